Context: an optimization exercise on an open-source flow, tuned for small area, a short achievable clock period and few clock cycles. The choices shown serve that exercise and are no tape-out recipe. Only simulation tests tie the RTL to the original design; equivalence was not proved. The runs stand in the order in which they began. Some may have run side by side, so a run need not build on the results above it, and the first need not be the original design. Not every run is shown, and edits may drop behaviour that the tests do not exercise.

<file path="config.mk">
export PLATFORM = sky130hd
export DESIGN_NAME = MDC
export DESIGN_NICKNAME = MDC
export VERILOG_FILES = /design/flow/design.v
export SDC_FILE = /design/flow/constraint.sdc
export NUM_CORES = 4
export LEC_CHECK = 0
export CAP_MARGIN = 20
export CORE_MARGIN = 2
export CORE_UTILIZATION = 30
export SLEW_MARGIN = 20
</file>
<file path="constraint.sdc">
create_clock -name core_clock -period 13.5 [get_ports {clk}]
set_input_delay 2.7000 -clock core_clock [delete_from_list [all_inputs] [get_ports {clk}]]
set_output_delay 2.7000 -clock core_clock [all_outputs]
set_load 0.01 [all_outputs]
</file>
<file path="design.v">
module HAMMING_IP #(parameter IP_BIT = 8) (
    IN_code,
    OUT_code
);
input [IP_BIT+4-1:0] IN_code;
output reg [IP_BIT-1:0] OUT_code;
integer i;
wire [IP_BIT + 14:0] IN_pad = {IN_code, 11'b0};
wire [14:0] IN_ext = IN_pad[IP_BIT + 14:IP_BIT];
reg [14:0] corrected_code;
reg [10:0] OUT_ext;
wire signal_2_4;
wire signal_1_5, signal_1_6, signal_1_7, signal_1_8, signal_2_5, signal_2_6, signal_2_7, signal_2_8, signal_3_4, signal_3_5, signal_3_6, signal_3_7, signal_3_8, signal_4_2, signal_4_3, signal_4_4, signal_4_5, signal_4_6, signal_4_7, signal_4_8;
reg hamming_1, hamming_2, hamming_3, hamming_4;
wire [3:0] hamming_num;
assign signal_1_5 = IN_ext[14] ^ IN_ext[12] ^ IN_ext[10] ^ IN_ext[8] ^ IN_ext[6];
assign signal_1_6 = signal_1_5 ^ IN_ext[4];
assign signal_1_7 = signal_1_6 ^ IN_ext[2];
assign signal_1_8 = signal_1_7 ^ IN_ext[0];
assign signal_2_4 = IN_ext[13] ^ IN_ext[12] ^ IN_ext[9] ^ IN_ext[8];
assign signal_2_5 = signal_2_4 ^ IN_ext[5];
assign signal_2_6 = signal_2_5 ^ IN_ext[4];
assign signal_2_7 = signal_2_6 ^ IN_ext[1];
assign signal_2_8 = signal_2_7 ^ IN_ext[0];
assign signal_3_4 = IN_ext[11] ^ IN_ext[10] ^ IN_ext[9] ^ IN_ext[8];
assign signal_3_5 = signal_3_4 ^ IN_ext[3];
assign signal_3_6 = signal_3_5 ^ IN_ext[2];
assign signal_3_7 = signal_3_6 ^ IN_ext[1];
assign signal_3_8 = signal_3_7 ^ IN_ext[0];
assign signal_4_2 = IN_ext[7] ^ IN_ext[6];
assign signal_4_3 = signal_4_2 ^ IN_ext[5];
assign signal_4_4 = signal_4_3 ^ IN_ext[4];
assign signal_4_5 = signal_4_4 ^ IN_ext[3];
assign signal_4_6 = signal_4_5 ^ IN_ext[2];
assign signal_4_7 = signal_4_6 ^ IN_ext[1];
assign signal_4_8 = signal_4_7 ^ IN_ext[0];
always @(*) begin
    case(IP_BIT)
        5: hamming_1 = signal_4_2;
        6: hamming_1 = signal_4_3;
        7: hamming_1 = signal_4_4;
        8: hamming_1 = signal_4_5;
        9: hamming_1 = signal_4_6;
        10: hamming_1 = signal_4_7;
        11: hamming_1 = signal_4_8;
        default: hamming_1 = signal_4_2;
    endcase
end
always @(*) begin
    case(IP_BIT)
        5, 6, 7: hamming_2 = signal_3_4;
        8: hamming_2 = signal_3_5;
        9: hamming_2 = signal_3_6;
        10: hamming_2 = signal_3_7;
        11: hamming_2 = signal_3_8;
        default: hamming_2 = signal_3_4;
    endcase
end
always @(*) begin
    case(IP_BIT)
        5: hamming_3 = signal_2_4;
        6: hamming_3 = signal_2_5;
        7, 8, 9: hamming_3 = signal_2_6;
        10: hamming_3 = signal_2_7;
        11: hamming_3 = signal_2_8;
        default: hamming_3 = signal_2_6;
    endcase
end
always @(*) begin
    case(IP_BIT)
        5, 6: hamming_4 = signal_1_5;
        7, 8: hamming_4 = signal_1_6;
        9, 10: hamming_4 = signal_1_7;
        11: hamming_4 = signal_1_8;
        default: hamming_4 = signal_1_5;
    endcase
end
assign hamming_num = {hamming_1,hamming_2,hamming_3,hamming_4};
always @(*) begin
    for(i = 1; i <= 15; i  = i + 1) begin
        corrected_code[(15 - i)] = (i == hamming_num) ? ~IN_ext[(15 - i)] : IN_ext[(15 - i)];
    end
end
always @(*) begin
    OUT_ext[10] = corrected_code[12];
    OUT_ext[9] = corrected_code[10];
    OUT_ext[8] = corrected_code[9];
    OUT_ext[7] = corrected_code[8];
    OUT_ext[6] = corrected_code[6];
    OUT_ext[5] = corrected_code[5];
    OUT_ext[4] = corrected_code[4];
    OUT_ext[3] = corrected_code[3];
    OUT_ext[2] = corrected_code[2];
    OUT_ext[1] = corrected_code[1];
    OUT_ext[0] = corrected_code[0];
    OUT_code = OUT_ext[10 -: IP_BIT];
end
endmodule
module MDC(
    clk,
	rst_n,
	in_valid,
    in_data, 
	in_mode,
    out_valid, 
	out_data
);
input clk, rst_n, in_valid;
input [8:0] in_mode;
input [14:0] in_data;
output reg out_valid;
output reg [206:0] out_data;
parameter IN_DATA_BIT = 11;
parameter IN_MODE_BIT = 5;
wire [4:0] mode;
wire signed [10:0] indata;
reg [4:0] mode_reg;
reg [4:0] cnt;
reg signed [10:0] a,b,c,d,e,f,g,h,i;
reg signed [22:0] af_be, bg_cf, ch_dg, ej_fi, fk_gj ,gl_hk, jo_kn;
wire signed [22:0] kp_lo, in_jm;
reg signed [22:0] ag_ce, bh_df, ah_de, ek_gi, fl_hj;
reg signed [10:0] multiplicand_1, multiplicand_2, multiplicand_3, multiplicand_4, multiplicand_5, multiplier_1, multiplier_2;
reg signed [22:0] multiplier_3, multiplier_4, multiplier_5;
wire signed [10:0] multiplicand_6, multiplicand_7;
wire signed [35:0] multiplier_6, multiplier_7;
reg signed [35:0] summand1;
reg signed [35:0] ibg_jag_kaf, jch_kbh_lbg, ich_kah_lag, ibh_jah_laf, mfk_nek_oej;  
reg signed [35:0] jch_kbh, ibh_jah, ich_kah, ibg_jag, mfk_nek, ngl_ofl;
wire signed [35:0] ngl_ofl_pfk;
wire signed [22:0] mm12;
wire signed [35:0] mm34;
wire signed [35:0] smm5;
wire signed [47:0] mm67;
wire signed [47:0] det_4x4;
reg signed [47:0] mn;
HAMMING_IP #(IN_DATA_BIT) 
    IN_DECODE(.IN_code(in_data),.OUT_code(indata));
HAMMING_IP #(IN_MODE_BIT) 
    MODE_DECODE(.IN_code(in_mode),.OUT_code(mode));
always @(posedge clk or negedge rst_n) begin
    if(!rst_n) mode_reg <= 0;
    else if(in_valid && (cnt == 0)) mode_reg <= mode;
end
always @(posedge clk or negedge rst_n) begin
    if(!rst_n) out_data <= 0;
    else if(cnt == 16) begin
        if(mode_reg[4]) out_data <= {{159{det_4x4[47]}}, det_4x4};
        else if(mode_reg[1]) out_data <= {3'b0, {{15{ibg_jag_kaf[35]}},ibg_jag_kaf}, {{15{jch_kbh_lbg[35]}},jch_kbh_lbg}, {{15{mfk_nek_oej[35]}},mfk_nek_oej}, {{15{ngl_ofl_pfk[35]}},ngl_ofl_pfk}}; 
        else out_data <= {af_be, bg_cf, ch_dg, ej_fi, fk_gj, gl_hk, in_jm, jo_kn, kp_lo};   
    end
    else begin
        out_data <= 0;
    end
end
always @(posedge clk) begin
    if(in_valid) cnt <= cnt + 1;
    else cnt <= 0;
end
always @(posedge clk or negedge rst_n) begin
    if(!rst_n) out_valid <= 0;
    else if(cnt == 16) out_valid <= 1;
    else out_valid <= 0;
end
always @(posedge clk) begin
    if(in_valid && (cnt == 0 || cnt == 9)) a <= indata;  
end
always @(posedge clk) begin
    if(in_valid && (cnt == 1 || cnt == 10)) b <= indata;  
end
always @(posedge clk) begin
    if(in_valid && (cnt == 2 || cnt == 11)) c <= indata;  
end
always @(posedge clk) begin
    if(in_valid && (cnt == 3 || cnt == 12)) d <= indata;  
end
always @(posedge clk) begin
    if(in_valid && (cnt == 4 || cnt == 13)) e <= indata;  
end
always @(posedge clk) begin
    if(in_valid && (cnt == 5 || cnt == 14)) f <= indata;  
end
always @(posedge clk) begin
    if(in_valid && (cnt == 6 || cnt == 15)) g <= indata;  
end
always @(posedge clk) begin
    if(in_valid && cnt == 7) h <= indata;
end
always @(posedge clk) begin
    if(in_valid && cnt == 8) i <= indata;
end
always @(*) begin
    case(cnt)
        8: multiplicand_1 = c;
        10: multiplicand_1 = e;
        11: multiplicand_1 = f;
        12: multiplicand_1 = e;
        13: multiplicand_1 = f;
        14: multiplicand_1 = g;
        16: multiplicand_1 = i;
        default: multiplicand_1 = a;
    endcase
end
always @(*) begin
    case(cnt)
        6: multiplier_1 = f;
        7: multiplier_1 = g;
        8: multiplier_1 = h;
        10: multiplier_1 = a;
        13: multiplier_1 = c;
        14: multiplier_1 = c;
        15: multiplier_1 = f;
        16: multiplier_1 = e;
        default: multiplier_1 = b;
    endcase
end
always @(*) begin
    case(cnt)
        6: multiplicand_2 = b;
        7: multiplicand_2 = c;
        8: multiplicand_2 = d;
        10: multiplicand_2 = f;
        13: multiplicand_2 = h;
        14: multiplicand_2 = h;
        15: multiplicand_2 = b;
        16: multiplicand_2 = a;
        default: multiplicand_2 = g;
    endcase
end
always @(*) begin
    case(cnt)
        8: multiplier_2 = g;
        10: multiplier_2 = i;
        11: multiplier_2 = a;
        12: multiplier_2 = i;
        13: multiplier_2 = a;
        14: multiplier_2 = b;
        16: multiplier_2 = d;
        default: multiplier_2 = e;
    endcase
end
assign mm12 = multiplicand_1 * multiplier_1 - multiplicand_2 * multiplier_2;
always @(posedge clk) begin
    if(in_valid && cnt == 6) af_be <= mm12;
end
always @(posedge clk) begin
    if(in_valid && cnt == 7) ag_ce <= mm12;
end
always @(posedge clk) begin
    if(in_valid && cnt == 8) ch_dg <= mm12;
end
always @(posedge clk) begin
    if(in_valid && cnt == 10) ej_fi <= mm12;
end
always @(posedge clk) begin
    if(in_valid && cnt == 11) fk_gj <= mm12;
end
always @(posedge clk) begin
    if(in_valid && cnt == 12) ek_gi <= mm12;
end
always @(posedge clk) begin
    if(in_valid && cnt == 13) fl_hj <= mm12;
end
always @(posedge clk) begin
    if(in_valid && cnt == 14) gl_hk <= mm12;
end
always @(posedge clk) begin
    if(in_valid && cnt == 15) jo_kn <= mm12;
end
assign  in_jm = (cnt == 16) ? mm12 : 0;
always @(*) begin
    case(cnt)
        8: multiplicand_3 = a;
        10: multiplicand_3 = i;
        11: multiplicand_3 = a;
        12: multiplicand_3 = i;
        13: multiplicand_3 = i;
        14: multiplicand_3 = d;
        15: multiplicand_3 = e;
        default: multiplicand_3 = b;
    endcase
end
always @(*) begin
    case(cnt)
        7: multiplier_3 = g;
        10: multiplier_3 = bg_cf;
        11: multiplier_3 = ch_dg;
        12: multiplier_3 = ch_dg;
        13: multiplier_3 = bh_df;
        14: multiplier_3 = fk_gj;
        15: multiplier_3 = gl_hk;
        16: multiplier_3 = g;
        default: multiplier_3 = h;
    endcase
end
always @(*) begin
    case(cnt)
        7: multiplicand_4 = c;
        8: multiplicand_4 = d;
        9: multiplicand_4 = d;
        10: multiplicand_4 = a;
        13: multiplicand_4 = a;
        14: multiplicand_4 = e;
        15: multiplicand_4 = f;
        16: multiplicand_4 = c;
        default: multiplicand_4 = b;
    endcase
end
always @(*) begin
    case(cnt)
        8: multiplier_4 = e;
        10: multiplier_4 = ag_ce;
        11: multiplier_4 = bh_df;
        12: multiplier_4 = ah_de;
        13: multiplier_4 = ah_de;
        14: multiplier_4 = ek_gi;
        15: multiplier_4 = fl_hj;
        default: multiplier_4 = f;
    endcase
end
assign mm34 = multiplier_3 * multiplicand_3 - multiplier_4 * multiplicand_4;
always @(posedge clk) begin
    if(in_valid && cnt == 7) bg_cf <= mm34;
end
always @(posedge clk) begin
    if(in_valid && cnt == 8) ah_de <= mm34;
end
always @(posedge clk) begin
    if(in_valid && cnt == 9) bh_df <= mm34;
end
always @(posedge clk) begin
    if(in_valid && cnt == 10) ibg_jag <= mm34;
end
always @(posedge clk) begin
    if(in_valid && cnt == 11) jch_kbh <= mm34;
end
always @(posedge clk) begin
    if(in_valid && cnt == 12) ich_kah <= mm34;
end
always @(posedge clk) begin
    if(in_valid && cnt == 13) ibh_jah <= mm34;
end
always @(posedge clk) begin
    if(in_valid && cnt == 14) mfk_nek <= mm34;
end
always @(posedge clk) begin
    if(in_valid && cnt == 15) ngl_ofl <= mm34;
end
assign  kp_lo = (cnt == 16) ? mm34 : 0;
always @(*) begin
    case(cnt)
        11: summand1 = ibg_jag;
        12: summand1 = jch_kbh;
        13: summand1 = ich_kah;
        14: summand1 = ibh_jah;
        15: summand1 = mfk_nek;
        16: summand1 = ngl_ofl;
        default: summand1 = 0;
    endcase
end
always @(*) begin
    case(cnt)
        11: multiplicand_5 = b;
        15: multiplicand_5 = f;
        16: multiplicand_5 = g;
        default: multiplicand_5 = c;
    endcase
end
always @(*) begin
    case(cnt)
        11: multiplier_5 = af_be;
        12: multiplier_5 = bg_cf;
        13: multiplier_5 = ag_ce;
        14: multiplier_5 = af_be;
        15: multiplier_5 = ej_fi;
        16: multiplier_5 = fk_gj;
        default: multiplier_5 = 0;
    endcase
end
assign smm5 = summand1 + multiplier_5 * multiplicand_5;
always @(posedge clk) begin
    if(in_valid && cnt == 11) ibg_jag_kaf <= smm5;
end
always @(posedge clk) begin
    if(in_valid && cnt == 12) jch_kbh_lbg <= smm5;
end
always @(posedge clk) begin
    if(in_valid && cnt == 13) ich_kah_lag <= smm5;
end
always @(posedge clk) begin
    if(in_valid && cnt == 14) ibh_jah_laf <= smm5;
end
always @(posedge clk) begin
    if(in_valid && cnt == 15) mfk_nek_oej <= smm5;
end
assign ngl_ofl_pfk = (cnt == 16) ? smm5 : 0;
assign multiplicand_6 = (cnt == 16) ? g : e;
assign multiplier_6 = (cnt == 16) ? ibg_jag_kaf : ich_kah_lag;
assign multiplicand_7 = (cnt == 16) ? f : d;
assign multiplier_7 = (cnt == 16) ? ibh_jah_laf : jch_kbh_lbg;
assign mm67 =  multiplier_6 * multiplicand_6 - multiplier_7 * multiplicand_7;
always @(posedge clk) begin
    if(cnt == 14) mn <= mm67;
end
assign  det_4x4 = (cnt == 16) ? (mn + mm67) : 0;
endmodule
</file>
<file path="run.sh">
#!/bin/bash
# synth_recipe.tcl (not shown) runs the flow's synth.tcl, then flattens the netlist and writes it again
# the make line also repeats each setting of config.mk as NAME=value (left out here)
make -C /OpenROAD-flow-scripts/flow DESIGN_CONFIG=/design/flow/config.mk WORK_HOME=/design/flow/orfs CLKGATE_MAP_FILE= SYNTH_SCRIPT=/design/flow/synth_recipe.tcl finish
</file>
==> impl_metrics.csv, run 1 <==
group,metric,value,unit
finish,nets,12913,
synth,synth_cell_types,79,
timing,rsz0062_at_grt,"false",
clock_tree,clk_latency,830,ps
detailed_routing,drt-initial-drc-count,9683,
placement,dp_cells,15184,
synth,syn_avg_cell_area,10.4,µm²
worst_setup_path,crit_required,14110,ps
clock_tree,htreeDepth,3,
global_routing,grt_pass1_wl,602,mm
global_routing,grt_max_degree,114,
finish,nFillCells,35850,
clock_tree,cts_tree,"yes",
synth,yosysSeqAreaShare,27.8,%
synth,synth_flop_cell,"edfxtp_1",
die,core_area,355000,µm²
worst_setup_path,slowest_stage,"a21boi_4",
clock_tree,ctsHoldBuffers,0,
detailed_routing,routed_wl,424,mm
die,start_util,30.1,%
synth,synth_area_leader_cell,"fa_1",
timing,finalMaxSlewViolations,0,
placement,dp.final_hpwl,340,mm
placement,port_buffers,234,
worst_setup_path,reg2reg_depth,43,
timing,finClkSkew,96.5,ps
clock_tree,clk_pin_slew,60,ps
synth,synth_seq_cells,1028,
worst_setup_path,cp-startpoint,"cnt[0]$_SDFF_PN0_",
global_routing,overflow,0,
synth,synth-edff-count,813,
timing,setup_slack,598,ps
timing,slew_headroom,9.43,%
hold_path,hold_class,"reg2reg",
worst_setup_path,crit_arrival,13520,ps
timing,tns,0,ps
detailed_routing,viasPerCell,5.22,
clock_tree,ctsLongestPathBuffers,3,
worst_setup_path,worstSetupEndpoint,"out_data[100]$_DFF_PN0_",
finish,final_cell_mix,"1837 x inv_1, 1837 x fa_1, 1410 x nand2_1",
worst_setup_path,path_max_fanout,45,
die,die_width,601,µm
detailed_routing,drc,0,
placement,place_area,117000,µm²
die,die_y,601,µm
detailed_routing,vias,80590,
die,dieArea,361000,µm²
worst_setup_path,cp-start-kind,"register",
placement,place_congestion,1.00,
timing,finalCriticalPeriod,12900,ps
finish,syn_to_final_growth,13.2,%
synth,synth_area_leaders,"fa_1 34%, edfxtp_1 23%, inv_1 6.5%",
synth,syn_area,107000,µm²
worst_setup_path,path_class,"reg2reg",
die,io_pins,235,
timing,fmax,0.0775,GHz
detailed_routing,drt_pass1_iterations,13,
finish,fin_area,121000,µm²
clock_tree,clk_root_buffer_cell,"clkbuf_16",
worst_setup_path,r2r_start,"cnt[0]$_SDFF_PN0_",
timing,hold_viol,0,
timing,finalSetupViolations,0,
worst_setup_path,setup.worst_path.end_class,"register",
status,status,"finished clean",
clock_tree,cts_buffers,113,
die,rows,219,
finish,layout-drive-gt1-share,7.97,%
finish,top_register,"out_data",
clock_tree,numClockSinks,1028,
synth,syn-instance-count,10313,
finish,largest_register_ffs,207,
detailed_routing,final_antenna_net_count,0,
timing,worst_pin_slew,1360,ps
detailed_routing,routedWlPerCell,27.5,µm
job,cap_violations,0,
worst_setup_path,reg2reg_to,"out_data[100]$_DFF_PN0_",
global_routing,grt_pass1_vias,81687,
synth,synthArstFlopShare,20.4,%
global_routing,antenna_found_initial,41,
synth,syn-num-nets,12675,
finish,top_regs,"out_data (207), mn (48)",
synth,yosysWarnings,3,
placement,dp_slack,364,ps
timing,post-route-period-util,95.6,%
worst_setup_path,cpMostUsedCell,"fa_1",
finish,finalNonFillerCells,15429,
synth,synth_top_cell_area_share,34.4,%
global_routing,grt_usage,23.3,%
worst_setup_path,slowest_delay,640,ps
worst_setup_path,r2r_setup_slack,600,ps
-- kinds of logic after synthesis --
logic type	count (synthesis)	share of synthesized area, %
buffers and inverters	2311	8.24
flip-flops	1028	27.8
adder cells (fa/ha/maj)	2335	40.2
AND/OR/NAND/NOR	2952	11.7
multiplexers	195	1.83
AO/OA/AOI/OAI	1239	8.08
XOR/XNOR	253	2.07
-- area by class of cell --
class / instances / area [µm²] / area share, %
tap: 4751 / 5940 / 4.91
clock inverter: 73 / 822 / 0.679
sequential: 1028 / 29800 / 24.6
inverter: 1841 / 6930 / 5.72
multi-input combinational: 6974 / 69100 / 57.1
timing repair buffer: 593 / 5250 / 4.34
clock buffer: 142 / 3130 / 2.59
antenna: 27 / 67.6 / 0.0558
-- routing by layer --
metal  wire (µm)  up-vias  GRT usage [%]
li1            -    33415              -
met1      150000    41290           28.0
met2      185000     4647           35.1
met3       45500     1210           6.13
met4       42800       28           18.9
met5         180        -              0
-- per-stage QoR --
stage / hold slack, ps / util, %
after floorplan: 451 / -
after global placement: 482 / 32.9
after detailed placement: 476 / 32.9
after CTS: 491 / 34.0
after global routing: 529 / 34.0
final: 499 / 34.1
-- synthesized netlist by cell type (all sizes together) (8+ instances only) --
library cell	instances
a41oi	27
a221oi	46
o21ai	137
fa	1837
a21o	81
a22oi	275
and4	30
o22ai	9
or2	138
clkbuf	393
nor2	934
nor3	43
nand4	66
a21oi	315
nand2	1410
and3	13
dfrtp	210
o211ai	15
nand2b	54
mux2i	191
xor2	64
edfxtp	813
a211oi	43
a222oi	66
a31oi	56
nor3b	11
xnor2	189
inv	1841
a31o	15
or3	8
nor2b	83
o21bai	26
and2	52
buf	77
o31ai	9
a41o	15
a22o	10
a21boi	13
ha	498
nand3	92
o21a	26
-- how the worst min path moves through the flow --
stage | slack, ps | from | cells past startpoint | end
floorplan | 450 | cnt[0]$_SDFF_PN0_ | 1 | cnt[0]$_SDFF_PN0_
global placement | 480 | cnt[0]$_SDFF_PN0_ | 1 | cnt[0]$_SDFF_PN0_
detailed placement | 480 | cnt[0]$_SDFF_PN0_ | 1 | cnt[0]$_SDFF_PN0_
CTS | 490 | cnt[0]$_SDFF_PN0_ | 1 | cnt[0]$_SDFF_PN0_
global route | 530 | cnt[0]$_SDFF_PN0_ | 1 | cnt[0]$_SDFF_PN0_
finish | 500 | cnt[0]$_SDFF_PN0_ | 1 | cnt[0]$_SDFF_PN0_
-- timing repair --
action / 4_1_cts / 5_1_grt
endpoints found under the setup margin: 0 / 129
buffers inserted: 0 / 2
gates resized for setup: 0 / 5
-- critical path, delay by kind of cell, from the launching register on --
kind	cells	cell delay [ps]
simple gates	13	3430
buf+inv	9	1580
compound gates	10	2590
fa+ha+maj	10	4440
flops	1	400
xor+xnor	1	180
Testbench counts, summed over its fixed seeds: cycles 8,168.
Power of run 1 is left out: the tool's default activity adds up to more than one toggle a clock period on the data nets, which glitch-free logic cannot reach.
==> run 2: changes to the inputs <==
==> design.v (replaced) <==
module HAMMING_IP #(parameter IP_BIT = 8) (
    IN_code,
    OUT_code
);
input  [IP_BIT+4-1:0] IN_code;
output reg [IP_BIT-1:0] OUT_code;
localparam N = IP_BIT + 4;
integer p, k;
reg [3:0] syn;
always @(*) begin
    syn = 4'd0;
    for (p = 1; p <= N; p = p + 1)
        if (IN_code[N-p]) syn = syn ^ p[3:0];
    k = IP_BIT - 1;
    OUT_code = {IP_BIT{1'b0}};
    for (p = 1; p <= N; p = p + 1) begin
        if ((p & (p - 1)) != 0) begin
            OUT_code[k] = IN_code[N-p] ^ (syn == p[3:0]);
            k = k - 1;
        end
    end
end
endmodule
module MDC(
    clk,
    rst_n,
    in_valid,
    in_data,
    in_mode,
    out_valid,
    out_data
);
input clk, rst_n, in_valid;
input [8:0] in_mode;
input [14:0] in_data;
output reg out_valid;
output reg [206:0] out_data;
wire [10:0] dec_data;
wire [4:0] dec_mode;
HAMMING_IP #(11) IN_DECODE (.IN_code(in_data), .OUT_code(dec_data));
HAMMING_IP #(5) MODE_DECODE (.IN_code(in_mode), .OUT_code(dec_mode));
reg [3:0] cnt;         
reg       v_r;         
reg [3:0] s_r;         
reg [10:0] x_r;
reg m4, m3;            
always @(posedge clk or negedge rst_n) begin
    if (!rst_n) begin
        cnt <= 4'd0;
        v_r <= 1'b0;
        s_r <= 4'd0;
        out_valid <= 1'b0;
    end else begin
        cnt <= in_valid ? cnt + 4'd1 : 4'd0;
        v_r <= in_valid;
        s_r <= cnt;
        out_valid <= v_r & (s_r == 4'd15);
    end
end
always @(posedge clk) begin
    if (in_valid) x_r <= dec_data;
    if (in_valid && cnt == 4'd0) begin
        m4 <= dec_mode[4];
        m3 <= ~dec_mode[4] & dec_mode[1];
    end
end
wire m2 = ~m4 & ~m3;
wire [15:0] sl = v_r ? (16'd1 << s_r) : 16'd0;
reg signed [10:0] E0, E1, E2, E3, F0, F1, F2, F3;
reg [21:0] P1a;
reg [21:0] P1b;
reg [24:0] P2a;
reg [21:0] P2b;
reg [21:0] P3a;
reg [21:0] P3b;
reg [33:0] Q1;
reg [33:0] Q2;
reg [33:0] Q3;
reg [33:0] Q4;
wire [10:0] X1;
wire [21:0] Y1;
wire [33:0] A1, S1;
wire init1, neg1;
assign X1 = ({11{(m4 & sl[4]) | (m4 & sl[5]) | (m4 & sl[6]) | (m4 & sl[7]) | (m4 & sl[8]) | (m4 & sl[9]) | (m4 & sl[10]) | (m4 & sl[11]) | (m4 & sl[12]) | (m4 & sl[13]) | (m4 & sl[14]) | (m4 & sl[15]) | (m3 & sl[8]) | (m3 & sl[9]) | (m3 & sl[10]) | (m3 & sl[11]) | (m3 & sl[12]) | (m3 & sl[13]) | (m3 & sl[14]) | (m2 & sl[4]) | (m2 & sl[5]) | (m2 & sl[6]) | (m2 & sl[7]) | (m2 & sl[12]) | (m2 & sl[13]) | (m2 & sl[14]) | (m2 & sl[15])}} & x_r);
assign Y1 = ({22{(m4 & sl[5]) | (m2 & sl[5]) | (m2 & sl[13])}} & {{11{E0[10]}}, E0})
    | ({22{(m4 & sl[4]) | (m2 & sl[4]) | (m2 & sl[12])}} & {{11{E1[10]}}, E1})
    | ({22{(m4 & sl[7]) | (m2 & sl[7]) | (m2 & sl[15])}} & {{11{E2[10]}}, E2})
    | ({22{(m4 & sl[6]) | (m2 & sl[6]) | (m2 & sl[14])}} & {{11{E3[10]}}, E3})
    | ({22{(m3 & sl[9])}} & {{11{F0[10]}}, F0})
    | ({22{(m3 & sl[8])}} & {{11{F1[10]}}, F1})
    | ({22{(m3 & sl[11])}} & {{11{F2[10]}}, F2})
    | ({22{(m3 & sl[10])}} & {{11{F3[10]}}, F3})
    | ({22{(m3 & sl[14])}} & P1a[21:0])
    | ({22{(m4 & sl[9])}} & P1b[21:0])
    | ({22{(m3 & sl[13])}} & P2a[21:0])
    | ({22{(m4 & sl[10])}} & P2b[21:0])
    | ({22{(m3 & sl[12])}} & P3a[21:0])
    | ({22{(m4 & sl[8]) | (m4 & sl[11])}} & P3b[21:0])
    | ({22{(m4 & sl[12])}} & Q1[33:12])
    | ({22{(m4 & sl[13])}} & Q2[33:12])
    | ({22{(m4 & sl[14])}} & Q3[33:12])
    | ({22{(m4 & sl[15])}} & Q4[33:12]);
assign A1 = ({34{(m4 & sl[5]) | (m3 & sl[9]) | (m2 & sl[5])}} & {{12{P1a[21]}}, P1a})
    | ({34{(m4 & sl[7]) | (m3 & sl[11]) | (m2 & sl[7])}} & {{12{P1b[21]}}, P1b})
    | ({34{(m4 & sl[10]) | (m4 & sl[11]) | (m4 & sl[13]) | (m4 & sl[14]) | (m4 & sl[15]) | (m3 & sl[13]) | (m3 & sl[14]) | (m2 & sl[13])}} & Q1)
    | ({34{(m2 & sl[15])}} & Q4);
assign neg1 = (m4 & sl[4]) | (m4 & sl[6]) | (m4 & sl[10]) | (m4 & sl[12]) | (m4 & sl[14]) | (m3 & sl[8]) | (m3 & sl[10]) | (m3 & sl[13]) | (m2 & sl[4]) | (m2 & sl[6]) | (m2 & sl[12]) | (m2 & sl[14]);
boothmac L1 (.x(X1), .sub(neg1), .y(Y1), .acc(A1), .sum(S1));
wire [10:0] X2;
wire [21:0] Y2;
wire [33:0] A2, S2;
wire init2, neg2;
assign X2 = ({11{(m3 & sl[12])}} & E1)
    | ({11{(m4 & sl[4]) | (m4 & sl[5]) | (m4 & sl[6]) | (m4 & sl[7]) | (m4 & sl[8]) | (m4 & sl[9]) | (m4 & sl[10]) | (m4 & sl[11]) | (m4 & sl[12]) | (m4 & sl[13]) | (m4 & sl[14]) | (m4 & sl[15]) | (m3 & sl[8]) | (m3 & sl[9]) | (m3 & sl[10]) | (m3 & sl[11]) | (m3 & sl[13]) | (m3 & sl[14]) | (m3 & sl[15]) | (m2 & sl[5]) | (m2 & sl[6]) | (m2 & sl[9]) | (m2 & sl[10])}} & x_r);
assign Y2 = ({22{(m4 & sl[6])}} & {{11{E0[10]}}, E0})
    | ({22{(m4 & sl[7]) | (m2 & sl[6])}} & {{11{E1[10]}}, E1})
    | ({22{(m4 & sl[4]) | (m2 & sl[5])}} & {{11{E2[10]}}, E2})
    | ({22{(m4 & sl[5])}} & {{11{E3[10]}}, E3})
    | ({22{(m3 & sl[10])}} & {{11{F0[10]}}, F0})
    | ({22{(m3 & sl[11]) | (m2 & sl[10])}} & {{11{F1[10]}}, F1})
    | ({22{(m3 & sl[8]) | (m2 & sl[9])}} & {{11{F2[10]}}, F2})
    | ({22{(m3 & sl[9])}} & {{11{F3[10]}}, F3})
    | ({22{(m4 & sl[8]) | (m3 & sl[12]) | (m3 & sl[13])}} & P1b[21:0])
    | ({22{(m4 & sl[9]) | (m4 & sl[11])}} & P2a[21:0])
    | ({22{(m3 & sl[14])}} & P2b[21:0])
    | ({22{(m4 & sl[10]) | (m3 & sl[15])}} & P3a[21:0])
    | ({22{(m4 & sl[12])}} & {10'd0, Q1[11:0]})
    | ({22{(m4 & sl[13])}} & {10'd0, Q2[11:0]})
    | ({22{(m4 & sl[14])}} & {10'd0, Q3[11:0]})
    | ({22{(m4 & sl[15])}} & {10'd0, Q4[11:0]});
assign A2 = ({34{(m4 & sl[6]) | (m4 & sl[13]) | (m4 & sl[14]) | (m4 & sl[15]) | (m3 & sl[10]) | (m2 & sl[6])}} & {{9{P2a[24]}}, P2a})
    | ({34{(m4 & sl[7]) | (m3 & sl[11]) | (m2 & sl[10])}} & {{12{P2b[21]}}, P2b})
    | ({34{(m4 & sl[10]) | (m4 & sl[11]) | (m3 & sl[14]) | (m3 & sl[15])}} & Q2)
    | ({34{(m4 & sl[9])}} & Q4);
assign neg2 = (m4 & sl[4]) | (m4 & sl[5]) | (m4 & sl[9]) | (m4 & sl[10]) | (m4 & sl[12]) | (m4 & sl[14]) | (m3 & sl[8]) | (m3 & sl[9]) | (m3 & sl[14]) | (m2 & sl[5]) | (m2 & sl[9]);
boothmac L2 (.x(X2), .sub(neg2), .y(Y2), .acc(A2), .sum(S2));
wire [10:0] X3;
wire [21:0] Y3;
wire [33:0] A3, S3;
wire init3, neg3;
assign X3 = ({11{(m3 & sl[11])}} & E0)
    | ({11{(m3 & sl[12])}} & E1)
    | ({11{(m3 & sl[13]) | (m3 & sl[14])}} & E2)
    | ({11{(m3 & sl[15])}} & E3)
    | ({11{(m4 & sl[4]) | (m4 & sl[5]) | (m4 & sl[6]) | (m4 & sl[7]) | (m4 & sl[8]) | (m4 & sl[9]) | (m4 & sl[10]) | (m4 & sl[11]) | (m3 & sl[9]) | (m3 & sl[10]) | (m2 & sl[8]) | (m2 & sl[9]) | (m2 & sl[10]) | (m2 & sl[11]) | (m2 & sl[13]) | (m2 & sl[14])}} & x_r);
assign Y3 = ({22{(m4 & sl[7])}} & {{11{E0[10]}}, E0})
    | ({22{(m4 & sl[6]) | (m2 & sl[14])}} & {{11{E1[10]}}, E1})
    | ({22{(m4 & sl[5]) | (m2 & sl[13])}} & {{11{E2[10]}}, E2})
    | ({22{(m4 & sl[4])}} & {{11{E3[10]}}, E3})
    | ({22{(m2 & sl[9])}} & {{11{F0[10]}}, F0})
    | ({22{(m3 & sl[10]) | (m2 & sl[8])}} & {{11{F1[10]}}, F1})
    | ({22{(m3 & sl[9]) | (m2 & sl[11])}} & {{11{F2[10]}}, F2})
    | ({22{(m2 & sl[10])}} & {{11{F3[10]}}, F3})
    | ({22{(m4 & sl[10]) | (m4 & sl[11]) | (m3 & sl[13])}} & P1a[21:0])
    | ({22{(m3 & sl[12])}} & P2a[21:0])
    | ({22{(m4 & sl[8]) | (m3 & sl[14])}} & P2b[21:0])
    | ({22{(m4 & sl[9]) | (m3 & sl[11]) | (m3 & sl[15])}} & P3a[21:0]);
assign A3 = ({34{(m4 & sl[7]) | (m3 & sl[10]) | (m2 & sl[9])}} & {{12{P3a[21]}}, P3a})
    | ({34{(m4 & sl[6]) | (m2 & sl[11])}} & {{12{P3b[21]}}, P3b})
    | ({34{(m4 & sl[9]) | (m4 & sl[11]) | (m3 & sl[12]) | (m3 & sl[13]) | (m2 & sl[14])}} & Q3)
    | ({34{(m4 & sl[10]) | (m3 & sl[14]) | (m3 & sl[15])}} & Q4);
assign neg3 = (m4 & sl[4]) | (m4 & sl[5]) | (m4 & sl[9]) | (m3 & sl[9]) | (m3 & sl[12]) | (m3 & sl[14]) | (m2 & sl[8]) | (m2 & sl[10]) | (m2 & sl[13]);
boothmac L3 (.x(X3), .sub(neg3), .y(Y3), .acc(A3), .sum(S3));
always @(posedge clk) begin
    if ((m4 & sl[4]) | (m4 & sl[5]) | (m3 & sl[8]) | (m3 & sl[9]) | (m2 & sl[4]) | (m2 & sl[5])) P1a <= S1[21:0];
    if ((m4 & sl[6]) | (m4 & sl[7]) | (m3 & sl[10]) | (m3 & sl[11]) | (m2 & sl[6]) | (m2 & sl[7])) P1b <= S1[21:0];
    if ((m4 & sl[4]) | (m4 & sl[6]) | (m4 & sl[12]) | (m4 & sl[13]) | (m4 & sl[14]) | (m4 & sl[15]) | (m3 & sl[8]) | (m3 & sl[10]) | (m2 & sl[5]) | (m2 & sl[6])) P2a <= S2[24:0];
    if ((m4 & sl[5]) | (m4 & sl[7]) | (m3 & sl[9]) | (m3 & sl[11]) | (m2 & sl[9]) | (m2 & sl[10])) P2b <= S2[21:0];
    if ((m4 & sl[4]) | (m4 & sl[7]) | (m3 & sl[9]) | (m3 & sl[10]) | (m2 & sl[8]) | (m2 & sl[9])) P3a <= S3[21:0];
    if ((m4 & sl[5]) | (m4 & sl[6]) | (m2 & sl[10]) | (m2 & sl[11])) P3b <= S3[21:0];
    if ((m4 & sl[9]) | (m4 & sl[10]) | (m4 & sl[11]) | (m4 & sl[12]) | (m4 & sl[13]) | (m4 & sl[14]) | (m4 & sl[15]) | (m3 & sl[12]) | (m3 & sl[13]) | (m3 & sl[14]) | (m2 & sl[12]) | (m2 & sl[13])) Q1 <= S1[33:0];
    if ((m4 & sl[8]) | (m4 & sl[10]) | (m4 & sl[11]) | (m3 & sl[13]) | (m3 & sl[14]) | (m3 & sl[15])) Q2 <= S2[33:0];
    if ((m4 & sl[8]) | (m4 & sl[9]) | (m4 & sl[11]) | (m3 & sl[11]) | (m3 & sl[12]) | (m3 & sl[13]) | (m2 & sl[13]) | (m2 & sl[14])) Q3 <= S3[33:0];
    if ((m4 & sl[8]) | (m2 & sl[14]) | (m2 & sl[15])) Q4 <= S1[33:0];
    else if ((m4 & sl[9]) | (m3 & sl[12])) Q4 <= S2[33:0];
    else if ((m4 & sl[10]) | (m3 & sl[14]) | (m3 & sl[15])) Q4 <= S3[33:0];
    if ((m2 & sl[0]) | (m3 & sl[0]) | (m4 & sl[0]) | (m2 & sl[8])) E0 <= x_r;
    if ((m2 & sl[1]) | (m3 & sl[1]) | (m4 & sl[1]) | (m2 & sl[9])) E1 <= x_r;
    if ((m2 & sl[2]) | (m3 & sl[2]) | (m4 & sl[2]) | (m2 & sl[10])) E2 <= x_r;
    if ((m2 & sl[3]) | (m3 & sl[3]) | (m4 & sl[3]) | (m2 & sl[11])) E3 <= x_r;
    if ((m2 & sl[4]) | (m3 & sl[4])) F0 <= x_r;
    if ((m2 & sl[5]) | (m3 & sl[5])) F1 <= x_r;
    if ((m2 & sl[6]) | (m3 & sl[6])) F2 <= x_r;
    if ((m2 & sl[7]) | (m3 & sl[7])) F3 <= x_r;
end
wire [33:0] det_hi = Q1 + {{21{P2a[24]}}, P2a[24:12]};
wire [45:0] det = {det_hi, P2a[11:0]};
always @(*) begin
    if (m4)
        out_data = {{161{det[45]}}, det};
    else if (m3)
        out_data = {3'b000, {17{Q3[33]}}, Q3, {17{Q4[33]}}, Q4,
                    {17{Q1[33]}}, Q1, {17{Q2[33]}}, Q2};
    else
        out_data = {P1a[21], P1a, P2a[21], P2a[21:0], P1b[21], P1b,
                    P3a[21], P3a, P2b[21], P2b, P3b[21], P3b,
                    Q1[21], Q1[21:0], Q3[21], Q3[21:0], Q4[21], Q4[21:0]};
end
endmodule
module boothmac (
    input  [10:0] x,
    input         sub,
    input  [21:0] y,
    input  [33:0] acc,
    output [33:0] sum
);
localparam YW = 22;
localparam AW = 34;
wire [12:0] xe = {x[10], x, 1'b0};
reg [AW-1:0] rows0, rows1, rows2, rows3, rows4, rows5, negs, cst;
reg [AW-1:0] r;
reg [YW:0] b;
reg one, two, ng;
integer j, i;
always @(*) begin
    cst = {AW{1'b0}};
    negs = {AW{1'b0}};
    rows0 = 0; rows1 = 0; rows2 = 0; rows3 = 0; rows4 = 0; rows5 = 0;
    for (j = 0; j < 6; j = j + 1) begin
        one = xe[2*j+1] ^ xe[2*j];
        two = (xe[2*j+2] & ~xe[2*j+1] & ~xe[2*j]) | (~xe[2*j+2] & xe[2*j+1] & xe[2*j]);
        ng  = (xe[2*j+2] ^ sub) & (one | two);
        for (i = 0; i <= YW; i = i + 1)
            b[i] = ((one & (i < YW ? y[i] : y[YW-1])) | (two & (i > 0 ? y[i-1] : 1'b0))) ^ ng;
        b[YW] = ~b[YW];
        r = {AW{1'b0}};
        for (i = 0; i <= YW; i = i + 1)
            if (i + 2*j < AW) r[i+2*j] = b[i];
        case (j)
            0: rows0 = r;
            1: rows1 = r;
            2: rows2 = r;
            3: rows3 = r;
            4: rows4 = r;
            default: rows5 = r;
        endcase
        negs[2*j] = ng;
        cst = cst - ({{(AW-1){1'b0}}, 1'b1} << (YW + 2*j));
    end
end
wire [AW-1:0] s1a = rows0 ^ rows1 ^ rows2;
wire [AW-1:0] c1a = ((rows0 & rows1) | (rows0 & rows2) | (rows1 & rows2)) << 1;
wire [AW-1:0] s1b = rows3 ^ rows4 ^ rows5;
wire [AW-1:0] c1b = ((rows3 & rows4) | (rows3 & rows5) | (rows4 & rows5)) << 1;
wire [AW-1:0] s1c = negs ^ cst ^ acc;
wire [AW-1:0] c1c = ((negs & cst) | (negs & acc) | (cst & acc)) << 1;
wire [AW-1:0] s2a = s1a ^ c1a ^ s1b;
wire [AW-1:0] c2a = ((s1a & c1a) | (s1a & s1b) | (c1a & s1b)) << 1;
wire [AW-1:0] s2b = c1b ^ s1c ^ c1c;
wire [AW-1:0] c2b = ((c1b & s1c) | (c1b & c1c) | (s1c & c1c)) << 1;
wire [AW-1:0] s3 = s2a ^ c2a ^ s2b;
wire [AW-1:0] c3 = ((s2a & c2a) | (s2a & s2b) | (c2a & s2b)) << 1;
wire [AW-1:0] s4 = s3 ^ c3 ^ c2b;
wire [AW-1:0] c4 = ((s3 & c3) | (s3 & c2b) | (c3 & c2b)) << 1;
assign sum = s4 + c4;
endmodule
==> run 2 against run 1 <==
Sequential share of layout area down 4.5 points. Via count down 36%. Die area fell by 53%. Highest routed layer unchanged. Critical path type unchanged. Hold slack worse by 62 ps. Worst setup slack better by 1500 ps. Core utilization increased by 0.33 points.
==> impl_metrics.csv, run 2 <==
group,metric,value,unit
timing,tns,0,ps
die,io_pins,235,
worst_setup_path,path_class,"reg2reg",
detailed_routing,final_antenna_net_count,0,
finish,final_cell_mix,"684 x nand2_1, 577 x inv_1, 533 x a21oi_1",
timing,worst_pin_slew,1240,ps
detailed_routing,vias,51667,
clock_tree,numClockSinks,382,
worst_setup_path,r2r_setup_slack,2100,ps
finish,syn_to_final_growth,13.7,%
clock_tree,ctsLongestPathBuffers,3,
job,cap_violations,0,
placement,port_buffers,234,
clock_tree,cts_tree,"yes",
detailed_routing,drt-initial-drc-count,10027,
placement,place_congestion,1.09,
worst_setup_path,cp.buffers_inverters,1,
worst_setup_path,cp.depth,26,
worst_setup_path,cp-startpoint,"m3$_DFFE_PP_",
detailed_routing,routed_wl,289,mm
clock_tree,htreeDepth,2,
status,status,"finished clean",
synth,syn-num-nets,6432,
clock_tree,cts_buffers,47,
timing,hold_viol,0,
placement,dp.final_hpwl,223,mm
finish,layout-drive-gt1-share,7.40,%
timing,finClkSkew,44.2,ps
synth,syn-instance-count,5766,
worst_setup_path,cpMostUsedCell,"fa_1",
timing,finalCriticalPeriod,11400,ps
worst_setup_path,worstSetupEndpoint,"Q4[31]$_DFFE_PP_",
synth,synth_area_leaders,"edfxtp_1 22%, fa_1 14%, ha_1 7.2%",
finish,fin_util,34.4,%
worst_setup_path,reg2reg_depth,26,
synth,synth_flop_cell,"edfxtp_1",
global_routing,overflow,0,
die,die_width,412,µm
worst_setup_path,path_max_fanout,25,
die,core_area,165000,µm²
synth,syn_avg_cell_area,8.67,µm²
timing,rsz0062_at_grt,"false",
detailed_routing,routedWlPerCell,36.1,µm
hold_path,hold_class,"reg2reg",
detailed_routing,drc,0,
die,die_y,412,µm
clock_tree,cts_resized,0,
timing,post-route-period-util,84.5,%
synth,syn_area,50000,µm²
timing,fmax,0.0877,GHz
clock_tree,post-cts-setup-buffer-count,0,
worst_setup_path,r2r_start,"m3$_DFFE_PP_",
synth,synth_seq_cells,382,
detailed_routing,viasPerCell,6.44,
die,start_util,30.3,%
finish,final_common_cell,"nand2_1",
worst_setup_path,crit_arrival,11820,ps
die,rows,149,
clock_tree,clk_latency,660,ps
synth,synth_top_cell_area_share,22.4,%
synth,synth-edff-count,372,
detailed_routing,drt_pass1_iterations,14,
timing,slew_headroom,17.5,%
worst_setup_path,cp-start-kind,"register",
synth,synthArstFlopShare,2.62,%
synth,ys_top_cells_by_count,"685 x nand2_1, 577 x inv_1, 540 x a21oi_1, 372 x edfxtp_1, 352 x fa_1",
worst_setup_path,slowest_delay,950,ps
clock_tree,clk_pin_slew,70,ps
worst_setup_path,setup.worst_path.end_class,"register",
global_routing,grt_usage,32.9,%
synth,synth_area_leader_cell,"edfxtp_1",
synth,yosysSeqAreaShare,22.9,%
synth,synth.most_common_cell,"nand2_1",
synth,synth_cell_types,99,
clock_tree,ctsHoldBuffers,0,
worst_setup_path,reg2reg_to,"Q4[31]$_DFFE_PP_",
global_routing,antenna_found_initial,23,
timing,finalSetupViolations,0,
die,dieArea,170000,µm²
worst_setup_path,crit_required,13920,ps
finish,nets,6455,
worst_setup_path,slowest_stage,"edfxtp_1",
global_routing,grt_pass1_wl,394,mm
global_routing,grt_pass1_vias,47910,
synth,yosysWarnings,4,
worst_setup_path,path_delay_family,"compound AO/OA/AOI/OAI gates",
timing,finalMaxSlewViolations,0,
global_routing,grt_max_degree,126,
clock_tree,clk_root_buffer_cell,"clkbuf_16",
run 2: changes by cell type in the layout (fill, tap and decap cells not counted), sizes merged, moves of 69 or more:
cell	previous run	this run
ha	498	287
buf	360	190
inv	1856	583
nand2	1410	687
xnor2	189	258
a222oi	66	148
or2	138	23
a21oi	315	540
fa	1837	352
edfxtp	813	372
dfrtp	210	10
a31oi	56	170
nor2	934	247
clkbuf	142	52
run 2: worst min path at each step:
stage / start / endpoint / slack [ps] / cells past startpoint
CTS: cnt[1]$_DFF_PN0_ / s_r[1]$_DFF_PN0_ / 440 / 0
finish: cnt[1]$_DFF_PN0_ / s_r[1]$_DFF_PN0_ / 440 / 0
global placement: cnt[3]$_DFF_PN0_ / s_r[3]$_DFF_PN0_ / 410 / 0
global route: cnt[1]$_DFF_PN0_ / s_r[1]$_DFF_PN0_ / 450 / 0
floorplan: cnt[3]$_DFF_PN0_ / s_r[3]$_DFF_PN0_ / 390 / 0
detailed placement: cnt[1]$_DFF_PN0_ / s_r[1]$_DFF_PN0_ / 420 / 0
run 2: through the flow:
stage	setup slack (ps)	cell area, µm²	cells	hold slack [ps]
detailed placement	2340	55000	7924	423
floorplan	5640	50000	5766	394
global placement	2470	54900	7922	408
finish	2100	56800	8023	437
global route	1620	56800	8013	448
CTS	2300	56700	8008	437
run 2: layout make-up:
type | instances | area, µm²
Timing Repair Buffer | 426 | 3870
Clock inverter | 34 | 488
Clock buffer | 50 | 1190
Fill cell | 17123 | 108000
Inverter | 579 | 2170
Tap cell | 2189 | 2740
Multi-Input combinational cell | 4353 | 34900
Sequential cell | 382 | 11400
Antenna cell | 10 | 25.0
run 2: metal layers:
metal  part of all wire, %  GRT usage (%)  up-vias
li1                      -              -    21049
met1                    38           42.7    25571
met2                    40           46.5     4200
met3                    15           13.2      827
met4                   6.7           17.6       20
met5                 0.046              0        -
run 2: kinds of logic (layout without fill, tap and decap cells):
family,Yosys count,after routing,synth area share [%]
adders and majority gates,639,639,21.3
xor gates and xnor gates,382,382,6.85
buffers and inverters,1031,1089,8.17
other,0,10,0
DFF,382,382,22.9
and+or+nand+nor,1296,1296,11.5
muxes,128,128,2.57
AOI/OAI and AO/OA,1908,1908,26.7
Testbench counts for the RTL of run 2, summed over its fixed seeds: cycles 8,168.
Power of run 2 is not shown: the default activity estimate is doubtful for this run.
==> run 3: changes to the inputs <==
==> design.v (replaced) <==
module HAMMING_IP #(parameter IP_BIT = 8) (
    IN_code,
    OUT_code
);
input  [IP_BIT+4-1:0] IN_code;
output reg [IP_BIT-1:0] OUT_code;
localparam N = IP_BIT + 4;
integer p, k;
reg [3:0] syn;
always @(*) begin
    syn = 4'd0;
    for (p = 1; p <= N; p = p + 1)
        if (IN_code[N-p]) syn = syn ^ p[3:0];
    k = IP_BIT - 1;
    OUT_code = {IP_BIT{1'b0}};
    for (p = 1; p <= N; p = p + 1) begin
        if ((p & (p - 1)) != 0) begin
            OUT_code[k] = IN_code[N-p] ^ (syn == p[3:0]);
            k = k - 1;
        end
    end
end
endmodule
module MDC(
    clk,
    rst_n,
    in_valid,
    in_data,
    in_mode,
    out_valid,
    out_data
);
input clk, rst_n, in_valid;
input [8:0] in_mode;
input [14:0] in_data;
output reg out_valid;
output reg [206:0] out_data;
wire [10:0] dec_data;
wire [4:0] dec_mode;
HAMMING_IP #(11) IN_DECODE (.IN_code(in_data), .OUT_code(dec_data));
HAMMING_IP #(5) MODE_DECODE (.IN_code(in_mode), .OUT_code(dec_mode));
reg [3:0] cnt;         
reg last_r;            
reg m4, m3, m2;        
always @(posedge clk or negedge rst_n) begin
    if (!rst_n) begin
        cnt <= 4'd0;
        last_r <= 1'b0;
        out_valid <= 1'b0;
    end else begin
        cnt <= in_valid ? cnt + 4'd1 : 4'd0;
        last_r <= in_valid & (cnt == 4'd15);
        out_valid <= last_r;
    end
end
always @(posedge clk) begin
    if (in_valid && cnt == 4'd0) begin
        m4 <= dec_mode[4];
        m3 <= ~dec_mode[4] & dec_mode[1];
        m2 <= ~dec_mode[4] & ~dec_mode[1];
    end
end
reg signed [10:0] E0, E1, E2, E3, F0, F1, F2, F3;
reg [21:0] P1a;
reg [21:0] P1b;
reg [24:0] P2a;
reg [21:0] P2b;
reg [21:0] P3a;
reg [21:0] P3b;
reg [33:0] Q1;
reg [33:0] Q2;
reg [33:0] Q3;
reg [33:0] Q4;
function [17:0] booth;
    input [10:0] v;
    input sub;
    reg [12:0] e;
    integer j;
    reg o, t;
    begin
        e = {v[10], v, 1'b0};
        for (j = 0; j < 6; j = j + 1) begin
            o = e[2*j+1] ^ e[2*j];
            t = (e[2*j+2] & ~e[2*j+1] & ~e[2*j]) | (~e[2*j+2] & e[2*j+1] & e[2*j]);
            booth[j] = o;
            booth[6+j] = t;
            booth[12+j] = (e[2*j+2] ^ sub) & (o | t);
        end
    end
endfunction
wire [10:0] Xin1;
wire [21:0] Yin1;
wire sub1;
reg [17:0] BX1;
reg [21:0] Y1;
wire [33:0] A1, S1;
assign Xin1 = dec_data;
assign sub1 = (in_valid & (((cnt == 4'd4) & (m2 | m4)) | ((cnt == 4'd6) & (m2 | m4)) | ((cnt == 4'd8) & (m3)) | ((cnt == 4'd10) & (m3 | m4)) | ((cnt == 4'd12) & (m2 | m4)) | ((cnt == 4'd13) & (m3)) | ((cnt == 4'd14) & (m2 | m4))));
assign Yin1 = ({22{(in_valid & (((cnt == 4'd5) & (m2 | m4)) | ((cnt == 4'd13) & (m2))))}} & {{11{E0[10]}}, E0})
    | ({22{(in_valid & (((cnt == 4'd4) & (m2 | m4)) | ((cnt == 4'd12) & (m2))))}} & {{11{E1[10]}}, E1})
    | ({22{(in_valid & (((cnt == 4'd7) & (m2 | m4)) | ((cnt == 4'd15) & (m2))))}} & {{11{E2[10]}}, E2})
    | ({22{(in_valid & (((cnt == 4'd6) & (m2 | m4)) | ((cnt == 4'd14) & (m2))))}} & {{11{E3[10]}}, E3})
    | ({22{(in_valid & (((cnt == 4'd9) & (m3))))}} & {{11{F0[10]}}, F0})
    | ({22{(in_valid & (((cnt == 4'd8) & (m3))))}} & {{11{F1[10]}}, F1})
    | ({22{(in_valid & (((cnt == 4'd11) & (m3))))}} & {{11{F2[10]}}, F2})
    | ({22{(in_valid & (((cnt == 4'd10) & (m3))))}} & {{11{F3[10]}}, F3})
    | ({22{(in_valid & (((cnt == 4'd14) & (m3))))}} & P1a[21:0])
    | ({22{(in_valid & (((cnt == 4'd9) & (m4))))}} & P1b[21:0])
    | ({22{(in_valid & (((cnt == 4'd13) & (m3))))}} & P2a[21:0])
    | ({22{(in_valid & (((cnt == 4'd10) & (m4))))}} & P2b[21:0])
    | ({22{(in_valid & (((cnt == 4'd12) & (m3))))}} & P3a[21:0])
    | ({22{(in_valid & (((cnt == 4'd8) & (m4)) | ((cnt == 4'd11) & (m4))))}} & P3b[21:0])
    | ({22{(in_valid & (((cnt == 4'd12) & (m4))))}} & S1[33:12])
    | ({22{(in_valid & (((cnt == 4'd13) & (m4))))}} & Q2[33:12])
    | ({22{(in_valid & (((cnt == 4'd14) & (m4))))}} & Q3[33:12])
    | ({22{(in_valid & (((cnt == 4'd15) & (m4))))}} & Q4[33:12]);
always @(posedge clk) begin
    BX1 <= booth(Xin1, sub1);
    Y1 <= Yin1;
end
assign A1 = ({34{k0}} & {{12{P1a[21]}}, P1a})
    | ({34{k1}} & {{12{P1b[21]}}, P1b})
    | ({34{k2}} & Q1)
    | ({34{k3}} & Q4);
boothmac L1 (.one_i(BX1[5:0]), .two_i(BX1[11:6]), .ng_i(BX1[17:12]), .y(Y1), .acc(A1), .sum(S1));
wire [10:0] Xin2;
wire [21:0] Yin2;
wire sub2;
reg [17:0] BX2;
reg [21:0] Y2;
wire [33:0] A2, S2;
assign Xin2 = ({11{(in_valid & (((cnt == 4'd12) & (m3))))}} & E1)
    | ({11{(in_valid & (((cnt == 4'd4) & (m4)) | ((cnt == 4'd5) & (m2 | m4)) | ((cnt == 4'd6) & (m2 | m4)) | ((cnt == 4'd7) & (m4)) | ((cnt == 4'd8) & (m3 | m4)) | (cnt == 4'd9) | (cnt == 4'd10) | ((cnt == 4'd11) & (m3 | m4)) | ((cnt == 4'd12) & (m4)) | ((cnt == 4'd13) & (m3 | m4)) | ((cnt == 4'd14) & (m3 | m4)) | ((cnt == 4'd15) & (m3 | m4))))}} & dec_data);
assign sub2 = (in_valid & (((cnt == 4'd4) & (m4)) | ((cnt == 4'd5) & (m2 | m4)) | ((cnt == 4'd8) & (m3)) | (cnt == 4'd9) | ((cnt == 4'd10) & (m4)) | ((cnt == 4'd12) & (m4)) | ((cnt == 4'd14) & (m3 | m4))));
assign Yin2 = ({22{(in_valid & (((cnt == 4'd6) & (m4))))}} & {{11{E0[10]}}, E0})
    | ({22{(in_valid & (((cnt == 4'd6) & (m2)) | ((cnt == 4'd7) & (m4))))}} & {{11{E1[10]}}, E1})
    | ({22{(in_valid & (((cnt == 4'd4) & (m4)) | ((cnt == 4'd5) & (m2))))}} & {{11{E2[10]}}, E2})
    | ({22{(in_valid & (((cnt == 4'd5) & (m4))))}} & {{11{E3[10]}}, E3})
    | ({22{(in_valid & (((cnt == 4'd10) & (m3))))}} & {{11{F0[10]}}, F0})
    | ({22{(in_valid & (((cnt == 4'd10) & (m2)) | ((cnt == 4'd11) & (m3))))}} & {{11{F1[10]}}, F1})
    | ({22{(in_valid & (((cnt == 4'd8) & (m3)) | ((cnt == 4'd9) & (m2))))}} & {{11{F2[10]}}, F2})
    | ({22{(in_valid & (((cnt == 4'd9) & (m3))))}} & {{11{F3[10]}}, F3})
    | ({22{(in_valid & (((cnt == 4'd13) & (m3))))}} & P1b[21:0])
    | ({22{(in_valid & (((cnt == 4'd8) & (m4)) | ((cnt == 4'd12) & (m3))))}} & S1[21:0])
    | ({22{(in_valid & (((cnt == 4'd9) & (m4)) | ((cnt == 4'd11) & (m4))))}} & P2a[21:0])
    | ({22{(in_valid & (((cnt == 4'd14) & (m3))))}} & P2b[21:0])
    | ({22{(in_valid & (((cnt == 4'd10) & (m4)) | ((cnt == 4'd15) & (m3))))}} & P3a[21:0])
    | ({22{(in_valid & (((cnt == 4'd12) & (m4))))}} & {10'd0, S1[11:0]})
    | ({22{(in_valid & (((cnt == 4'd13) & (m4))))}} & {10'd0, Q2[11:0]})
    | ({22{(in_valid & (((cnt == 4'd14) & (m4))))}} & {10'd0, Q3[11:0]})
    | ({22{(in_valid & (((cnt == 4'd15) & (m4))))}} & {10'd0, Q4[11:0]});
always @(posedge clk) begin
    BX2 <= booth(Xin2, sub2);
    Y2 <= Yin2;
end
assign A2 = ({34{k4}} & {{9{P2a[24]}}, P2a})
    | ({34{k5}} & {{12{P2b[21]}}, P2b})
    | ({34{k6}} & Q2)
    | ({34{k7}} & Q4);
boothmac L2 (.one_i(BX2[5:0]), .two_i(BX2[11:6]), .ng_i(BX2[17:12]), .y(Y2), .acc(A2), .sum(S2));
wire [10:0] Xin3;
wire [21:0] Yin3;
wire sub3;
reg [17:0] BX3;
reg [21:0] Y3;
wire [33:0] A3, S3;
assign Xin3 = ({11{(in_valid & (((cnt == 4'd11) & (m3))))}} & E0)
    | ({11{(in_valid & (((cnt == 4'd12) & (m3))))}} & E1)
    | ({11{(in_valid & (((cnt == 4'd13) & (m3)) | ((cnt == 4'd14) & (m3))))}} & E2)
    | ({11{(in_valid & (((cnt == 4'd15) & (m3))))}} & E3)
    | ({11{(in_valid & (((cnt == 4'd4) & (m4)) | ((cnt == 4'd5) & (m4)) | ((cnt == 4'd6) & (m4)) | ((cnt == 4'd7) & (m4)) | ((cnt == 4'd8) & (m2 | m4)) | (cnt == 4'd9) | (cnt == 4'd10) | ((cnt == 4'd11) & (m2 | m4)) | ((cnt == 4'd13) & (m2)) | ((cnt == 4'd14) & (m2))))}} & dec_data);
assign sub3 = (in_valid & (((cnt == 4'd4) & (m4)) | ((cnt == 4'd5) & (m4)) | ((cnt == 4'd8) & (m2)) | ((cnt == 4'd9) & (m3 | m4)) | ((cnt == 4'd10) & (m2)) | ((cnt == 4'd12) & (m3)) | ((cnt == 4'd13) & (m2)) | ((cnt == 4'd14) & (m3))));
assign Yin3 = ({22{(in_valid & (((cnt == 4'd7) & (m4))))}} & {{11{E0[10]}}, E0})
    | ({22{(in_valid & (((cnt == 4'd6) & (m4)) | ((cnt == 4'd14) & (m2))))}} & {{11{E1[10]}}, E1})
    | ({22{(in_valid & (((cnt == 4'd5) & (m4)) | ((cnt == 4'd13) & (m2))))}} & {{11{E2[10]}}, E2})
    | ({22{(in_valid & (((cnt == 4'd4) & (m4))))}} & {{11{E3[10]}}, E3})
    | ({22{(in_valid & (((cnt == 4'd9) & (m2))))}} & {{11{F0[10]}}, F0})
    | ({22{(in_valid & (((cnt == 4'd8) & (m2)) | ((cnt == 4'd10) & (m3))))}} & {{11{F1[10]}}, F1})
    | ({22{(in_valid & (((cnt == 4'd9) & (m3)) | ((cnt == 4'd11) & (m2))))}} & {{11{F2[10]}}, F2})
    | ({22{(in_valid & (((cnt == 4'd10) & (m2))))}} & {{11{F3[10]}}, F3})
    | ({22{(in_valid & (((cnt == 4'd10) & (m4)) | ((cnt == 4'd11) & (m4)) | ((cnt == 4'd13) & (m3))))}} & P1a[21:0])
    | ({22{(in_valid & (((cnt == 4'd12) & (m3))))}} & P2a[21:0])
    | ({22{(in_valid & (((cnt == 4'd14) & (m3))))}} & P2b[21:0])
    | ({22{(in_valid & (((cnt == 4'd8) & (m4))))}} & S2[21:0])
    | ({22{(in_valid & (((cnt == 4'd9) & (m4)) | ((cnt == 4'd15) & (m3))))}} & P3a[21:0])
    | ({22{(in_valid & (((cnt == 4'd11) & (m3))))}} & S3[21:0]);
always @(posedge clk) begin
    BX3 <= booth(Xin3, sub3);
    Y3 <= Yin3;
end
assign A3 = ({34{k8}} & {{12{P3a[21]}}, P3a})
    | ({34{k9}} & {{12{P3b[21]}}, P3b})
    | ({34{k10}} & Q3)
    | ({34{k11}} & Q4);
boothmac L3 (.one_i(BX3[5:0]), .two_i(BX3[11:6]), .ng_i(BX3[17:12]), .y(Y3), .acc(A3), .sum(S3));
always @(posedge clk) begin
    if (k12) P1a <= S1[21:0];
    if (k13) P1b <= S1[21:0];
    if (k14) P2a <= S2[24:0];
    if (k15) P2b <= S2[21:0];
    if (k16) P3a <= S3[21:0];
    if (k17) P3b <= S3[21:0];
    if (k18) Q1 <= S1[33:0];
    if (k19) Q2 <= S2[33:0];
    if (k20) Q3 <= S3[33:0];
    if (k21) Q4 <= S1[33:0];
    else if (k22) Q4 <= S2[33:0];
    else if (k11) Q4 <= S3[33:0];
    if ((in_valid & ((cnt == 4'd0) | ((cnt == 4'd8) & (m2))))) E0 <= dec_data;
    if ((in_valid & ((cnt == 4'd1) | ((cnt == 4'd9) & (m2))))) E1 <= dec_data;
    if ((in_valid & ((cnt == 4'd2) | ((cnt == 4'd10) & (m2))))) E2 <= dec_data;
    if ((in_valid & ((cnt == 4'd3) | ((cnt == 4'd11) & (m2))))) E3 <= dec_data;
    if ((in_valid & (((cnt == 4'd4) & (m2 | m3))))) F0 <= dec_data;
    if ((in_valid & (((cnt == 4'd5) & (m2 | m3))))) F1 <= dec_data;
    if ((in_valid & (((cnt == 4'd6) & (m2 | m3))))) F2 <= dec_data;
    if ((in_valid & (((cnt == 4'd7) & (m2 | m3))))) F3 <= dec_data;
end
reg k0;
always @(posedge clk) k0 <= (in_valid & (((cnt == 4'd5) & (m2 | m4)) | ((cnt == 4'd9) & (m3))));
reg k1;
always @(posedge clk) k1 <= (in_valid & (((cnt == 4'd7) & (m2 | m4)) | ((cnt == 4'd11) & (m3))));
reg k2;
always @(posedge clk) k2 <= (in_valid & (((cnt == 4'd10) & (m4)) | ((cnt == 4'd11) & (m4)) | (cnt == 4'd13) | ((cnt == 4'd14) & (m3 | m4)) | ((cnt == 4'd15) & (m4))));
reg k3;
always @(posedge clk) k3 <= (in_valid & (((cnt == 4'd15) & (m2))));
reg k4;
always @(posedge clk) k4 <= (in_valid & (((cnt == 4'd6) & (m2 | m4)) | ((cnt == 4'd10) & (m3)) | ((cnt == 4'd13) & (m4)) | ((cnt == 4'd14) & (m4)) | ((cnt == 4'd15) & (m4))));
reg k5;
always @(posedge clk) k5 <= (in_valid & (((cnt == 4'd7) & (m4)) | ((cnt == 4'd10) & (m2)) | ((cnt == 4'd11) & (m3))));
reg k6;
always @(posedge clk) k6 <= (in_valid & (((cnt == 4'd10) & (m4)) | ((cnt == 4'd11) & (m4)) | ((cnt == 4'd14) & (m3)) | ((cnt == 4'd15) & (m3))));
reg k7;
always @(posedge clk) k7 <= (in_valid & (((cnt == 4'd9) & (m4))));
reg k8;
always @(posedge clk) k8 <= (in_valid & (((cnt == 4'd7) & (m4)) | ((cnt == 4'd9) & (m2)) | ((cnt == 4'd10) & (m3))));
reg k9;
always @(posedge clk) k9 <= (in_valid & (((cnt == 4'd6) & (m4)) | ((cnt == 4'd11) & (m2))));
reg k10;
always @(posedge clk) k10 <= (in_valid & (((cnt == 4'd9) & (m4)) | ((cnt == 4'd11) & (m4)) | ((cnt == 4'd12) & (m3)) | ((cnt == 4'd13) & (m3)) | ((cnt == 4'd14) & (m2))));
reg k11;
always @(posedge clk) k11 <= (in_valid & (((cnt == 4'd10) & (m4)) | ((cnt == 4'd14) & (m3)) | ((cnt == 4'd15) & (m3))));
reg k12;
always @(posedge clk) k12 <= (in_valid & (((cnt == 4'd4) & (m2 | m4)) | ((cnt == 4'd5) & (m2 | m4)) | ((cnt == 4'd8) & (m3)) | ((cnt == 4'd9) & (m3))));
reg k13;
always @(posedge clk) k13 <= (in_valid & (((cnt == 4'd6) & (m2 | m4)) | ((cnt == 4'd7) & (m2 | m4)) | ((cnt == 4'd10) & (m3)) | ((cnt == 4'd11) & (m3))));
reg k14;
always @(posedge clk) k14 <= (in_valid & (((cnt == 4'd4) & (m4)) | ((cnt == 4'd5) & (m2)) | ((cnt == 4'd6) & (m2 | m4)) | ((cnt == 4'd8) & (m3)) | ((cnt == 4'd10) & (m3)) | ((cnt == 4'd12) & (m4)) | ((cnt == 4'd13) & (m4)) | ((cnt == 4'd14) & (m4)) | ((cnt == 4'd15) & (m4))));
reg k15;
always @(posedge clk) k15 <= (in_valid & (((cnt == 4'd5) & (m4)) | ((cnt == 4'd7) & (m4)) | ((cnt == 4'd9) & (m2 | m3)) | ((cnt == 4'd10) & (m2)) | ((cnt == 4'd11) & (m3))));
reg k16;
always @(posedge clk) k16 <= (in_valid & (((cnt == 4'd4) & (m4)) | ((cnt == 4'd7) & (m4)) | ((cnt == 4'd8) & (m2)) | ((cnt == 4'd9) & (m2 | m3)) | ((cnt == 4'd10) & (m3))));
reg k17;
always @(posedge clk) k17 <= (in_valid & (((cnt == 4'd5) & (m4)) | ((cnt == 4'd6) & (m4)) | ((cnt == 4'd10) & (m2)) | ((cnt == 4'd11) & (m2))));
reg k18;
always @(posedge clk) k18 <= (in_valid & (((cnt == 4'd9) & (m4)) | ((cnt == 4'd10) & (m4)) | ((cnt == 4'd11) & (m4)) | (cnt == 4'd12) | (cnt == 4'd13) | ((cnt == 4'd14) & (m3 | m4)) | ((cnt == 4'd15) & (m4))));
reg k19;
always @(posedge clk) k19 <= (in_valid & (((cnt == 4'd8) & (m4)) | ((cnt == 4'd10) & (m4)) | ((cnt == 4'd11) & (m4)) | ((cnt == 4'd13) & (m3)) | ((cnt == 4'd14) & (m3)) | ((cnt == 4'd15) & (m3))));
reg k20;
always @(posedge clk) k20 <= (in_valid & (((cnt == 4'd8) & (m4)) | ((cnt == 4'd9) & (m4)) | ((cnt == 4'd11) & (m3 | m4)) | ((cnt == 4'd12) & (m3)) | ((cnt == 4'd13) & (m2 | m3)) | ((cnt == 4'd14) & (m2))));
reg k21;
always @(posedge clk) k21 <= (in_valid & (((cnt == 4'd8) & (m4)) | ((cnt == 4'd14) & (m2)) | ((cnt == 4'd15) & (m2))));
reg k22;
always @(posedge clk) k22 <= (in_valid & (((cnt == 4'd9) & (m4)) | ((cnt == 4'd12) & (m3))));
wire [33:0] det_hi = Q1 + {{21{P2a[24]}}, P2a[24:12]};
wire [45:0] det = {det_hi, P2a[11:0]};
always @(*) begin
    if (m4)
        out_data = {{161{det[45]}}, det};
    else if (m3)
        out_data = {3'b000, {17{Q3[33]}}, Q3, {17{Q4[33]}}, Q4,
                    {17{Q1[33]}}, Q1, {17{Q2[33]}}, Q2};
    else
        out_data = {P1a[21], P1a, P2a[21], P2a[21:0], P1b[21], P1b,
                    P3a[21], P3a, P2b[21], P2b, P3b[21], P3b,
                    Q1[21], Q1[21:0], Q3[21], Q3[21:0], Q4[21], Q4[21:0]};
end
endmodule
module boothmac (
    input  [5:0] one_i,
    input  [5:0] two_i,
    input  [5:0] ng_i,
    input  [21:0] y,
    input  [33:0] acc,
    output [33:0] sum
);
wire one0 = one_i[0];
wire two0 = two_i[0];
wire ng0 = ng_i[0];
wire [22:0] pp0;
assign pp0[0] = ((one0 & y[0]) | (two0 & 1'b0)) ^ ng0;
assign pp0[1] = ((one0 & y[1]) | (two0 & y[0])) ^ ng0;
assign pp0[2] = ((one0 & y[2]) | (two0 & y[1])) ^ ng0;
assign pp0[3] = ((one0 & y[3]) | (two0 & y[2])) ^ ng0;
assign pp0[4] = ((one0 & y[4]) | (two0 & y[3])) ^ ng0;
assign pp0[5] = ((one0 & y[5]) | (two0 & y[4])) ^ ng0;
assign pp0[6] = ((one0 & y[6]) | (two0 & y[5])) ^ ng0;
assign pp0[7] = ((one0 & y[7]) | (two0 & y[6])) ^ ng0;
assign pp0[8] = ((one0 & y[8]) | (two0 & y[7])) ^ ng0;
assign pp0[9] = ((one0 & y[9]) | (two0 & y[8])) ^ ng0;
assign pp0[10] = ((one0 & y[10]) | (two0 & y[9])) ^ ng0;
assign pp0[11] = ((one0 & y[11]) | (two0 & y[10])) ^ ng0;
assign pp0[12] = ((one0 & y[12]) | (two0 & y[11])) ^ ng0;
assign pp0[13] = ((one0 & y[13]) | (two0 & y[12])) ^ ng0;
assign pp0[14] = ((one0 & y[14]) | (two0 & y[13])) ^ ng0;
assign pp0[15] = ((one0 & y[15]) | (two0 & y[14])) ^ ng0;
assign pp0[16] = ((one0 & y[16]) | (two0 & y[15])) ^ ng0;
assign pp0[17] = ((one0 & y[17]) | (two0 & y[16])) ^ ng0;
assign pp0[18] = ((one0 & y[18]) | (two0 & y[17])) ^ ng0;
assign pp0[19] = ((one0 & y[19]) | (two0 & y[18])) ^ ng0;
assign pp0[20] = ((one0 & y[20]) | (two0 & y[19])) ^ ng0;
assign pp0[21] = ((one0 & y[21]) | (two0 & y[20])) ^ ng0;
assign pp0[22] = ~(((one0 & y[21]) | (two0 & y[21])) ^ ng0);
wire one1 = one_i[1];
wire two1 = two_i[1];
wire ng1 = ng_i[1];
wire [22:0] pp1;
assign pp1[0] = ((one1 & y[0]) | (two1 & 1'b0)) ^ ng1;
assign pp1[1] = ((one1 & y[1]) | (two1 & y[0])) ^ ng1;
assign pp1[2] = ((one1 & y[2]) | (two1 & y[1])) ^ ng1;
assign pp1[3] = ((one1 & y[3]) | (two1 & y[2])) ^ ng1;
assign pp1[4] = ((one1 & y[4]) | (two1 & y[3])) ^ ng1;
assign pp1[5] = ((one1 & y[5]) | (two1 & y[4])) ^ ng1;
assign pp1[6] = ((one1 & y[6]) | (two1 & y[5])) ^ ng1;
assign pp1[7] = ((one1 & y[7]) | (two1 & y[6])) ^ ng1;
assign pp1[8] = ((one1 & y[8]) | (two1 & y[7])) ^ ng1;
assign pp1[9] = ((one1 & y[9]) | (two1 & y[8])) ^ ng1;
assign pp1[10] = ((one1 & y[10]) | (two1 & y[9])) ^ ng1;
assign pp1[11] = ((one1 & y[11]) | (two1 & y[10])) ^ ng1;
assign pp1[12] = ((one1 & y[12]) | (two1 & y[11])) ^ ng1;
assign pp1[13] = ((one1 & y[13]) | (two1 & y[12])) ^ ng1;
assign pp1[14] = ((one1 & y[14]) | (two1 & y[13])) ^ ng1;
assign pp1[15] = ((one1 & y[15]) | (two1 & y[14])) ^ ng1;
assign pp1[16] = ((one1 & y[16]) | (two1 & y[15])) ^ ng1;
assign pp1[17] = ((one1 & y[17]) | (two1 & y[16])) ^ ng1;
assign pp1[18] = ((one1 & y[18]) | (two1 & y[17])) ^ ng1;
assign pp1[19] = ((one1 & y[19]) | (two1 & y[18])) ^ ng1;
assign pp1[20] = ((one1 & y[20]) | (two1 & y[19])) ^ ng1;
assign pp1[21] = ((one1 & y[21]) | (two1 & y[20])) ^ ng1;
assign pp1[22] = ~(((one1 & y[21]) | (two1 & y[21])) ^ ng1);
wire one2 = one_i[2];
wire two2 = two_i[2];
wire ng2 = ng_i[2];
wire [22:0] pp2;
assign pp2[0] = ((one2 & y[0]) | (two2 & 1'b0)) ^ ng2;
assign pp2[1] = ((one2 & y[1]) | (two2 & y[0])) ^ ng2;
assign pp2[2] = ((one2 & y[2]) | (two2 & y[1])) ^ ng2;
assign pp2[3] = ((one2 & y[3]) | (two2 & y[2])) ^ ng2;
assign pp2[4] = ((one2 & y[4]) | (two2 & y[3])) ^ ng2;
assign pp2[5] = ((one2 & y[5]) | (two2 & y[4])) ^ ng2;
assign pp2[6] = ((one2 & y[6]) | (two2 & y[5])) ^ ng2;
assign pp2[7] = ((one2 & y[7]) | (two2 & y[6])) ^ ng2;
assign pp2[8] = ((one2 & y[8]) | (two2 & y[7])) ^ ng2;
assign pp2[9] = ((one2 & y[9]) | (two2 & y[8])) ^ ng2;
assign pp2[10] = ((one2 & y[10]) | (two2 & y[9])) ^ ng2;
assign pp2[11] = ((one2 & y[11]) | (two2 & y[10])) ^ ng2;
assign pp2[12] = ((one2 & y[12]) | (two2 & y[11])) ^ ng2;
assign pp2[13] = ((one2 & y[13]) | (two2 & y[12])) ^ ng2;
assign pp2[14] = ((one2 & y[14]) | (two2 & y[13])) ^ ng2;
assign pp2[15] = ((one2 & y[15]) | (two2 & y[14])) ^ ng2;
assign pp2[16] = ((one2 & y[16]) | (two2 & y[15])) ^ ng2;
assign pp2[17] = ((one2 & y[17]) | (two2 & y[16])) ^ ng2;
assign pp2[18] = ((one2 & y[18]) | (two2 & y[17])) ^ ng2;
assign pp2[19] = ((one2 & y[19]) | (two2 & y[18])) ^ ng2;
assign pp2[20] = ((one2 & y[20]) | (two2 & y[19])) ^ ng2;
assign pp2[21] = ((one2 & y[21]) | (two2 & y[20])) ^ ng2;
assign pp2[22] = ~(((one2 & y[21]) | (two2 & y[21])) ^ ng2);
wire one3 = one_i[3];
wire two3 = two_i[3];
wire ng3 = ng_i[3];
wire [22:0] pp3;
assign pp3[0] = ((one3 & y[0]) | (two3 & 1'b0)) ^ ng3;
assign pp3[1] = ((one3 & y[1]) | (two3 & y[0])) ^ ng3;
assign pp3[2] = ((one3 & y[2]) | (two3 & y[1])) ^ ng3;
assign pp3[3] = ((one3 & y[3]) | (two3 & y[2])) ^ ng3;
assign pp3[4] = ((one3 & y[4]) | (two3 & y[3])) ^ ng3;
assign pp3[5] = ((one3 & y[5]) | (two3 & y[4])) ^ ng3;
assign pp3[6] = ((one3 & y[6]) | (two3 & y[5])) ^ ng3;
assign pp3[7] = ((one3 & y[7]) | (two3 & y[6])) ^ ng3;
assign pp3[8] = ((one3 & y[8]) | (two3 & y[7])) ^ ng3;
assign pp3[9] = ((one3 & y[9]) | (two3 & y[8])) ^ ng3;
assign pp3[10] = ((one3 & y[10]) | (two3 & y[9])) ^ ng3;
assign pp3[11] = ((one3 & y[11]) | (two3 & y[10])) ^ ng3;
assign pp3[12] = ((one3 & y[12]) | (two3 & y[11])) ^ ng3;
assign pp3[13] = ((one3 & y[13]) | (two3 & y[12])) ^ ng3;
assign pp3[14] = ((one3 & y[14]) | (two3 & y[13])) ^ ng3;
assign pp3[15] = ((one3 & y[15]) | (two3 & y[14])) ^ ng3;
assign pp3[16] = ((one3 & y[16]) | (two3 & y[15])) ^ ng3;
assign pp3[17] = ((one3 & y[17]) | (two3 & y[16])) ^ ng3;
assign pp3[18] = ((one3 & y[18]) | (two3 & y[17])) ^ ng3;
assign pp3[19] = ((one3 & y[19]) | (two3 & y[18])) ^ ng3;
assign pp3[20] = ((one3 & y[20]) | (two3 & y[19])) ^ ng3;
assign pp3[21] = ((one3 & y[21]) | (two3 & y[20])) ^ ng3;
assign pp3[22] = ~(((one3 & y[21]) | (two3 & y[21])) ^ ng3);
wire one4 = one_i[4];
wire two4 = two_i[4];
wire ng4 = ng_i[4];
wire [22:0] pp4;
assign pp4[0] = ((one4 & y[0]) | (two4 & 1'b0)) ^ ng4;
assign pp4[1] = ((one4 & y[1]) | (two4 & y[0])) ^ ng4;
assign pp4[2] = ((one4 & y[2]) | (two4 & y[1])) ^ ng4;
assign pp4[3] = ((one4 & y[3]) | (two4 & y[2])) ^ ng4;
assign pp4[4] = ((one4 & y[4]) | (two4 & y[3])) ^ ng4;
assign pp4[5] = ((one4 & y[5]) | (two4 & y[4])) ^ ng4;
assign pp4[6] = ((one4 & y[6]) | (two4 & y[5])) ^ ng4;
assign pp4[7] = ((one4 & y[7]) | (two4 & y[6])) ^ ng4;
assign pp4[8] = ((one4 & y[8]) | (two4 & y[7])) ^ ng4;
assign pp4[9] = ((one4 & y[9]) | (two4 & y[8])) ^ ng4;
assign pp4[10] = ((one4 & y[10]) | (two4 & y[9])) ^ ng4;
assign pp4[11] = ((one4 & y[11]) | (two4 & y[10])) ^ ng4;
assign pp4[12] = ((one4 & y[12]) | (two4 & y[11])) ^ ng4;
assign pp4[13] = ((one4 & y[13]) | (two4 & y[12])) ^ ng4;
assign pp4[14] = ((one4 & y[14]) | (two4 & y[13])) ^ ng4;
assign pp4[15] = ((one4 & y[15]) | (two4 & y[14])) ^ ng4;
assign pp4[16] = ((one4 & y[16]) | (two4 & y[15])) ^ ng4;
assign pp4[17] = ((one4 & y[17]) | (two4 & y[16])) ^ ng4;
assign pp4[18] = ((one4 & y[18]) | (two4 & y[17])) ^ ng4;
assign pp4[19] = ((one4 & y[19]) | (two4 & y[18])) ^ ng4;
assign pp4[20] = ((one4 & y[20]) | (two4 & y[19])) ^ ng4;
assign pp4[21] = ((one4 & y[21]) | (two4 & y[20])) ^ ng4;
assign pp4[22] = ~(((one4 & y[21]) | (two4 & y[21])) ^ ng4);
wire one5 = one_i[5];
wire two5 = two_i[5];
wire ng5 = ng_i[5];
wire [22:0] pp5;
assign pp5[0] = ((one5 & y[0]) | (two5 & 1'b0)) ^ ng5;
assign pp5[1] = ((one5 & y[1]) | (two5 & y[0])) ^ ng5;
assign pp5[2] = ((one5 & y[2]) | (two5 & y[1])) ^ ng5;
assign pp5[3] = ((one5 & y[3]) | (two5 & y[2])) ^ ng5;
assign pp5[4] = ((one5 & y[4]) | (two5 & y[3])) ^ ng5;
assign pp5[5] = ((one5 & y[5]) | (two5 & y[4])) ^ ng5;
assign pp5[6] = ((one5 & y[6]) | (two5 & y[5])) ^ ng5;
assign pp5[7] = ((one5 & y[7]) | (two5 & y[6])) ^ ng5;
assign pp5[8] = ((one5 & y[8]) | (two5 & y[7])) ^ ng5;
assign pp5[9] = ((one5 & y[9]) | (two5 & y[8])) ^ ng5;
assign pp5[10] = ((one5 & y[10]) | (two5 & y[9])) ^ ng5;
assign pp5[11] = ((one5 & y[11]) | (two5 & y[10])) ^ ng5;
assign pp5[12] = ((one5 & y[12]) | (two5 & y[11])) ^ ng5;
assign pp5[13] = ((one5 & y[13]) | (two5 & y[12])) ^ ng5;
assign pp5[14] = ((one5 & y[14]) | (two5 & y[13])) ^ ng5;
assign pp5[15] = ((one5 & y[15]) | (two5 & y[14])) ^ ng5;
assign pp5[16] = ((one5 & y[16]) | (two5 & y[15])) ^ ng5;
assign pp5[17] = ((one5 & y[17]) | (two5 & y[16])) ^ ng5;
assign pp5[18] = ((one5 & y[18]) | (two5 & y[17])) ^ ng5;
assign pp5[19] = ((one5 & y[19]) | (two5 & y[18])) ^ ng5;
assign pp5[20] = ((one5 & y[20]) | (two5 & y[19])) ^ ng5;
assign pp5[21] = ((one5 & y[21]) | (two5 & y[20])) ^ ng5;
assign pp5[22] = ~(((one5 & y[21]) | (two5 & y[21])) ^ ng5);
wire s1 = pp0[8] ^ pp1[6];
wire c2 = pp0[8] & pp1[6];
wire s3 = pp0[9] ^ pp1[7];
wire c4 = pp0[9] & pp1[7];
wire s5 = pp0[10] ^ pp1[8] ^ pp2[6];
wire c6 = (pp0[10] & pp1[8]) | (pp0[10] & pp2[6]) | (pp1[8] & pp2[6]);
wire s7 = pp3[4] ^ pp4[2];
wire c8 = pp3[4] & pp4[2];
wire s9 = pp0[11] ^ pp1[9] ^ pp2[7];
wire c10 = (pp0[11] & pp1[9]) | (pp0[11] & pp2[7]) | (pp1[9] & pp2[7]);
wire s11 = pp3[5] ^ pp4[3];
wire c12 = pp3[5] & pp4[3];
wire s13 = pp0[12] ^ pp1[10] ^ pp2[8];
wire c14 = (pp0[12] & pp1[10]) | (pp0[12] & pp2[8]) | (pp1[10] & pp2[8]);
wire s15 = pp3[6] ^ pp4[4];
wire c16 = pp3[6] & pp4[4];
wire s17 = pp0[13] ^ pp1[11] ^ pp2[9];
wire c18 = (pp0[13] & pp1[11]) | (pp0[13] & pp2[9]) | (pp1[11] & pp2[9]);
wire s19 = pp3[7] ^ pp4[5];
wire c20 = pp3[7] & pp4[5];
wire s21 = pp0[14] ^ pp1[12] ^ pp2[10];
wire c22 = (pp0[14] & pp1[12]) | (pp0[14] & pp2[10]) | (pp1[12] & pp2[10]);
wire s23 = pp3[8] ^ pp4[6];
wire c24 = pp3[8] & pp4[6];
wire s25 = pp0[15] ^ pp1[13] ^ pp2[11];
wire c26 = (pp0[15] & pp1[13]) | (pp0[15] & pp2[11]) | (pp1[13] & pp2[11]);
wire s27 = pp3[9] ^ pp4[7];
wire c28 = pp3[9] & pp4[7];
wire s29 = pp0[16] ^ pp1[14] ^ pp2[12];
wire c30 = (pp0[16] & pp1[14]) | (pp0[16] & pp2[12]) | (pp1[14] & pp2[12]);
wire s31 = pp3[10] ^ pp4[8];
wire c32 = pp3[10] & pp4[8];
wire s33 = pp0[17] ^ pp1[15] ^ pp2[13];
wire c34 = (pp0[17] & pp1[15]) | (pp0[17] & pp2[13]) | (pp1[15] & pp2[13]);
wire s35 = pp3[11] ^ pp4[9];
wire c36 = pp3[11] & pp4[9];
wire s37 = pp0[18] ^ pp1[16] ^ pp2[14];
wire c38 = (pp0[18] & pp1[16]) | (pp0[18] & pp2[14]) | (pp1[16] & pp2[14]);
wire s39 = pp3[12] ^ pp4[10];
wire c40 = pp3[12] & pp4[10];
wire s41 = pp0[19] ^ pp1[17] ^ pp2[15];
wire c42 = (pp0[19] & pp1[17]) | (pp0[19] & pp2[15]) | (pp1[17] & pp2[15]);
wire s43 = pp3[13] ^ pp4[11];
wire c44 = pp3[13] & pp4[11];
wire s45 = pp0[20] ^ pp1[18] ^ pp2[16];
wire c46 = (pp0[20] & pp1[18]) | (pp0[20] & pp2[16]) | (pp1[18] & pp2[16]);
wire s47 = pp3[14] ^ pp4[12];
wire c48 = pp3[14] & pp4[12];
wire s49 = pp0[21] ^ pp1[19] ^ pp2[17];
wire c50 = (pp0[21] & pp1[19]) | (pp0[21] & pp2[17]) | (pp1[19] & pp2[17]);
wire s51 = pp3[15] ^ pp4[13];
wire c52 = pp3[15] & pp4[13];
wire s53 = pp0[22] ^ pp1[20] ^ pp2[18];
wire c54 = (pp0[22] & pp1[20]) | (pp0[22] & pp2[18]) | (pp1[20] & pp2[18]);
wire s55 = pp3[16] ^ pp4[14] ^ pp5[12];
wire c56 = (pp3[16] & pp4[14]) | (pp3[16] & pp5[12]) | (pp4[14] & pp5[12]);
wire s57 = pp1[21] ^ pp2[19] ^ pp3[17];
wire c58 = (pp1[21] & pp2[19]) | (pp1[21] & pp3[17]) | (pp2[19] & pp3[17]);
wire s59 = pp4[15] ^ pp5[13];
wire c60 = pp4[15] & pp5[13];
wire s61 = pp1[22] ^ pp2[20] ^ pp3[18];
wire c62 = (pp1[22] & pp2[20]) | (pp1[22] & pp3[18]) | (pp2[20] & pp3[18]);
wire s63 = pp2[21] ^ pp3[19];
wire c64 = pp2[21] & pp3[19];
wire s65 = pp0[4] ^ pp1[2];
wire c66 = pp0[4] & pp1[2];
wire s67 = pp0[5] ^ pp1[3];
wire c68 = pp0[5] & pp1[3];
wire s69 = pp0[6] ^ pp1[4] ^ pp2[2];
wire c70 = (pp0[6] & pp1[4]) | (pp0[6] & pp2[2]) | (pp1[4] & pp2[2]);
wire s71 = pp3[0] ^ ng3;
wire c72 = pp3[0] & ng3;
wire s73 = pp0[7] ^ pp1[5] ^ pp2[3];
wire c74 = (pp0[7] & pp1[5]) | (pp0[7] & pp2[3]) | (pp1[5] & pp2[3]);
wire s75 = pp3[1] ^ acc[7];
wire c76 = pp3[1] & acc[7];
wire s77 = s1 ^ pp2[4] ^ pp3[2];
wire c78 = (s1 & pp2[4]) | (s1 & pp3[2]) | (pp2[4] & pp3[2]);
wire s79 = pp4[0] ^ ng4 ^ acc[8];
wire c80 = (pp4[0] & ng4) | (pp4[0] & acc[8]) | (ng4 & acc[8]);
wire s81 = c2 ^ s3 ^ pp2[5];
wire c82 = (c2 & s3) | (c2 & pp2[5]) | (s3 & pp2[5]);
wire s83 = pp3[3] ^ pp4[1] ^ acc[9];
wire c84 = (pp3[3] & pp4[1]) | (pp3[3] & acc[9]) | (pp4[1] & acc[9]);
wire s85 = c4 ^ s5 ^ s7;
wire c86 = (c4 & s5) | (c4 & s7) | (s5 & s7);
wire s87 = pp5[0] ^ ng5 ^ acc[10];
wire c88 = (pp5[0] & ng5) | (pp5[0] & acc[10]) | (ng5 & acc[10]);
wire s89 = c6 ^ c8 ^ s9;
wire c90 = (c6 & c8) | (c6 & s9) | (c8 & s9);
wire s91 = s11 ^ pp5[1] ^ acc[11];
wire c92 = (s11 & pp5[1]) | (s11 & acc[11]) | (pp5[1] & acc[11]);
wire s93 = c10 ^ c12 ^ s13;
wire c94 = (c10 & c12) | (c10 & s13) | (c12 & s13);
wire s95 = s15 ^ pp5[2] ^ acc[12];
wire c96 = (s15 & pp5[2]) | (s15 & acc[12]) | (pp5[2] & acc[12]);
wire s97 = c14 ^ c16 ^ s17;
wire c98 = (c14 & c16) | (c14 & s17) | (c16 & s17);
wire s99 = s19 ^ pp5[3] ^ acc[13];
wire c100 = (s19 & pp5[3]) | (s19 & acc[13]) | (pp5[3] & acc[13]);
wire s101 = c18 ^ c20 ^ s21;
wire c102 = (c18 & c20) | (c18 & s21) | (c20 & s21);
wire s103 = s23 ^ pp5[4] ^ acc[14];
wire c104 = (s23 & pp5[4]) | (s23 & acc[14]) | (pp5[4] & acc[14]);
wire s105 = c22 ^ c24 ^ s25;
wire c106 = (c22 & c24) | (c22 & s25) | (c24 & s25);
wire s107 = s27 ^ pp5[5] ^ acc[15];
wire c108 = (s27 & pp5[5]) | (s27 & acc[15]) | (pp5[5] & acc[15]);
wire s109 = c26 ^ c28 ^ s29;
wire c110 = (c26 & c28) | (c26 & s29) | (c28 & s29);
wire s111 = s31 ^ pp5[6] ^ acc[16];
wire c112 = (s31 & pp5[6]) | (s31 & acc[16]) | (pp5[6] & acc[16]);
wire s113 = c30 ^ c32 ^ s33;
wire c114 = (c30 & c32) | (c30 & s33) | (c32 & s33);
wire s115 = s35 ^ pp5[7] ^ acc[17];
wire c116 = (s35 & pp5[7]) | (s35 & acc[17]) | (pp5[7] & acc[17]);
wire s117 = c34 ^ c36 ^ s37;
wire c118 = (c34 & c36) | (c34 & s37) | (c36 & s37);
wire s119 = s39 ^ pp5[8] ^ acc[18];
wire c120 = (s39 & pp5[8]) | (s39 & acc[18]) | (pp5[8] & acc[18]);
wire s121 = c38 ^ c40 ^ s41;
wire c122 = (c38 & c40) | (c38 & s41) | (c40 & s41);
wire s123 = s43 ^ pp5[9] ^ acc[19];
wire c124 = (s43 & pp5[9]) | (s43 & acc[19]) | (pp5[9] & acc[19]);
wire s125 = c42 ^ c44 ^ s45;
wire c126 = (c42 & c44) | (c42 & s45) | (c44 & s45);
wire s127 = s47 ^ pp5[10] ^ acc[20];
wire c128 = (s47 & pp5[10]) | (s47 & acc[20]) | (pp5[10] & acc[20]);
wire s129 = c46 ^ c48 ^ s49;
wire c130 = (c46 & c48) | (c46 & s49) | (c48 & s49);
wire s131 = s51 ^ pp5[11] ^ acc[21];
wire c132 = (s51 & pp5[11]) | (s51 & acc[21]) | (pp5[11] & acc[21]);
wire s133 = c50 ^ c52 ^ s53;
wire c134 = (c50 & c52) | (c50 & s53) | (c52 & s53);
wire s135 = s55 ^ acc[22] ^ 1'b1;
wire c136 = (s55 & acc[22]) | (s55 & 1'b1) | (acc[22] & 1'b1);
wire s137 = c54 ^ c56 ^ s57;
wire c138 = (c54 & c56) | (c54 & s57) | (c56 & s57);
wire s139 = s59 ^ acc[23] ^ 1'b1;
wire c140 = (s59 & acc[23]) | (s59 & 1'b1) | (acc[23] & 1'b1);
wire s141 = c58 ^ c60 ^ s61;
wire c142 = (c58 & c60) | (c58 & s61) | (c60 & s61);
wire s143 = pp4[16] ^ pp5[14] ^ acc[24];
wire c144 = (pp4[16] & pp5[14]) | (pp4[16] & acc[24]) | (pp5[14] & acc[24]);
wire s145 = c62 ^ s63 ^ pp4[17];
wire c146 = (c62 & s63) | (c62 & pp4[17]) | (s63 & pp4[17]);
wire s147 = pp5[15] ^ acc[25] ^ 1'b1;
wire c148 = (pp5[15] & acc[25]) | (pp5[15] & 1'b1) | (acc[25] & 1'b1);
wire s149 = c64 ^ pp2[22] ^ pp3[20];
wire c150 = (c64 & pp2[22]) | (c64 & pp3[20]) | (pp2[22] & pp3[20]);
wire s151 = pp4[18] ^ pp5[16] ^ acc[26];
wire c152 = (pp4[18] & pp5[16]) | (pp4[18] & acc[26]) | (pp5[16] & acc[26]);
wire s153 = pp3[21] ^ pp4[19] ^ pp5[17];
wire c154 = (pp3[21] & pp4[19]) | (pp3[21] & pp5[17]) | (pp4[19] & pp5[17]);
wire s155 = acc[27] ^ 1'b1;
wire c156 = acc[27] & 1'b1;
wire s157 = pp3[22] ^ pp4[20] ^ pp5[18];
wire c158 = (pp3[22] & pp4[20]) | (pp3[22] & pp5[18]) | (pp4[20] & pp5[18]);
wire s159 = pp4[21] ^ pp5[19];
wire c160 = pp4[21] & pp5[19];
wire s161 = pp0[2] ^ pp1[0];
wire c162 = pp0[2] & pp1[0];
wire s163 = pp0[3] ^ pp1[1];
wire c164 = pp0[3] & pp1[1];
wire s165 = s65 ^ pp2[0] ^ ng2;
wire c166 = (s65 & pp2[0]) | (s65 & ng2) | (pp2[0] & ng2);
wire s167 = c66 ^ s67 ^ pp2[1];
wire c168 = (c66 & s67) | (c66 & pp2[1]) | (s67 & pp2[1]);
wire s169 = c68 ^ s69 ^ s71;
wire c170 = (c68 & s69) | (c68 & s71) | (s69 & s71);
wire s171 = c70 ^ c72 ^ s73;
wire c172 = (c70 & c72) | (c70 & s73) | (c72 & s73);
wire s173 = c74 ^ c76 ^ s77;
wire c174 = (c74 & c76) | (c74 & s77) | (c76 & s77);
wire s175 = c78 ^ c80 ^ s81;
wire c176 = (c78 & c80) | (c78 & s81) | (c80 & s81);
wire s177 = c82 ^ c84 ^ s85;
wire c178 = (c82 & c84) | (c82 & s85) | (c84 & s85);
wire s179 = c86 ^ c88 ^ s89;
wire c180 = (c86 & c88) | (c86 & s89) | (c88 & s89);
wire s181 = c90 ^ c92 ^ s93;
wire c182 = (c90 & c92) | (c90 & s93) | (c92 & s93);
wire s183 = c94 ^ c96 ^ s97;
wire c184 = (c94 & c96) | (c94 & s97) | (c96 & s97);
wire s185 = c98 ^ c100 ^ s101;
wire c186 = (c98 & c100) | (c98 & s101) | (c100 & s101);
wire s187 = c102 ^ c104 ^ s105;
wire c188 = (c102 & c104) | (c102 & s105) | (c104 & s105);
wire s189 = c106 ^ c108 ^ s109;
wire c190 = (c106 & c108) | (c106 & s109) | (c108 & s109);
wire s191 = c110 ^ c112 ^ s113;
wire c192 = (c110 & c112) | (c110 & s113) | (c112 & s113);
wire s193 = c114 ^ c116 ^ s117;
wire c194 = (c114 & c116) | (c114 & s117) | (c116 & s117);
wire s195 = c118 ^ c120 ^ s121;
wire c196 = (c118 & c120) | (c118 & s121) | (c120 & s121);
wire s197 = c122 ^ c124 ^ s125;
wire c198 = (c122 & c124) | (c122 & s125) | (c124 & s125);
wire s199 = c126 ^ c128 ^ s129;
wire c200 = (c126 & c128) | (c126 & s129) | (c128 & s129);
wire s201 = c130 ^ c132 ^ s133;
wire c202 = (c130 & c132) | (c130 & s133) | (c132 & s133);
wire s203 = c134 ^ c136 ^ s137;
wire c204 = (c134 & c136) | (c134 & s137) | (c136 & s137);
wire s205 = c138 ^ c140 ^ s141;
wire c206 = (c138 & c140) | (c138 & s141) | (c140 & s141);
wire s207 = c142 ^ c144 ^ s145;
wire c208 = (c142 & c144) | (c142 & s145) | (c144 & s145);
wire s209 = c146 ^ c148 ^ s149;
wire c210 = (c146 & c148) | (c146 & s149) | (c148 & s149);
wire s211 = c150 ^ c152 ^ s153;
wire c212 = (c150 & c152) | (c150 & s153) | (c152 & s153);
wire s213 = c154 ^ c156 ^ s157;
wire c214 = (c154 & c156) | (c154 & s157) | (c156 & s157);
wire s215 = c158 ^ s159 ^ acc[29];
wire c216 = (c158 & s159) | (c158 & acc[29]) | (s159 & acc[29]);
wire s217 = c160 ^ pp4[22] ^ pp5[20];
wire c218 = (c160 & pp4[22]) | (c160 & pp5[20]) | (pp4[22] & pp5[20]);
wire s219 = pp5[21] ^ acc[31];
wire c220 = pp5[21] & acc[31];
wire s221 = pp0[0] ^ ng0;
wire c222 = pp0[0] & ng0;
wire s223 = pp0[1] ^ acc[1];
wire c224 = pp0[1] & acc[1];
wire s225 = s161 ^ ng1 ^ acc[2];
wire c226 = (s161 & ng1) | (s161 & acc[2]) | (ng1 & acc[2]);
wire s227 = c162 ^ s163 ^ acc[3];
wire c228 = (c162 & s163) | (c162 & acc[3]) | (s163 & acc[3]);
wire s229 = c164 ^ s165 ^ acc[4];
wire c230 = (c164 & s165) | (c164 & acc[4]) | (s165 & acc[4]);
wire s231 = c166 ^ s167 ^ acc[5];
wire c232 = (c166 & s167) | (c166 & acc[5]) | (s167 & acc[5]);
wire s233 = c168 ^ s169 ^ acc[6];
wire c234 = (c168 & s169) | (c168 & acc[6]) | (s169 & acc[6]);
wire s235 = c170 ^ s171 ^ s75;
wire c236 = (c170 & s171) | (c170 & s75) | (s171 & s75);
wire s237 = c172 ^ s173 ^ s79;
wire c238 = (c172 & s173) | (c172 & s79) | (s173 & s79);
wire s239 = c174 ^ s175 ^ s83;
wire c240 = (c174 & s175) | (c174 & s83) | (s175 & s83);
wire s241 = c176 ^ s177 ^ s87;
wire c242 = (c176 & s177) | (c176 & s87) | (s177 & s87);
wire s243 = c178 ^ s179 ^ s91;
wire c244 = (c178 & s179) | (c178 & s91) | (s179 & s91);
wire s245 = c180 ^ s181 ^ s95;
wire c246 = (c180 & s181) | (c180 & s95) | (s181 & s95);
wire s247 = c182 ^ s183 ^ s99;
wire c248 = (c182 & s183) | (c182 & s99) | (s183 & s99);
wire s249 = c184 ^ s185 ^ s103;
wire c250 = (c184 & s185) | (c184 & s103) | (s185 & s103);
wire s251 = c186 ^ s187 ^ s107;
wire c252 = (c186 & s187) | (c186 & s107) | (s187 & s107);
wire s253 = c188 ^ s189 ^ s111;
wire c254 = (c188 & s189) | (c188 & s111) | (s189 & s111);
wire s255 = c190 ^ s191 ^ s115;
wire c256 = (c190 & s191) | (c190 & s115) | (s191 & s115);
wire s257 = c192 ^ s193 ^ s119;
wire c258 = (c192 & s193) | (c192 & s119) | (s193 & s119);
wire s259 = c194 ^ s195 ^ s123;
wire c260 = (c194 & s195) | (c194 & s123) | (s195 & s123);
wire s261 = c196 ^ s197 ^ s127;
wire c262 = (c196 & s197) | (c196 & s127) | (s197 & s127);
wire s263 = c198 ^ s199 ^ s131;
wire c264 = (c198 & s199) | (c198 & s131) | (s199 & s131);
wire s265 = c200 ^ s201 ^ s135;
wire c266 = (c200 & s201) | (c200 & s135) | (s201 & s135);
wire s267 = c202 ^ s203 ^ s139;
wire c268 = (c202 & s203) | (c202 & s139) | (s203 & s139);
wire s269 = c204 ^ s205 ^ s143;
wire c270 = (c204 & s205) | (c204 & s143) | (s205 & s143);
wire s271 = c206 ^ s207 ^ s147;
wire c272 = (c206 & s207) | (c206 & s147) | (s207 & s147);
wire s273 = c208 ^ s209 ^ s151;
wire c274 = (c208 & s209) | (c208 & s151) | (s209 & s151);
wire s275 = c210 ^ s211 ^ s155;
wire c276 = (c210 & s211) | (c210 & s155) | (s211 & s155);
wire s277 = c212 ^ s213 ^ acc[28];
wire c278 = (c212 & s213) | (c212 & acc[28]) | (s213 & acc[28]);
wire s279 = c214 ^ s215 ^ 1'b1;
wire c280 = (c214 & s215) | (c214 & 1'b1) | (s215 & 1'b1);
wire s281 = c216 ^ s217 ^ acc[30];
wire c282 = (c216 & s217) | (c216 & acc[30]) | (s217 & acc[30]);
wire s283 = c218 ^ s219 ^ 1'b1;
wire c284 = (c218 & s219) | (c218 & 1'b1) | (s219 & 1'b1);
wire s285 = c220 ^ pp5[22] ^ acc[32];
wire c286 = (c220 & pp5[22]) | (c220 & acc[32]) | (pp5[22] & acc[32]);
wire s287 = acc[33] ^ 1'b1;
wire c288 = acc[33] & 1'b1;
wire [33:0] ra = {c286, c284, c282, c280, c278, c276, c274, c272, c270, c268, c266, c264, c262, c260, c258, c256, c254, c252, c250, c248, c246, c244, c242, c240, c238, c236, c234, c232, c230, c228, c226, c224, c222, s221};
wire [33:0] rb = {s287, s285, s283, s281, s279, s277, s275, s273, s271, s269, s267, s265, s263, s261, s259, s257, s255, s253, s251, s249, s247, s245, s243, s241, s239, s237, s235, s233, s231, s229, s227, s225, s223, acc[0]};
wire [33:0] pg_p0 = ra ^ rb;
wire [33:0] pg_g0 = ra & rb;
wire [33:0] pg_p1, pg_g1;
assign pg_g1[0] = pg_g0[0];
assign pg_p1[0] = pg_p0[0];
assign pg_g1[1] = pg_g0[1] | (pg_p0[1] & pg_g0[0]);
assign pg_p1[1] = pg_p0[1] & pg_p0[0];
assign pg_g1[2] = pg_g0[2] | (pg_p0[2] & pg_g0[1]);
assign pg_p1[2] = pg_p0[2] & pg_p0[1];
assign pg_g1[3] = pg_g0[3] | (pg_p0[3] & pg_g0[2]);
assign pg_p1[3] = pg_p0[3] & pg_p0[2];
assign pg_g1[4] = pg_g0[4] | (pg_p0[4] & pg_g0[3]);
assign pg_p1[4] = pg_p0[4] & pg_p0[3];
assign pg_g1[5] = pg_g0[5] | (pg_p0[5] & pg_g0[4]);
assign pg_p1[5] = pg_p0[5] & pg_p0[4];
assign pg_g1[6] = pg_g0[6] | (pg_p0[6] & pg_g0[5]);
assign pg_p1[6] = pg_p0[6] & pg_p0[5];
assign pg_g1[7] = pg_g0[7] | (pg_p0[7] & pg_g0[6]);
assign pg_p1[7] = pg_p0[7] & pg_p0[6];
assign pg_g1[8] = pg_g0[8] | (pg_p0[8] & pg_g0[7]);
assign pg_p1[8] = pg_p0[8] & pg_p0[7];
assign pg_g1[9] = pg_g0[9] | (pg_p0[9] & pg_g0[8]);
assign pg_p1[9] = pg_p0[9] & pg_p0[8];
assign pg_g1[10] = pg_g0[10] | (pg_p0[10] & pg_g0[9]);
assign pg_p1[10] = pg_p0[10] & pg_p0[9];
assign pg_g1[11] = pg_g0[11] | (pg_p0[11] & pg_g0[10]);
assign pg_p1[11] = pg_p0[11] & pg_p0[10];
assign pg_g1[12] = pg_g0[12] | (pg_p0[12] & pg_g0[11]);
assign pg_p1[12] = pg_p0[12] & pg_p0[11];
assign pg_g1[13] = pg_g0[13] | (pg_p0[13] & pg_g0[12]);
assign pg_p1[13] = pg_p0[13] & pg_p0[12];
assign pg_g1[14] = pg_g0[14] | (pg_p0[14] & pg_g0[13]);
assign pg_p1[14] = pg_p0[14] & pg_p0[13];
assign pg_g1[15] = pg_g0[15] | (pg_p0[15] & pg_g0[14]);
assign pg_p1[15] = pg_p0[15] & pg_p0[14];
assign pg_g1[16] = pg_g0[16] | (pg_p0[16] & pg_g0[15]);
assign pg_p1[16] = pg_p0[16] & pg_p0[15];
assign pg_g1[17] = pg_g0[17] | (pg_p0[17] & pg_g0[16]);
assign pg_p1[17] = pg_p0[17] & pg_p0[16];
assign pg_g1[18] = pg_g0[18] | (pg_p0[18] & pg_g0[17]);
assign pg_p1[18] = pg_p0[18] & pg_p0[17];
assign pg_g1[19] = pg_g0[19] | (pg_p0[19] & pg_g0[18]);
assign pg_p1[19] = pg_p0[19] & pg_p0[18];
assign pg_g1[20] = pg_g0[20] | (pg_p0[20] & pg_g0[19]);
assign pg_p1[20] = pg_p0[20] & pg_p0[19];
assign pg_g1[21] = pg_g0[21] | (pg_p0[21] & pg_g0[20]);
assign pg_p1[21] = pg_p0[21] & pg_p0[20];
assign pg_g1[22] = pg_g0[22] | (pg_p0[22] & pg_g0[21]);
assign pg_p1[22] = pg_p0[22] & pg_p0[21];
assign pg_g1[23] = pg_g0[23] | (pg_p0[23] & pg_g0[22]);
assign pg_p1[23] = pg_p0[23] & pg_p0[22];
assign pg_g1[24] = pg_g0[24] | (pg_p0[24] & pg_g0[23]);
assign pg_p1[24] = pg_p0[24] & pg_p0[23];
assign pg_g1[25] = pg_g0[25] | (pg_p0[25] & pg_g0[24]);
assign pg_p1[25] = pg_p0[25] & pg_p0[24];
assign pg_g1[26] = pg_g0[26] | (pg_p0[26] & pg_g0[25]);
assign pg_p1[26] = pg_p0[26] & pg_p0[25];
assign pg_g1[27] = pg_g0[27] | (pg_p0[27] & pg_g0[26]);
assign pg_p1[27] = pg_p0[27] & pg_p0[26];
assign pg_g1[28] = pg_g0[28] | (pg_p0[28] & pg_g0[27]);
assign pg_p1[28] = pg_p0[28] & pg_p0[27];
assign pg_g1[29] = pg_g0[29] | (pg_p0[29] & pg_g0[28]);
assign pg_p1[29] = pg_p0[29] & pg_p0[28];
assign pg_g1[30] = pg_g0[30] | (pg_p0[30] & pg_g0[29]);
assign pg_p1[30] = pg_p0[30] & pg_p0[29];
assign pg_g1[31] = pg_g0[31] | (pg_p0[31] & pg_g0[30]);
assign pg_p1[31] = pg_p0[31] & pg_p0[30];
assign pg_g1[32] = pg_g0[32] | (pg_p0[32] & pg_g0[31]);
assign pg_p1[32] = pg_p0[32] & pg_p0[31];
assign pg_g1[33] = pg_g0[33] | (pg_p0[33] & pg_g0[32]);
assign pg_p1[33] = pg_p0[33] & pg_p0[32];
wire [33:0] pg_p2, pg_g2;
assign pg_g2[0] = pg_g1[0];
assign pg_p2[0] = pg_p1[0];
assign pg_g2[1] = pg_g1[1];
assign pg_p2[1] = pg_p1[1];
assign pg_g2[2] = pg_g1[2] | (pg_p1[2] & pg_g1[0]);
assign pg_p2[2] = pg_p1[2] & pg_p1[0];
assign pg_g2[3] = pg_g1[3] | (pg_p1[3] & pg_g1[1]);
assign pg_p2[3] = pg_p1[3] & pg_p1[1];
assign pg_g2[4] = pg_g1[4] | (pg_p1[4] & pg_g1[2]);
assign pg_p2[4] = pg_p1[4] & pg_p1[2];
assign pg_g2[5] = pg_g1[5] | (pg_p1[5] & pg_g1[3]);
assign pg_p2[5] = pg_p1[5] & pg_p1[3];
assign pg_g2[6] = pg_g1[6] | (pg_p1[6] & pg_g1[4]);
assign pg_p2[6] = pg_p1[6] & pg_p1[4];
assign pg_g2[7] = pg_g1[7] | (pg_p1[7] & pg_g1[5]);
assign pg_p2[7] = pg_p1[7] & pg_p1[5];
assign pg_g2[8] = pg_g1[8] | (pg_p1[8] & pg_g1[6]);
assign pg_p2[8] = pg_p1[8] & pg_p1[6];
assign pg_g2[9] = pg_g1[9] | (pg_p1[9] & pg_g1[7]);
assign pg_p2[9] = pg_p1[9] & pg_p1[7];
assign pg_g2[10] = pg_g1[10] | (pg_p1[10] & pg_g1[8]);
assign pg_p2[10] = pg_p1[10] & pg_p1[8];
assign pg_g2[11] = pg_g1[11] | (pg_p1[11] & pg_g1[9]);
assign pg_p2[11] = pg_p1[11] & pg_p1[9];
assign pg_g2[12] = pg_g1[12] | (pg_p1[12] & pg_g1[10]);
assign pg_p2[12] = pg_p1[12] & pg_p1[10];
assign pg_g2[13] = pg_g1[13] | (pg_p1[13] & pg_g1[11]);
assign pg_p2[13] = pg_p1[13] & pg_p1[11];
assign pg_g2[14] = pg_g1[14] | (pg_p1[14] & pg_g1[12]);
assign pg_p2[14] = pg_p1[14] & pg_p1[12];
assign pg_g2[15] = pg_g1[15] | (pg_p1[15] & pg_g1[13]);
assign pg_p2[15] = pg_p1[15] & pg_p1[13];
assign pg_g2[16] = pg_g1[16] | (pg_p1[16] & pg_g1[14]);
assign pg_p2[16] = pg_p1[16] & pg_p1[14];
assign pg_g2[17] = pg_g1[17] | (pg_p1[17] & pg_g1[15]);
assign pg_p2[17] = pg_p1[17] & pg_p1[15];
assign pg_g2[18] = pg_g1[18] | (pg_p1[18] & pg_g1[16]);
assign pg_p2[18] = pg_p1[18] & pg_p1[16];
assign pg_g2[19] = pg_g1[19] | (pg_p1[19] & pg_g1[17]);
assign pg_p2[19] = pg_p1[19] & pg_p1[17];
assign pg_g2[20] = pg_g1[20] | (pg_p1[20] & pg_g1[18]);
assign pg_p2[20] = pg_p1[20] & pg_p1[18];
assign pg_g2[21] = pg_g1[21] | (pg_p1[21] & pg_g1[19]);
assign pg_p2[21] = pg_p1[21] & pg_p1[19];
assign pg_g2[22] = pg_g1[22] | (pg_p1[22] & pg_g1[20]);
assign pg_p2[22] = pg_p1[22] & pg_p1[20];
assign pg_g2[23] = pg_g1[23] | (pg_p1[23] & pg_g1[21]);
assign pg_p2[23] = pg_p1[23] & pg_p1[21];
assign pg_g2[24] = pg_g1[24] | (pg_p1[24] & pg_g1[22]);
assign pg_p2[24] = pg_p1[24] & pg_p1[22];
assign pg_g2[25] = pg_g1[25] | (pg_p1[25] & pg_g1[23]);
assign pg_p2[25] = pg_p1[25] & pg_p1[23];
assign pg_g2[26] = pg_g1[26] | (pg_p1[26] & pg_g1[24]);
assign pg_p2[26] = pg_p1[26] & pg_p1[24];
assign pg_g2[27] = pg_g1[27] | (pg_p1[27] & pg_g1[25]);
assign pg_p2[27] = pg_p1[27] & pg_p1[25];
assign pg_g2[28] = pg_g1[28] | (pg_p1[28] & pg_g1[26]);
assign pg_p2[28] = pg_p1[28] & pg_p1[26];
assign pg_g2[29] = pg_g1[29] | (pg_p1[29] & pg_g1[27]);
assign pg_p2[29] = pg_p1[29] & pg_p1[27];
assign pg_g2[30] = pg_g1[30] | (pg_p1[30] & pg_g1[28]);
assign pg_p2[30] = pg_p1[30] & pg_p1[28];
assign pg_g2[31] = pg_g1[31] | (pg_p1[31] & pg_g1[29]);
assign pg_p2[31] = pg_p1[31] & pg_p1[29];
assign pg_g2[32] = pg_g1[32] | (pg_p1[32] & pg_g1[30]);
assign pg_p2[32] = pg_p1[32] & pg_p1[30];
assign pg_g2[33] = pg_g1[33] | (pg_p1[33] & pg_g1[31]);
assign pg_p2[33] = pg_p1[33] & pg_p1[31];
wire [33:0] pg_p3, pg_g3;
assign pg_g3[0] = pg_g2[0];
assign pg_p3[0] = pg_p2[0];
assign pg_g3[1] = pg_g2[1];
assign pg_p3[1] = pg_p2[1];
assign pg_g3[2] = pg_g2[2];
assign pg_p3[2] = pg_p2[2];
assign pg_g3[3] = pg_g2[3];
assign pg_p3[3] = pg_p2[3];
assign pg_g3[4] = pg_g2[4] | (pg_p2[4] & pg_g2[0]);
assign pg_p3[4] = pg_p2[4] & pg_p2[0];
assign pg_g3[5] = pg_g2[5] | (pg_p2[5] & pg_g2[1]);
assign pg_p3[5] = pg_p2[5] & pg_p2[1];
assign pg_g3[6] = pg_g2[6] | (pg_p2[6] & pg_g2[2]);
assign pg_p3[6] = pg_p2[6] & pg_p2[2];
assign pg_g3[7] = pg_g2[7] | (pg_p2[7] & pg_g2[3]);
assign pg_p3[7] = pg_p2[7] & pg_p2[3];
assign pg_g3[8] = pg_g2[8] | (pg_p2[8] & pg_g2[4]);
assign pg_p3[8] = pg_p2[8] & pg_p2[4];
assign pg_g3[9] = pg_g2[9] | (pg_p2[9] & pg_g2[5]);
assign pg_p3[9] = pg_p2[9] & pg_p2[5];
assign pg_g3[10] = pg_g2[10] | (pg_p2[10] & pg_g2[6]);
assign pg_p3[10] = pg_p2[10] & pg_p2[6];
assign pg_g3[11] = pg_g2[11] | (pg_p2[11] & pg_g2[7]);
assign pg_p3[11] = pg_p2[11] & pg_p2[7];
assign pg_g3[12] = pg_g2[12] | (pg_p2[12] & pg_g2[8]);
assign pg_p3[12] = pg_p2[12] & pg_p2[8];
assign pg_g3[13] = pg_g2[13] | (pg_p2[13] & pg_g2[9]);
assign pg_p3[13] = pg_p2[13] & pg_p2[9];
assign pg_g3[14] = pg_g2[14] | (pg_p2[14] & pg_g2[10]);
assign pg_p3[14] = pg_p2[14] & pg_p2[10];
assign pg_g3[15] = pg_g2[15] | (pg_p2[15] & pg_g2[11]);
assign pg_p3[15] = pg_p2[15] & pg_p2[11];
assign pg_g3[16] = pg_g2[16] | (pg_p2[16] & pg_g2[12]);
assign pg_p3[16] = pg_p2[16] & pg_p2[12];
assign pg_g3[17] = pg_g2[17] | (pg_p2[17] & pg_g2[13]);
assign pg_p3[17] = pg_p2[17] & pg_p2[13];
assign pg_g3[18] = pg_g2[18] | (pg_p2[18] & pg_g2[14]);
assign pg_p3[18] = pg_p2[18] & pg_p2[14];
assign pg_g3[19] = pg_g2[19] | (pg_p2[19] & pg_g2[15]);
assign pg_p3[19] = pg_p2[19] & pg_p2[15];
assign pg_g3[20] = pg_g2[20] | (pg_p2[20] & pg_g2[16]);
assign pg_p3[20] = pg_p2[20] & pg_p2[16];
assign pg_g3[21] = pg_g2[21] | (pg_p2[21] & pg_g2[17]);
assign pg_p3[21] = pg_p2[21] & pg_p2[17];
assign pg_g3[22] = pg_g2[22] | (pg_p2[22] & pg_g2[18]);
assign pg_p3[22] = pg_p2[22] & pg_p2[18];
assign pg_g3[23] = pg_g2[23] | (pg_p2[23] & pg_g2[19]);
assign pg_p3[23] = pg_p2[23] & pg_p2[19];
assign pg_g3[24] = pg_g2[24] | (pg_p2[24] & pg_g2[20]);
assign pg_p3[24] = pg_p2[24] & pg_p2[20];
assign pg_g3[25] = pg_g2[25] | (pg_p2[25] & pg_g2[21]);
assign pg_p3[25] = pg_p2[25] & pg_p2[21];
assign pg_g3[26] = pg_g2[26] | (pg_p2[26] & pg_g2[22]);
assign pg_p3[26] = pg_p2[26] & pg_p2[22];
assign pg_g3[27] = pg_g2[27] | (pg_p2[27] & pg_g2[23]);
assign pg_p3[27] = pg_p2[27] & pg_p2[23];
assign pg_g3[28] = pg_g2[28] | (pg_p2[28] & pg_g2[24]);
assign pg_p3[28] = pg_p2[28] & pg_p2[24];
assign pg_g3[29] = pg_g2[29] | (pg_p2[29] & pg_g2[25]);
assign pg_p3[29] = pg_p2[29] & pg_p2[25];
assign pg_g3[30] = pg_g2[30] | (pg_p2[30] & pg_g2[26]);
assign pg_p3[30] = pg_p2[30] & pg_p2[26];
assign pg_g3[31] = pg_g2[31] | (pg_p2[31] & pg_g2[27]);
assign pg_p3[31] = pg_p2[31] & pg_p2[27];
assign pg_g3[32] = pg_g2[32] | (pg_p2[32] & pg_g2[28]);
assign pg_p3[32] = pg_p2[32] & pg_p2[28];
assign pg_g3[33] = pg_g2[33] | (pg_p2[33] & pg_g2[29]);
assign pg_p3[33] = pg_p2[33] & pg_p2[29];
wire [33:0] pg_p4, pg_g4;
assign pg_g4[0] = pg_g3[0];
assign pg_p4[0] = pg_p3[0];
assign pg_g4[1] = pg_g3[1];
assign pg_p4[1] = pg_p3[1];
assign pg_g4[2] = pg_g3[2];
assign pg_p4[2] = pg_p3[2];
assign pg_g4[3] = pg_g3[3];
assign pg_p4[3] = pg_p3[3];
assign pg_g4[4] = pg_g3[4];
assign pg_p4[4] = pg_p3[4];
assign pg_g4[5] = pg_g3[5];
assign pg_p4[5] = pg_p3[5];
assign pg_g4[6] = pg_g3[6];
assign pg_p4[6] = pg_p3[6];
assign pg_g4[7] = pg_g3[7];
assign pg_p4[7] = pg_p3[7];
assign pg_g4[8] = pg_g3[8] | (pg_p3[8] & pg_g3[0]);
assign pg_p4[8] = pg_p3[8] & pg_p3[0];
assign pg_g4[9] = pg_g3[9] | (pg_p3[9] & pg_g3[1]);
assign pg_p4[9] = pg_p3[9] & pg_p3[1];
assign pg_g4[10] = pg_g3[10] | (pg_p3[10] & pg_g3[2]);
assign pg_p4[10] = pg_p3[10] & pg_p3[2];
assign pg_g4[11] = pg_g3[11] | (pg_p3[11] & pg_g3[3]);
assign pg_p4[11] = pg_p3[11] & pg_p3[3];
assign pg_g4[12] = pg_g3[12] | (pg_p3[12] & pg_g3[4]);
assign pg_p4[12] = pg_p3[12] & pg_p3[4];
assign pg_g4[13] = pg_g3[13] | (pg_p3[13] & pg_g3[5]);
assign pg_p4[13] = pg_p3[13] & pg_p3[5];
assign pg_g4[14] = pg_g3[14] | (pg_p3[14] & pg_g3[6]);
assign pg_p4[14] = pg_p3[14] & pg_p3[6];
assign pg_g4[15] = pg_g3[15] | (pg_p3[15] & pg_g3[7]);
assign pg_p4[15] = pg_p3[15] & pg_p3[7];
assign pg_g4[16] = pg_g3[16] | (pg_p3[16] & pg_g3[8]);
assign pg_p4[16] = pg_p3[16] & pg_p3[8];
assign pg_g4[17] = pg_g3[17] | (pg_p3[17] & pg_g3[9]);
assign pg_p4[17] = pg_p3[17] & pg_p3[9];
assign pg_g4[18] = pg_g3[18] | (pg_p3[18] & pg_g3[10]);
assign pg_p4[18] = pg_p3[18] & pg_p3[10];
assign pg_g4[19] = pg_g3[19] | (pg_p3[19] & pg_g3[11]);
assign pg_p4[19] = pg_p3[19] & pg_p3[11];
assign pg_g4[20] = pg_g3[20] | (pg_p3[20] & pg_g3[12]);
assign pg_p4[20] = pg_p3[20] & pg_p3[12];
assign pg_g4[21] = pg_g3[21] | (pg_p3[21] & pg_g3[13]);
assign pg_p4[21] = pg_p3[21] & pg_p3[13];
assign pg_g4[22] = pg_g3[22] | (pg_p3[22] & pg_g3[14]);
assign pg_p4[22] = pg_p3[22] & pg_p3[14];
assign pg_g4[23] = pg_g3[23] | (pg_p3[23] & pg_g3[15]);
assign pg_p4[23] = pg_p3[23] & pg_p3[15];
assign pg_g4[24] = pg_g3[24] | (pg_p3[24] & pg_g3[16]);
assign pg_p4[24] = pg_p3[24] & pg_p3[16];
assign pg_g4[25] = pg_g3[25] | (pg_p3[25] & pg_g3[17]);
assign pg_p4[25] = pg_p3[25] & pg_p3[17];
assign pg_g4[26] = pg_g3[26] | (pg_p3[26] & pg_g3[18]);
assign pg_p4[26] = pg_p3[26] & pg_p3[18];
assign pg_g4[27] = pg_g3[27] | (pg_p3[27] & pg_g3[19]);
assign pg_p4[27] = pg_p3[27] & pg_p3[19];
assign pg_g4[28] = pg_g3[28] | (pg_p3[28] & pg_g3[20]);
assign pg_p4[28] = pg_p3[28] & pg_p3[20];
assign pg_g4[29] = pg_g3[29] | (pg_p3[29] & pg_g3[21]);
assign pg_p4[29] = pg_p3[29] & pg_p3[21];
assign pg_g4[30] = pg_g3[30] | (pg_p3[30] & pg_g3[22]);
assign pg_p4[30] = pg_p3[30] & pg_p3[22];
assign pg_g4[31] = pg_g3[31] | (pg_p3[31] & pg_g3[23]);
assign pg_p4[31] = pg_p3[31] & pg_p3[23];
assign pg_g4[32] = pg_g3[32] | (pg_p3[32] & pg_g3[24]);
assign pg_p4[32] = pg_p3[32] & pg_p3[24];
assign pg_g4[33] = pg_g3[33] | (pg_p3[33] & pg_g3[25]);
assign pg_p4[33] = pg_p3[33] & pg_p3[25];
wire [33:0] pg_p5, pg_g5;
assign pg_g5[0] = pg_g4[0];
assign pg_p5[0] = pg_p4[0];
assign pg_g5[1] = pg_g4[1];
assign pg_p5[1] = pg_p4[1];
assign pg_g5[2] = pg_g4[2];
assign pg_p5[2] = pg_p4[2];
assign pg_g5[3] = pg_g4[3];
assign pg_p5[3] = pg_p4[3];
assign pg_g5[4] = pg_g4[4];
assign pg_p5[4] = pg_p4[4];
assign pg_g5[5] = pg_g4[5];
assign pg_p5[5] = pg_p4[5];
assign pg_g5[6] = pg_g4[6];
assign pg_p5[6] = pg_p4[6];
assign pg_g5[7] = pg_g4[7];
assign pg_p5[7] = pg_p4[7];
assign pg_g5[8] = pg_g4[8];
assign pg_p5[8] = pg_p4[8];
assign pg_g5[9] = pg_g4[9];
assign pg_p5[9] = pg_p4[9];
assign pg_g5[10] = pg_g4[10];
assign pg_p5[10] = pg_p4[10];
assign pg_g5[11] = pg_g4[11];
assign pg_p5[11] = pg_p4[11];
assign pg_g5[12] = pg_g4[12];
assign pg_p5[12] = pg_p4[12];
assign pg_g5[13] = pg_g4[13];
assign pg_p5[13] = pg_p4[13];
assign pg_g5[14] = pg_g4[14];
assign pg_p5[14] = pg_p4[14];
assign pg_g5[15] = pg_g4[15];
assign pg_p5[15] = pg_p4[15];
assign pg_g5[16] = pg_g4[16] | (pg_p4[16] & pg_g4[0]);
assign pg_p5[16] = pg_p4[16] & pg_p4[0];
assign pg_g5[17] = pg_g4[17] | (pg_p4[17] & pg_g4[1]);
assign pg_p5[17] = pg_p4[17] & pg_p4[1];
assign pg_g5[18] = pg_g4[18] | (pg_p4[18] & pg_g4[2]);
assign pg_p5[18] = pg_p4[18] & pg_p4[2];
assign pg_g5[19] = pg_g4[19] | (pg_p4[19] & pg_g4[3]);
assign pg_p5[19] = pg_p4[19] & pg_p4[3];
assign pg_g5[20] = pg_g4[20] | (pg_p4[20] & pg_g4[4]);
assign pg_p5[20] = pg_p4[20] & pg_p4[4];
assign pg_g5[21] = pg_g4[21] | (pg_p4[21] & pg_g4[5]);
assign pg_p5[21] = pg_p4[21] & pg_p4[5];
assign pg_g5[22] = pg_g4[22] | (pg_p4[22] & pg_g4[6]);
assign pg_p5[22] = pg_p4[22] & pg_p4[6];
assign pg_g5[23] = pg_g4[23] | (pg_p4[23] & pg_g4[7]);
assign pg_p5[23] = pg_p4[23] & pg_p4[7];
assign pg_g5[24] = pg_g4[24] | (pg_p4[24] & pg_g4[8]);
assign pg_p5[24] = pg_p4[24] & pg_p4[8];
assign pg_g5[25] = pg_g4[25] | (pg_p4[25] & pg_g4[9]);
assign pg_p5[25] = pg_p4[25] & pg_p4[9];
assign pg_g5[26] = pg_g4[26] | (pg_p4[26] & pg_g4[10]);
assign pg_p5[26] = pg_p4[26] & pg_p4[10];
assign pg_g5[27] = pg_g4[27] | (pg_p4[27] & pg_g4[11]);
assign pg_p5[27] = pg_p4[27] & pg_p4[11];
assign pg_g5[28] = pg_g4[28] | (pg_p4[28] & pg_g4[12]);
assign pg_p5[28] = pg_p4[28] & pg_p4[12];
assign pg_g5[29] = pg_g4[29] | (pg_p4[29] & pg_g4[13]);
assign pg_p5[29] = pg_p4[29] & pg_p4[13];
assign pg_g5[30] = pg_g4[30] | (pg_p4[30] & pg_g4[14]);
assign pg_p5[30] = pg_p4[30] & pg_p4[14];
assign pg_g5[31] = pg_g4[31] | (pg_p4[31] & pg_g4[15]);
assign pg_p5[31] = pg_p4[31] & pg_p4[15];
assign pg_g5[32] = pg_g4[32] | (pg_p4[32] & pg_g4[16]);
assign pg_p5[32] = pg_p4[32] & pg_p4[16];
assign pg_g5[33] = pg_g4[33] | (pg_p4[33] & pg_g4[17]);
assign pg_p5[33] = pg_p4[33] & pg_p4[17];
wire [33:0] pg_p6, pg_g6;
assign pg_g6[0] = pg_g5[0];
assign pg_p6[0] = pg_p5[0];
assign pg_g6[1] = pg_g5[1];
assign pg_p6[1] = pg_p5[1];
assign pg_g6[2] = pg_g5[2];
assign pg_p6[2] = pg_p5[2];
assign pg_g6[3] = pg_g5[3];
assign pg_p6[3] = pg_p5[3];
assign pg_g6[4] = pg_g5[4];
assign pg_p6[4] = pg_p5[4];
assign pg_g6[5] = pg_g5[5];
assign pg_p6[5] = pg_p5[5];
assign pg_g6[6] = pg_g5[6];
assign pg_p6[6] = pg_p5[6];
assign pg_g6[7] = pg_g5[7];
assign pg_p6[7] = pg_p5[7];
assign pg_g6[8] = pg_g5[8];
assign pg_p6[8] = pg_p5[8];
assign pg_g6[9] = pg_g5[9];
assign pg_p6[9] = pg_p5[9];
assign pg_g6[10] = pg_g5[10];
assign pg_p6[10] = pg_p5[10];
assign pg_g6[11] = pg_g5[11];
assign pg_p6[11] = pg_p5[11];
assign pg_g6[12] = pg_g5[12];
assign pg_p6[12] = pg_p5[12];
assign pg_g6[13] = pg_g5[13];
assign pg_p6[13] = pg_p5[13];
assign pg_g6[14] = pg_g5[14];
assign pg_p6[14] = pg_p5[14];
assign pg_g6[15] = pg_g5[15];
assign pg_p6[15] = pg_p5[15];
assign pg_g6[16] = pg_g5[16];
assign pg_p6[16] = pg_p5[16];
assign pg_g6[17] = pg_g5[17];
assign pg_p6[17] = pg_p5[17];
assign pg_g6[18] = pg_g5[18];
assign pg_p6[18] = pg_p5[18];
assign pg_g6[19] = pg_g5[19];
assign pg_p6[19] = pg_p5[19];
assign pg_g6[20] = pg_g5[20];
assign pg_p6[20] = pg_p5[20];
assign pg_g6[21] = pg_g5[21];
assign pg_p6[21] = pg_p5[21];
assign pg_g6[22] = pg_g5[22];
assign pg_p6[22] = pg_p5[22];
assign pg_g6[23] = pg_g5[23];
assign pg_p6[23] = pg_p5[23];
assign pg_g6[24] = pg_g5[24];
assign pg_p6[24] = pg_p5[24];
assign pg_g6[25] = pg_g5[25];
assign pg_p6[25] = pg_p5[25];
assign pg_g6[26] = pg_g5[26];
assign pg_p6[26] = pg_p5[26];
assign pg_g6[27] = pg_g5[27];
assign pg_p6[27] = pg_p5[27];
assign pg_g6[28] = pg_g5[28];
assign pg_p6[28] = pg_p5[28];
assign pg_g6[29] = pg_g5[29];
assign pg_p6[29] = pg_p5[29];
assign pg_g6[30] = pg_g5[30];
assign pg_p6[30] = pg_p5[30];
assign pg_g6[31] = pg_g5[31];
assign pg_p6[31] = pg_p5[31];
assign pg_g6[32] = pg_g5[32] | (pg_p5[32] & pg_g5[0]);
assign pg_p6[32] = pg_p5[32] & pg_p5[0];
assign pg_g6[33] = pg_g5[33] | (pg_p5[33] & pg_g5[1]);
assign pg_p6[33] = pg_p5[33] & pg_p5[1];
assign sum = pg_p0 ^ {pg_g6[32:0], 1'b0};
endmodule
--- a/config.mk
+++ b/config.mk
@@ -8,4 +8,5 @@
 export CAP_MARGIN = 20
 export CORE_MARGIN = 2
-export CORE_UTILIZATION = 30
+export CORE_UTILIZATION = 40
+export SETUP_SLACK_MARGIN = 5
 export SLEW_MARGIN = 20
==> run 3 against run 2 <==
Critical endpoint is now out_data[91]. Maximum frequency grew 39%. Worst setup slack better by 3200 ps. Die area is 26% lower. Clock skew increased by 28 ps. First-iteration DRC count down 17%. Flip-flop and latch count increased by 126. Final area shrank 2.8%. Synthesized cell count is 9.7% lower. Register-to-register slack gained 3900 ps. Hold slack worse by 85 ps.
==> impl_metrics.csv, run 3 <==
group,metric,value,unit
status,status,"finished clean",
synth,synth_seq_cells,508,
clock_tree,ctsLongestPathBuffers,3,
global_routing,grt_max_degree,132,
die,start_util,40.2,%
timing,hold_viol,0,
synth,synth_top_cell_area_share,22.2,%
hold_path,holdPathStages,0,
timing,finalMaxSlewViolations,0,
global_routing,grt_usage,40.1,%
die,die_y,354,µm
clock_tree,cts_resized,3,
global_routing,grt_pass1_vias,43489,
placement,place_congestion,1.10,
worst_setup_path,reg2reg_depth,20,
finish,nets,5791,
clock_tree,numClockSinks,508,
detailed_routing,drc,0,
die,io_pins,235,
hold_path,holdPathEnd,"out_valid$_DFF_PN0_",
timing,post-route-period-util,60.7,%
global_routing,antenna_found_initial,34,
detailed_routing,viasPerCell,6.76,
worst_setup_path,r2r_setup_slack,5970,ps
clock_tree,clk_root_buffer_cell,"clkbuf_16",
synth,syn_area,48900,µm²
timing,finalCriticalPeriod,8190,ps
die,dieArea,125000,µm²
synth,synth_flop_cell,"edfxtp_1",
clock_tree,cts_buffers,59,
worst_setup_path,setup.worst_path.end_class,"primary output",
die,core_area,122000,µm²
finish,nFillCells,11605,
synth,synth_cell_types,84,
clock_tree,htreeDepth,2,
synth,syn-instance-count,5207,
timing,tns,0,ps
hold_path,hold_class,"reg2reg",
detailed_routing,final_antenna_net_count,0,
placement,port_buffers,234,
worst_setup_path,crit_arrival,5490,ps
worst_setup_path,path_class,"reg2out",
synth,yosysSeqAreaShare,28.3,%
timing,fmax,0.122,GHz
job,cap_violations,0,
timing,finalSetupViolations,0,
worst_setup_path,crit_required,10800,ps
finish,layout-drive-gt1-share,6.71,%
clock_tree,ctsHoldBuffers,0,
timing,finClkSkew,72.3,ps
timing,rsz0062_at_grt,"false",
clock_tree,clk_latency,740,ps
placement,dp.final_hpwl,195,mm
timing,worst_pin_slew,1350,ps
synth,ys_top_cells_by_count,"536 x a22oi_1, 452 x inv_1, 379 x nand2_1, 370 x clkbuf_1, 362 x edfxtp_1",
worst_setup_path,r2r_start,"BX2[2]$_DFF_P_",
detailed_routing,routedWlPerCell,37.4,µm
global_routing,grt_pass1_wl,354,mm
worst_setup_path,path_max_fanout,131,
timing,slew_headroom,9.81,%
finish,syn_to_final_growth,13.0,%
die,die_width,354,µm
finish,final_common_cell,"a22oi_1",
synth,synth-edff-count,362,
clock_tree,clk_pin_slew,60,ps
finish,final_cell_mix,"536 x a22oi_1, 452 x inv_1, 379 x nand2_1",
detailed_routing,vias,46751,
synth,syn-num-nets,5785,
synth,synth_area_leader_cell,"edfxtp_1",
clock_tree,post-cts-setup-buffer-count,0,
detailed_routing,routed_wl,258,mm
detailed_routing,drt_pass1_iterations,10,
synth,synth_area_leaders,"edfxtp_1 22%, fa_1 13%, a22oi_1 8.2%",
clock_tree,cts_tree,"yes",
synth,synthArstFlopShare,1.18,%
detailed_routing,drt-initial-drc-count,8371,
die,rows,128,
global_routing,overflow,0,
synth,syn_avg_cell_area,9.39,µm²
hold_path,min_from,"last_r$_DFF_PN0_",
synth,yosysWarnings,3,
synth,synth.most_common_cell,"a22oi_1",
worst_setup_path,reg2reg_to,"Q4[32]$_DFFE_PP_",
worst_setup_path,cp-start-kind,"register",
run 3: cell count changes after synthesis, sizes merged, moves of 137 or more:
cell and delta:
a22oi +225, o21ai +174, a31oi -157, xor2 +137, dfxtp +140, a21oi -286
nand2 -308
run 3: worst max path at each step:
stage                    start               end  slack (ps)  cells after the start
2_1_floorplan  BX2[13]$_DFF_P_  Q4[32]$_DFFE_PP_        7290                     22
3_3_place_gp   Q1[1]$_DFFE_PP_      out_data[91]        5260                     13
3_5_place_dp   Q1[1]$_DFFE_PP_      out_data[91]        5120                     13
4_1_cts        Q1[1]$_DFFE_PP_      out_data[91]        5050                     13
5_1_grt        Q1[1]$_DFFE_PP_      out_data[91]        5170                     13
6_report       Q1[1]$_DFFE_PP_      out_data[91]        5310                     13
run 3: layout make-up:
| type | count | area (µm²) | area share [%] |
|---|---|---|---|
| inverter | 455 | 1710 | 3.09 |
| clock inverter | 31 | 377 | 0.682 |
| multi-input combinational | 3808 | 32100 | 58.1 |
| clock buffer | 81 | 1630 | 2.96 |
| antenna | 25 | 62.6 | 0.113 |
| tap | 1625 | 2030 | 3.68 |
| sequential | 508 | 13800 | 25.1 |
| timing repair buffer | 381 | 3480 | 6.31 |
run 3: cells by family (layout without fill, tap and decap cells):
logic type	Yosys count	count (layout)	share of synthesized area [%]
XOR/XNOR	573	573	10.5
adder cells (fa/ha/maj)	554	554	19.2
flip-flops	508	508	28.3
AND/OR/NAND/NOR	862	862	8.14
buffers and inverters	891	948	6.88
multiplexers	151	151	3.12
AO/OA/AOI/OAI	1668	1668	23.9
other	0	25	0
run 3: through the flow:
stage	instance area (µm²)	util, %	hold slack, ps	setup slack (ps)	instances
6_report	55200	45.4	352	5310	6914
5_1_grt	55200	45.4	378	5170	6892
4_1_cts	55100	45.3	355	5050	6886
3_5_place_dp	53100	43.7	340	5120	6774
3_3_place_gp	53000	43.6	336	5260	6774
2_1_floorplan	48900	-	331	7290	5207
run 3: worst max-delay path, stage by stage, from the launching register on:
cell	delay, ps
edfxtp_1	550
ha_1	340
a21o_1	160
a21oi_1	280
o31a_1	270
a31oi_1	150
nor3b_1	440
o21ai_0	230
a21oi_1	340
o21ai_0	190
mux2_4	460
buf_16	300
o21ai_2	270
clkdlybuf4s50_1	750
run 3: routing by layer:
layer | wire length, µm | up-vias | GRT usage [%]
li1 | - | 19005 | -
met5 | 302 | - | 0.717
met4 | 19500 | 28 | 24.5
met2 | 102000 | 3776 | 54.6
met1 | 99500 | 23105 | 52.1
met3 | 37500 | 837 | 16.9
Testbench counts for the RTL of run 3, summed over its fixed seeds: cycles 8,168.
Power of run 3 is not shown: the default activity estimate is doubtful for this run.
==> run 4: changes to the inputs <==
==> flow/run.sh (new file) <==
#!/bin/bash
set -euo pipefail
MARGIN=$(cat flow/margin.txt)
bash standard.sh synth > synth.log 2>&1
sed 's/"\${@:-finish}"/SETUP_SLACK_MARGIN='"$MARGIN"' "${@:-finish}"/' standard.sh > standard_margin.sh
grep -q "SETUP_SLACK_MARGIN=$MARGIN" standard_margin.sh
bash standard_margin.sh finish > layout.log 2>&1
==> flow/margin.txt (new file) <==
7.5
==> standard.sh (new file) <==
#!/bin/bash
# synth_recipe.tcl (not shown) runs the flow's synth.tcl, then flattens the netlist and writes it again
# the make line also repeats each setting of config.mk as NAME=value (left out here)
make -C /OpenROAD-flow-scripts/flow DESIGN_CONFIG=/design/flow/config.mk WORK_HOME=/design/flow/orfs CLKGATE_MAP_FILE= SYNTH_SCRIPT=/design/flow/synth_recipe.tcl "${@:-finish}"
removed: run.sh
==> run 4 against run 3 <==
Synthesized cell count unchanged. Final area up 6.8%. Sequential share of layout area is 1.3 points lower. Count of clock-buffer cells in the layout shrank 1. Critical path type unchanged. Non-clock buffer count increased by 175. Flip-flop and latch count stayed put. Die area unchanged. Worst setup slack improved by 1400 ps. First-iteration DRC count up 11%. Still clean on timing, DRC and antenna. Register-to-register slack improved by 1500 ps. Clock skew decreased by 39 ps.
==> impl_metrics.csv, run 4 <==
group,metric,value,unit
status,status,"finished clean",
synth,yosysWarnings,3,
timing,slew_headroom,9.02,%
detailed_routing,routedWlPerCell,39.0,µm
detailed_routing,drt_pass1_iterations,14,
worst_setup_path,slowest_stage,"edfxtp_1",
synth,synth_seq_cells,508,
finish,final_cell_mix,"496 x a22oi_1, 448 x inv_1, 371 x nand2_1",
finish,nets,5969,
detailed_routing,viasPerCell,6.86,
job,cap_violations,0,
synth,synth_area_leaders,"edfxtp_1 22%, fa_1 13%, a22oi_1 8.2%",
die,die_y,354,µm
detailed_routing,routed_wl,277,mm
die,rows,128,
synth,synth_area_leader_cell,"edfxtp_1",
clock_tree,cts_buffers,60,
worst_setup_path,setup.worst_path.end_class,"primary output",
finish,final_common_cell,"a22oi_1",
timing,post-route-period-util,50.4,%
worst_setup_path,path_max_fanout,6,
die,dieArea,125000,µm²
synth,syn-num-nets,5785,
timing,finalCriticalPeriod,6800,ps
detailed_routing,final_antenna_net_count,0,
detailed_routing,drt-initial-drc-count,9259,
worst_setup_path,path_delay_family,"compound AO/OA/AOI/OAI gates",
die,die_width,354,µm
clock_tree,cts_tree,"yes",
placement,port_buffers,234,
synth,synth-edff-count,362,
clock_tree,clk_latency,700,ps
global_routing,grt_usage,42.1,%
finish,finalNonFillerCells,7087,
finish,syn_to_final_growth,20.6,%
placement,place_congestion,1.11,
clock_tree,numClockSinks,508,
clock_tree,ctsLongestPathBuffers,3,
timing,finClkSkew,33.6,ps
clock_tree,clk_root_buffer_cell,"clkbuf_16",
timing,finalMaxSlewViolations,0,
detailed_routing,vias,48605,
worst_setup_path,crit_required,10800,ps
timing,holdWs,349,ps
synth,synth_cell_types,84,
synth,ys_top_cells_by_count,"536 x a22oi_1, 452 x inv_1, 379 x nand2_1, 370 x clkbuf_1, 362 x edfxtp_1",
global_routing,overflow,0,
clock_tree,ctsHoldBuffers,0,
clock_tree,htreeDepth,2,
global_routing,antenna_found_initial,41,
timing,tns,0,ps
worst_setup_path,slowest_delay,430,ps
synth,yosysSeqAreaShare,28.3,%
timing,fmax,0.147,GHz
clock_tree,clk_pin_slew,70,ps
synth,synth_flop_cell,"edfxtp_1",
global_routing,grt_max_degree,131,
timing,rsz0062_at_grt,"true",
worst_setup_path,path_class,"reg2out",
global_routing,grt_pass1_wl,371,mm
synth,syn_avg_cell_area,9.39,µm²
worst_setup_path,cp.buffers_inverters,4,
placement,dp_cells,6785,
global_routing,grt_pass1_vias,44860,
worst_setup_path,cp_cell_sequence,"buf_6 -> buf_12 -> ha_4 -> and3_4 -> a221o_1 -> a21o_1 -> a211o_1 -> o2111ai_2 -> a21oi_2 -> a211o_1 -> buf_6 -> xnor2_2 -> a21oi_2 -> buf_2",
die,core_area,122000,µm²
worst_setup_path,crit_arrival,4100,ps
synth,synthArstFlopShare,1.18,%
finish,layout-drive-gt1-share,20.2,%
die,start_util,40.2,%
synth,synth.most_common_cell,"a22oi_1",
worst_setup_path,cp-start-kind,"register",
synth,synth_top_cell_area_share,22.2,%
timing,finalSetupViolations,0,
detailed_routing,drc,0,
synth,syn_area,48900,µm²
hold_path,hold_class,"reg2reg",
finish,fin_util,48.5,%
synth,syn-instance-count,5207,
timing,worst_pin_slew,1360,ps
timing,hold_viol,0,
die,io_pins,235,
placement,dp.final_hpwl,196,mm
==> run 4: worst paths after layout <==
| path | start | endpoint | slack (ps) | cells after the start |
|---|---|---|---|---|
| worst max-delay path | P2a[24]$_DFFE_PP_ | out_data[40] | 6700 | 14 |
| worst min-delay path | last_r$_DFF_PN0_ | out_valid$_DFF_PN0_ | 350 | 0 |
| worst max register to register | BX2[7]$_DFF_P_ | Y3[19]$_DFF_P_ | 7480 | 27 |
| worst min register to register | last_r$_DFF_PN0_ | out_valid$_DFF_PN0_ | 350 | 0 |
| max in group asynchronous | rst_n | cnt[2]$_DFF_PN0_ | 11070 | 1 |
| min in group asynchronous | rst_n | last_r$_DFF_PN0_ | 2230 | 1 |
==> run 4: through the flow <==
step | instance area (µm²) | setup slack, ps
after floorplan | 48900 | 7450
after CTS | 57100 | 6720
after detailed placement | 53100 | 5870
after global routing | 58900 | 6650
after global placement | 53100 | 6060
final | 58900 | 6700
==> run 4: final cells by class <==
type | count | area (µm²)
Fill cell | 11388 | 62600
Multi-Input combinational cell | 3810 | 34000
Sequential cell | 508 | 14000
Timing Repair Buffer | 556 | 5070
Tap cell | 1625 | 2030
Inverter | 455 | 1710
Clock buffer | 80 | 1670
Clock inverter | 33 | 377
Antenna cell | 20 | 50.0
==> run 4: kinds of logic after synthesis <==
group | count (synthesis) | share of synthesized area, %
compound gates | 1668 | 23.9
xor+xnor | 573 | 10.5
fa+ha+maj | 554 | 19.2
buf+inv | 891 | 6.88
flops | 508 | 28.3
mux | 151 | 3.12
simple gates | 862 | 8.14
==> run 4: metal layers <==
metal	wire length, µm	part of all wire [%]	global-route usage [%]	up-vias
met3	43500	16	18.6	923
met1	104000	38	55.0	24058
met5	494	0.18	0	-
met2	108000	39	56.9	4182
li1	-	-	-	19400
met4	21000	7.6	25.0	42
==> run 4: repair_timing <==
item,in CTS,in global routing
setup endpoints to repair,289,265
resized for setup,1102,451
cloned,22,10
endpoints found under the hold margin,0,0
buffers inserted,87,50
pin swaps,80,152
Power of run 4 is not shown: the default activity estimate is doubtful for this run.
==> run 5: changes to the inputs <==
--- a/design.v
+++ b/design.v
@@ -42,4 +42,5 @@
 reg [3:0] cnt;         
 reg last_r;            
+reg fin_r;             
 reg m4, m3, m2;        
 always @(posedge clk or negedge rst_n) begin
@@ -47,9 +48,11 @@
         cnt <= 4'd0;
         last_r <= 1'b0;
+        fin_r <= 1'b0;
         out_valid <= 1'b0;
     end else begin
         cnt <= in_valid ? cnt + 4'd1 : 4'd0;
         last_r <= in_valid & (cnt == 4'd15);
-        out_valid <= last_r;
+        fin_r <= last_r;
+        out_valid <= fin_r;
     end
 end
@@ -95,24 +98,26 @@
 reg [21:0] Y1;
 wire [33:0] A1, S1;
-assign Xin1 = dec_data;
-assign sub1 = (in_valid & (((cnt == 4'd4) & (m2 | m4)) | ((cnt == 4'd6) & (m2 | m4)) | ((cnt == 4'd8) & (m3)) | ((cnt == 4'd10) & (m3 | m4)) | ((cnt == 4'd12) & (m2 | m4)) | ((cnt == 4'd13) & (m3)) | ((cnt == 4'd14) & (m2 | m4))));
-assign Yin1 = ({22{(in_valid & (((cnt == 4'd5) & (m2 | m4)) | ((cnt == 4'd13) & (m2))))}} & {{11{E0[10]}}, E0})
-    | ({22{(in_valid & (((cnt == 4'd4) & (m2 | m4)) | ((cnt == 4'd12) & (m2))))}} & {{11{E1[10]}}, E1})
-    | ({22{(in_valid & (((cnt == 4'd7) & (m2 | m4)) | ((cnt == 4'd15) & (m2))))}} & {{11{E2[10]}}, E2})
-    | ({22{(in_valid & (((cnt == 4'd6) & (m2 | m4)) | ((cnt == 4'd14) & (m2))))}} & {{11{E3[10]}}, E3})
-    | ({22{(in_valid & (((cnt == 4'd9) & (m3))))}} & {{11{F0[10]}}, F0})
-    | ({22{(in_valid & (((cnt == 4'd8) & (m3))))}} & {{11{F1[10]}}, F1})
-    | ({22{(in_valid & (((cnt == 4'd11) & (m3))))}} & {{11{F2[10]}}, F2})
-    | ({22{(in_valid & (((cnt == 4'd10) & (m3))))}} & {{11{F3[10]}}, F3})
-    | ({22{(in_valid & (((cnt == 4'd14) & (m3))))}} & P1a[21:0])
-    | ({22{(in_valid & (((cnt == 4'd9) & (m4))))}} & P1b[21:0])
-    | ({22{(in_valid & (((cnt == 4'd13) & (m3))))}} & P2a[21:0])
-    | ({22{(in_valid & (((cnt == 4'd10) & (m4))))}} & P2b[21:0])
-    | ({22{(in_valid & (((cnt == 4'd12) & (m3))))}} & P3a[21:0])
-    | ({22{(in_valid & (((cnt == 4'd8) & (m4)) | ((cnt == 4'd11) & (m4))))}} & P3b[21:0])
-    | ({22{(in_valid & (((cnt == 4'd12) & (m4))))}} & S1[33:12])
-    | ({22{(in_valid & (((cnt == 4'd13) & (m4))))}} & Q2[33:12])
-    | ({22{(in_valid & (((cnt == 4'd14) & (m4))))}} & Q3[33:12])
-    | ({22{(in_valid & (((cnt == 4'd15) & (m4))))}} & Q4[33:12]);
+assign Xin1 = ({11{((last_r & (m4)))}} & 11'd1)
+    | ({11{((in_valid & (((cnt == 4'd4) & (m2 | m4)) | ((cnt == 4'd5) & (m2 | m4)) | ((cnt == 4'd6) & (m2 | m4)) | ((cnt == 4'd7) & (m2 | m4)) | ((cnt == 4'd8) & (m3 | m4)) | ((cnt == 4'd9) & (m3 | m4)) | ((cnt == 4'd10) & (m3 | m4)) | ((cnt == 4'd11) & (m3 | m4)) | (cnt == 4'd12) | (cnt == 4'd13) | (cnt == 4'd14) | ((cnt == 4'd15) & (m2 | m4)))))}} & dec_data);
+assign sub1 = ((in_valid & (((cnt == 4'd4) & (m2 | m4)) | ((cnt == 4'd6) & (m2 | m4)) | ((cnt == 4'd8) & (m3)) | ((cnt == 4'd10) & (m3 | m4)) | ((cnt == 4'd12) & (m2 | m4)) | ((cnt == 4'd13) & (m3)) | ((cnt == 4'd14) & (m2 | m4)))));
+assign Yin1 = ({22{((in_valid & (((cnt == 4'd5) & (m2 | m4)) | ((cnt == 4'd13) & (m2)))))}} & {{11{E0[10]}}, E0})
+    | ({22{((in_valid & (((cnt == 4'd4) & (m2 | m4)) | ((cnt == 4'd12) & (m2)))))}} & {{11{E1[10]}}, E1})
+    | ({22{((in_valid & (((cnt == 4'd7) & (m2 | m4)) | ((cnt == 4'd15) & (m2)))))}} & {{11{E2[10]}}, E2})
+    | ({22{((in_valid & (((cnt == 4'd6) & (m2 | m4)) | ((cnt == 4'd14) & (m2)))))}} & {{11{E3[10]}}, E3})
+    | ({22{((in_valid & (((cnt == 4'd9) & (m3)))))}} & {{11{F0[10]}}, F0})
+    | ({22{((in_valid & (((cnt == 4'd8) & (m3)))))}} & {{11{F1[10]}}, F1})
+    | ({22{((in_valid & (((cnt == 4'd11) & (m3)))))}} & {{11{F2[10]}}, F2})
+    | ({22{((in_valid & (((cnt == 4'd10) & (m3)))))}} & {{11{F3[10]}}, F3})
+    | ({22{((in_valid & (((cnt == 4'd14) & (m3)))))}} & P1a[21:0])
+    | ({22{((in_valid & (((cnt == 4'd9) & (m4)))))}} & P1b[21:0])
+    | ({22{((in_valid & (((cnt == 4'd13) & (m3)))))}} & P2a[21:0])
+    | ({22{((last_r & (m4)))}} & {{9{S2[24]}}, S2[24:12]})
+    | ({22{((in_valid & (((cnt == 4'd10) & (m4)))))}} & P2b[21:0])
+    | ({22{((in_valid & (((cnt == 4'd12) & (m3)))))}} & P3a[21:0])
+    | ({22{((in_valid & (((cnt == 4'd8) & (m4)) | ((cnt == 4'd11) & (m4)))))}} & P3b[21:0])
+    | ({22{((in_valid & (((cnt == 4'd12) & (m4)))))}} & S1[33:12])
+    | ({22{((in_valid & (((cnt == 4'd13) & (m4)))))}} & Q2[33:12])
+    | ({22{((in_valid & (((cnt == 4'd14) & (m4)))))}} & Q3[33:12])
+    | ({22{((in_valid & (((cnt == 4'd15) & (m4)))))}} & Q4[33:12]);
 always @(posedge clk) begin
     BX1 <= booth(Xin1, sub1);
@@ -130,24 +135,24 @@
 reg [21:0] Y2;
 wire [33:0] A2, S2;
-assign Xin2 = ({11{(in_valid & (((cnt == 4'd12) & (m3))))}} & E1)
-    | ({11{(in_valid & (((cnt == 4'd4) & (m4)) | ((cnt == 4'd5) & (m2 | m4)) | ((cnt == 4'd6) & (m2 | m4)) | ((cnt == 4'd7) & (m4)) | ((cnt == 4'd8) & (m3 | m4)) | (cnt == 4'd9) | (cnt == 4'd10) | ((cnt == 4'd11) & (m3 | m4)) | ((cnt == 4'd12) & (m4)) | ((cnt == 4'd13) & (m3 | m4)) | ((cnt == 4'd14) & (m3 | m4)) | ((cnt == 4'd15) & (m3 | m4))))}} & dec_data);
-assign sub2 = (in_valid & (((cnt == 4'd4) & (m4)) | ((cnt == 4'd5) & (m2 | m4)) | ((cnt == 4'd8) & (m3)) | (cnt == 4'd9) | ((cnt == 4'd10) & (m4)) | ((cnt == 4'd12) & (m4)) | ((cnt == 4'd14) & (m3 | m4))));
-assign Yin2 = ({22{(in_valid & (((cnt == 4'd6) & (m4))))}} & {{11{E0[10]}}, E0})
-    | ({22{(in_valid & (((cnt == 4'd6) & (m2)) | ((cnt == 4'd7) & (m4))))}} & {{11{E1[10]}}, E1})
-    | ({22{(in_valid & (((cnt == 4'd4) & (m4)) | ((cnt == 4'd5) & (m2))))}} & {{11{E2[10]}}, E2})
-    | ({22{(in_valid & (((cnt == 4'd5) & (m4))))}} & {{11{E3[10]}}, E3})
-    | ({22{(in_valid & (((cnt == 4'd10) & (m3))))}} & {{11{F0[10]}}, F0})
-    | ({22{(in_valid & (((cnt == 4'd10) & (m2)) | ((cnt == 4'd11) & (m3))))}} & {{11{F1[10]}}, F1})
-    | ({22{(in_valid & (((cnt == 4'd8) & (m3)) | ((cnt == 4'd9) & (m2))))}} & {{11{F2[10]}}, F2})
-    | ({22{(in_valid & (((cnt == 4'd9) & (m3))))}} & {{11{F3[10]}}, F3})
-    | ({22{(in_valid & (((cnt == 4'd13) & (m3))))}} & P1b[21:0])
-    | ({22{(in_valid & (((cnt == 4'd8) & (m4)) | ((cnt == 4'd12) & (m3))))}} & S1[21:0])
-    | ({22{(in_valid & (((cnt == 4'd9) & (m4)) | ((cnt == 4'd11) & (m4))))}} & P2a[21:0])
-    | ({22{(in_valid & (((cnt == 4'd14) & (m3))))}} & P2b[21:0])
-    | ({22{(in_valid & (((cnt == 4'd10) & (m4)) | ((cnt == 4'd15) & (m3))))}} & P3a[21:0])
-    | ({22{(in_valid & (((cnt == 4'd12) & (m4))))}} & {10'd0, S1[11:0]})
-    | ({22{(in_valid & (((cnt == 4'd13) & (m4))))}} & {10'd0, Q2[11:0]})
-    | ({22{(in_valid & (((cnt == 4'd14) & (m4))))}} & {10'd0, Q3[11:0]})
-    | ({22{(in_valid & (((cnt == 4'd15) & (m4))))}} & {10'd0, Q4[11:0]});
+assign Xin2 = ({11{((in_valid & (((cnt == 4'd12) & (m3)))))}} & E1)
+    | ({11{((in_valid & (((cnt == 4'd4) & (m4)) | ((cnt == 4'd5) & (m2 | m4)) | ((cnt == 4'd6) & (m2 | m4)) | ((cnt == 4'd7) & (m4)) | ((cnt == 4'd8) & (m3 | m4)) | (cnt == 4'd9) | (cnt == 4'd10) | ((cnt == 4'd11) & (m3 | m4)) | ((cnt == 4'd12) & (m4)) | ((cnt == 4'd13) & (m3 | m4)) | ((cnt == 4'd14) & (m3 | m4)) | ((cnt == 4'd15) & (m3 | m4)))))}} & dec_data);
+assign sub2 = ((in_valid & (((cnt == 4'd4) & (m4)) | ((cnt == 4'd5) & (m2 | m4)) | ((cnt == 4'd8) & (m3)) | (cnt == 4'd9) | ((cnt == 4'd10) & (m4)) | ((cnt == 4'd12) & (m4)) | ((cnt == 4'd14) & (m3 | m4)))));
+assign Yin2 = ({22{((in_valid & (((cnt == 4'd6) & (m4)))))}} & {{11{E0[10]}}, E0})
+    | ({22{((in_valid & (((cnt == 4'd6) & (m2)) | ((cnt == 4'd7) & (m4)))))}} & {{11{E1[10]}}, E1})
+    | ({22{((in_valid & (((cnt == 4'd4) & (m4)) | ((cnt == 4'd5) & (m2)))))}} & {{11{E2[10]}}, E2})
+    | ({22{((in_valid & (((cnt == 4'd5) & (m4)))))}} & {{11{E3[10]}}, E3})
+    | ({22{((in_valid & (((cnt == 4'd10) & (m3)))))}} & {{11{F0[10]}}, F0})
+    | ({22{((in_valid & (((cnt == 4'd10) & (m2)) | ((cnt == 4'd11) & (m3)))))}} & {{11{F1[10]}}, F1})
+    | ({22{((in_valid & (((cnt == 4'd8) & (m3)) | ((cnt == 4'd9) & (m2)))))}} & {{11{F2[10]}}, F2})
+    | ({22{((in_valid & (((cnt == 4'd9) & (m3)))))}} & {{11{F3[10]}}, F3})
+    | ({22{((in_valid & (((cnt == 4'd13) & (m3)))))}} & P1b[21:0])
+    | ({22{((in_valid & (((cnt == 4'd8) & (m4)) | ((cnt == 4'd12) & (m3)))))}} & S1[21:0])
+    | ({22{((in_valid & (((cnt == 4'd9) & (m4)) | ((cnt == 4'd11) & (m4)))))}} & P2a[21:0])
+    | ({22{((in_valid & (((cnt == 4'd14) & (m3)))))}} & P2b[21:0])
+    | ({22{((in_valid & (((cnt == 4'd10) & (m4)) | ((cnt == 4'd15) & (m3)))))}} & P3a[21:0])
+    | ({22{((in_valid & (((cnt == 4'd12) & (m4)))))}} & {10'd0, S1[11:0]})
+    | ({22{((in_valid & (((cnt == 4'd13) & (m4)))))}} & {10'd0, Q2[11:0]})
+    | ({22{((in_valid & (((cnt == 4'd14) & (m4)))))}} & {10'd0, Q3[11:0]})
+    | ({22{((in_valid & (((cnt == 4'd15) & (m4)))))}} & {10'd0, Q4[11:0]});
 always @(posedge clk) begin
     BX2 <= booth(Xin2, sub2);
@@ -165,24 +170,24 @@
 reg [21:0] Y3;
 wire [33:0] A3, S3;
-assign Xin3 = ({11{(in_valid & (((cnt == 4'd11) & (m3))))}} & E0)
-    | ({11{(in_valid & (((cnt == 4'd12) & (m3))))}} & E1)
-    | ({11{(in_valid & (((cnt == 4'd13) & (m3)) | ((cnt == 4'd14) & (m3))))}} & E2)
-    | ({11{(in_valid & (((cnt == 4'd15) & (m3))))}} & E3)
-    | ({11{(in_valid & (((cnt == 4'd4) & (m4)) | ((cnt == 4'd5) & (m4)) | ((cnt == 4'd6) & (m4)) | ((cnt == 4'd7) & (m4)) | ((cnt == 4'd8) & (m2 | m4)) | (cnt == 4'd9) | (cnt == 4'd10) | ((cnt == 4'd11) & (m2 | m4)) | ((cnt == 4'd13) & (m2)) | ((cnt == 4'd14) & (m2))))}} & dec_data);
-assign sub3 = (in_valid & (((cnt == 4'd4) & (m4)) | ((cnt == 4'd5) & (m4)) | ((cnt == 4'd8) & (m2)) | ((cnt == 4'd9) & (m3 | m4)) | ((cnt == 4'd10) & (m2)) | ((cnt == 4'd12) & (m3)) | ((cnt == 4'd13) & (m2)) | ((cnt == 4'd14) & (m3))));
-assign Yin3 = ({22{(in_valid & (((cnt == 4'd7) & (m4))))}} & {{11{E0[10]}}, E0})
-    | ({22{(in_valid & (((cnt == 4'd6) & (m4)) | ((cnt == 4'd14) & (m2))))}} & {{11{E1[10]}}, E1})
-    | ({22{(in_valid & (((cnt == 4'd5) & (m4)) | ((cnt == 4'd13) & (m2))))}} & {{11{E2[10]}}, E2})
-    | ({22{(in_valid & (((cnt == 4'd4) & (m4))))}} & {{11{E3[10]}}, E3})
-    | ({22{(in_valid & (((cnt == 4'd9) & (m2))))}} & {{11{F0[10]}}, F0})
-    | ({22{(in_valid & (((cnt == 4'd8) & (m2)) | ((cnt == 4'd10) & (m3))))}} & {{11{F1[10]}}, F1})
-    | ({22{(in_valid & (((cnt == 4'd9) & (m3)) | ((cnt == 4'd11) & (m2))))}} & {{11{F2[10]}}, F2})
-    | ({22{(in_valid & (((cnt == 4'd10) & (m2))))}} & {{11{F3[10]}}, F3})
-    | ({22{(in_valid & (((cnt == 4'd10) & (m4)) | ((cnt == 4'd11) & (m4)) | ((cnt == 4'd13) & (m3))))}} & P1a[21:0])
-    | ({22{(in_valid & (((cnt == 4'd12) & (m3))))}} & P2a[21:0])
-    | ({22{(in_valid & (((cnt == 4'd14) & (m3))))}} & P2b[21:0])
-    | ({22{(in_valid & (((cnt == 4'd8) & (m4))))}} & S2[21:0])
-    | ({22{(in_valid & (((cnt == 4'd9) & (m4)) | ((cnt == 4'd15) & (m3))))}} & P3a[21:0])
-    | ({22{(in_valid & (((cnt == 4'd11) & (m3))))}} & S3[21:0]);
+assign Xin3 = ({11{((in_valid & (((cnt == 4'd11) & (m3)))))}} & E0)
+    | ({11{((in_valid & (((cnt == 4'd12) & (m3)))))}} & E1)
+    | ({11{((in_valid & (((cnt == 4'd13) & (m3)) | ((cnt == 4'd14) & (m3)))))}} & E2)
+    | ({11{((in_valid & (((cnt == 4'd15) & (m3)))))}} & E3)
+    | ({11{((in_valid & (((cnt == 4'd4) & (m4)) | ((cnt == 4'd5) & (m4)) | ((cnt == 4'd6) & (m4)) | ((cnt == 4'd7) & (m4)) | ((cnt == 4'd8) & (m2 | m4)) | (cnt == 4'd9) | (cnt == 4'd10) | ((cnt == 4'd11) & (m2 | m4)) | ((cnt == 4'd13) & (m2)) | ((cnt == 4'd14) & (m2)))))}} & dec_data);
+assign sub3 = ((in_valid & (((cnt == 4'd4) & (m4)) | ((cnt == 4'd5) & (m4)) | ((cnt == 4'd8) & (m2)) | ((cnt == 4'd9) & (m3 | m4)) | ((cnt == 4'd10) & (m2)) | ((cnt == 4'd12) & (m3)) | ((cnt == 4'd13) & (m2)) | ((cnt == 4'd14) & (m3)))));
+assign Yin3 = ({22{((in_valid & (((cnt == 4'd7) & (m4)))))}} & {{11{E0[10]}}, E0})
+    | ({22{((in_valid & (((cnt == 4'd6) & (m4)) | ((cnt == 4'd14) & (m2)))))}} & {{11{E1[10]}}, E1})
+    | ({22{((in_valid & (((cnt == 4'd5) & (m4)) | ((cnt == 4'd13) & (m2)))))}} & {{11{E2[10]}}, E2})
+    | ({22{((in_valid & (((cnt == 4'd4) & (m4)))))}} & {{11{E3[10]}}, E3})
+    | ({22{((in_valid & (((cnt == 4'd9) & (m2)))))}} & {{11{F0[10]}}, F0})
+    | ({22{((in_valid & (((cnt == 4'd8) & (m2)) | ((cnt == 4'd10) & (m3)))))}} & {{11{F1[10]}}, F1})
+    | ({22{((in_valid & (((cnt == 4'd9) & (m3)) | ((cnt == 4'd11) & (m2)))))}} & {{11{F2[10]}}, F2})
+    | ({22{((in_valid & (((cnt == 4'd10) & (m2)))))}} & {{11{F3[10]}}, F3})
+    | ({22{((in_valid & (((cnt == 4'd10) & (m4)) | ((cnt == 4'd11) & (m4)) | ((cnt == 4'd13) & (m3)))))}} & P1a[21:0])
+    | ({22{((in_valid & (((cnt == 4'd12) & (m3)))))}} & P2a[21:0])
+    | ({22{((in_valid & (((cnt == 4'd14) & (m3)))))}} & P2b[21:0])
+    | ({22{((in_valid & (((cnt == 4'd8) & (m4)))))}} & S2[21:0])
+    | ({22{((in_valid & (((cnt == 4'd9) & (m4)) | ((cnt == 4'd15) & (m3)))))}} & P3a[21:0])
+    | ({22{((in_valid & (((cnt == 4'd11) & (m3)))))}} & S3[21:0]);
 always @(posedge clk) begin
     BX3 <= booth(Xin3, sub3);
@@ -207,61 +212,60 @@
     else if (k22) Q4 <= S2[33:0];
     else if (k11) Q4 <= S3[33:0];
-    if ((in_valid & ((cnt == 4'd0) | ((cnt == 4'd8) & (m2))))) E0 <= dec_data;
-    if ((in_valid & ((cnt == 4'd1) | ((cnt == 4'd9) & (m2))))) E1 <= dec_data;
-    if ((in_valid & ((cnt == 4'd2) | ((cnt == 4'd10) & (m2))))) E2 <= dec_data;
-    if ((in_valid & ((cnt == 4'd3) | ((cnt == 4'd11) & (m2))))) E3 <= dec_data;
-    if ((in_valid & (((cnt == 4'd4) & (m2 | m3))))) F0 <= dec_data;
-    if ((in_valid & (((cnt == 4'd5) & (m2 | m3))))) F1 <= dec_data;
-    if ((in_valid & (((cnt == 4'd6) & (m2 | m3))))) F2 <= dec_data;
-    if ((in_valid & (((cnt == 4'd7) & (m2 | m3))))) F3 <= dec_data;
+    if (((in_valid & ((cnt == 4'd0) | ((cnt == 4'd8) & (m2)))))) E0 <= dec_data;
+    if (((in_valid & ((cnt == 4'd1) | ((cnt == 4'd9) & (m2)))))) E1 <= dec_data;
+    if (((in_valid & ((cnt == 4'd2) | ((cnt == 4'd10) & (m2)))))) E2 <= dec_data;
+    if (((in_valid & ((cnt == 4'd3) | ((cnt == 4'd11) & (m2)))))) E3 <= dec_data;
+    if (((in_valid & (((cnt == 4'd4) & (m2 | m3)))))) F0 <= dec_data;
+    if (((in_valid & (((cnt == 4'd5) & (m2 | m3)))))) F1 <= dec_data;
+    if (((in_valid & (((cnt == 4'd6) & (m2 | m3)))))) F2 <= dec_data;
+    if (((in_valid & (((cnt == 4'd7) & (m2 | m3)))))) F3 <= dec_data;
 end
 reg k0;
-always @(posedge clk) k0 <= (in_valid & (((cnt == 4'd5) & (m2 | m4)) | ((cnt == 4'd9) & (m3))));
+always @(posedge clk) k0 <= ((in_valid & (((cnt == 4'd5) & (m2 | m4)) | ((cnt == 4'd9) & (m3)))));
 reg k1;
-always @(posedge clk) k1 <= (in_valid & (((cnt == 4'd7) & (m2 | m4)) | ((cnt == 4'd11) & (m3))));
+always @(posedge clk) k1 <= ((in_valid & (((cnt == 4'd7) & (m2 | m4)) | ((cnt == 4'd11) & (m3)))));
 reg k2;
-always @(posedge clk) k2 <= (in_valid & (((cnt == 4'd10) & (m4)) | ((cnt == 4'd11) & (m4)) | (cnt == 4'd13) | ((cnt == 4'd14) & (m3 | m4)) | ((cnt == 4'd15) & (m4))));
+always @(posedge clk) k2 <= ((in_valid & (((cnt == 4'd10) & (m4)) | ((cnt == 4'd11) & (m4)) | (cnt == 4'd13) | ((cnt == 4'd14) & (m3 | m4)) | ((cnt == 4'd15) & (m4)))) | (last_r & (m4)));
 reg k3;
-always @(posedge clk) k3 <= (in_valid & (((cnt == 4'd15) & (m2))));
+always @(posedge clk) k3 <= ((in_valid & (((cnt == 4'd15) & (m2)))));
 reg k4;
-always @(posedge clk) k4 <= (in_valid & (((cnt == 4'd6) & (m2 | m4)) | ((cnt == 4'd10) & (m3)) | ((cnt == 4'd13) & (m4)) | ((cnt == 4'd14) & (m4)) | ((cnt == 4'd15) & (m4))));
+always @(posedge clk) k4 <= ((in_valid & (((cnt == 4'd6) & (m2 | m4)) | ((cnt == 4'd10) & (m3)) | ((cnt == 4'd13) & (m4)) | ((cnt == 4'd14) & (m4)) | ((cnt == 4'd15) & (m4)))));
 reg k5;
-always @(posedge clk) k5 <= (in_valid & (((cnt == 4'd7) & (m4)) | ((cnt == 4'd10) & (m2)) | ((cnt == 4'd11) & (m3))));
+always @(posedge clk) k5 <= ((in_valid & (((cnt == 4'd7) & (m4)) | ((cnt == 4'd10) & (m2)) | ((cnt == 4'd11) & (m3)))));
 reg k6;
-always @(posedge clk) k6 <= (in_valid & (((cnt == 4'd10) & (m4)) | ((cnt == 4'd11) & (m4)) | ((cnt == 4'd14) & (m3)) | ((cnt == 4'd15) & (m3))));
+always @(posedge clk) k6 <= ((in_valid & (((cnt == 4'd10) & (m4)) | ((cnt == 4'd11) & (m4)) | ((cnt == 4'd14) & (m3)) | ((cnt == 4'd15) & (m3)))));
 reg k7;
-always @(posedge clk) k7 <= (in_valid & (((cnt == 4'd9) & (m4))));
+always @(posedge clk) k7 <= ((in_valid & (((cnt == 4'd9) & (m4)))));
 reg k8;
-always @(posedge clk) k8 <= (in_valid & (((cnt == 4'd7) & (m4)) | ((cnt == 4'd9) & (m2)) | ((cnt == 4'd10) & (m3))));
+always @(posedge clk) k8 <= ((in_valid & (((cnt == 4'd7) & (m4)) | ((cnt == 4'd9) & (m2)) | ((cnt == 4'd10) & (m3)))));
 reg k9;
-always @(posedge clk) k9 <= (in_valid & (((cnt == 4'd6) & (m4)) | ((cnt == 4'd11) & (m2))));
+always @(posedge clk) k9 <= ((in_valid & (((cnt == 4'd6) & (m4)) | ((cnt == 4'd11) & (m2)))));
 reg k10;
-always @(posedge clk) k10 <= (in_valid & (((cnt == 4'd9) & (m4)) | ((cnt == 4'd11) & (m4)) | ((cnt == 4'd12) & (m3)) | ((cnt == 4'd13) & (m3)) | ((cnt == 4'd14) & (m2))));
+always @(posedge clk) k10 <= ((in_valid & (((cnt == 4'd9) & (m4)) | ((cnt == 4'd11) & (m4)) | ((cnt == 4'd12) & (m3)) | ((cnt == 4'd13) & (m3)) | ((cnt == 4'd14) & (m2)))));
 reg k11;
-always @(posedge clk) k11 <= (in_valid & (((cnt == 4'd10) & (m4)) | ((cnt == 4'd14) & (m3)) | ((cnt == 4'd15) & (m3))));
+always @(posedge clk) k11 <= ((in_valid & (((cnt == 4'd10) & (m4)) | ((cnt == 4'd14) & (m3)) | ((cnt == 4'd15) & (m3)))));
 reg k12;
-always @(posedge clk) k12 <= (in_valid & (((cnt == 4'd4) & (m2 | m4)) | ((cnt == 4'd5) & (m2 | m4)) | ((cnt == 4'd8) & (m3)) | ((cnt == 4'd9) & (m3))));
+always @(posedge clk) k12 <= ((in_valid & (((cnt == 4'd4) & (m2 | m4)) | ((cnt == 4'd5) & (m2 | m4)) | ((cnt == 4'd8) & (m3)) | ((cnt == 4'd9) & (m3)))));
 reg k13;
-always @(posedge clk) k13 <= (in_valid & (((cnt == 4'd6) & (m2 | m4)) | ((cnt == 4'd7) & (m2 | m4)) | ((cnt == 4'd10) & (m3)) | ((cnt == 4'd11) & (m3))));
+always @(posedge clk) k13 <= ((in_valid & (((cnt == 4'd6) & (m2 | m4)) | ((cnt == 4'd7) & (m2 | m4)) | ((cnt == 4'd10) & (m3)) | ((cnt == 4'd11) & (m3)))));
 reg k14;
-always @(posedge clk) k14 <= (in_valid & (((cnt == 4'd4) & (m4)) | ((cnt == 4'd5) & (m2)) | ((cnt == 4'd6) & (m2 | m4)) | ((cnt == 4'd8) & (m3)) | ((cnt == 4'd10) & (m3)) | ((cnt == 4'd12) & (m4)) | ((cnt == 4'd13) & (m4)) | ((cnt == 4'd14) & (m4)) | ((cnt == 4'd15) & (m4))));
+always @(posedge clk) k14 <= ((in_valid & (((cnt == 4'd4) & (m4)) | ((cnt == 4'd5) & (m2)) | ((cnt == 4'd6) & (m2 | m4)) | ((cnt == 4'd8) & (m3)) | ((cnt == 4'd10) & (m3)) | ((cnt == 4'd12) & (m4)) | ((cnt == 4'd13) & (m4)) | ((cnt == 4'd14) & (m4)) | ((cnt == 4'd15) & (m4)))));
 reg k15;
-always @(posedge clk) k15 <= (in_valid & (((cnt == 4'd5) & (m4)) | ((cnt == 4'd7) & (m4)) | ((cnt == 4'd9) & (m2 | m3)) | ((cnt == 4'd10) & (m2)) | ((cnt == 4'd11) & (m3))));
+always @(posedge clk) k15 <= ((in_valid & (((cnt == 4'd5) & (m4)) | ((cnt == 4'd7) & (m4)) | ((cnt == 4'd9) & (m2 | m3)) | ((cnt == 4'd10) & (m2)) | ((cnt == 4'd11) & (m3)))));
 reg k16;
-always @(posedge clk) k16 <= (in_valid & (((cnt == 4'd4) & (m4)) | ((cnt == 4'd7) & (m4)) | ((cnt == 4'd8) & (m2)) | ((cnt == 4'd9) & (m2 | m3)) | ((cnt == 4'd10) & (m3))));
+always @(posedge clk) k16 <= ((in_valid & (((cnt == 4'd4) & (m4)) | ((cnt == 4'd7) & (m4)) | ((cnt == 4'd8) & (m2)) | ((cnt == 4'd9) & (m2 | m3)) | ((cnt == 4'd10) & (m3)))));
 reg k17;
-always @(posedge clk) k17 <= (in_valid & (((cnt == 4'd5) & (m4)) | ((cnt == 4'd6) & (m4)) | ((cnt == 4'd10) & (m2)) | ((cnt == 4'd11) & (m2))));
+always @(posedge clk) k17 <= ((in_valid & (((cnt == 4'd5) & (m4)) | ((cnt == 4'd6) & (m4)) | ((cnt == 4'd10) & (m2)) | ((cnt == 4'd11) & (m2)))));
 reg k18;
-always @(posedge clk) k18 <= (in_valid & (((cnt == 4'd9) & (m4)) | ((cnt == 4'd10) & (m4)) | ((cnt == 4'd11) & (m4)) | (cnt == 4'd12) | (cnt == 4'd13) | ((cnt == 4'd14) & (m3 | m4)) | ((cnt == 4'd15) & (m4))));
+always @(posedge clk) k18 <= ((in_valid & (((cnt == 4'd9) & (m4)) | ((cnt == 4'd10) & (m4)) | ((cnt == 4'd11) & (m4)) | (cnt == 4'd12) | (cnt == 4'd13) | ((cnt == 4'd14) & (m3 | m4)) | ((cnt == 4'd15) & (m4)))) | (last_r & (m4)));
 reg k19;
-always @(posedge clk) k19 <= (in_valid & (((cnt == 4'd8) & (m4)) | ((cnt == 4'd10) & (m4)) | ((cnt == 4'd11) & (m4)) | ((cnt == 4'd13) & (m3)) | ((cnt == 4'd14) & (m3)) | ((cnt == 4'd15) & (m3))));
+always @(posedge clk) k19 <= ((in_valid & (((cnt == 4'd8) & (m4)) | ((cnt == 4'd10) & (m4)) | ((cnt == 4'd11) & (m4)) | ((cnt == 4'd13) & (m3)) | ((cnt == 4'd14) & (m3)) | ((cnt == 4'd15) & (m3)))));
 reg k20;
-always @(posedge clk) k20 <= (in_valid & (((cnt == 4'd8) & (m4)) | ((cnt == 4'd9) & (m4)) | ((cnt == 4'd11) & (m3 | m4)) | ((cnt == 4'd12) & (m3)) | ((cnt == 4'd13) & (m2 | m3)) | ((cnt == 4'd14) & (m2))));
+always @(posedge clk) k20 <= ((in_valid & (((cnt == 4'd8) & (m4)) | ((cnt == 4'd9) & (m4)) | ((cnt == 4'd11) & (m3 | m4)) | ((cnt == 4'd12) & (m3)) | ((cnt == 4'd13) & (m2 | m3)) | ((cnt == 4'd14) & (m2)))));
 reg k21;
-always @(posedge clk) k21 <= (in_valid & (((cnt == 4'd8) & (m4)) | ((cnt == 4'd14) & (m2)) | ((cnt == 4'd15) & (m2))));
+always @(posedge clk) k21 <= ((in_valid & (((cnt == 4'd8) & (m4)) | ((cnt == 4'd14) & (m2)) | ((cnt == 4'd15) & (m2)))));
 reg k22;
-always @(posedge clk) k22 <= (in_valid & (((cnt == 4'd9) & (m4)) | ((cnt == 4'd12) & (m3))));
-wire [33:0] det_hi = Q1 + {{21{P2a[24]}}, P2a[24:12]};
-wire [45:0] det = {det_hi, P2a[11:0]};
+always @(posedge clk) k22 <= ((in_valid & (((cnt == 4'd9) & (m4)) | ((cnt == 4'd12) & (m3)))));
+wire [45:0] det = {Q1, P2a[11:0]};
 always @(*) begin
     if (m4)
==> flow/run.sh (replaced) <==
#!/bin/bash
# The standard layout (standard.sh) with the standard synthesis unchanged.  Two changes to how
# the layout is made, none to the constraints (the standard flow's SDC: clock period, I/O delays, loads):
#  - the resizer's timing repair aims at a larger setup margin (flow/margin.txt, in ns);
#  - the port buffers that the standard flow inserts use buf_4 cells.
# Each tool's output goes to its own log here (synth.log, layout.log) and under orfs/logs.
set -euo pipefail
MARGIN=$(cat flow/margin.txt)
bash standard.sh synth > synth.log 2>&1
sed 's/"\${@:-finish}"/SETUP_SLACK_MARGIN='"$MARGIN"' "BUFFER_PORTS_ARGS=-buffer_cell sky130_fd_sc_hd__buf_4" "${@:-finish}"/' standard.sh > standard_margin.sh
grep -q "SETUP_SLACK_MARGIN=$MARGIN" standard_margin.sh
bash standard_margin.sh finish > layout.log 2>&1
==> run 5 against run 4 <==
Final cell count down 6.6%. Global-route usage down 2.3 points. Area after synthesis is 3.0% lower. Still clean. Synthesized cell count decreased by 4.1%. Final area down 8.8%. Critical path type unchanged. Highest routed layer unchanged. Core utilization fell by 2.9 points. Worst setup slack improved by 670 ps.
==> impl_metrics.csv, run 5 <==
group,metric,value,unit
timing,finalSetupViolations,0,
finish,finalNonFillerCells,6617,
placement,dp_slack,6660,ps
timing,rsz0062_at_grt,"true",
synth,synth_flop_cell,"edfxtp_1",
worst_setup_path,r2r_start,"BX1[8]$_DFF_P_",
finish,layout-drive-gt1-share,14.7,%
detailed_routing,drt_pass1_iterations,13,
clock_tree,clk_latency,730,ps
timing,worst_pin_slew,1310,ps
die,die_width,348,µm
placement,dp.final_hpwl,184,mm
placement,dp_cells,6464,
finish,final_cell_mix,"454 x a22oi_1, 410 x nand2_1, 390 x inv_1",
timing,tns,0,ps
status,status,"finished clean",
finish,fin_area,53700,µm²
clock_tree,clk_pin_slew,60,ps
synth,synth_cell_types,86,
global_routing,antenna_found_initial,23,
die,io_pins,235,
global_routing,overflow,0,
worst_setup_path,cp-startpoint,"m3$_DFFE_PP_",
global_routing,grt_usage,39.9,%
die,die_y,348,µm
worst_setup_path,cp-start-kind,"register",
job,cap_violations,0,
synth,syn-instance-count,4994,
detailed_routing,drt-initial-drc-count,7791,
worst_setup_path,path_class,"reg2out",
placement,place_area,50700,µm²
hold_path,min_from,"fin_r$_DFF_PN0_",
timing,setup_slack,7360,ps
worst_setup_path,reg2reg_depth,17,
clock_tree,ctsLongestPathBuffers,3,
synth,synth_seq_cells,509,
finish,nets,5558,
clock_tree,cts_tree,"yes",
clock_tree,numClockSinks,509,
die,core_area,118000,µm²
placement,place_congestion,1.03,
clock_tree,htreeDepth,2,
timing,finalMaxSlewViolations,0,
die,start_util,40.3,%
worst_setup_path,path_max_fanout,71,
hold_path,hold_class,"reg2reg",
synth,synth_area_leader_cell,"edfxtp_1",
worst_setup_path,setup.worst_path.end_class,"primary output",
global_routing,grt_pass1_wl,341,mm
die,dieArea,121000,µm²
worst_setup_path,slowest_stage,"a211oi_2",
die,rows,126,
global_routing,grt_pass1_vias,42272,
synth,yosysWarnings,3,
global_routing,grt_max_degree,128,
timing,finClkSkew,61.4,ps
clock_tree,cts_buffers,61,
synth,synthArstFlopShare,1.38,%
timing,post-route-period-util,45.5,%
worst_setup_path,crit_required,10800,ps
detailed_routing,routedWlPerCell,37.8,µm
finish,final_common_cell,"a22oi_1",
clock_tree,ctsHoldBuffers,0,
synth,ys_top_cells_by_count,"466 x a22oi_1, 413 x nand2_1, 390 x inv_1, 362 x edfxtp_1, 351 x clkbuf_1",
worst_setup_path,slowest_delay,770,ps
synth,synth-edff-count,362,
timing,hold_viol,0,
timing,slew_headroom,12.1,%
worst_setup_path,cp.buffers_inverters,4,
synth,synth_area_leaders,"edfxtp_1 23%, fa_1 14%, a22oi_1 7.4%",
timing,fmax,0.163,GHz
detailed_routing,drc,0,
clock_tree,clk_root_buffer_cell,"clkbuf_16",
worst_setup_path,cp_cell_sequence,"buf_8 -> clkinv_4 -> buf_8 -> a211oi_2 -> nor2_1 -> buf_4",
worst_setup_path,crit_arrival,3440,ps
worst_setup_path,cpMostUsedCell,"buf_8",
synth,synth.most_common_cell,"a22oi_1",
placement,port_buffers,234,
worst_setup_path,cp.depth,6,
synth,syn-num-nets,5538,
synth,synth_top_cell_area_share,22.9,%
timing,finalCriticalPeriod,6140,ps
synth,syn_avg_cell_area,9.49,µm²
detailed_routing,vias,44996,
synth,syn_area,47400,µm²
synth,yosysSeqAreaShare,29.2,%
detailed_routing,viasPerCell,6.80,
detailed_routing,final_antenna_net_count,0,
hold_path,holdPathStages,0,
finish,syn_to_final_growth,13.3,%
detailed_routing,routed_wl,250,mm
worst_setup_path,path_delay_family,"buffers and inverters",
run 5: changes by cell type in the layout (fill, tap and decap cells not counted), moves of 42 or more:
cell             change
o21ai_2             -79
o21ai_1             -78
buf_2              -173
nor2_1             +101
a22oi_1             -42
and2_1              +78
clkdlybuf4s50_1     -44
buf_4              +145
mux2i_1             -80
a211oi_1            +52
a21oi_1             -51
inv_1               -58
run 5: stage by stage:
step / utilization [%] / hold slack [ps]
after floorplan: - / 331
after global placement: 43.0 / 341
after detailed placement: 43.0 / 343
after CTS: 45.1 / 357
after global routing: 45.6 / 376
final: 45.6 / 355
run 5: cell type report:
type	instances	area (µm²)
Timing Repair Buffer	383	2980
Tap cell	1536	1920
Fill cell	11260	64000
Multi-Input combinational cell	3668	31200
Clock inverter	35	312
Sequential cell	509	14100
Inverter	391	1470
Antenna cell	14	35.0
Clock buffer	81	1690
run 5: cells by family (layout without fill, tap and decap cells):
logic type	count (synthesis)	after routing	share of synthesized area [%]
AOI/OAI and AO/OA	1506	1506	23.5
and+or+nand+nor	1035	1035	10.2
buffers and inverters	817	890	6.53
xor gates and xnor gates	547	547	10.4
adders and majority gates	520	520	18.8
DFF	509	509	29.2
muxes	60	60	1.28
other	0	14	0
run 5: timing repair:
| item | CTS | global route |
|---|---|---|
| resized for setup | 148 | 117 |
| buffers inserted | 6 | 17 |
| pin swaps | 3 | 27 |
| gates cloned | 0 | 0 |
| setup endpoints to repair | 239 | 88 |
run 5: worst paths after layout:
check,slack [ps],to
setup / recovery,7360,out_data[124]
hold / removal,360,out_valid$_DFF_PN0_
setup reg to reg,7510,Q4[31]$_DFFE_PP_
hold reg to reg,360,out_valid$_DFF_PN0_
min in group asynchronous,1790,last_r$_DFF_PN0_
max in group asynchronous,11570,cnt[3]$_DFF_PN0_
run 5: worst reg2reg max path, cell delays in order, from the launching register on:
cell and delay [ps]:
dfxtp_4 410, buf_4 210, a22oi_1 190, xor2_1 190, fa_1 480, fa_1 510
fa_1 560, inv_1 60, fa_1 570, ha_4 230, a21o_1 220, a221oi_1 290
a31o_2 300, o31ai_1 120, or4b_4 540, nand2_1 90, xor2_1 540, a22oi_1 200
run 5: routing by layer:
layer / global-route usage (%) / wire length, µm
met1: 51.8 / 94400
met2: 55.8 / 101000
met3: 14.7 / 34900
met4: 24.9 / 19100
met5: 0 / 187
Testbench counts for the RTL of run 5, summed over its fixed seeds: cycles 8,648.
Power of run 5 is not shown: the default activity estimate is doubtful for this run.
==> run 6: changes to the inputs <==
==> flow/run.sh (replaced) <==
#!/bin/bash
# The standard layout (standard.sh) with the standard synthesis unchanged.  Two changes to how
# the layout is made, none to the constraints (the standard flow's SDC: clock period, I/O delays, loads):
#  - the resizer's timing repair aims at a larger setup margin (flow/margin.txt, in ns);
#  - the port buffers that the standard flow inserts use buf_2 cells.
# Each tool's output goes to its own log here (synth.log, layout.log) and under orfs/logs.
set -euo pipefail
MARGIN=$(cat flow/margin.txt)
bash standard.sh synth > synth.log 2>&1
sed 's/"\${@:-finish}"/SETUP_SLACK_MARGIN='"$MARGIN"' "BUFFER_PORTS_ARGS=-buffer_cell sky130_fd_sc_hd__buf_2" "${@:-finish}"/' standard.sh > standard_margin.sh
grep -q "SETUP_SLACK_MARGIN=$MARGIN" standard_margin.sh
bash standard_margin.sh finish > layout.log 2>&1
==> run 6 against run 5 <==
Still clean. Critical path depth increased by 4. First-iteration DRC count down 1.4%. Core utilization fell by 0.53 points. Count of clock-buffer cells in the layout unchanged. Non-clock buffer count is 11 lower. Sequential share of layout area up 0.32 points. Wire length is 2.0% lower. Worst setup slack got worse by 33 ps. Clock skew increased by 9.1 ps. Final area fell by 1.2%.
==> impl_metrics.csv, run 6 <==
group,metric,value,unit
worst_setup_path,r2r_setup_slack,7570,ps
synth,syn_avg_cell_area,9.49,µm²
timing,rsz0062_at_grt,"true",
clock_tree,ctsLongestPathBuffers,3,
placement,place_congestion,1.03,
synth,synth_area_leaders,"edfxtp_1 23%, fa_1 14%, a22oi_1 7.4%",
synth,synth_xor_area_share,10.4,%
worst_setup_path,crit_required,14110,ps
die,dieArea,121000,µm²
synth,synth-simple-area-share,10.2,%
clock_tree,cts_buffers,61,
finish,layout-drive-gt1-share,14.5,%
synth,synth_seq_cells,509,
die,core_area,118000,µm²
placement,port_buffers,234,
synth,synth_fa_ha_area_share,18.8,%
finish,multiInputGateArea,31200,µm²
worst_setup_path,path_class,"in2reg",
die,start_util,40.3,%
synth,syn_area,47400,µm²
detailed_routing,drt-initial-drc-count,7681,
global_routing,antenna_found_initial,27,
worst_setup_path,setup.worst_path.end_class,"register",
placement,dp.final_hpwl,181,mm
synth,synth_top_cell_area_share,22.9,%
finish,syn_to_final_growth,12.0,%
timing,finClkSkew,70.5,ps
synth,synth_top_family_by_area,"compound AO/OA/AOI/OAI gates",
worst_setup_path,reg2reg_to,"Y1[7]$_DFF_P_",
synth,synth-compound-area-share,23.5,%
timing,tns,0,ps
synth,synthArstFlopShare,1.38,%
status,status,"finished clean",
synth,syn-num-nets,5538,
global_routing,grt_max_degree,92,
timing,post-route-period-util,45.7,%
clock_tree,clk_latency,740,ps
synth,synth-edff-count,362,
synth,yosysWarnings,3,
finish,final_cell_mix,"458 x a22oi_1, 411 x nand2_1, 390 x inv_1",
synth,synth_cell_types,86,
timing,slew_headroom,18.2,%
worst_setup_path,crit_arrival,6780,ps
hold_path,hold_class,"reg2reg",
synth,syn-instance-count,4994,
synth,synth_area_leader_cell,"edfxtp_1",
synth,synth_flop_cell,"edfxtp_1",
global_routing,overflow,0,
finish,nets,5547,
detailed_routing,viasPerCell,6.81,
global_routing,grt_pass1_wl,337,mm
hold_path,holdPathEnd,"out_valid$_DFF_PN0_",
hold_path,holdPathStages,0,
detailed_routing,final_antenna_net_count,0,
clock_tree,clk_pin_slew,60,ps
synth,synth.mux.area_fraction,1.28,%
global_routing,grt_pass1_vias,42098,
detailed_routing,vias,44994,
worst_setup_path,reg2reg_depth,18,
detailed_routing,routedWlPerCell,37.0,µm
timing,finalSetupViolations,0,
detailed_routing,drt_pass1_iterations,12,
timing,fmax,0.162,GHz
clock_tree,htreeDepth,2,
clock_tree,clk_root_buffer_cell,"clkbuf_16",
finish,nFillCells,11256,
synth,ys_top_cells_by_count,"466 x a22oi_1, 413 x nand2_1, 390 x inv_1, 362 x edfxtp_1, 351 x clkbuf_1",
timing,hold_viol,0,
timing,holdWs,350,ps
synth,synth.most_common_cell,"a22oi_1",
die,io_pins,235,
hold_path,min_from,"fin_r$_DFF_PN0_",
worst_setup_path,r2r_start,"BX1[8]$_DFF_P_",
timing,finalCriticalPeriod,6170,ps
die,die_y,348,µm
timing,finalMaxSlewViolations,0,
detailed_routing,routed_wl,245,mm
worst_setup_path,path_max_fanout,37,
finish,final_common_cell,"a22oi_1",
worst_setup_path,cp-start-kind,"primary input",
die,rows,126,
clock_tree,numClockSinks,509,
job,cap_violations,0,
synth,yosysSeqAreaShare,29.2,%
clock_tree,cts_tree,"yes",
finish,ff_latch_area,14100,µm²
timing,worst_pin_slew,1220,ps
detailed_routing,drc,0,
die,die_width,348,µm
global_routing,grt_usage,39.1,%
-- run 6: cell counts after synthesis --
No cell type changed its count.
-- run 6: worst max-delay path by stage --
stage                         start          endpoint  slack (ps)  depth (start not counted)
global placement     BX2[2]$_DFF_P_  Q4[32]$_DFFE_PP_        6840                         19
CTS                  BX1[7]$_DFF_P_  Q4[32]$_DFFE_PP_        7500                         18
detailed placement   BX2[1]$_DFF_P_  Q4[32]$_DFFE_PP_        6780                         19
finish                     in_valid     Y2[3]$_DFF_P_        7330                         10
floorplan           BX1[14]$_DFF_P_  Q4[33]$_DFFE_PP_        7510                         22
global route         Y1[19]$_DFF_P_  Q1[33]$_DFFE_PP_        7370                         20
-- run 6: worst max-delay path, stage by stage --
cell and delay (ps):
buf_2 320, nand2_1 470, buf_4 380, nor2_4 110
buf_4 530, buf_4 630, nor2_1 170, nand2_1 680
nand2_1 310, nand3_1 370
-- run 6: kinds of logic after synthesis --
logic type      after synthesis
flops                       509
simple gates               1035
xor+xnor                    547
fa+ha+maj                   520
mux                          60
compound gates             1506
buf+inv                     817
-- run 6: routing by layer --
layer / track usage (%) / routed length, µm
met1: 50.1 / 93000
met2: 53.9 / 97000
met3: 15.1 / 33800
met4: 26.7 / 20700
met5: 0.120 / 302
-- run 6: per-stage QoR --
stage / instance area, µm² / utilization (%) / std cells / setup slack [ps]
2_1_floorplan: 47400 / - / 4994 / 7510
3_3_place_gp: 50000 / 42.5 / 6456 / 6840
3_5_place_dp: 50000 / 42.5 / 6456 / 6780
4_1_cts: 52500 / 44.6 / 6582 / 7500
5_1_grt: 53100 / 45.1 / 6592 / 7370
6_report: 53100 / 45.1 / 6611 / 7330
-- run 6: final cells by class --
| class | instances | share of cell area [%] |
|---|---|---|
| Sequential cell | 509 | 26.5 |
| Inverter | 391 | 2.77 |
| Tap cell | 1536 | 3.62 |
| Clock buffer | 81 | 3.15 |
| Antenna cell | 19 | 0.0895 |
| Clock inverter | 35 | 0.728 |
| Multi-Input combinational cell | 3668 | 58.7 |
| Timing Repair Buffer | 372 | 4.44 |
-- run 6: repair_timing --
item	in CTS	in global routing
cloned	0	1
hold buffers	0	0
setup buffers	10	9
setup endpoints to repair	293	70
pin swaps	3	19
resized for setup	147	115
Power of run 6 is not shown: the default activity estimate is doubtful for this run.
==> run 7: changes to the inputs <==
==> flow/margin.txt (replaced) <==
8
==> run 7 against run 6 <==
Still clean. Critical path depth grew 6. First-iteration DRC count grew 6.4%. Die area is the same. Non-clock buffer count grew 145.
==> impl_metrics.csv, run 7 <==
group,metric,value,unit
status,status,"finished clean",
die,core_area,118000,µm²
global_routing,grtUsageMet3,17.6,%
detailed_routing,drt_pass1_iterations,14,
clock_tree,htreeDepth,2,
synth,synth_area_leaders,"edfxtp_1 23%, fa_1 14%, a22oi_1 7.4%",
detailed_routing,vias,46607,
detailed_routing,drt-initial-drc-count,8173,
worst_setup_path,cpMostUsedCell,"fa_1",
clock_tree,ctsHoldBuffers,0,
worst_setup_path,setup.worst_path.end_class,"register",
clock_tree,clk_latency,710,ps
timing,worst_pin_slew,1250,ps
synth,synth-edff-count,362,
global_routing,grt_pass1_wl,345,mm
worst_setup_path,reg2reg_to,"Q4[32]$_DFFE_PP_",
clock_tree,clk_root_buffer_cell,"clkbuf_16",
die,die_y,348,µm
worst_setup_path,r2r_setup_slack,7700,ps
timing,tns,0,ps
synth,yosysWarnings,3,
placement,dp_cells,6462,
detailed_routing,final_antenna_net_count,0,
worst_setup_path,cp.buffers_inverters,1,
detailed_routing,routed_wl,256,mm
timing,rsz0062_at_grt,"true",
clock_tree,cts_buffers,60,
finish,fin_area,56600,µm²
worst_setup_path,worstSetupEndpoint,"Q4[32]$_DFFE_PP_",
global_routing,grt_usage,40.3,%
clock_tree,ctsLongestPathBuffers,3,
synth,synthArstFlopShare,1.38,%
die,dieArea,121000,µm²
timing,fmax,0.172,GHz
placement,place_congestion,1.08,
placement,dp.final_hpwl,181,mm
synth,ys_top_cells_by_count,"466 x a22oi_1, 413 x nand2_1, 390 x inv_1, 362 x edfxtp_1, 351 x clkbuf_1",
hold_path,holdPathStages,0,
finish,final_common_cell,"nand2_1",
timing,slew_headroom,16.8,%
clock_tree,numClockSinks,509,
global_routing,antenna_found_initial,30,
global_routing,grt_pass1_vias,43124,
timing,finalCriticalPeriod,5800,ps
timing,finalMaxSlewViolations,0,
die,io_pins,235,
worst_setup_path,crit_required,13960,ps
worst_setup_path,reg2reg_depth,16,
hold_path,hold_class,"reg2reg",
die,start_util,40.3,%
clock_tree,cts_tree,"yes",
finish,multiInputGateArea,33000,µm²
worst_setup_path,slowest_delay,1070,ps
die,die_width,348,µm
synth,syn-instance-count,4994,
finish,nFillCells,10934,
synth,syn_avg_cell_area,9.49,µm²
synth,synth_cell_types,86,
finish,syn_to_final_growth,19.4,%
timing,finClkSkew,32.2,ps
detailed_routing,drc,0,
synth,synth_seq_cells,509,
global_routing,grt_busiest_layer,"met2",
clock_tree,clk_pin_slew,70,ps
worst_setup_path,path_max_fanout,6,
synth,synth_flop_cell,"edfxtp_1",
worst_setup_path,path_delay_family,"compound AO/OA/AOI/OAI gates",
worst_setup_path,cp-startpoint,"Q3[13]$_DFFE_PP_",
detailed_routing,routedWlPerCell,37.9,µm
finish,layout-drive-gt1-share,21.8,%
timing,finalSetupViolations,0,
synth,syn-num-nets,5538,
finish,ff_latch_area,14100,µm²
die,rows,126,
worst_setup_path,slowest_stage,"a221oi_1",
worst_setup_path,path_class,"reg2reg",
finish,nets,5692,
global_routing,grtUsageMet2,55.3,%
placement,port_buffers,234,
synth,synth.most_common_cell,"a22oi_1",
job,cap_violations,0,
synth,syn_area,47400,µm²
detailed_routing,viasPerCell,6.91,
timing,post-route-period-util,43.0,%
placement,place_area,50100,µm²
synth,yosysSeqAreaShare,29.2,%
timing,hold_viol,0,
worst_setup_path,crit_arrival,6260,ps
worst_setup_path,cp.depth,16,
synth,synth_top_cell_area_share,22.9,%
finish,finalNonFillerCells,6747,
global_routing,overflow,0,
global_routing,grt_use_met1,51.1,%
worst_setup_path,cp_cell_sequence,"a221oi_1 -> fa_1 -> fa_1 -> inv_1 -> fa_1 -> ha_2 -> and3_4 -> and2_1 -> o21a_1 -> o31a_1 -> nand3_2 -> nand4_1 -> a31oi_1 -> xnor2_1 -> a32o_1 -> a211o_1",
worst_setup_path,r2r_start,"Q3[13]$_DFFE_PP_",
synth,synth_area_leader_cell,"edfxtp_1",
worst_setup_path,cp-start-kind,"register",
finish,final_cell_mix,"405 x nand2_1, 395 x a22oi_1, 380 x inv_1",
global_routing,grt_max_degree,90,
-- run 7: changes by cell type in the layout (fill, tap and decap cells not counted), moves of 25 or more --
cell	previous run	this run
ha_4	3	29
a21oi_1	168	139
ha_1	183	150
a22oi_1	458	395
buf_4	117	206
xnor2_1	278	252
o21ai_0	147	121
a21oi_2	8	33
a22oi_2	10	73
-- run 7: worst min path at each step --
stage	from	end	slack (ps)
3_3_place_gp	fin_r$_DFF_PN0_	out_valid$_DFF_PN0_	330
4_1_cts	fin_r$_DFF_PN0_	out_valid$_DFF_PN0_	350
2_1_floorplan	fin_r$_DFF_PN0_	out_valid$_DFF_PN0_	330
5_1_grt	fin_r$_DFF_PN0_	out_valid$_DFF_PN0_	360
3_5_place_dp	fin_r$_DFF_PN0_	out_valid$_DFF_PN0_	340
6_report	fin_r$_DFF_PN0_	out_valid$_DFF_PN0_	350
-- run 7: area by class of cell --
type                       count  share of cell area, %
timing repair buffer         517                   7.17
tap                         1536                   3.40
sequential                   509                   25.0
clock inverter                39                  0.606
inverter                     391                   2.61
clock buffer                  75                   2.84
antenna                       11                 0.0486
multi-input combinational   3669                   58.4
-- run 7: cells by family (layout without fill, tap and decap cells) --
| family | after synthesis | in the layout | share of synthesized area, % |
|---|---|---|---|
| buffers and inverters | 817 | 1022 | 6.53 |
| AO/OA/AOI/OAI | 1506 | 1507 | 23.5 |
| AND/OR/NAND/NOR | 1035 | 1035 | 10.2 |
| multiplexers | 60 | 60 | 1.28 |
| other | 0 | 11 | 0 |
| adder cells (fa/ha/maj) | 520 | 520 | 18.8 |
| flip-flops | 509 | 509 | 29.2 |
| XOR/XNOR | 547 | 547 | 10.4 |
-- run 7: per-layer routing --
layer / up-vias / wire, µm
met3: 1027 / 38800
met5: - / 401
met1: 23107 / 94200
met2: 4019 / 101000
met4: 33 / 21800
li1: 18421 / -
-- run 7: metrics by stage --
stage / worst slack, ps / util [%] / hold slack, ps
2_1_floorplan: 8000 / - / 331
3_3_place_gp: 6810 / 42.6 / 335
3_5_place_dp: 6770 / 42.6 / 336
4_1_cts: 7740 / 46.3 / 350
5_1_grt: 7570 / 48.0 / 364
6_report: 7700 / 48.1 / 346
-- run 7: what timing repair did --
item / CTS / global route
pin swaps: 99 / 191
resized for setup: 426 / 268
setup endpoints to repair: 390 / 216
buffers inserted: 66 / 82
endpoints found under the hold margin: 0 / 0
cloned: 9 / 3
Power of run 7 is not shown: the default activity estimate is doubtful for this run.
==> run 8: changes to the inputs <==
--- a/design.v
+++ b/design.v
@@ -67,6 +67,6 @@
 reg [21:0] P1a;
 reg [21:0] P1b;
-reg [24:0] P2a;
-reg [21:0] P2b;
+reg [21:0] P2a;
+reg [24:0] P2b;
 reg [21:0] P3a;
 reg [21:0] P3b;
@@ -99,10 +99,10 @@
 wire [33:0] A1, S1;
 assign Xin1 = ({11{((last_r & (m4)))}} & 11'd1)
-    | ({11{((in_valid & (((cnt == 4'd4) & (m2 | m4)) | ((cnt == 4'd5) & (m2 | m4)) | ((cnt == 4'd6) & (m2 | m4)) | ((cnt == 4'd7) & (m2 | m4)) | ((cnt == 4'd8) & (m3 | m4)) | ((cnt == 4'd9) & (m3 | m4)) | ((cnt == 4'd10) & (m3 | m4)) | ((cnt == 4'd11) & (m3 | m4)) | (cnt == 4'd12) | (cnt == 4'd13) | (cnt == 4'd14) | ((cnt == 4'd15) & (m2 | m4)))))}} & dec_data);
-assign sub1 = ((in_valid & (((cnt == 4'd4) & (m2 | m4)) | ((cnt == 4'd6) & (m2 | m4)) | ((cnt == 4'd8) & (m3)) | ((cnt == 4'd10) & (m3 | m4)) | ((cnt == 4'd12) & (m2 | m4)) | ((cnt == 4'd13) & (m3)) | ((cnt == 4'd14) & (m2 | m4)))));
+    | ({11{((in_valid & (((cnt == 4'd4) & (m2 | m4)) | ((cnt == 4'd5) & (m2 | m4)) | ((cnt == 4'd6) & (m2 | m4)) | ((cnt == 4'd7) & (m2 | m4)) | ((cnt == 4'd8) & (m3)) | ((cnt == 4'd9) & (m3 | m4)) | ((cnt == 4'd10) & (m3 | m4)) | ((cnt == 4'd11) & (m3 | m4)) | (cnt == 4'd12) | (cnt == 4'd13) | ((cnt == 4'd14) & (m3 | m4)) | ((cnt == 4'd15) & (m4)))))}} & dec_data);
+assign sub1 = ((in_valid & (((cnt == 4'd4) & (m2 | m4)) | ((cnt == 4'd6) & (m2 | m4)) | ((cnt == 4'd8) & (m3)) | ((cnt == 4'd10) & (m3 | m4)) | ((cnt == 4'd12) & (m2 | m4)) | ((cnt == 4'd13) & (m3)) | ((cnt == 4'd14) & (m4)))));
 assign Yin1 = ({22{((in_valid & (((cnt == 4'd5) & (m2 | m4)) | ((cnt == 4'd13) & (m2)))))}} & {{11{E0[10]}}, E0})
     | ({22{((in_valid & (((cnt == 4'd4) & (m2 | m4)) | ((cnt == 4'd12) & (m2)))))}} & {{11{E1[10]}}, E1})
-    | ({22{((in_valid & (((cnt == 4'd7) & (m2 | m4)) | ((cnt == 4'd15) & (m2)))))}} & {{11{E2[10]}}, E2})
-    | ({22{((in_valid & (((cnt == 4'd6) & (m2 | m4)) | ((cnt == 4'd14) & (m2)))))}} & {{11{E3[10]}}, E3})
+    | ({22{((in_valid & (((cnt == 4'd7) & (m2 | m4)))))}} & {{11{E2[10]}}, E2})
+    | ({22{((in_valid & (((cnt == 4'd6) & (m2 | m4)))))}} & {{11{E3[10]}}, E3})
     | ({22{((in_valid & (((cnt == 4'd9) & (m3)))))}} & {{11{F0[10]}}, F0})
     | ({22{((in_valid & (((cnt == 4'd8) & (m3)))))}} & {{11{F1[10]}}, F1})
@@ -112,12 +112,12 @@
     | ({22{((in_valid & (((cnt == 4'd9) & (m4)))))}} & P1b[21:0])
     | ({22{((in_valid & (((cnt == 4'd13) & (m3)))))}} & P2a[21:0])
-    | ({22{((last_r & (m4)))}} & {{9{S2[24]}}, S2[24:12]})
     | ({22{((in_valid & (((cnt == 4'd10) & (m4)))))}} & P2b[21:0])
+    | ({22{((last_r & (m4)))}} & {{9{S2[24]}}, S2[24:12]})
     | ({22{((in_valid & (((cnt == 4'd12) & (m3)))))}} & P3a[21:0])
-    | ({22{((in_valid & (((cnt == 4'd8) & (m4)) | ((cnt == 4'd11) & (m4)))))}} & P3b[21:0])
+    | ({22{((in_valid & (((cnt == 4'd11) & (m4)))))}} & P3b[21:0])
     | ({22{((in_valid & (((cnt == 4'd12) & (m4)))))}} & S1[33:12])
     | ({22{((in_valid & (((cnt == 4'd13) & (m4)))))}} & Q2[33:12])
     | ({22{((in_valid & (((cnt == 4'd14) & (m4)))))}} & Q3[33:12])
-    | ({22{((in_valid & (((cnt == 4'd15) & (m4)))))}} & Q4[33:12]);
+    | ({22{((in_valid & (((cnt == 4'd15) & (m4)))))}} & S3[33:12]);
 always @(posedge clk) begin
     BX1 <= booth(Xin1, sub1);
@@ -126,6 +126,5 @@
 assign A1 = ({34{k0}} & {{12{P1a[21]}}, P1a})
     | ({34{k1}} & {{12{P1b[21]}}, P1b})
-    | ({34{k2}} & Q1)
-    | ({34{k3}} & Q4);
+    | ({34{k2}} & Q1);
 boothmac L1 (.one_i(BX1[5:0]), .two_i(BX1[11:6]), .ng_i(BX1[17:12]), .y(Y1), .acc(A1), .sum(S1));
 wire [10:0] Xin2;
@@ -135,10 +134,9 @@
 reg [21:0] Y2;
 wire [33:0] A2, S2;
-assign Xin2 = ({11{((in_valid & (((cnt == 4'd12) & (m3)))))}} & E1)
-    | ({11{((in_valid & (((cnt == 4'd4) & (m4)) | ((cnt == 4'd5) & (m2 | m4)) | ((cnt == 4'd6) & (m2 | m4)) | ((cnt == 4'd7) & (m4)) | ((cnt == 4'd8) & (m3 | m4)) | (cnt == 4'd9) | (cnt == 4'd10) | ((cnt == 4'd11) & (m3 | m4)) | ((cnt == 4'd12) & (m4)) | ((cnt == 4'd13) & (m3 | m4)) | ((cnt == 4'd14) & (m3 | m4)) | ((cnt == 4'd15) & (m3 | m4)))))}} & dec_data);
-assign sub2 = ((in_valid & (((cnt == 4'd4) & (m4)) | ((cnt == 4'd5) & (m2 | m4)) | ((cnt == 4'd8) & (m3)) | (cnt == 4'd9) | ((cnt == 4'd10) & (m4)) | ((cnt == 4'd12) & (m4)) | ((cnt == 4'd14) & (m3 | m4)))));
+assign Xin2 = dec_data;
+assign sub2 = ((in_valid & (((cnt == 4'd4) & (m4)) | ((cnt == 4'd5) & (m2 | m4)) | ((cnt == 4'd8) & (m3)) | ((cnt == 4'd9) & (m2 | m3)) | ((cnt == 4'd10) & (m4)) | ((cnt == 4'd12) & (m4)) | ((cnt == 4'd13) & (m2)) | ((cnt == 4'd14) & (m3 | m4)))));
 assign Yin2 = ({22{((in_valid & (((cnt == 4'd6) & (m4)))))}} & {{11{E0[10]}}, E0})
-    | ({22{((in_valid & (((cnt == 4'd6) & (m2)) | ((cnt == 4'd7) & (m4)))))}} & {{11{E1[10]}}, E1})
-    | ({22{((in_valid & (((cnt == 4'd4) & (m4)) | ((cnt == 4'd5) & (m2)))))}} & {{11{E2[10]}}, E2})
+    | ({22{((in_valid & (((cnt == 4'd6) & (m2)) | ((cnt == 4'd7) & (m4)) | ((cnt == 4'd14) & (m2)))))}} & {{11{E1[10]}}, E1})
+    | ({22{((in_valid & (((cnt == 4'd4) & (m4)) | ((cnt == 4'd5) & (m2)) | ((cnt == 4'd13) & (m2)))))}} & {{11{E2[10]}}, E2})
     | ({22{((in_valid & (((cnt == 4'd5) & (m4)))))}} & {{11{E3[10]}}, E3})
     | ({22{((in_valid & (((cnt == 4'd10) & (m3)))))}} & {{11{F0[10]}}, F0})
@@ -147,6 +145,6 @@
     | ({22{((in_valid & (((cnt == 4'd9) & (m3)))))}} & {{11{F3[10]}}, F3})
     | ({22{((in_valid & (((cnt == 4'd13) & (m3)))))}} & P1b[21:0])
-    | ({22{((in_valid & (((cnt == 4'd8) & (m4)) | ((cnt == 4'd12) & (m3)))))}} & S1[21:0])
-    | ({22{((in_valid & (((cnt == 4'd9) & (m4)) | ((cnt == 4'd11) & (m4)))))}} & P2a[21:0])
+    | ({22{((in_valid & (((cnt == 4'd8) & (m4)))))}} & S1[21:0])
+    | ({22{((in_valid & (((cnt == 4'd11) & (m4)))))}} & P2a[21:0])
     | ({22{((in_valid & (((cnt == 4'd14) & (m3)))))}} & P2b[21:0])
     | ({22{((in_valid & (((cnt == 4'd10) & (m4)) | ((cnt == 4'd15) & (m3)))))}} & P3a[21:0])
@@ -154,13 +152,12 @@
     | ({22{((in_valid & (((cnt == 4'd13) & (m4)))))}} & {10'd0, Q2[11:0]})
     | ({22{((in_valid & (((cnt == 4'd14) & (m4)))))}} & {10'd0, Q3[11:0]})
-    | ({22{((in_valid & (((cnt == 4'd15) & (m4)))))}} & {10'd0, Q4[11:0]});
+    | ({22{((in_valid & (((cnt == 4'd15) & (m4)))))}} & {10'd0, S3[11:0]});
 always @(posedge clk) begin
     BX2 <= booth(Xin2, sub2);
     Y2 <= Yin2;
 end
-assign A2 = ({34{k4}} & {{9{P2a[24]}}, P2a})
-    | ({34{k5}} & {{12{P2b[21]}}, P2b})
-    | ({34{k6}} & Q2)
-    | ({34{k7}} & Q4);
+assign A2 = ({34{k3}} & {{12{P2a[21]}}, P2a})
+    | ({34{k4}} & {{9{P2b[24]}}, P2b})
+    | ({34{k5}} & Q2);
 boothmac L2 (.one_i(BX2[5:0]), .two_i(BX2[11:6]), .ng_i(BX2[17:12]), .y(Y2), .acc(A2), .sum(S2));
 wire [10:0] Xin3;
@@ -171,52 +168,55 @@
 wire [33:0] A3, S3;
 assign Xin3 = ({11{((in_valid & (((cnt == 4'd11) & (m3)))))}} & E0)
-    | ({11{((in_valid & (((cnt == 4'd12) & (m3)))))}} & E1)
-    | ({11{((in_valid & (((cnt == 4'd13) & (m3)) | ((cnt == 4'd14) & (m3)))))}} & E2)
-    | ({11{((in_valid & (((cnt == 4'd15) & (m3)))))}} & E3)
-    | ({11{((in_valid & (((cnt == 4'd4) & (m4)) | ((cnt == 4'd5) & (m4)) | ((cnt == 4'd6) & (m4)) | ((cnt == 4'd7) & (m4)) | ((cnt == 4'd8) & (m2 | m4)) | (cnt == 4'd9) | (cnt == 4'd10) | ((cnt == 4'd11) & (m2 | m4)) | ((cnt == 4'd13) & (m2)) | ((cnt == 4'd14) & (m2)))))}} & dec_data);
-assign sub3 = ((in_valid & (((cnt == 4'd4) & (m4)) | ((cnt == 4'd5) & (m4)) | ((cnt == 4'd8) & (m2)) | ((cnt == 4'd9) & (m3 | m4)) | ((cnt == 4'd10) & (m2)) | ((cnt == 4'd12) & (m3)) | ((cnt == 4'd13) & (m2)) | ((cnt == 4'd14) & (m3)))));
+    | ({11{((in_valid & (((cnt == 4'd12) & (m3)) | ((cnt == 4'd14) & (m3)))))}} & E1)
+    | ({11{((in_valid & (((cnt == 4'd13) & (m3)) | ((cnt == 4'd15) & (m3)))))}} & E2)
+    | ({11{((last_r & (m3)))}} & E3)
+    | ({11{((in_valid & (((cnt == 4'd12) & (m4)))))}} & F0)
+    | ({11{((in_valid & (((cnt == 4'd13) & (m4)))))}} & F1)
+    | ({11{((in_valid & (((cnt == 4'd14) & (m4)))))}} & F2)
+    | ({11{((in_valid & (((cnt == 4'd4) & (m4)) | ((cnt == 4'd5) & (m4)) | ((cnt == 4'd6) & (m4)) | ((cnt == 4'd7) & (m4)) | ((cnt == 4'd8) & (m2 | m4)) | (cnt == 4'd9) | ((cnt == 4'd10) & (m2 | m3)) | ((cnt == 4'd11) & (m2 | m4)) | ((cnt == 4'd14) & (m2)) | ((cnt == 4'd15) & (m2)))))}} & dec_data);
+assign sub3 = ((in_valid & (((cnt == 4'd4) & (m4)) | ((cnt == 4'd5) & (m4)) | ((cnt == 4'd8) & (m2)) | ((cnt == 4'd9) & (m3 | m4)) | ((cnt == 4'd10) & (m2)) | ((cnt == 4'd12) & (m3)) | ((cnt == 4'd13) & (m4)) | ((cnt == 4'd14) & (m2)) | ((cnt == 4'd15) & (m3)))));
 assign Yin3 = ({22{((in_valid & (((cnt == 4'd7) & (m4)))))}} & {{11{E0[10]}}, E0})
-    | ({22{((in_valid & (((cnt == 4'd6) & (m4)) | ((cnt == 4'd14) & (m2)))))}} & {{11{E1[10]}}, E1})
-    | ({22{((in_valid & (((cnt == 4'd5) & (m4)) | ((cnt == 4'd13) & (m2)))))}} & {{11{E2[10]}}, E2})
-    | ({22{((in_valid & (((cnt == 4'd4) & (m4)))))}} & {{11{E3[10]}}, E3})
+    | ({22{((in_valid & (((cnt == 4'd6) & (m4)))))}} & {{11{E1[10]}}, E1})
+    | ({22{((in_valid & (((cnt == 4'd5) & (m4)) | ((cnt == 4'd15) & (m2)))))}} & {{11{E2[10]}}, E2})
+    | ({22{((in_valid & (((cnt == 4'd4) & (m4)) | ((cnt == 4'd14) & (m2)))))}} & {{11{E3[10]}}, E3})
     | ({22{((in_valid & (((cnt == 4'd9) & (m2)))))}} & {{11{F0[10]}}, F0})
     | ({22{((in_valid & (((cnt == 4'd8) & (m2)) | ((cnt == 4'd10) & (m3)))))}} & {{11{F1[10]}}, F1})
     | ({22{((in_valid & (((cnt == 4'd9) & (m3)) | ((cnt == 4'd11) & (m2)))))}} & {{11{F2[10]}}, F2})
     | ({22{((in_valid & (((cnt == 4'd10) & (m2)))))}} & {{11{F3[10]}}, F3})
-    | ({22{((in_valid & (((cnt == 4'd10) & (m4)) | ((cnt == 4'd11) & (m4)) | ((cnt == 4'd13) & (m3)))))}} & P1a[21:0])
-    | ({22{((in_valid & (((cnt == 4'd12) & (m3)))))}} & P2a[21:0])
-    | ({22{((in_valid & (((cnt == 4'd14) & (m3)))))}} & P2b[21:0])
+    | ({22{((in_valid & (((cnt == 4'd11) & (m4)) | ((cnt == 4'd13) & (m3)) | ((cnt == 4'd14) & (m4)))))}} & P1a[21:0])
+    | ({22{((in_valid & (((cnt == 4'd14) & (m3)))))}} & P1b[21:0])
+    | ({22{((in_valid & (((cnt == 4'd12) & (m3)) | ((cnt == 4'd13) & (m4)))))}} & P2a[21:0])
+    | ({22{((in_valid & (((cnt == 4'd15) & (m3)))))}} & P2b[21:0])
     | ({22{((in_valid & (((cnt == 4'd8) & (m4)))))}} & S2[21:0])
-    | ({22{((in_valid & (((cnt == 4'd9) & (m4)) | ((cnt == 4'd15) & (m3)))))}} & P3a[21:0])
-    | ({22{((in_valid & (((cnt == 4'd11) & (m3)))))}} & S3[21:0]);
+    | ({22{((in_valid & (((cnt == 4'd9) & (m4)))) | (last_r & (m3)))}} & P3a[21:0])
+    | ({22{((in_valid & (((cnt == 4'd11) & (m3)))))}} & S3[21:0])
+    | ({22{((in_valid & (((cnt == 4'd12) & (m4)))))}} & P3b[21:0]);
 always @(posedge clk) begin
     BX3 <= booth(Xin3, sub3);
     Y3 <= Yin3;
 end
-assign A3 = ({34{k8}} & {{12{P3a[21]}}, P3a})
-    | ({34{k9}} & {{12{P3b[21]}}, P3b})
-    | ({34{k10}} & Q3)
-    | ({34{k11}} & Q4);
+assign A3 = ({34{k6}} & {{12{P3a[21]}}, P3a})
+    | ({34{k7}} & {{12{P3b[21]}}, P3b})
+    | ({34{k8}} & Q3)
+    | ({34{k9}} & Q4);
 boothmac L3 (.one_i(BX3[5:0]), .two_i(BX3[11:6]), .ng_i(BX3[17:12]), .y(Y3), .acc(A3), .sum(S3));
 always @(posedge clk) begin
-    if (k12) P1a <= S1[21:0];
-    if (k13) P1b <= S1[21:0];
-    if (k14) P2a <= S2[24:0];
-    if (k15) P2b <= S2[21:0];
-    if (k16) P3a <= S3[21:0];
-    if (k17) P3b <= S3[21:0];
-    if (k18) Q1 <= S1[33:0];
-    if (k19) Q2 <= S2[33:0];
-    if (k20) Q3 <= S3[33:0];
-    if (k21) Q4 <= S1[33:0];
-    else if (k22) Q4 <= S2[33:0];
-    else if (k11) Q4 <= S3[33:0];
+    if (k10) P1a <= S1[21:0];
+    if (k11) P1b <= S1[21:0];
+    if (k12) P2a <= S2[21:0];
+    if (k13) P2b <= S2[24:0];
+    if (k14) P3a <= S3[21:0];
+    if (k15) P3b <= S3[21:0];
+    if (k16) Q1 <= S1[33:0];
+    if (k17) Q2 <= S2[33:0];
+    if (k18) Q3 <= S3[33:0];
+    if (k19) Q4 <= S3[33:0];
     if (((in_valid & ((cnt == 4'd0) | ((cnt == 4'd8) & (m2)))))) E0 <= dec_data;
     if (((in_valid & ((cnt == 4'd1) | ((cnt == 4'd9) & (m2)))))) E1 <= dec_data;
     if (((in_valid & ((cnt == 4'd2) | ((cnt == 4'd10) & (m2)))))) E2 <= dec_data;
     if (((in_valid & ((cnt == 4'd3) | ((cnt == 4'd11) & (m2)))))) E3 <= dec_data;
-    if (((in_valid & (((cnt == 4'd4) & (m2 | m3)))))) F0 <= dec_data;
-    if (((in_valid & (((cnt == 4'd5) & (m2 | m3)))))) F1 <= dec_data;
-    if (((in_valid & (((cnt == 4'd6) & (m2 | m3)))))) F2 <= dec_data;
+    if (((in_valid & (((cnt == 4'd4) & (m2 | m3)) | ((cnt == 4'd8) & (m4)))))) F0 <= dec_data;
+    if (((in_valid & (((cnt == 4'd5) & (m2 | m3)) | ((cnt == 4'd9) & (m4)))))) F1 <= dec_data;
+    if (((in_valid & (((cnt == 4'd6) & (m2 | m3)) | ((cnt == 4'd10) & (m4)))))) F2 <= dec_data;
     if (((in_valid & (((cnt == 4'd7) & (m2 | m3)))))) F3 <= dec_data;
 end
@@ -228,44 +228,38 @@
 always @(posedge clk) k2 <= ((in_valid & (((cnt == 4'd10) & (m4)) | ((cnt == 4'd11) & (m4)) | (cnt == 4'd13) | ((cnt == 4'd14) & (m3 | m4)) | ((cnt == 4'd15) & (m4)))) | (last_r & (m4)));
 reg k3;
-always @(posedge clk) k3 <= ((in_valid & (((cnt == 4'd15) & (m2)))));
+always @(posedge clk) k3 <= ((in_valid & (((cnt == 4'd6) & (m2 | m4)) | ((cnt == 4'd10) & (m3)))));
 reg k4;
-always @(posedge clk) k4 <= ((in_valid & (((cnt == 4'd6) & (m2 | m4)) | ((cnt == 4'd10) & (m3)) | ((cnt == 4'd13) & (m4)) | ((cnt == 4'd14) & (m4)) | ((cnt == 4'd15) & (m4)))));
+always @(posedge clk) k4 <= ((in_valid & (((cnt == 4'd7) & (m4)) | ((cnt == 4'd10) & (m2)) | ((cnt == 4'd11) & (m3)) | ((cnt == 4'd13) & (m4)) | ((cnt == 4'd14) & (m4)) | ((cnt == 4'd15) & (m4)))));
 reg k5;
-always @(posedge clk) k5 <= ((in_valid & (((cnt == 4'd7) & (m4)) | ((cnt == 4'd10) & (m2)) | ((cnt == 4'd11) & (m3)))));
+always @(posedge clk) k5 <= ((in_valid & (((cnt == 4'd10) & (m4)) | ((cnt == 4'd11) & (m4)) | ((cnt == 4'd14) & (m2 | m3)) | ((cnt == 4'd15) & (m3)))));
 reg k6;
-always @(posedge clk) k6 <= ((in_valid & (((cnt == 4'd10) & (m4)) | ((cnt == 4'd11) & (m4)) | ((cnt == 4'd14) & (m3)) | ((cnt == 4'd15) & (m3)))));
+always @(posedge clk) k6 <= ((in_valid & (((cnt == 4'd7) & (m4)) | ((cnt == 4'd9) & (m2)) | ((cnt == 4'd10) & (m3)))));
 reg k7;
-always @(posedge clk) k7 <= ((in_valid & (((cnt == 4'd9) & (m4)))));
+always @(posedge clk) k7 <= ((in_valid & (((cnt == 4'd6) & (m4)) | ((cnt == 4'd11) & (m2)))));
 reg k8;
-always @(posedge clk) k8 <= ((in_valid & (((cnt == 4'd7) & (m4)) | ((cnt == 4'd9) & (m2)) | ((cnt == 4'd10) & (m3)))));
+always @(posedge clk) k8 <= ((in_valid & (((cnt == 4'd9) & (m4)) | ((cnt == 4'd11) & (m4)) | ((cnt == 4'd12) & (m3)) | ((cnt == 4'd13) & (m3)))));
 reg k9;
-always @(posedge clk) k9 <= ((in_valid & (((cnt == 4'd6) & (m4)) | ((cnt == 4'd11) & (m2)))));
+always @(posedge clk) k9 <= ((in_valid & (((cnt == 4'd13) & (m4)) | ((cnt == 4'd14) & (m4)) | ((cnt == 4'd15) & (m2 | m3)))) | (last_r & (m3)));
 reg k10;
-always @(posedge clk) k10 <= ((in_valid & (((cnt == 4'd9) & (m4)) | ((cnt == 4'd11) & (m4)) | ((cnt == 4'd12) & (m3)) | ((cnt == 4'd13) & (m3)) | ((cnt == 4'd14) & (m2)))));
+always @(posedge clk) k10 <= ((in_valid & (((cnt == 4'd4) & (m2 | m4)) | ((cnt == 4'd5) & (m2 | m4)) | ((cnt == 4'd8) & (m3)) | ((cnt == 4'd9) & (m3)))));
 reg k11;
-always @(posedge clk) k11 <= ((in_valid & (((cnt == 4'd10) & (m4)) | ((cnt == 4'd14) & (m3)) | ((cnt == 4'd15) & (m3)))));
+always @(posedge clk) k11 <= ((in_valid & (((cnt == 4'd6) & (m2 | m4)) | ((cnt == 4'd7) & (m2 | m4)) | ((cnt == 4'd10) & (m3)) | ((cnt == 4'd11) & (m3)))));
 reg k12;
-always @(posedge clk) k12 <= ((in_valid & (((cnt == 4'd4) & (m2 | m4)) | ((cnt == 4'd5) & (m2 | m4)) | ((cnt == 4'd8) & (m3)) | ((cnt == 4'd9) & (m3)))));
+always @(posedge clk) k12 <= ((in_valid & (((cnt == 4'd4) & (m4)) | ((cnt == 4'd5) & (m2)) | ((cnt == 4'd6) & (m2 | m4)) | ((cnt == 4'd8) & (m3)) | ((cnt == 4'd10) & (m3)))));
 reg k13;
-always @(posedge clk) k13 <= ((in_valid & (((cnt == 4'd6) & (m2 | m4)) | ((cnt == 4'd7) & (m2 | m4)) | ((cnt == 4'd10) & (m3)) | ((cnt == 4'd11) & (m3)))));
+always @(posedge clk) k13 <= ((in_valid & (((cnt == 4'd5) & (m4)) | ((cnt == 4'd7) & (m4)) | ((cnt == 4'd9) & (m2 | m3)) | ((cnt == 4'd10) & (m2)) | ((cnt == 4'd11) & (m3)) | ((cnt == 4'd12) & (m4)) | ((cnt == 4'd13) & (m4)) | ((cnt == 4'd14) & (m4)) | ((cnt == 4'd15) & (m4)))));
 reg k14;
-always @(posedge clk) k14 <= ((in_valid & (((cnt == 4'd4) & (m4)) | ((cnt == 4'd5) & (m2)) | ((cnt == 4'd6) & (m2 | m4)) | ((cnt == 4'd8) & (m3)) | ((cnt == 4'd10) & (m3)) | ((cnt == 4'd12) & (m4)) | ((cnt == 4'd13) & (m4)) | ((cnt == 4'd14) & (m4)) | ((cnt == 4'd15) & (m4)))));
+always @(posedge clk) k14 <= ((in_valid & (((cnt == 4'd4) & (m4)) | ((cnt == 4'd7) & (m4)) | ((cnt == 4'd8) & (m2)) | ((cnt == 4'd9) & (m2 | m3)) | ((cnt == 4'd10) & (m3)))));
 reg k15;
-always @(posedge clk) k15 <= ((in_valid & (((cnt == 4'd5) & (m4)) | ((cnt == 4'd7) & (m4)) | ((cnt == 4'd9) & (m2 | m3)) | ((cnt == 4'd10) & (m2)) | ((cnt == 4'd11) & (m3)))));
+always @(posedge clk) k15 <= ((in_valid & (((cnt == 4'd5) & (m4)) | ((cnt == 4'd6) & (m4)) | ((cnt == 4'd10) & (m2)) | ((cnt == 4'd11) & (m2)))));
 reg k16;
-always @(posedge clk) k16 <= ((in_valid & (((cnt == 4'd4) & (m4)) | ((cnt == 4'd7) & (m4)) | ((cnt == 4'd8) & (m2)) | ((cnt == 4'd9) & (m2 | m3)) | ((cnt == 4'd10) & (m3)))));
+always @(posedge clk) k16 <= ((in_valid & (((cnt == 4'd9) & (m4)) | ((cnt == 4'd10) & (m4)) | ((cnt == 4'd11) & (m4)) | (cnt == 4'd12) | (cnt == 4'd13) | ((cnt == 4'd14) & (m3 | m4)) | ((cnt == 4'd15) & (m4)))) | (last_r & (m4)));
 reg k17;
-always @(posedge clk) k17 <= ((in_valid & (((cnt == 4'd5) & (m4)) | ((cnt == 4'd6) & (m4)) | ((cnt == 4'd10) & (m2)) | ((cnt == 4'd11) & (m2)))));
+always @(posedge clk) k17 <= ((in_valid & (((cnt == 4'd8) & (m4)) | ((cnt == 4'd10) & (m4)) | ((cnt == 4'd11) & (m4)) | ((cnt == 4'd13) & (m2 | m3)) | ((cnt == 4'd14) & (m2 | m3)) | ((cnt == 4'd15) & (m3)))));
 reg k18;
-always @(posedge clk) k18 <= ((in_valid & (((cnt == 4'd9) & (m4)) | ((cnt == 4'd10) & (m4)) | ((cnt == 4'd11) & (m4)) | (cnt == 4'd12) | (cnt == 4'd13) | ((cnt == 4'd14) & (m3 | m4)) | ((cnt == 4'd15) & (m4)))) | (last_r & (m4)));
+always @(posedge clk) k18 <= ((in_valid & (((cnt == 4'd8) & (m4)) | ((cnt == 4'd9) & (m4)) | ((cnt == 4'd11) & (m3 | m4)) | ((cnt == 4'd12) & (m3)) | ((cnt == 4'd13) & (m3)))));
 reg k19;
-always @(posedge clk) k19 <= ((in_valid & (((cnt == 4'd8) & (m4)) | ((cnt == 4'd10) & (m4)) | ((cnt == 4'd11) & (m4)) | ((cnt == 4'd13) & (m3)) | ((cnt == 4'd14) & (m3)) | ((cnt == 4'd15) & (m3)))));
-reg k20;
-always @(posedge clk) k20 <= ((in_valid & (((cnt == 4'd8) & (m4)) | ((cnt == 4'd9) & (m4)) | ((cnt == 4'd11) & (m3 | m4)) | ((cnt == 4'd12) & (m3)) | ((cnt == 4'd13) & (m2 | m3)) | ((cnt == 4'd14) & (m2)))));
-reg k21;
-always @(posedge clk) k21 <= ((in_valid & (((cnt == 4'd8) & (m4)) | ((cnt == 4'd14) & (m2)) | ((cnt == 4'd15) & (m2)))));
-reg k22;
-always @(posedge clk) k22 <= ((in_valid & (((cnt == 4'd9) & (m4)) | ((cnt == 4'd12) & (m3)))));
-wire [45:0] det = {Q1, P2a[11:0]};
+always @(posedge clk) k19 <= ((in_valid & (((cnt == 4'd12) & (m4)) | ((cnt == 4'd13) & (m4)) | (cnt == 4'd14) | ((cnt == 4'd15) & (m2 | m3)))) | (last_r & (m3)));
+wire [45:0] det = {Q1, P2b[11:0]};
 always @(*) begin
     if (m4)
@@ -275,7 +269,7 @@
                     {17{Q1[33]}}, Q1, {17{Q2[33]}}, Q2};
     else
-        out_data = {P1a[21], P1a, P2a[21], P2a[21:0], P1b[21], P1b,
-                    P3a[21], P3a, P2b[21], P2b, P3b[21], P3b,
-                    Q1[21], Q1[21:0], Q3[21], Q3[21:0], Q4[21], Q4[21:0]};
+        out_data = {P1a[21], P1a, P2a[21], P2a, P1b[21], P1b,
+                    P3a[21], P3a, P2b[21], P2b[21:0], P3b[21], P3b,
+                    Q1[21], Q1[21:0], Q2[21], Q2[21:0], Q4[21], Q4[21:0]};
 end
 endmodule
==> flow/margin.txt (replaced) <==
7.5
==> run 8 against run 7 <==
Flip-flop and latch count is 3 lower. Clock skew is 13 ps higher. Hold slack hardly changed. Sequential share of layout area is 2.0 points higher. Core utilization is 3.2 points lower. Still clean on timing, DRC and antenna. Critical path type unchanged. Worst setup slack worse by 320 ps. Die area is 1.4% lower. Critical path depth is 2 lower.
==> impl_metrics.csv, run 8 <==
group,metric,value,unit
timing,post-route-period-util,45.3,%
hold_path,hold_class,"reg2reg",
worst_setup_path,path_max_fanout,6,
synth,syn-num-nets,5470,
worst_setup_path,cpMostUsedCell,"fa_1",
global_routing,grt_usage,36.0,%
timing,slew_headroom,14.0,%
synth,syn_area,46800,µm²
clock_tree,ctsLongestPathBuffers,3,
placement,port_buffers,234,
worst_setup_path,cp-start-kind,"register",
synth,syn-instance-count,4926,
detailed_routing,drt_pass1_iterations,23,
synth,synth.mux.area_fraction,0.870,%
synth,synth_area_leader_cell,"edfxtp_1",
synth,synth.most_common_cell,"inv_1",
synth,synth_area_leaders,"edfxtp_1 23%, fa_1 14%, a22oi_1 7.2%",
worst_setup_path,cp_cell_sequence,"a22o_1 -> a221oi_1 -> fa_1 -> fa_1 -> inv_1 -> fa_1 -> ha_1 -> and4_1 -> o211a_1 -> o21ai_0 -> nor2b_1 -> xor2_1 -> o21ai_0 -> a221o_1",
worst_setup_path,slowest_delay,840,ps
job,cap_violations,0,
synth,syn_avg_cell_area,9.49,µm²
synth,synth-compound-area-share,23.4,%
synth,synth_xor_area_share,10.4,%
detailed_routing,vias,44315,
die,core_area,116000,µm²
synth,synth-simple-area-share,9.70,%
detailed_routing,viasPerCell,6.79,
finish,nets,5482,
worst_setup_path,crit_required,14060,ps
synth,synth_flop_cell,"edfxtp_1",
clock_tree,clk_latency,690,ps
timing,worst_pin_slew,1290,ps
timing,finalCriticalPeriod,6120,ps
worst_setup_path,path_class,"reg2reg",
status,status,"finished clean",
global_routing,overflow,0,
clock_tree,cts_tree,"yes",
timing,finalSetupViolations,0,
worst_setup_path,setup.worst_path.end_class,"register",
clock_tree,htreeDepth,2,
synth,yosysSeqAreaShare,29.5,%
worst_setup_path,slowest_stage,"a221oi_1",
finish,final_cell_mix,"458 x inv_1, 449 x a22oi_1, 362 x edfxtp_1",
finish,final_common_cell,"inv_1",
synth,synth_fa_ha_area_share,19.1,%
die,die_y,346,µm
placement,place_congestion,1.09,
synth,synth_top_cell_area_share,23.3,%
synth,synth_cell_types,82,
global_routing,grt_max_degree,74,
finish,syn_to_final_growth,11.3,%
synth,synth_seq_cells,506,
detailed_routing,routedWlPerCell,34.6,µm
timing,tns,0,ps
clock_tree,cts_buffers,58,
timing,fmax,0.163,GHz
die,rows,125,
die,dieArea,120000,µm²
die,io_pins,235,
detailed_routing,routed_wl,226,mm
detailed_routing,drc,0,
worst_setup_path,r2r_setup_slack,7380,ps
global_routing,grt_pass1_wl,312,mm
die,start_util,40.3,%
die,die_width,346,µm
timing,hold_viol,0,
synth,synth_top_family_by_area,"compound AO/OA/AOI/OAI gates",
timing,finalMaxSlewViolations,0,
worst_setup_path,crit_arrival,6680,ps
finish,layout-drive-gt1-share,13.1,%
synth,synthArstFlopShare,1.38,%
timing,finClkSkew,44.8,ps
global_routing,grt_pass1_vias,41595,
clock_tree,clk_root_buffer_cell,"clkbuf_16",
global_routing,antenna_found_initial,23,
detailed_routing,final_antenna_net_count,0,
synth,synth-edff-count,362,
detailed_routing,drt-initial-drc-count,9931,
synth,yosysWarnings,3,
synth,ys_top_cells_by_count,"459 x inv_1, 450 x a22oi_1, 364 x nand2_1, 362 x edfxtp_1, 341 x clkbuf_1",
clock_tree,numClockSinks,506,
clock_tree,clk_pin_slew,70,ps
placement,dp.final_hpwl,165,mm
timing,rsz0062_at_grt,"true",
==> run 8: layer usage <==
metal	share of wire, %	up-vias	global-route usage, %
li1	-	17820	-
met1	36	21435	44.4
met2	39	4006	49.3
met3	17	1018	18.1
met4	8.8	36	22.7
met5	0.21	-	1.88
==> run 8: final cells by class <==
type                            count  area (µm²)
Fill cell                       11128       64000
Multi-Input combinational cell   3541       30100
Sequential cell                   506       14000
Timing Repair Buffer              372        2370
Tap cell                         1524        1910
Inverter                          459        1720
Clock buffer                       73        1570
Clock inverter                     35         368
Antenna cell                       13        32.5
==> run 8: final timing paths <==
path / startpoint / endpoint / cells after the start
max: P3a[9]$_DFFE_PP_ / Y1[1]$_DFF_P_ / 14
min: fin_r$_DFF_PN0_ / out_valid$_DFF_PN0_ / 0
max reg2reg: P3a[9]$_DFFE_PP_ / Y1[1]$_DFF_P_ / 14
min reg2reg: fin_r$_DFF_PN0_ / out_valid$_DFF_PN0_ / 0
max in group asynchronous: rst_n / last_r$_DFF_PN0_ / 1
min in group asynchronous: rst_n / cnt[2]$_DFF_PN0_ / 1
==> run 8: through the flow <==
step / instance area [µm²] / setup WS (ps) / util, % / hold slack, ps / cells
2_1_floorplan: 46800 / 7550 / - / 331 / 4926
3_3_place_gp: 49200 / 6770 / 42.4 / 334 / 6366
3_5_place_dp: 49200 / 6590 / 42.4 / 336 / 6366
6_report: 52000 / 7380 / 44.8 / 347 / 6523
5_1_grt: 52000 / 7370 / 44.8 / 364 / 6511
4_1_cts: 51400 / 7420 / 44.3 / 349 / 6478
==> run 8: cells by family after synthesis <==
| group | count (synthesis) |
|---|---|
| AOI/OAI and AO/OA | 1467 |
| and+or+nand+nor | 967 |
| buffers and inverters | 880 |
| xor gates and xnor gates | 548 |
| adders and majority gates | 518 |
| DFF | 506 |
| muxes | 40 |
==> run 8: worst max-delay path: cells and delay by family (launching register included) <==
family	cells	cell delay [ps]
buffers and inverters	1	90
xor gates and xnor gates	1	680
and+or+nand+nor	2	410
AOI/OAI and AO/OA	6	2590
adders and majority gates	4	1600
DFF	1	610
==> run 8: timing repair <==
item                       in CTS  in global routing
setup endpoints to repair     269                174
hold buffers                    0                  0
resized for setup              91                108
cloned                          2                  0
setup buffers                   2                 28
pin swaps                       2                 13
Testbench counts for the RTL of run 8, summed over its fixed seeds: cycles 8,648.
Power of run 8 is not shown: the default activity estimate is doubtful for this run.
==> run 9: changes to the inputs <==
==> flow/margin.txt (replaced) <==
8
==> run 9 against run 8 <==
Wire length up 8.7%. Flip-flop and latch count unchanged. Largest cell class unchanged. Non-clock buffer count up 160. Still clean. Synthesized cell count unchanged.
==> impl_metrics.csv, run 9 <==
group,metric,value,unit
timing,fmax,0.174,GHz
timing,finalSetupViolations,0,
finish,final_common_cell,"inv_1",
hold_path,holdPathEnd,"out_valid$_DFF_PN0_",
synth,synthArstFlopShare,1.38,%
global_routing,grt_usage,38.9,%
detailed_routing,final_antenna_net_count,0,
synth,synth_cell_types,82,
global_routing,grt_busiest_layer,"met2",
worst_setup_path,r2r_setup_slack,7770,ps
die,die_y,346,µm
clock_tree,cts_tree,"yes",
detailed_routing,viasPerCell,6.80,
finish,nets,5644,
hold_path,hold_class,"reg2reg",
worst_setup_path,cpMostUsedCell,"fa_1",
die,start_util,40.3,%
worst_setup_path,r2r_start,"BX1[8]$_DFF_P_",
worst_setup_path,setup.worst_path.end_class,"register",
worst_setup_path,crit_arrival,6160,ps
timing,rsz0062_at_grt,"true",
synth,synth_top_cell_area_share,23.3,%
global_routing,grt_use_met1,50.5,%
synth,synth-edff-count,362,
worst_setup_path,cp_cell_sequence,"buf_6 -> buf_4 -> a22oi_2 -> xor2_1 -> fa_1 -> fa_1 -> fa_1 -> inv_1 -> fa_1 -> ha_4 -> and4_4 -> nand2_2 -> or4_4 -> o211ai_1 -> o21ai_2 -> a2111oi_4 -> o21ai_1 -> nand2b_1 -> xnor2_4 -> o2111ai_4",
worst_setup_path,slowest_stage,"fa_1",
clock_tree,numClockSinks,506,
worst_setup_path,cp.buffers_inverters,3,
global_routing,grtUsageMet2,55.5,%
die,dieArea,120000,µm²
synth,syn-num-nets,5470,
timing,worst_pin_slew,1280,ps
clock_tree,clk_pin_slew,70,ps
synth,yosysSeqAreaShare,29.5,%
synth,yosysWarnings,3,
clock_tree,cts_buffers,59,
hold_path,min_from,"fin_r$_DFF_PN0_",
worst_setup_path,slowest_delay,500,ps
timing,tns,0,ps
clock_tree,ctsLongestPathBuffers,3,
clock_tree,clk_latency,680,ps
finish,syn_to_final_growth,19.1,%
detailed_routing,routed_wl,245,mm
finish,nFillCells,10811,
clock_tree,htreeDepth,2,
hold_path,holdPathStages,0,
worst_setup_path,path_max_fanout,7,
global_routing,grtUsageMet3,16.1,%
global_routing,grt_pass1_vias,42100,
synth,synth.most_common_cell,"inv_1",
detailed_routing,drt_pass1_iterations,12,
synth,synth_seq_cells,506,
detailed_routing,vias,45468,
worst_setup_path,crit_required,13930,ps
global_routing,antenna_found_initial,28,
job,cap_violations,0,
synth,ys_top_cells_by_count,"459 x inv_1, 450 x a22oi_1, 364 x nand2_1, 362 x edfxtp_1, 341 x clkbuf_1",
worst_setup_path,path_class,"reg2reg",
worst_setup_path,reg2reg_to,"Y2[21]$_DFF_P_",
detailed_routing,drt-initial-drc-count,8050,
die,io_pins,235,
worst_setup_path,path_delay_family,"adder cells",
die,core_area,116000,µm²
clock_tree,ctsHoldBuffers,0,
synth,syn_avg_cell_area,9.49,µm²
timing,hold_viol,0,
finish,final_cell_mix,"444 x inv_1, 382 x a22oi_1, 362 x edfxtp_1",
synth,synth_flop_cell,"edfxtp_1",
global_routing,grt_max_degree,140,
worst_setup_path,reg2reg_depth,20,
detailed_routing,routedWlPerCell,36.7,µm
worst_setup_path,cp-start-kind,"register",
finish,multiInputGateArea,31900,µm²
finish,ff_latch_area,14100,µm²
finish,layout-drive-gt1-share,21.2,%
placement,place_congestion,1.06,
global_routing,grt_pass1_wl,333,mm
clock_tree,clk_root_buffer_cell,"clkbuf_16",
die,rows,125,
placement,dp.final_hpwl,177,mm
global_routing,overflow,0,
status,status,"finished clean",
die,die_width,346,µm
detailed_routing,drc,0,
synth,syn_area,46800,µm²
synth,syn-instance-count,4926,
timing,slew_headroom,14.4,%
timing,finClkSkew,34.2,ps
timing,finalCriticalPeriod,5730,ps
timing,finalMaxSlewViolations,0,
placement,port_buffers,234,
synth,synth_area_leaders,"edfxtp_1 23%, fa_1 14%, a22oi_1 7.2%",
timing,post-route-period-util,42.5,%
synth,synth_area_leader_cell,"edfxtp_1",
## run 9: cell counts after synthesis
Identical to the previous run, type by type.
## run 9: worst max-delay path by stage
stage / startpoint / end / slack [ps] / cells after the start
2_1_floorplan: BX3[12]$_DFF_P_ / Y1[18]$_DFF_P_ / 7990 / 21
4_1_cts: BX1[2]$_DFF_P_ / Y2[21]$_DFF_P_ / 7850 / 20
5_1_grt: BX1[8]$_DFF_P_ / Y2[21]$_DFF_P_ / 7680 / 20
3_3_place_gp: BX1[1]$_DFF_P_ / Y1[6]$_DFF_P_ / 6660 / 17
6_report: BX1[8]$_DFF_P_ / Y2[21]$_DFF_P_ / 7770 / 20
3_5_place_dp: BX1[1]$_DFF_P_ / Y1[6]$_DFF_P_ / 6670 / 17
## run 9: layer usage
metal | vias to the layer above | share of wire [%]
li1 | 18157 | -
met1 | 22473 | 37
met2 | 3958 | 40
met3 | 846 | 15
met4 | 34 | 7.0
met5 | - | 0.20
## run 9: stage by stage
step | std cells | instance area, µm² | worst slack [ps] | hold WS (ps) | util, %
final | 6687 | 55700 | 7770 | 353 | 48.0
after global routing | 6677 | 55700 | 7680 | 367 | 48.0
after CTS | 6549 | 53100 | 7850 | 355 | 45.7
after detailed placement | 6368 | 49200 | 6670 | 342 | 42.4
after global placement | 6367 | 49200 | 6660 | 337 | 42.4
after floorplan | 4926 | 46800 | 7990 | 331 | -
## run 9: final cells by class
type	instances	share of cell area, %
clock inverters	42	0.746
repair buffers	532	7.28
diodes	12	0.0539
inverters	459	3.09
clock buffers	70	2.76
well taps	1524	3.42
flip-flops and latches	506	25.3
multi-input cells	3542	57.4
## run 9: repair_timing
item | CTS | global route
pin swaps | 58 | 246
endpoints found under the setup margin | 374 | 178
hold endpoints to repair | 0 | 0
buffers inserted | 66 | 119
gates cloned | 3 | 3
resized for setup | 368 | 309
## run 9: cells by family (layout without fill, tap and decap cells)
logic type,Yosys count,in the layout,share of synthesized area (%)
muxes,40,40,0.870
and+or+nand+nor,967,969,9.70
buffers and inverters,880,1103,7.11
DFF,506,506,29.5
other,0,12,0
AOI/OAI and AO/OA,1467,1467,23.4
xor gates and xnor gates,548,548,10.4
adders and majority gates,518,518,19.1
## run 9: worst reg2reg max path: stages, from the launching register on
cell       delay [ps]
dfxtp_4           390
buf_6             160
buf_4             130
a22oi_2           150
xor2_1            210
fa_1              480
fa_1              460
fa_1              500
inv_1              50
fa_1              490
ha_4              320
and4_4            250
nand2_2            60
or4_4             430
o211ai_1          240
o21ai_2           180
a2111oi_4         310
o21ai_1           110
nand2b_1          170
xnor2_4           190
o2111ai_4         240
Power of run 9 is not shown: the default activity estimate is doubtful for this run.
==> run 10: changes to the inputs <==
--- a/config.mk
+++ b/config.mk
@@ -9,4 +9,5 @@
 export CORE_MARGIN = 2
 export CORE_UTILIZATION = 40
+export CTS_BUF_LIST = sky130_fd_sc_hd__clkbuf_8
 export SETUP_SLACK_MARGIN = 5
 export SLEW_MARGIN = 20
==> run 10 against run 9 <==
Clock skew increased by 34 ps. Via count decreased by 0.35%. Global-route usage up 0.51 points. Register-to-register slack worse by 50 ps. Hold slack improved by 3.0 ps. Count of clock-buffer cells in the layout grew 33. Flip-flop and latch count did not move. Sequential share of layout area rose by 0.17 points. Still clean. First-iteration DRC count grew 5.0%. Largest cell class unchanged.
==> impl_metrics.csv, run 10 <==
group,metric,value,unit
worst_setup_path,reg2reg_depth,20,
timing,rsz0062_at_grt,"true",
synth,synth_seq_cells,506,
global_routing,overflow,0,
timing,finalSetupViolations,0,
worst_setup_path,crit_required,14030,ps
worst_setup_path,cp-startpoint,"Y1[12]$_DFF_P_",
clock_tree,cts_buffers,93,
die,rows,125,
clock_tree,ctsHoldBuffers,0,
synth,ys_top_cells_by_count,"459 x inv_1, 450 x a22oi_1, 364 x nand2_1, 362 x edfxtp_1, 341 x clkbuf_1",
clock_tree,ctsLongestPathBuffers,3,
clock_tree,clk_latency,810,ps
synth,synth_area_leader_cell,"edfxtp_1",
synth,syn_avg_cell_area,9.49,µm²
detailed_routing,vias,45309,
worst_setup_path,r2r_start,"Y1[12]$_DFF_P_",
clock_tree,numClockSinks,506,
finish,nets,5638,
worst_setup_path,path_class,"reg2reg",
clock_tree,htreeDepth,3,
synth,synth.most_common_cell,"inv_1",
timing,finalCriticalPeriod,5790,ps
detailed_routing,drc,0,
timing,fmax,0.173,GHz
synth,yosysSeqAreaShare,29.5,%
timing,worst_pin_slew,1280,ps
global_routing,antenna_found_initial,20,
synth,synth_flop_cell,"edfxtp_1",
clock_tree,clk_pin_slew,60,ps
placement,port_buffers,234,
synth,synth-edff-count,362,
detailed_routing,final_antenna_net_count,0,
placement,place_congestion,1.06,
finish,finalNonFillerCells,6707,
hold_path,min_from,"fin_r$_DFF_PN0_",
die,start_util,40.3,%
placement,dp_cells,6368,
clock_tree,cts_tree,"yes",
worst_setup_path,setup.worst_path.end_class,"register",
die,die_y,346,µm
placement,place_area,49200,µm²
detailed_routing,drt-initial-drc-count,8452,
finish,final_cell_mix,"470 x inv_1, 400 x a22oi_1, 362 x edfxtp_1",
detailed_routing,viasPerCell,6.76,
synth,synth_cell_types,82,
global_routing,grt_max_degree,84,
synth,yosysWarnings,3,
timing,finClkSkew,67.9,ps
synth,syn-num-nets,5470,
finish,layout-drive-gt1-share,21.1,%
detailed_routing,routed_wl,244,mm
hold_path,hold_class,"reg2reg",
global_routing,grt_pass1_vias,43041,
worst_setup_path,crit_arrival,6320,ps
synth,synth_top_cell_area_share,23.3,%
timing,post-route-period-util,42.9,%
global_routing,grt_pass1_wl,337,mm
synth,synth_area_leaders,"edfxtp_1 23%, fa_1 14%, a22oi_1 7.2%",
worst_setup_path,cp-start-kind,"register",
clock_tree,clk_root_buffer_cell,"clkbuf_8",
timing,tns,0,ps
detailed_routing,drt_pass1_iterations,15,
placement,dp.final_hpwl,177,mm
finish,syn_to_final_growth,18.2,%
finish,final_common_cell,"inv_1",
synth,syn-instance-count,4926,
die,core_area,116000,µm²
global_routing,grt_usage,39.4,%
timing,slew_headroom,14.4,%
timing,finalMaxSlewViolations,0,
status,status,"finished clean",
die,die_width,346,µm
die,io_pins,235,
synth,syn_area,46800,µm²
die,dieArea,120000,µm²
detailed_routing,routedWlPerCell,36.4,µm
hold_path,holdPathStages,0,
job,cap_violations,0,
worst_setup_path,path_max_fanout,11,
finish,fin_area,55300,µm²
finish,nFillCells,10885,
synth,synthArstFlopShare,1.38,%
timing,hold_viol,0,
==> run 10: cell counts after synthesis <==
No cell type changed its count.
==> run 10: worst max-delay path, cell delays in order, from the launching register on <==
cell and delay (ps):
dfxtp_4 490, a22oi_2 120, xor2_1 170, fa_1 530
inv_1 60, fa_1 530, inv_1 50, fa_1 470
inv_1 50, fa_1 490, ha_4 330, and4_4 260
nand2_2 60, or4_4 430, o211ai_1 270, o21ai_2 180
a2111oi_4 330, o21ai_1 90, nand2b_1 180, xnor2_4 200
o2111ai_4 230
==> run 10: logic make-up after synthesis <==
| logic type | count (synthesis) | synth area share [%] |
|---|---|---|
| DFF | 506 | 29.5 |
| AOI/OAI and AO/OA | 1467 | 23.4 |
| and+or+nand+nor | 967 | 9.70 |
| buffers and inverters | 880 | 7.11 |
| xor gates and xnor gates | 548 | 10.4 |
| adders and majority gates | 518 | 19.1 |
| muxes | 40 | 0.870 |
==> run 10: layout make-up <==
cell class                 instances  area [µm²]  area share (%)
sequential                       506       14100            25.4
antenna                           10        25.0          0.0453
tap                             1524        1910            3.45
clock inverter                    71         576            1.04
multi-input combinational       3542       31900            57.8
clock buffer                     103        1420            2.56
inverter                         459        1720            3.12
timing repair buffer             492        3640            6.58
==> run 10: what timing repair did <==
action / in CTS / in global routing
gates resized for setup: 420 / 221
pin swaps: 78 / 158
buffers inserted: 82 / 62
gates cloned: 5 / 0
endpoints found under the setup margin: 389 / 148
==> run 10: per-layer routing <==
layer,GRT usage (%),share of wire (%),vias up
li1,-,-,18159
met1,50.1,37,22384
met2,55.7,40,3866
met3,17.5,15,884
met4,20.9,6.9,16
met5,1.20,0.16,-
==> run 10: per-stage QoR <==
step | setup WS (ps) | util, % | hold WS [ps]
after detailed placement | 6670 | 42.4 | 342
after CTS | 7860 | 46.2 | 356
final | 7710 | 47.6 | 356
after floorplan | 7990 | - | 331
after global placement | 6660 | 42.4 | 337
after global routing | 7620 | 47.6 | 369
==> run 10: worst paths after layout <==
path / to / slack, ps
worst max-delay path: Y2[21]$_DFF_P_ / 7710
worst min-delay path: out_valid$_DFF_PN0_ / 360
worst max register to register: Y2[21]$_DFF_P_ / 7710
worst min register to register: out_valid$_DFF_PN0_ / 360
max in group asynchronous: cnt[3]$_DFF_PN0_ / 11580
min in group asynchronous: fin_r$_DFF_PN0_ / 1770
Power of run 10 is not shown: the default activity estimate is doubtful for this run.
==> run 11: changes to the inputs <==
--- a/config.mk
+++ b/config.mk
@@ -6,8 +6,7 @@
 export NUM_CORES = 4
 export LEC_CHECK = 0
-export CAP_MARGIN = 20
+export CAP_MARGIN = 10
 export CORE_MARGIN = 2
 export CORE_UTILIZATION = 40
-export CTS_BUF_LIST = sky130_fd_sc_hd__clkbuf_8
 export SETUP_SLACK_MARGIN = 5
-export SLEW_MARGIN = 20
+export SLEW_MARGIN = 10
==> run 11 against run 10 <==
First-iteration DRC count increased by 1.7%. Critical path type unchanged. Worst setup slack improved by 46 ps. Maximum frequency increased by 0.81%. Synthesized cell count unchanged. Final cell count decreased by 0.37%. Highest routed layer unchanged. Flip-flop and latch count unchanged.
==> impl_metrics.csv, run 11 <==
group,metric,value,unit
timing,fmax,0.174,GHz
clock_tree,ctsLongestPathBuffers,3,
worst_setup_path,setup.worst_path.end_class,"register",
placement,port_buffers,234,
worst_setup_path,slowest_stage,"fa_1",
clock_tree,htreeDepth,2,
die,core_area,116000,µm²
synth,synth.most_common_cell,"inv_1",
timing,finalSetupViolations,0,
finish,syn_to_final_growth,19.1,%
job,cap_violations,0,
worst_setup_path,cp_cell_sequence,"buf_6 -> a22oi_2 -> xor2_2 -> fa_1 -> inv_2 -> fa_1 -> inv_1 -> fa_1 -> inv_1 -> fa_1 -> ha_4 -> and4_4 -> nand2_2 -> or4_4 -> o211ai_1 -> o21ai_2 -> a2111oi_4 -> o21ai_0 -> nand2b_1 -> xnor2_2 -> o2111ai_4",
die,start_util,40.3,%
worst_setup_path,reg2reg_depth,21,
synth,synth_flop_cell,"edfxtp_1",
worst_setup_path,path_class,"reg2reg",
placement,dp_cells,6367,
finish,nets,5639,
synth,synth_top_cell_area_share,23.3,%
synth,syn_avg_cell_area,9.49,µm²
worst_setup_path,crit_arrival,6180,ps
detailed_routing,viasPerCell,6.77,
synth,ys_top_cells_by_count,"459 x inv_1, 450 x a22oi_1, 364 x nand2_1, 362 x edfxtp_1, 341 x clkbuf_1",
finish,final_common_cell,"inv_1",
detailed_routing,final_antenna_net_count,0,
timing,post-route-period-util,42.5,%
detailed_routing,drt_pass1_iterations,17,
synth,synthArstFlopShare,1.38,%
finish,finalNonFillerCells,6682,
timing,worst_pin_slew,1470,ps
global_routing,overflow,0,
timing,slew_headroom,2.22,%
synth,synth_seq_cells,506,
placement,place_congestion,1.06,
clock_tree,clk_pin_slew,60,ps
detailed_routing,routed_wl,246,mm
detailed_routing,routedWlPerCell,36.8,µm
synth,syn-instance-count,4926,
clock_tree,cts_buffers,59,
global_routing,grt_pass1_wl,337,mm
die,die_width,346,µm
clock_tree,cts_tree,"yes",
timing,rsz0062_at_grt,"true",
worst_setup_path,crit_required,13940,ps
die,io_pins,235,
synth,synth_cell_types,82,
placement,place_area,49200,µm²
clock_tree,numClockSinks,506,
hold_path,hold_class,"reg2reg",
worst_setup_path,cpMostUsedCell,"fa_1",
clock_tree,clk_root_buffer_cell,"clkbuf_16",
detailed_routing,drt-initial-drc-count,8597,
synth,yosysWarnings,3,
synth,synth-edff-count,362,
timing,finClkSkew,52.0,ps
detailed_routing,drc,0,
worst_setup_path,slowest_delay,530,ps
synth,synth_area_leader_cell,"edfxtp_1",
timing,finalCriticalPeriod,5740,ps
worst_setup_path,cp-start-kind,"register",
hold_path,holdPathStages,0,
die,dieArea,120000,µm²
status,status,"finished clean",
global_routing,grt_pass1_vias,42677,
die,die_y,346,µm
placement,dp.final_hpwl,177,mm
die,rows,125,
timing,hold_viol,0,
finish,fin_area,55700,µm²
synth,syn-num-nets,5470,
finish,final_cell_mix,"445 x inv_1, 396 x a22oi_1, 362 x edfxtp_1",
timing,finalMaxSlewViolations,0,
synth,synth_area_leaders,"edfxtp_1 23%, fa_1 14%, a22oi_1 7.2%",
synth,syn_area,46800,µm²
synth,yosysSeqAreaShare,29.5,%
timing,tns,0,ps
global_routing,antenna_found_initial,23,
finish,fin_util,48.0,%
worst_setup_path,path_max_fanout,7,
global_routing,grt_usage,39.3,%
global_routing,grt_max_degree,84,
detailed_routing,vias,45265,
clock_tree,clk_latency,700,ps
finish,layout-drive-gt1-share,21.0,%
## run 11: repair_timing
action / in CTS / in global routing
hold buffers: 0 / 0
endpoints found under the setup margin: 374 / 129
gates cloned: 6 / 4
endpoints found under the hold margin: 0 / 0
pin swaps: 87 / 148
setup buffers: 98 / 80
resized for setup: 428 / 216
## run 11: cell type report
type / count / area (µm²)
clock inverter: 41 / 444
timing repair buffer: 527 / 4090
antenna: 12 / 30.0
multi-input combinational: 3542 / 31800
tap: 1524 / 1910
fill: 10814 / 60400
clock buffer: 71 / 1580
inverter: 459 / 1720
sequential: 506 / 14100
## run 11: metrics by stage
stage	setup WS, ps	hold WS [ps]
2_1_floorplan	7990	331
3_3_place_gp	6660	337
3_5_place_dp	6660	343
4_1_cts	7870	357
5_1_grt	7640	369
6_report	7760	354
## run 11: worst paths after layout
kind,from,end,slack [ps]
max in group asynchronous,rst_n,cnt[2]$_DFF_PN0_,11490
min in group asynchronous,rst_n,out_valid$_DFF_PN0_,1860
min,fin_r$_DFF_PN0_,out_valid$_DFF_PN0_,350
max,BX1[7]$_DFF_P_,Y2[21]$_DFF_P_,7760
max reg2reg,BX1[7]$_DFF_P_,Y2[21]$_DFF_P_,7760
min reg2reg,fin_r$_DFF_PN0_,out_valid$_DFF_PN0_,350
## run 11: kinds of logic after synthesis
group           count (synthesis)  synth area share [%]
mux                            40                 0.870
compound gates               1467                  23.4
xor+xnor                      548                  10.4
buf+inv                       880                  7.11
fa+ha+maj                     518                  19.1
flops                         506                  29.5
simple gates                  967                  9.70
## run 11: worst max-delay path: cells and delay by family, from the launching register on
kind	cells	cell delay, ps
AO/OA/AOI/OAI	6	1260
XOR/XNOR	2	320
adder cells (fa/ha/maj)	5	2370
buffers and inverters	4	300
flip-flops	1	400
AND/OR/NAND/NOR	4	850
## run 11: metal layers
metal	vias up	track usage [%]	wire [µm]
li1	18140	-	-
met2	3844	56.2	99100
met3	876	16.4	37800
met1	22377	50.9	91000
met5	-	0.920	299
met4	28	19.2	17500
Power of run 11 is not shown: the default activity estimate is doubtful for this run.

-- static timing again, ports no longer ideal --
No port has a modelled driver above. Below, the same layouts with a new extraction and two added sets of constraints.
Step 1 sets driving cells, clkbuf_16 on the clock port and buf_2 on the other inputs (assumed; they add their load-dependent delay and slew).
Step 2 moves the port delays by t, midway between the first and last clock arrival at a register: inputs arrive t later, outputs are due t later. That takes back most of the time a late clock gives input paths.
Slacks: ideal / step 1 / step 2; pairs: ideal / step 1.
| run | t (ns) | setup WS [ns] | slew at the worst register clock pin (ns) |
|---|---|---|---|
| run 1 | 0.887 | 0.598 / 0.598 / 0.598 | 0.08 / 0.08 |
| run 2 | 0.706 | 2.096 / 2.096 / 2.096 | 0.07 / 0.07 |
| run 3 | 0.774 | 5.311 / 5.237 / 5.970 | 0.07 / 0.07 |
| run 4 | 0.763 | 6.697 / 6.620 / 7.004 | 0.07 / 0.07 |
| run 5 | 0.768 | 7.362 / 7.290 / 7.140 | 0.07 / 0.07 |
| run 6 | 0.778 | 7.329 / 7.382 / 6.608 | 0.08 / 0.08 |
| run 7 | 0.778 | 7.698 / 7.698 / 7.287 | 0.07 / 0.07 |
| run 8 | 0.738 | 7.381 / 7.381 / 6.699 | 0.08 / 0.08 |
| run 9 | 0.732 | 7.767 / 7.767 / 7.365 | 0.07 / 0.07 |
| run 10 | 0.842 | 7.714 / 7.714 / 7.102 | 0.08 / 0.08 |
| run 11 | 0.748 | 7.760 / 7.760 / 7.240 | 0.07 / 0.07 |
After both steps setup and hold are still met in every run listed. The setup slack of run 6, which loses most, moves by +0.053 ns with the drivers and by -0.721 ns with both steps.
